Context: an optimization exercise on an open-source flow, tuned for small area and a short achievable clock period. The choices shown serve that exercise and are no tape-out recipe.
Only simulation tests tie the RTL to the original design; equivalence was not proved.
The runs stand in the order in which they began. Some may have run side by side, so a run need not build on the results above it, and the first need not be the original design.
Some runs may be left out. An edit can pass the tests and still lose a function that they never use.

## flow/config.mk

```make
export PLATFORM = sky130hd
export DESIGN_NAME = conv3x3_unit
export DESIGN_NICKNAME = conv3x3_unit
export VERILOG_FILES = /design/flow/design.v
export SDC_FILE = /design/flow/constraint.sdc
export NUM_CORES = 8
export LEC_CHECK = 0
export CAP_MARGIN = 20
export CORE_MARGIN = 2
export CORE_UTILIZATION = 40
export PLACE_DENSITY = 0.6
export SETUP_SLACK_MARGIN = 4
export SLEW_MARGIN = 20
```

## flow/constraint.sdc

```tcl
create_clock -name core_clock -period 125.0 [get_ports {clk}]
set_input_delay 25.0000 -clock core_clock [delete_from_list [all_inputs] [get_ports {clk}]]
set_output_delay 25.0000 -clock core_clock [all_outputs]
set_load 0.01 [all_outputs]
```

## flow/design.v

```verilog
`timescale 1ns / 1ps
module multiplication_normaliser(in_e, in_m, out_e, out_m);
  input [7:0] in_e;
  input [47:0] in_m;
  output [7:0] out_e;
  output [47:0] out_m;
  wire [7:0] in_e;
  wire [47:0] in_m;
  reg [7:0] out_e;
  reg [47:0] out_m;
  always @ ( * ) begin
    out_e = in_e;
    out_m = in_m;
	  if (in_m[46:41] == 6'b000001) begin
			out_e = in_e - 5;
			out_m = in_m << 5;
		end else if (in_m[46:42] == 5'b00001) begin
			out_e = in_e - 4;
			out_m = in_m << 4;
		end else if (in_m[46:43] == 4'b0001) begin
			out_e = in_e - 3;
			out_m = in_m << 3;
		end else if (in_m[46:44] == 3'b001) begin
			out_e = in_e - 2;
			out_m = in_m << 2;
		end else if (in_m[46:45] == 2'b01) begin
			out_e = in_e - 1;
			out_m = in_m << 1;
		end
  end
endmodule
`timescale 1ns / 1ps
module multiplier(
    a,
    b,
    out
    );
  input wire  [31:0] a, b;
  output wire [31:0] out;
	reg a_sign;
  reg [7:0] a_exponent;
  reg [23:0] a_mantissa;
	reg b_sign;
  reg [7:0] b_exponent;
  reg [23:0] b_mantissa;
  reg o_sign;
  reg [7:0] o_exponent;
  reg [24:0] o_mantissa;
	reg [47:0] product;
  assign out = ((a == 32'h0 || a == 32'h80000000) || (b == 32'h0 || b == 32'h80000000) || (a_exponent == 255 || b_exponent == 255)) ? 32'h0 : {o_sign, o_exponent, o_mantissa[22:0]};
	reg  [7:0] i_e;
	reg  [47:0] i_m;
	wire [7:0] o_e;
	wire [47:0] o_m;
	multiplication_normaliser norm1
	(
		.in_e(i_e),
		.in_m(i_m),
		.out_e(o_e),
		.out_m(o_m)
	);
  always @ ( * ) begin
    i_e = 8'd0;
    i_m = 48'd0;
		a_sign = a[31];
		if(a[30:23] == 0) begin
			a_exponent = 8'b00000001;
			a_mantissa = {1'b0, a[22:0]};
		end else begin
			a_exponent = a[30:23];
			a_mantissa = {1'b1, a[22:0]};
		end
		b_sign = b[31];
		if(b[30:23] == 0) begin
			b_exponent = 8'b00000001;
			b_mantissa = {1'b0, b[22:0]};
		end else begin
			b_exponent = b[30:23];
			b_mantissa = {1'b1, b[22:0]};
		end
    o_sign = a_sign ^ b_sign;
    o_exponent = a_exponent + b_exponent - 127;
    product = a_mantissa * b_mantissa;
    if(product[47] == 1) begin
      o_exponent = o_exponent + 1;
      product = product >> 1;
    end else if((product[46] != 1) && (o_exponent != 0)) begin
      i_e = o_exponent;
      i_m = product;
      o_exponent = o_e;
      product = o_m;
    end
		o_mantissa = product[46:23];
	end
endmodule
`timescale 1ns / 1ps
module addition_normaliser(in_e, in_m, out_e, out_m);
  input [7:0] in_e;
  input [24:0] in_m;
  output [7:0] out_e;
  output [24:0] out_m;
  wire [7:0] in_e;
  wire [24:0] in_m;
  reg [7:0] out_e;
  reg [24:0] out_m;
  always @ ( * ) begin
    out_e = in_e;
    out_m = in_m;
		if (in_m[23:3] == 21'b000000000000000000001) begin
			out_e = in_e - 20;
			out_m = in_m << 20;
		end else if (in_m[23:4] == 20'b00000000000000000001) begin
			out_e = in_e - 19;
			out_m = in_m << 19;
		end else if (in_m[23:5] == 19'b0000000000000000001) begin
			out_e = in_e - 18;
			out_m = in_m << 18;
		end else if (in_m[23:6] == 18'b000000000000000001) begin
			out_e = in_e - 17;
			out_m = in_m << 17;
		end else if (in_m[23:7] == 17'b00000000000000001) begin
			out_e = in_e - 16;
			out_m = in_m << 16;
		end else if (in_m[23:8] == 16'b0000000000000001) begin
			out_e = in_e - 15;
			out_m = in_m << 15;
		end else if (in_m[23:9] == 15'b000000000000001) begin
			out_e = in_e - 14;
			out_m = in_m << 14;
		end else if (in_m[23:10] == 14'b00000000000001) begin
			out_e = in_e - 13;
			out_m = in_m << 13;
		end else if (in_m[23:11] == 13'b0000000000001) begin
			out_e = in_e - 12;
			out_m = in_m << 12;
		end else if (in_m[23:12] == 12'b000000000001) begin
			out_e = in_e - 11;
			out_m = in_m << 11;
		end else if (in_m[23:13] == 11'b00000000001) begin
			out_e = in_e - 10;
			out_m = in_m << 10;
		end else if (in_m[23:14] == 10'b0000000001) begin
			out_e = in_e - 9;
			out_m = in_m << 9;
		end else if (in_m[23:15] == 9'b000000001) begin
			out_e = in_e - 8;
			out_m = in_m << 8;
		end else if (in_m[23:16] == 8'b00000001) begin
			out_e = in_e - 7;
			out_m = in_m << 7;
		end else if (in_m[23:17] == 7'b0000001) begin
			out_e = in_e - 6;
			out_m = in_m << 6;
		end else if (in_m[23:18] == 6'b000001) begin
			out_e = in_e - 5;
			out_m = in_m << 5;
		end else if (in_m[23:19] == 5'b00001) begin
			out_e = in_e - 4;
			out_m = in_m << 4;
		end else if (in_m[23:20] == 4'b0001) begin
			out_e = in_e - 3;
			out_m = in_m << 3;
		end else if (in_m[23:21] == 3'b001) begin
			out_e = in_e - 2;
			out_m = in_m << 2;
		end else if (in_m[23:22] == 2'b01) begin
			out_e = in_e - 1;
			out_m = in_m << 1;
		end
  end
endmodule
`timescale 1ns / 1ps
module adder(
    a,
    b,
    out
    );
  input wire  [31:0] a, b;
  output wire [31:0] out;
	reg a_sign;
	reg [7:0] a_exponent;
	reg [23:0] a_mantissa;
	reg b_sign;
	reg [7:0] b_exponent;
	reg [23:0] b_mantissa;
  reg o_sign;
  reg [7:0] o_exponent;
  reg [24:0] o_mantissa;
  reg [7:0] diff;
  reg [23:0] tmp_mantissa;
  reg [7:0] tmp_exponent;
  reg  [7:0] i_e;
  reg  [24:0] i_m;
  wire [7:0] o_e;
  wire [24:0] o_m;
  assign out = ((a[31] == ~b[31] && a[30:0] == b[30:0]) || ((a == 32'h0 || a == 32'h80000000) && (b == 32'h0 || b == 32'h80000000)) || ((a_exponent == 255) || (b_exponent == 255))) ? 32'h0 : {o_sign, o_exponent[7:0], o_mantissa[22:0]};
  always @ ( * ) begin
    i_e = 8'd0;
    i_m = 25'd0;
    diff = 8'd0;
    tmp_mantissa = 24'd0;
		a_sign = a[31];
		if(a[30:23] == 0) begin
			a_exponent = 8'b00000001;
			a_mantissa = {1'b0, a[22:0]};
		end else begin
			a_exponent = a[30:23];
			a_mantissa = {1'b1, a[22:0]};
		end
		b_sign = b[31];
		if(b[30:23] == 0) begin
			b_exponent = 8'b00000001;
			b_mantissa = {1'b0, b[22:0]};
		end else begin
			b_exponent = b[30:23];
			b_mantissa = {1'b1, b[22:0]};
		end
    if (a_exponent == b_exponent) begin  
      o_exponent = a_exponent;
      if (a_sign == b_sign) begin  
        o_mantissa = a_mantissa + b_mantissa;
        o_mantissa[24] = 1;
        o_sign = a_sign;
      end else begin  
        if(a_mantissa > b_mantissa) begin
          o_mantissa = a_mantissa - b_mantissa;
          o_sign = a_sign;
        end else begin
          o_mantissa = b_mantissa - a_mantissa;
          o_sign = b_sign;
        end
      end
    end else begin  
      if (a_exponent > b_exponent) begin  
        o_exponent = a_exponent;
        o_sign = a_sign;
				diff = a_exponent - b_exponent;
        tmp_mantissa = b_mantissa >> diff;
        if (a_sign == b_sign)
          o_mantissa = a_mantissa + tmp_mantissa;
        else
          	o_mantissa = a_mantissa - tmp_mantissa;
      end else begin  
        o_exponent = b_exponent;
        o_sign = b_sign;
        diff = b_exponent - a_exponent;
        tmp_mantissa = a_mantissa >> diff;
        if (a_sign == b_sign) begin
          o_mantissa = b_mantissa + tmp_mantissa;
        end else begin
					o_mantissa = b_mantissa - tmp_mantissa;
        end
      end
    end
    if(o_mantissa[24] == 1) begin
      o_exponent = o_exponent + 1;
      o_mantissa = o_mantissa >> 1;
    end else if((o_mantissa[23] != 1) && (o_exponent != 0)) begin
      i_e = o_exponent;
      i_m = o_mantissa;
      o_exponent = o_e;
      o_mantissa = o_m;
    end
  end
addition_normaliser norm1
  (
    .in_e(i_e),
    .in_m(i_m),
    .out_e(o_e),
    .out_m(o_m)
  );
endmodule
`timescale 1ns / 1ps
module multiplier_tree
    #(
    parameter in_weight0 = 32'b10111111100000000000000000000000,
    parameter in_weight1 = 32'b0,
    parameter in_weight2 = 32'b00111111100000000000000000000000,
    parameter in_weight3 = 32'b11000000000000000000000000000000,
    parameter in_weight4 = 32'b0,
    parameter in_weight5 = 32'b01000000000000000000000000000000,
    parameter in_weight6 = 32'b10111111100000000000000000000000,
    parameter in_weight7 = 32'b0,
    parameter in_weight8 = 32'b00111111100000000000000000000000
    )
    (
    mul0, 
    mul1,
    mul2, 
    mul3, 
    mul4, 
    mul5, 
    mul6, 
    mul7, 
    mul8,
    in_mul0,
    in_mul1,
    in_mul2,
    in_mul3,
    in_mul4,
    in_mul5,
    in_mul6,
    in_mul7,
    in_mul8
    );
    input wire [31:0] in_mul0,
                    in_mul1,
                    in_mul2,
                    in_mul3,
                    in_mul4,
                    in_mul5,
                    in_mul6,
                    in_mul7,
                    in_mul8;
    output wire [31:0] mul0, 
                    mul1,
                    mul2, 
                    mul3, 
                    mul4, 
                    mul5, 
                    mul6, 
                    mul7, 
                    mul8;
multiplier m0(
    .a(in_mul0),
    .b(in_weight0),
    .out(mul0)
);
multiplier m1(
    .a(in_mul1),
    .b(in_weight1),
    .out(mul1)
);
multiplier m2(
    .a(in_mul2),
    .b(in_weight2),
    .out(mul2)
);
multiplier m3(
    .a(in_mul3),
    .b(in_weight3),
    .out(mul3)
);    
multiplier m4(
    .a(in_mul4),
    .b(in_weight4),
    .out(mul4)
);    
multiplier m5(
    .a(in_mul5),
    .b(in_weight5),
    .out(mul5)
);    
multiplier m6(
    .a(in_mul6),
    .b(in_weight6),
    .out(mul6)
);   
multiplier m7(
    .a(in_mul7),
    .b(in_weight7),
    .out(mul7)
);   
multiplier m8(
    .a(in_mul8),
    .b(in_weight8),
    .out(mul8)
);
endmodule
`timescale 1ns / 1ps
module adder_tree(
    result,
    in_add0,
    in_add1,
    in_add2,
    in_add3,
    in_add4,
    in_add5,
    in_add6,
    in_add7,
    in_add8
    );
    input wire [31:0] in_add0,
                    in_add1,
                    in_add2,
                    in_add3,
                    in_add4,
                    in_add5,
                    in_add6,
                    in_add7,
                    in_add8;
    output wire [31:0] result;
    wire [31:0] add0,
                add1,
                add2,
                add3,
                add4,
                add5,
                add6;
adder a0(
    .a(in_add0),
    .b(in_add1),
    .out(add0)
);
adder a1(
    .a(add0),
    .b(in_add2),
    .out(add1)
);
adder a2(
    .a(add1),
    .b(in_add3),
    .out(add2)
);
adder a3(
    .a(add2),
    .b(in_add4),
    .out(add3)
);
adder a4(
    .a(add3),
    .b(in_add5),
    .out(add4)
);
adder a5(
    .a(add4),
    .b(in_add6),
    .out(add5)
);
adder a6(
    .a(add5),
    .b(in_add7),
    .out(add6)
);
adder a7(
    .a(add6),
    .b(in_add8),
    .out(result)
);
endmodule
`timescale 1ns / 1ps
module conv_core
    #(
    parameter in_weight0 = 32'b10111111100000000000000000000000,
    parameter in_weight1 = 32'b0,
    parameter in_weight2 = 32'b00111111100000000000000000000000,
    parameter in_weight3 = 32'b11000000000000000000000000000000,
    parameter in_weight4 = 32'b0,
    parameter in_weight5 = 32'b01000000000000000000000000000000,
    parameter in_weight6 = 32'b10111111100000000000000000000000,
    parameter in_weight7 = 32'b0,
    parameter in_weight8 = 32'b00111111100000000000000000000000
    )
    (
    result,
    in0,
    in1,
    in2,
    in3,
    in4,
    in5,
    in6,
    in7,
    in8
    );
    input wire [31:0] in0,
                    in1,
                    in2,
                    in3,
                    in4,
                    in5,
                    in6,
                    in7,
                    in8;
    output wire [31:0] result;
    wire [31:0] in_add0,
                in_add1,
                in_add2,
                in_add3,
                in_add4,
                in_add5,
                in_add6,
                in_add7,
                in_add8;
multiplier_tree #(in_weight0,
                  in_weight1,
                  in_weight2,
                  in_weight3,
                  in_weight4,
                  in_weight5,
                  in_weight6,
                  in_weight7,
                  in_weight8)
                  mt0(
    .mul0(in_add0), 
    .mul1(in_add1),
    .mul2(in_add2), 
    .mul3(in_add3), 
    .mul4(in_add4), 
    .mul5(in_add5), 
    .mul6(in_add6), 
    .mul7(in_add7), 
    .mul8(in_add8),
    .in_mul0(in0),
    .in_mul1(in1),
    .in_mul2(in2),
    .in_mul3(in3),
    .in_mul4(in4),
    .in_mul5(in5),
    .in_mul6(in6),
    .in_mul7(in7),
    .in_mul8(in8)
    );
adder_tree at0(
    .result(result),
    .in_add0(in_add0),
    .in_add1(in_add1),
    .in_add2(in_add2),
    .in_add3(in_add3),
    .in_add4(in_add4),
    .in_add5(in_add5),
    .in_add6(in_add6),
    .in_add7(in_add7),
    .in_add8(in_add8)
    );
endmodule
module conv3x3_unit (
    input  wire        clk,
    input  wire        rst,
    input  wire        in_valid,
    input  wire [31:0] in0,
    input  wire [31:0] in1,
    input  wire [31:0] in2,
    input  wire [31:0] in3,
    input  wire [31:0] in4,
    input  wire [31:0] in5,
    input  wire [31:0] in6,
    input  wire [31:0] in7,
    input  wire [31:0] in8,
    output reg         out_valid,
    output reg  [31:0] result
);
    reg        v_q;
    reg [31:0] in0_q, in1_q, in2_q, in3_q, in4_q, in5_q, in6_q, in7_q, in8_q;
    wire [31:0] sum;
    always @(posedge clk) begin
        if (rst) begin
            v_q       <= 1'b0;
            out_valid <= 1'b0;
        end else begin
            v_q       <= in_valid;
            out_valid <= v_q;
        end
        in0_q  <= in0;
        in1_q  <= in1;
        in2_q  <= in2;
        in3_q  <= in3;
        in4_q  <= in4;
        in5_q  <= in5;
        in6_q  <= in6;
        in7_q  <= in7;
        in8_q  <= in8;
        result <= sum;
    end
    conv_core #(
        .in_weight0(32'b10111101110101001000001111011010),
        .in_weight1(32'b10111101101111101011011000001110),
        .in_weight2(32'b10111110000000000010100010110000),
        .in_weight3(32'b10111100101000110010001101101001),
        .in_weight4(32'b10111100110001001010111101111101),
        .in_weight5(32'b10111101101000010100111110001000),
        .in_weight6(32'b00111110000111111001110100100100),
        .in_weight7(32'b00111101100100011000110000001110),
        .in_weight8(32'b00111101111000111111001011001000)
    ) core (
        .result(sum),
        .in0(in0_q), .in1(in1_q), .in2(in2_q),
        .in3(in3_q), .in4(in4_q), .in5(in5_q),
        .in6(in6_q), .in7(in7_q), .in8(in8_q)
    );
endmodule
```

## flow/run.sh

```bash
#!/bin/bash
# synth_recipe.tcl (not shown) runs the flow's synth.tcl, then flattens the netlist and writes it again
# the make line also repeats each setting of config.mk as NAME=value (left out here)
make -C /OpenROAD-flow-scripts/flow DESIGN_CONFIG=/design/flow/config.mk WORK_HOME=/design/flow/orfs CLKGATE_MAP_FILE= SYNTH_SCRIPT=/design/flow/synth_recipe.tcl finish
```

==> reports/metrics.yaml, run 1 <==
global_route:
  first_global_vias: 290000
  grt_max_degree: 86
  antenna_found_initial: 62
  grt_overflow: 0
  track_usage_pct: 39.8
  grt_pass1_wl_um: 2000000
synthesis:
  syn_area_per_cell_um2: 7.09
  synthMuxAreaShare_pct: 2.63
  synthTopCellsByCount: "3862 x inv_1, 3521 x ha_1, 3155 x nor2_1"
  synth_top_cell_by_area: "ha_1"
  ys_seq_area_share_pct: 2.49
  synthTopCellsByArea: "ha_1 17%, fa_1 13%, inv_1 5.6%"
  syn_nets: 42000
  synth_cell_types: 147
  synth_adder_area_share_pct: 29.8
  syn_area_um2: 259000
  synth-compound-area-share_pct: 31.6
  synth_ff_type: "dfxtp_1"
  synth-simple-area-share_pct: 18.8
  yosys_warnings: 5
  synth_top_family_by_area: "compound AO/OA/AOI/OAI gates"
  synthMostInstantiatedCell: "inv_1"
  synth-xor-area-share_pct: 5.62
  synth_top_area_share_pct: 17.0
  async_flop_share_pct: 0
  synth_enable_flop_cells: 0
  synth_seq_cells: 322
  syn_inst: 36500
finish:
  nFillCells: 67200
  multi_input_area_um2: 232000
  ff_latch_area_um2: 6450
  post_layout_nonfiller_instances: 45000
  syn_to_final_growth_pct: 8.83
  nets: 41700
  drive_above_1_share_pct: 8.05
die:
  start_util_pct: 40.1
  dieArea_um2: 653000
  die_w_um: 808
  die_h_um: 808
  coreArea_um2: 645000
  ios: 324
  fp-row-count: 295
worst_setup_path:
  crit_path_end: "result[0]$_SDFF_PP0_"
  end_kind: "flop"
  reg2regPathDepth: 532
  slowest_stage: "o31ai_1"
  worstSetupPathType: "flop to flop"
  worstSetupPathDepth: 532
  cp_num_buf_inv: 58
  r2r-start: "in0_q[25]$_DFF_P_"
  r2r_slack_ns: 10.42
  slowest_delay_ns: 0.95
  crit_fanout: 36
  r2r-end: "result[0]$_SDFF_PP0_"
  cp.arrival_ns: 115.30
  start_kind: "flop"
  worstSetupStartpoint: "in0_q[25]$_DFF_P_"
  critPathMostFrequentCell: "a21oi_1"
  required_ns: 125.72
  path_delay_family: "compound AO/OA/AOI/OAI gates"
timing:
  setup_viol: 0
  tns_ns: 0
  worst-slew-pin-transition_ns: 1.28
  hold_violations: 0
  finClkSkew_ns: 0.0754
  max_freq_mhz: 8.73
  finalCritPeriodShare_pct: 91.7
  rsz0062_at_grt: "false"
  maxSlewHeadroom_pct: 14.1
  fin_crit_ns: 114.58
  drv_slew: 0
status:
  status: "finished clean"
clock_tree:
  cts_tree: "built"
  path_clk_slew_ns: 0.09
  cts_sinks: 322
  htreeDepth: 2
  cts_inserted_buffers: 49
  clock_tree.buffer_depth: 3
  cts-root-buf: "clkbuf_16"
  clk_latency_ns: 0.85
route:
  vias: 302000
  firstDrtPassIters: 12
  wl_per_cell_um: 30.5
  wl_um: 1370000
  drc: 0
  drt_iter0_drc: 41500
  drt-vias-per-instance: 6.70
  ant_nets: 0
min_path:
  min_from: "v_q$_SDFF_PP0_"
  hold-path-endpoint: "out_valid$_SDFF_PP0_"
  hold_class: "flop to flop"
  hold_depth: 1
run:
  cap_violations: 0
placed_design:
  post-place-cells: 44800
  gp_routability_congestion: 1.06
  io_buffers: 323
  dp_hpwl_um: 1090000
cell type report:
cell class / instances / share of cell area (%)
Clock buffer: 54 / 0.460
Inverter: 3923 / 5.24
Multi-Input combinational cell: 30000 / 82.4
Antenna cell: 74 / 0.0657
Tap cell: 8613 / 3.83
Timing Repair Buffer: 1974 / 5.59
Clock inverter: 37 / 0.160
Sequential cell: 322 / 2.29
registers in the layout, summed over array words and instances (netlist names):
signal and flops:
in3_q 32, in1_q 32, in2_q 32, in4_q 32, in0_q 32, result 32, v_q 1, out_valid 1
in8_q 32, in5_q 32, in6_q 32, in7_q 32
cell families (layout without fill, tap and decap cells):
kind of cell / after synthesis / count (layout)
AND/OR/NAND/NOR: 10400 / 10400
multiplexers: 605 / 605
flip-flops: 322 / 322
buffers and inverters: 6156 / 5988
AO/OA/AOI/OAI: 12200 / 12200
XOR/XNOR: 1656 / 1656
other: 2 / 76
adder cells (fa/ha/maj): 5175 / 5175
routing by layer:
| layer | global-route usage (%) | vias to the layer above | wire length (um) |
|---|---|---|---|
| met5 | 0.00731 | - | 310 |
| met4 | 25.0 | 38 | 107000 |
| met3 | 7.62 | 4946 | 135000 |
| met2 | 61.6 | 19600 | 589000 |
| met1 | 50.9 | 145000 | 542000 |
| li1 | - | 132000 | - |
through the flow:
step	area [um^2]	worst slack [ns]	hold slack [ns]	util (%)
global route	282000	3.84	0.474	43.7
global placement	278000	4.18	0.434	43.1
CTS	280000	4.04	0.460	43.4
floorplan	259000	17.10	0.414	-
finish	282000	10.42	0.458	43.7
detailed placement	278000	4.38	0.436	43.1
timing repair:
item | 4_1_cts | 5_1_grt
gates resized for setup | 1 | 314
setup endpoints to repair | 9 | 32
cloned | 0 | 1
pin swaps | 0 | 28
buffers inserted | 0 | 55
hold buffers | 0 | 0
cells in the final DEF, fill, tap and decap left out, types with 226 or more instances in the layout:
master           synthesis  layout
a211oi_1               684     667
a21o_1                 642     640
a21oi_1               2811    2754
a221oi_1               306     301
a22oi_1                268     265
a31oi_1                542     526
and2_1                 231     229
and3_1                 271     270
buf_4                   27    1634
clkdlybuf4s50_1          0     323
dfxtp_1                322     321
fa_1                  1652    1650
ha_1                  3521    3492
inv_1                 3862    3855
mux2i_1                419     406
nand2_1               2980    2958
nand2b_1               237     236
nand3_1                909     902
nand4_1                401     401
nor2_1                3155    3094
nor3_1                 922     873
nor4_1                 274     255
o211ai_1               551     551
o21a_1                 257     254
o21ai_0               2066    2026
o21ai_1                224     226
o21bai_1               467     465
o221ai_1               376     372
o22ai_1                500     496
o31ai_1                278     266
or3_1                  268     261
xnor2_1               1198    1148
xor2_1                 455     440
Power of run 1 is not shown: the default activity estimate is doubtful for this run.
--- run 2: outline of the changes from run 1 ---
flow/design.v: 581 -> 5827 lines; modules unchanged: 0
  fmul0: new, 24 lines
  cmul0: new, 707 lines, not shown
  fmul1: new, 24 lines
  cmul1: new, 643 lines, not shown
  fmul2: new, 24 lines
  cmul2: new, 391 lines, not shown
  fmul3: new, 24 lines
  cmul3: new, 792 lines, shown in part
  fmul4: new, 24 lines
  cmul4: new, 676 lines, not shown
  fmul5: new, 24 lines
  cmul5: new, 512 lines, not shown
  fmul6: new, 24 lines
  cmul6: new, 604 lines, not shown
  fmul7: new, 24 lines
  cmul7: new, 596 lines, not shown
  fmul8: new, 24 lines
  cmul8: new, 604 lines, not shown
  fadd: new, 33 lines
  conv3x3_unit: edited, 55 -> 53 lines
  removed: multiplication_normaliser, multiplier, addition_normaliser, adder, multiplier_tree, adder_tree, conv_core
  code outside the modules changed too, not shown
==> module fmul0 as of run 2 <==
module fmul0 (input [31:0] a, output [31:0] out);
  localparam [7:0] EW = 8'd123;
  localparam SUBNZ = ((8'd1 + EW - 8'd127) != 8'd0);    
  wire [7:0] ea = a[30:23];
  wire ha = |ea;
  wire [7:0] ea1 = {ea[7:1], ea[0] | ~ha};
  wire [47:18] p;
  cmul0 u (.x({ha, a[22:0]}), .p(p));
  reg [2:0] k;
  always @(*) begin
    if (p[47]) k = 3'd0;
    else if (p[46] | ~SUBNZ) k = 3'd1;
    else if (p[45]) k = 3'd2;
    else if (p[44]) k = 3'd3;
    else if (p[43]) k = 3'd4;
    else if (p[42]) k = 3'd5;
    else if (p[41]) k = 3'd6;
    else k = 3'd1;
  end
  wire [28:0] q = p[46:18] << k;
  wire [7:0] eo = ea1 + (EW - 8'd126) - {5'd0, k};
  wire zero = ~|a[30:0] | (&ea);
  assign out = zero ? 32'd0 : {a[31] ^ 1'b1, eo, q[28:6]};
endmodule
==> module fmul1 as of run 2 <==
module fmul1 (input [31:0] a, output [31:0] out);
  localparam [7:0] EW = 8'd123;
  localparam SUBNZ = ((8'd1 + EW - 8'd127) != 8'd0);    
  wire [7:0] ea = a[30:23];
  wire ha = |ea;
  wire [7:0] ea1 = {ea[7:1], ea[0] | ~ha};
  wire [47:18] p;
  cmul1 u (.x({ha, a[22:0]}), .p(p));
  reg [2:0] k;
  always @(*) begin
    if (p[47]) k = 3'd0;
    else if (p[46] | ~SUBNZ) k = 3'd1;
    else if (p[45]) k = 3'd2;
    else if (p[44]) k = 3'd3;
    else if (p[43]) k = 3'd4;
    else if (p[42]) k = 3'd5;
    else if (p[41]) k = 3'd6;
    else k = 3'd1;
  end
  wire [28:0] q = p[46:18] << k;
  wire [7:0] eo = ea1 + (EW - 8'd126) - {5'd0, k};
  wire zero = ~|a[30:0] | (&ea);
  assign out = zero ? 32'd0 : {a[31] ^ 1'b1, eo, q[28:6]};
endmodule
==> module fmul2 as of run 2 <==
module fmul2 (input [31:0] a, output [31:0] out);
  localparam [7:0] EW = 8'd124;
  localparam SUBNZ = ((8'd1 + EW - 8'd127) != 8'd0);    
  wire [7:0] ea = a[30:23];
  wire ha = |ea;
  wire [7:0] ea1 = {ea[7:1], ea[0] | ~ha};
  wire [47:18] p;
  cmul2 u (.x({ha, a[22:0]}), .p(p));
  reg [2:0] k;
  always @(*) begin
    if (p[47]) k = 3'd0;
    else if (p[46] | ~SUBNZ) k = 3'd1;
    else if (p[45]) k = 3'd2;
    else if (p[44]) k = 3'd3;
    else if (p[43]) k = 3'd4;
    else if (p[42]) k = 3'd5;
    else if (p[41]) k = 3'd6;
    else k = 3'd1;
  end
  wire [28:0] q = p[46:18] << k;
  wire [7:0] eo = ea1 + (EW - 8'd126) - {5'd0, k};
  wire zero = ~|a[30:0] | (&ea);
  assign out = zero ? 32'd0 : {a[31] ^ 1'b1, eo, q[28:6]};
endmodule
==> module fmul3 as of run 2 <==
module fmul3 (input [31:0] a, output [31:0] out);
  localparam [7:0] EW = 8'd121;
  localparam SUBNZ = ((8'd1 + EW - 8'd127) != 8'd0);    
  wire [7:0] ea = a[30:23];
  wire ha = |ea;
  wire [7:0] ea1 = {ea[7:1], ea[0] | ~ha};
  wire [47:18] p;
  cmul3 u (.x({ha, a[22:0]}), .p(p));
  reg [2:0] k;
  always @(*) begin
    if (p[47]) k = 3'd0;
    else if (p[46] | ~SUBNZ) k = 3'd1;
    else if (p[45]) k = 3'd2;
    else if (p[44]) k = 3'd3;
    else if (p[43]) k = 3'd4;
    else if (p[42]) k = 3'd5;
    else if (p[41]) k = 3'd6;
    else k = 3'd1;
  end
  wire [28:0] q = p[46:18] << k;
  wire [7:0] eo = ea1 + (EW - 8'd126) - {5'd0, k};
  wire zero = ~|a[30:0] | (&ea);
  assign out = zero ? 32'd0 : {a[31] ^ 1'b1, eo, q[28:6]};
endmodule
==> module cmul3 as of run 2, first 143 of 792 lines <==
module cmul3(input [23:0] x, output [47:18] p);
  wire [23:0] nx = ~x;
  wire t1;
  wire t2;
  wire t3;
  wire t4;
  wire t5;
  wire t6;
  wire t7;
  wire t8;
  wire t9;
  wire t10;
  wire t11;
  wire t12;
  wire t13;
  wire t14;
  wire t15;
  wire t16;
  wire t17;
  wire t18;
  wire t19;
  wire t20;
  wire t21;
  wire t22;
  wire t23;
  wire t24;
  wire t25;
  wire t26;
  wire t27;
  wire t28;
  wire t29;
  wire t30;
  wire t31;
  wire t32;
  wire t33;
  wire t34;
  wire t35;
  wire t36;
  wire t37;
  wire t38;
  wire t39;
  wire t40;
  wire t41;
  wire t42;
  wire t43;
  wire t44;
  wire t45;
  wire t46;
  wire t47;
  wire t48;
  wire t49;
  wire t50;
  wire t51;
  wire t52;
  wire t53;
  wire t54;
  wire t55;
  wire t56;
  wire t57;
  wire t58;
  wire t59;
  wire t60;
  wire t61;
  wire t62;
  wire t63;
  wire t64;
  wire t65;
  wire t66;
  wire t67;
  wire t68;
  wire t69;
  wire t70;
  wire t71;
  wire t72;
  wire t73;
  wire t74;
  wire t75;
  wire t76;
  wire t77;
  wire t78;
  wire t79;
  wire t80;
  wire t81;
  wire t82;
  wire t83;
  wire t84;
  wire t85;
  wire t86;
  wire t87;
  wire t88;
  wire t89;
  wire t90;
  wire t91;
  wire t92;
  wire t93;
  wire t94;
  wire t95;
  wire t96;
  wire t97;
  wire t98;
  wire t99;
  wire t100;
  wire t101;
  wire t102;
  wire t103;
  wire t104;
  wire t105;
  wire t106;
  wire t107;
  wire t108;
  wire t109;
  wire t110;
  wire t111;
  wire t112;
  wire t113;
  wire t114;
  wire t115;
  wire t116;
  wire t117;
  wire t118;
  wire t119;
  wire t120;
  wire t121;
  wire t122;
  wire t123;
  wire t124;
  wire t125;
  wire t126;
  wire t127;
  wire t128;
  wire t129;
  wire t130;
  wire t131;
  wire t132;
  wire t133;
  wire t134;
  wire t135;
  wire t136;
  wire t137;
  wire t138;
  wire t139;
  wire t140;
  wire t141;
==> module fmul4 as of run 2 <==
module fmul4 (input [31:0] a, output [31:0] out);
  localparam [7:0] EW = 8'd121;
  localparam SUBNZ = ((8'd1 + EW - 8'd127) != 8'd0);    
  wire [7:0] ea = a[30:23];
  wire ha = |ea;
  wire [7:0] ea1 = {ea[7:1], ea[0] | ~ha};
  wire [47:18] p;
  cmul4 u (.x({ha, a[22:0]}), .p(p));
  reg [2:0] k;
  always @(*) begin
    if (p[47]) k = 3'd0;
    else if (p[46] | ~SUBNZ) k = 3'd1;
    else if (p[45]) k = 3'd2;
    else if (p[44]) k = 3'd3;
    else if (p[43]) k = 3'd4;
    else if (p[42]) k = 3'd5;
    else if (p[41]) k = 3'd6;
    else k = 3'd1;
  end
  wire [28:0] q = p[46:18] << k;
  wire [7:0] eo = ea1 + (EW - 8'd126) - {5'd0, k};
  wire zero = ~|a[30:0] | (&ea);
  assign out = zero ? 32'd0 : {a[31] ^ 1'b1, eo, q[28:6]};
endmodule
==> module fmul5 as of run 2 <==
module fmul5 (input [31:0] a, output [31:0] out);
  localparam [7:0] EW = 8'd123;
  localparam SUBNZ = ((8'd1 + EW - 8'd127) != 8'd0);    
  wire [7:0] ea = a[30:23];
  wire ha = |ea;
  wire [7:0] ea1 = {ea[7:1], ea[0] | ~ha};
  wire [47:18] p;
  cmul5 u (.x({ha, a[22:0]}), .p(p));
  reg [2:0] k;
  always @(*) begin
    if (p[47]) k = 3'd0;
    else if (p[46] | ~SUBNZ) k = 3'd1;
    else if (p[45]) k = 3'd2;
    else if (p[44]) k = 3'd3;
    else if (p[43]) k = 3'd4;
    else if (p[42]) k = 3'd5;
    else if (p[41]) k = 3'd6;
    else k = 3'd1;
  end
  wire [28:0] q = p[46:18] << k;
  wire [7:0] eo = ea1 + (EW - 8'd126) - {5'd0, k};
  wire zero = ~|a[30:0] | (&ea);
  assign out = zero ? 32'd0 : {a[31] ^ 1'b1, eo, q[28:6]};
endmodule
==> module fmul6 as of run 2 <==
module fmul6 (input [31:0] a, output [31:0] out);
  localparam [7:0] EW = 8'd124;
  localparam SUBNZ = ((8'd1 + EW - 8'd127) != 8'd0);    
  wire [7:0] ea = a[30:23];
  wire ha = |ea;
  wire [7:0] ea1 = {ea[7:1], ea[0] | ~ha};
  wire [47:18] p;
  cmul6 u (.x({ha, a[22:0]}), .p(p));
  reg [2:0] k;
  always @(*) begin
    if (p[47]) k = 3'd0;
    else if (p[46] | ~SUBNZ) k = 3'd1;
    else if (p[45]) k = 3'd2;
    else if (p[44]) k = 3'd3;
    else if (p[43]) k = 3'd4;
    else if (p[42]) k = 3'd5;
    else if (p[41]) k = 3'd6;
    else k = 3'd1;
  end
  wire [28:0] q = p[46:18] << k;
  wire [7:0] eo = ea1 + (EW - 8'd126) - {5'd0, k};
  wire zero = ~|a[30:0] | (&ea);
  assign out = zero ? 32'd0 : {a[31] ^ 1'b0, eo, q[28:6]};
endmodule
==> module fmul7 as of run 2 <==
module fmul7 (input [31:0] a, output [31:0] out);
  localparam [7:0] EW = 8'd123;
  localparam SUBNZ = ((8'd1 + EW - 8'd127) != 8'd0);    
  wire [7:0] ea = a[30:23];
  wire ha = |ea;
  wire [7:0] ea1 = {ea[7:1], ea[0] | ~ha};
  wire [47:18] p;
  cmul7 u (.x({ha, a[22:0]}), .p(p));
  reg [2:0] k;
  always @(*) begin
    if (p[47]) k = 3'd0;
    else if (p[46] | ~SUBNZ) k = 3'd1;
    else if (p[45]) k = 3'd2;
    else if (p[44]) k = 3'd3;
    else if (p[43]) k = 3'd4;
    else if (p[42]) k = 3'd5;
    else if (p[41]) k = 3'd6;
    else k = 3'd1;
  end
  wire [28:0] q = p[46:18] << k;
  wire [7:0] eo = ea1 + (EW - 8'd126) - {5'd0, k};
  wire zero = ~|a[30:0] | (&ea);
  assign out = zero ? 32'd0 : {a[31] ^ 1'b0, eo, q[28:6]};
endmodule
==> module fmul8 as of run 2 <==
module fmul8 (input [31:0] a, output [31:0] out);
  localparam [7:0] EW = 8'd123;
  localparam SUBNZ = ((8'd1 + EW - 8'd127) != 8'd0);    
  wire [7:0] ea = a[30:23];
  wire ha = |ea;
  wire [7:0] ea1 = {ea[7:1], ea[0] | ~ha};
  wire [47:18] p;
  cmul8 u (.x({ha, a[22:0]}), .p(p));
  reg [2:0] k;
  always @(*) begin
    if (p[47]) k = 3'd0;
    else if (p[46] | ~SUBNZ) k = 3'd1;
    else if (p[45]) k = 3'd2;
    else if (p[44]) k = 3'd3;
    else if (p[43]) k = 3'd4;
    else if (p[42]) k = 3'd5;
    else if (p[41]) k = 3'd6;
    else k = 3'd1;
  end
  wire [28:0] q = p[46:18] << k;
  wire [7:0] eo = ea1 + (EW - 8'd126) - {5'd0, k};
  wire zero = ~|a[30:0] | (&ea);
  assign out = zero ? 32'd0 : {a[31] ^ 1'b0, eo, q[28:6]};
endmodule
==> module fadd as of run 2 <==
module fadd (input [31:0] a, input [31:0] b, output [31:0] out);
  wire [7:0] ea = a[30:23], eb = b[30:23];
  wire ha = |ea, hb = |eb;
  wire [7:0] ea1 = {ea[7:1], ea[0] | ~ha};
  wire [7:0] eb1 = {eb[7:1], eb[0] | ~hb};
  wire swap = b[30:0] > a[30:0];
  wire eq = a[30:0] == b[30:0];
  wire [7:0] dab = ea1 - eb1;
  wire [7:0] dba = eb1 - ea1;
  wire [7:0] d = swap ? dba : dab;
  wire eqe = ea1 == eb1;
  wire [7:0] eB = swap ? eb1 : ea1;
  wire [23:0] mB = swap ? {hb, b[22:0]} : {ha, a[22:0]};
  wire [23:0] mS = swap ? {ha, a[22:0]} : {hb, b[22:0]};
  wire sB = swap ? b[31] : a[31];
  wire sub = a[31] ^ b[31];
  wire [23:0] mSa = (|d[7:5]) ? 24'd0 : (mS >> d[4:0]);
  wire [24:0] sum = {1'b0, mB} + {1'b0, mSa ^ {24{sub}}} + {24'd0, sub};
  wire carry = (sum[24] & ~sub) | (eqe & ~sub);
  reg [4:0] lz;
  integer i;
  always @(*) begin
    lz = 5'd0;
    for (i = 3; i <= 22; i = i + 1)
      if (sum[i]) lz = 23 - i;
  end
  wire [4:0] s = (carry | sum[23]) ? 5'd0 : lz;
  wire [23:0] x = carry ? sum[24:1] : sum[23:0];
  wire [23:0] xs = x << s;
  wire [7:0] eo = eB + {7'd0, carry} - {3'd0, s};
  wire zero = (eq & (sub | ~|a[30:0])) | (&ea) | (&eb);
  assign out = zero ? 32'd0 : {sB, eo, xs[22:0]};
endmodule
==> module conv3x3_unit as of run 2 <==
module conv3x3_unit (
    input  wire        clk,
    input  wire        rst,
    input  wire        in_valid,
    input  wire [31:0] in0,
    input  wire [31:0] in1,
    input  wire [31:0] in2,
    input  wire [31:0] in3,
    input  wire [31:0] in4,
    input  wire [31:0] in5,
    input  wire [31:0] in6,
    input  wire [31:0] in7,
    input  wire [31:0] in8,
    output reg         out_valid,
    output reg  [31:0] result
);
    reg        v0, v1, v2;
    reg [31:0] x0, x1, x2, x3, x4, x5, x6, x7, x8;
    reg [31:0] s2_q, p3_q, p4_q, p5_q, p6_q, p7_q, p8_q;
    reg [31:0] s5_q, p6_qq, p7_qq, p8_qq;
    wire [31:0] p0, p1, p2, p3, p4, p5, p6, p7, p8;
    wire [31:0] s1, s2, s3, s4, s5, s6, s7, s8;
    fmul0 m0 (.a(x0), .out(p0));
    fmul1 m1 (.a(x1), .out(p1));
    fmul2 m2 (.a(x2), .out(p2));
    fmul3 m3 (.a(x3), .out(p3));
    fmul4 m4 (.a(x4), .out(p4));
    fmul5 m5 (.a(x5), .out(p5));
    fmul6 m6 (.a(x6), .out(p6));
    fmul7 m7 (.a(x7), .out(p7));
    fmul8 m8 (.a(x8), .out(p8));
    fadd a1 (.a(p0),   .b(p1),    .out(s1));
    fadd a2 (.a(s1),   .b(p2),    .out(s2));
    fadd a3 (.a(s2_q), .b(p3_q),  .out(s3));
    fadd a4 (.a(s3),   .b(p4_q),  .out(s4));
    fadd a5 (.a(s4),   .b(p5_q),  .out(s5));
    fadd a6 (.a(s5_q), .b(p6_qq), .out(s6));
    fadd a7 (.a(s6),   .b(p7_qq), .out(s7));
    fadd a8 (.a(s7),   .b(p8_qq), .out(s8));
    always @(posedge clk) begin
        if (rst) begin
            v0 <= 1'b0; v1 <= 1'b0; v2 <= 1'b0; out_valid <= 1'b0;
        end else begin
            v0 <= in_valid; v1 <= v0; v2 <= v1; out_valid <= v2;
        end
        x0 <= in0; x1 <= in1; x2 <= in2; x3 <= in3; x4 <= in4;
        x5 <= in5; x6 <= in6; x7 <= in7; x8 <= in8;
        s2_q <= s2; p3_q <= p3; p4_q <= p4; p5_q <= p5;
        p6_q <= p6; p7_q <= p7; p8_q <= p8;
        s5_q <= s5; p6_qq <= p6_q; p7_qq <= p7_q; p8_qq <= p8_q;
        result <= s8;
    end
endmodule
--- a/flow/config.mk
+++ b/flow/config.mk
@@ -6,4 +6,5 @@
 export NUM_CORES = 8
 export LEC_CHECK = 0
+export ABC_AREA = 1
 export CAP_MARGIN = 20
 export CORE_MARGIN = 2
==> reports/metrics.yaml, run 2 <==
status:
  status: "finished clean"
die:
  coreArea_um2: 293000  # -55%
  dieArea_um2: 299000  # -54%
  die_w_um: 547  # -32%
  start_util_pct: 40.1  # about the same
  fp-row-count: 199  # -33%
  die_h_um: 547  # -32%
  ios: 324  # unchanged
route:
  wl_um: 374000  # -73%
  drt_iter0_drc: 8941  # -78%
  wl_per_cell_um: 17.9  # -41%
  drt-vias-per-instance: 5.25  # -22%
  ant_nets: 0  # unchanged
  vias: 110000  # -64%
  firstDrtPassIters: 7  # -5
  drc: 0  # unchanged
finish:
  drive_above_1_share_pct: 3.37  # -4.7 points
  final_cell_mix: "3547 x nand2_1, 2848 x inv_1, 1973 x nand3_1"
  nets: 19600  # -53%
  design_area_um2: 127000  # -55%
  utilization_pct: 43.4  # -0.28 points
  syn_to_final_growth_pct: 8.13
  layout_commonest_cell: "nand2_1"
synthesis:
  synth_top_cell_by_area: "fa_1"
  syn_area_um2: 118000  # -55%
  ys_seq_area_share_pct: 11.5  # +9.0 points
  async_flop_share_pct: 0  # unchanged
  synthMostInstantiatedCell: "nand2_1"
  synth_ff_type: "dfxtp_1"
  synthTopCellsByCount: "3550 x nand2_1, 2852 x inv_1, 1974 x nand3_1"
  synth_enable_flop_cells: 0  # unchanged
  syn_nets: 19700  # -53%
  syn_inst: 17000  # -53%
  synth_cell_types: 92  # -37%
  yosys_warnings: 11  # +6
  synth_seq_cells: 676  # +110%
  synth_top_area_share_pct: 20.5  # +3.4 points
  synthTopCellsByArea: "fa_1 20%, ha_1 12%, dfxtp_1 11%"
  syn_area_per_cell_um2: 6.93  # -2.3%
timing:
  setup_viol: 0  # unchanged
  finalCritPeriodShare_pct: 27.4  # -64 points
  worst-slew-pin-transition_ns: 1.06  # -0.217 ns
  fin_crit_ns: 34.25  # -80.34 ns
  finClkSkew_ns: 0.0941  # +0.0187 ns
  fin_worst_hold_slack_ns: 0.318  # -0.141 ns
  hold_violations: 0  # unchanged
  max_freq_mhz: 29.2  # +230%
  tns_ns: 0  # unchanged
  maxSlewHeadroom_pct: 29.2  # +15 points
  rsz0062_at_grt: "false"
  drv_slew: 0  # unchanged
global_route:
  grt_max_degree: 76  # -12%
  antenna_found_initial: 15  # -76%
  first_global_vias: 107000  # -63%
  grt_overflow: 0  # unchanged
  grt_pass1_wl_um: 600000  # -70%
  track_usage_pct: 24.8  # -15 points
placed_design:
  dp_hpwl_um: 315000  # -71%
  gp_routability_congestion: 0.980  # -7.2%
  io_buffers: 323  # unchanged
  place_area_um2: 124000  # -55%
min_path:
  min_from: "p7_q[26]$_SDFF_PP0_"
  hold-path-endpoint: "p7_qq[26]$_DFF_P_"
  hold_class: "flop to flop"
  hold_depth: 0  # -1
worst_setup_path:
  r2r-end: "result[30]$_SDFF_PP0_"
  slowest_delay_ns: 0.86  # -0.09 ns
  worstSetupStartpoint: "p6_qq[27]$_DFF_P_"
  start_kind: "flop"
  critPathMostFrequentCell: "nand2_1"
  required_ns: 125.81  # +0.09 ns
  worstSetupPathType: "flop to flop"
  crit_fanout: 68  # +89%
  r2r-start: "p6_qq[27]$_DFF_P_"
  r2r_slack_ns: 90.75  # +80.34 ns
  reg2regPathDepth: 190  # -64%
  cp.arrival_ns: 35.05  # -80.25 ns
  end_kind: "flop"
  slowest_stage: "nand2_4"
clock_tree:
  htreeDepth: 3  # +1
  cts-root-buf: "clkbuf_16"
  clock_tree.buffer_depth: 4  # +1
  cts-resized-gates: 0  # -1
  clk_latency_ns: 0.87  # +0.02 ns
  cts.hold.buffers_added: 0  # unchanged
  cts_tree: "built"
  cts_sinks: 676  # +110%
  postCtsSetupBuffers: 0  # unchanged
  path_clk_slew_ns: 0.06  # -0.03 ns
  cts_inserted_buffers: 94  # +92%
run:
  cap_violations: 0  # unchanged
-- run 2: cell count changes after synthesis, sizes merged, moves of 467 or more --
cell    change
a211oi    -664
a21oi    -2016
xnor2    -1077
a21o      -601
o21ai    -1034
clkbuf   -1569
nor3      -803
inv       -993
nand2     +625
o22ai     -467
nor2     -2168
nand3    +1086
ha       -2351
-- run 2: metrics by stage --
stage                     setup WS (ns)  cells
after floorplan                   99.67  17000
after global placement            91.71  20800
after detailed placement          91.37  20800
after CTS                         91.31  20900
after global routing              86.76  20900
final                             90.75  20900
-- run 2: cell families after synthesis --
logic type                 count (synthesis)  share of synthesized area [%]
adders and majority gates               2384                           33.0
AOI/OAI and AO/OA                       2620                           12.4
xor gates and xnor gates                 518                           3.95
muxes                                     92                          0.782
DFF                                      676                           11.5
and+or+nand+nor                         7200                           26.7
buffers and inverters                   3505                           11.7
-- run 2: final cells by class --
type / instances / area [um^2]
clock inverters: 51 / 609
flip-flops and latches: 676 / 13500
diodes: 1 / 2.50
inverters: 2941 / 11100
repair buffers: 424 / 4000
clock buffers: 116 / 2600
multi-input cells: 12800 / 90600
fillers: 31000 / 166000
well taps: 3919 / 4900
-- run 2: worst max-delay path, delay by kind of cell (launching register included) --
| kind | cells | cell delay [ns] |
|---|---|---|
| compound gates | 46 | 7.74 |
| xor+xnor | 7 | 1.28 |
| fa+ha+maj | 12 | 4.72 |
| buf+inv | 28 | 6.22 |
| flops | 1 | 0.36 |
| simple gates | 97 | 13.73 |
-- run 2: worst max path at each step --
| stage | end | slack (ns) | cells past startpoint |
|---|---|---|---|
| floorplan | out_valid | 99.67 | 0 |
| global placement | result[30]$_SDFF_PP0_ | 91.71 | 189 |
| detailed placement | result[30]$_SDFF_PP0_ | 91.37 | 190 |
| CTS | result[30]$_SDFF_PP0_ | 91.31 | 189 |
| global route | result[30]$_SDFF_PP0_ | 86.76 | 189 |
| finish | result[30]$_SDFF_PP0_ | 90.75 | 190 |
-- run 2: layer usage --
metal	wire, um	up-vias	track usage [%]
li1	-	54800	-
met1	170000	51700	33.6
met2	174000	2853	41.7
met3	17200	496	2.14
met4	12700	8	7.71
met5	61	-	0
Power of run 2 is not shown: default switching activity piles up to over one toggle a cycle in this logic, so the estimate is an artifact.
## Run 3: large edit since run 2, in outline
flow/design.v: 5827 -> 6265 lines; modules unchanged: 10
  cmul0: edited, 707 -> 708 lines
  cmul0_cpa: new, 181 lines, not shown
  cmul1: edited, 643 -> 644 lines
  cmul1_cpa: new, 181 lines, not shown
  cmul2: edited, 391 -> 214 lines, not shown
  cmul2_pre: new, 95 lines, not shown
  cmul2_cpa: new, 181 lines, not shown
  cmul3: edited, 792 -> 542 lines, shown in part
  cmul3_pre: new, 59 lines
  cmul3_cpa: new, 99 lines, not shown
  cmul4: edited, 676 -> 403 lines, not shown
  cmul4_pre: new, 55 lines
  cmul4_cpa: new, 99 lines, not shown
  cmul5: edited, 512 -> 342 lines, not shown
  cmul5_pre: new, 57 lines
  cmul5_cpa: new, 99 lines, not shown
  cmul6: edited, 604 -> 442 lines, not shown
  cmul6_pre: new, 55 lines
  cmul6_cpa: new, 99 lines, not shown
  cmul7: edited, 596 -> 410 lines, not shown
  cmul7_pre: new, 55 lines
  cmul7_cpa: new, 99 lines, not shown
  cmul8: edited, 604 -> 455 lines, not shown
  cmul8_pre: new, 57 lines
  cmul8_cpa: new, 99 lines, not shown
  fadd: edited, 33 -> 40 lines
  add31: new, 110 lines, not shown
  add8: new, 28 lines
  add24: new, 88 lines, not shown
==> module cmul0, changes in run 3 <==
@@ -1,3 +1,3 @@
-module cmul0(input [23:0] x, output [47:18] p);
+module cmul0 (input [23:0] x, output [47:18] p);
   wire [23:0] nx = ~x;
   wire t1;
@@ -703,5 +703,6 @@
   wire [47:0] ra = {t348, t346, t344, t342, t340, t338, t336, t334, t332, t330, t328, t326, t324, t322, t320, t318, t316, t314, t312, t310, t308, t306, t304, t302, t300, t298, t296, t294, t292, t290, t288, t286, t284, t282, t280, t278, t276, t274, t272, t270, t268, t266, t264, t262, t261, x[1], x[0], 1'b0};
   wire [47:0] rb = {t349, t347, t345, t343, t341, t339, t337, t335, t333, t331, t329, t327, t325, t323, t321, t319, t317, t315, t313, t311, t309, t307, t305, t303, t301, t299, t297, t295, t293, t291, t289, t287, t285, t283, t281, t279, t277, t275, t273, t271, t269, t267, t265, t263, 1'b1, 1'b0, 1'b0, 1'b0};
-  wire [47:0] sm = ra + rb;
+  wire [47:0] sm;
+  cmul0_cpa u (.a(ra), .b(rb), .ci(1'b0), .s(sm));
   assign p = sm[47:18];
 endmodule
==> module cmul1, changes in run 3 <==
@@ -1,3 +1,3 @@
-module cmul1(input [23:0] x, output [47:18] p);
+module cmul1 (input [23:0] x, output [47:18] p);
   wire [23:0] nx = ~x;
   wire t1;
@@ -639,5 +639,6 @@
   wire [47:0] ra = {t316, t314, t312, t310, t308, t306, t304, t302, t300, t298, t296, t294, t292, t290, t288, t286, t284, t282, t280, t278, t276, t274, t272, t270, t268, t266, t264, t262, t260, t258, t256, t254, t252, t250, t248, t246, t244, t242, t241, nx[7], nx[6], nx[5], nx[4], nx[3], nx[2], nx[1], nx[0], 1'b0};
   wire [47:0] rb = {t317, t315, t313, t311, t309, t307, t305, t303, t301, t299, t297, t295, t293, t291, t289, t287, t285, t283, t281, t279, t277, t275, t273, t271, t269, t267, t265, t263, t261, t259, t257, t255, t253, t251, t249, t247, t245, t243, 1'b1, x[4], x[3], x[2], x[1], x[0], 1'b0, 1'b0, 1'b1, 1'b0};
-  wire [47:0] sm = ra + rb;
+  wire [47:0] sm;
+  cmul1_cpa u (.a(ra), .b(rb), .ci(1'b0), .s(sm));
   assign p = sm[47:18];
 endmodule
==> module cmul3 as of run 3, first 138 of 542 lines <==
module cmul3 (input [23:0] x, output [47:18] p);
  wire [27:0] y;
  cmul3_pre up (.a({4'd0, x}), .b({1'b0, x, 3'd0}), .ci(1'b0), .s(y));
  wire [23:0] nx = ~x;
  wire t1;
  wire t2;
  wire t3;
  wire t4;
  wire t5;
  wire t6;
  wire t7;
  wire t8;
  wire t9;
  wire t10;
  wire t11;
  wire t12;
  wire t13;
  wire t14;
  wire t15;
  wire t16;
  wire t17;
  wire t18;
  wire t19;
  wire t20;
  wire t21;
  wire t22;
  wire t23;
  wire t24;
  wire t25;
  wire t26;
  wire t27;
  wire t28;
  wire t29;
  wire t30;
  wire t31;
  wire t32;
  wire t33;
  wire t34;
  wire t35;
  wire t36;
  wire t37;
  wire t38;
  wire t39;
  wire t40;
  wire t41;
  wire t42;
  wire t43;
  wire t44;
  wire t45;
  wire t46;
  wire t47;
  wire t48;
  wire t49;
  wire t50;
  wire t51;
  wire t52;
  wire t53;
  wire t54;
  wire t55;
  wire t56;
  wire t57;
  wire t58;
  wire t59;
  wire t60;
  wire t61;
  wire t62;
  wire t63;
  wire t64;
  wire t65;
  wire t66;
  wire t67;
  wire t68;
  wire t69;
  wire t70;
  wire t71;
  wire t72;
  wire t73;
  wire t74;
  wire t75;
  wire t76;
  wire t77;
  wire t78;
  wire t79;
  wire t80;
  wire t81;
  wire t82;
  wire t83;
  wire t84;
  wire t85;
  wire t86;
  wire t87;
  wire t88;
  wire t89;
  wire t90;
  wire t91;
  wire t92;
  wire t93;
  wire t94;
  wire t95;
  wire t96;
  wire t97;
  wire t98;
  wire t99;
  wire t100;
  wire t101;
  wire t102;
  wire t103;
  wire t104;
  wire t105;
  wire t106;
  wire t107;
  wire t108;
  wire t109;
  wire t110;
  wire t111;
  wire t112;
  wire t113;
  wire t114;
  wire t115;
  wire t116;
  wire t117;
  wire t118;
  wire t119;
  wire t120;
  wire t121;
  wire t122;
  wire t123;
  wire t124;
  wire t125;
  wire t126;
  wire t127;
  wire t128;
  wire t129;
  wire t130;
  wire t131;
  wire t132;
  wire t133;
  wire t134;
==> module cmul3_pre as of run 3 <==
module cmul3_pre (input [27:0] a, input [27:0] b, input ci, output [27:0] s);
  wire [27:0] p0 = a ^ b;
  wire [27:0] g0 = a & b;
  wire gc0 = g0[0] | (p0[0] & ci);
  wire gg1 = g0[1] | (p0[1] & gc0);
  wire gg2 = g0[2] | (p0[2] & gg1);
  wire pp2 = p0[2] & p0[1];
  wire gg3 = g0[3] | (p0[3] & gg2);
  wire pp3 = p0[3] & pp2;
  wire gg4 = g0[4] | (p0[4] & gg3);
  wire pp4 = p0[4] & pp3;
  wire gg5 = g0[5] | (p0[5] & gg4);
  wire pp5 = p0[5] & pp4;
  wire gg6 = g0[6] | (p0[6] & gg5);
  wire pp6 = p0[6] & pp5;
  wire gg7 = g0[7] | (p0[7] & gg6);
  wire pp7 = p0[7] & pp6;
  wire gg8 = g0[8] | (p0[8] & gg7);
  wire pp8 = p0[8] & pp7;
  wire gg9 = g0[9] | (p0[9] & gg8);
  wire pp9 = p0[9] & pp8;
  wire gg10 = g0[10] | (p0[10] & gg9);
  wire pp10 = p0[10] & pp9;
  wire gg11 = g0[11] | (p0[11] & gg10);
  wire pp11 = p0[11] & pp10;
  wire gg12 = g0[12] | (p0[12] & gg11);
  wire pp12 = p0[12] & pp11;
  wire gg13 = g0[13] | (p0[13] & gg12);
  wire pp13 = p0[13] & pp12;
  wire gg14 = g0[14] | (p0[14] & gg13);
  wire pp14 = p0[14] & pp13;
  wire gg15 = g0[15] | (p0[15] & gg14);
  wire pp15 = p0[15] & pp14;
  wire gg16 = g0[16] | (p0[16] & gg15);
  wire pp16 = p0[16] & pp15;
  wire gg17 = g0[17] | (p0[17] & gg16);
  wire pp17 = p0[17] & pp16;
  wire gg18 = g0[18] | (p0[18] & gg17);
  wire pp18 = p0[18] & pp17;
  wire gg19 = g0[19] | (p0[19] & gg18);
  wire pp19 = p0[19] & pp18;
  wire gg20 = g0[20] | (p0[20] & gg19);
  wire pp20 = p0[20] & pp19;
  wire gg21 = g0[21] | (p0[21] & gg20);
  wire pp21 = p0[21] & pp20;
  wire gg22 = g0[22] | (p0[22] & gg21);
  wire pp22 = p0[22] & pp21;
  wire gg23 = g0[23] | (p0[23] & gg22);
  wire pp23 = p0[23] & pp22;
  wire gg24 = g0[24] | (p0[24] & gg23);
  wire pp24 = p0[24] & pp23;
  wire gg25 = g0[25] | (p0[25] & gg24);
  wire pp25 = p0[25] & pp24;
  wire gg26 = g0[26] | (p0[26] & gg25);
  wire pp26 = p0[26] & pp25;
  wire gg27 = g0[27] | (p0[27] & gg26);
  wire pp27 = p0[27] & pp26;
  assign s = p0 ^ {gg26, gg25, gg24, gg23, gg22, gg21, gg20, gg19, gg18, gg17, gg16, gg15, gg14, gg13, gg12, gg11, gg10, gg9, gg8, gg7, gg6, gg5, gg4, gg3, gg2, gg1, gc0, ci};
endmodule
==> module cmul4_pre as of run 3 <==
module cmul4_pre (input [25:0] a, input [25:0] b, input ci, output [25:0] s);
  wire [25:0] p0 = a ^ b;
  wire [25:0] g0 = a & b;
  wire gc0 = g0[0] | (p0[0] & ci);
  wire gg1 = g0[1] | (p0[1] & gc0);
  wire gg2 = g0[2] | (p0[2] & gg1);
  wire pp2 = p0[2] & p0[1];
  wire gg3 = g0[3] | (p0[3] & gg2);
  wire pp3 = p0[3] & pp2;
  wire gg4 = g0[4] | (p0[4] & gg3);
  wire pp4 = p0[4] & pp3;
  wire gg5 = g0[5] | (p0[5] & gg4);
  wire pp5 = p0[5] & pp4;
  wire gg6 = g0[6] | (p0[6] & gg5);
  wire pp6 = p0[6] & pp5;
  wire gg7 = g0[7] | (p0[7] & gg6);
  wire pp7 = p0[7] & pp6;
  wire gg8 = g0[8] | (p0[8] & gg7);
  wire pp8 = p0[8] & pp7;
  wire gg9 = g0[9] | (p0[9] & gg8);
  wire pp9 = p0[9] & pp8;
  wire gg10 = g0[10] | (p0[10] & gg9);
  wire pp10 = p0[10] & pp9;
  wire gg11 = g0[11] | (p0[11] & gg10);
  wire pp11 = p0[11] & pp10;
  wire gg12 = g0[12] | (p0[12] & gg11);
  wire pp12 = p0[12] & pp11;
  wire gg13 = g0[13] | (p0[13] & gg12);
  wire pp13 = p0[13] & pp12;
  wire gg14 = g0[14] | (p0[14] & gg13);
  wire pp14 = p0[14] & pp13;
  wire gg15 = g0[15] | (p0[15] & gg14);
  wire pp15 = p0[15] & pp14;
  wire gg16 = g0[16] | (p0[16] & gg15);
  wire pp16 = p0[16] & pp15;
  wire gg17 = g0[17] | (p0[17] & gg16);
  wire pp17 = p0[17] & pp16;
  wire gg18 = g0[18] | (p0[18] & gg17);
  wire pp18 = p0[18] & pp17;
  wire gg19 = g0[19] | (p0[19] & gg18);
  wire pp19 = p0[19] & pp18;
  wire gg20 = g0[20] | (p0[20] & gg19);
  wire pp20 = p0[20] & pp19;
  wire gg21 = g0[21] | (p0[21] & gg20);
  wire pp21 = p0[21] & pp20;
  wire gg22 = g0[22] | (p0[22] & gg21);
  wire pp22 = p0[22] & pp21;
  wire gg23 = g0[23] | (p0[23] & gg22);
  wire pp23 = p0[23] & pp22;
  wire gg24 = g0[24] | (p0[24] & gg23);
  wire pp24 = p0[24] & pp23;
  wire gg25 = g0[25] | (p0[25] & gg24);
  wire pp25 = p0[25] & pp24;
  assign s = p0 ^ {gg24, gg23, gg22, gg21, gg20, gg19, gg18, gg17, gg16, gg15, gg14, gg13, gg12, gg11, gg10, gg9, gg8, gg7, gg6, gg5, gg4, gg3, gg2, gg1, gc0, ci};
endmodule
==> module cmul5_pre as of run 3 <==
module cmul5_pre (input [26:0] a, input [26:0] b, input ci, output [26:0] s);
  wire [26:0] p0 = a ^ b;
  wire [26:0] g0 = a & b;
  wire gc0 = g0[0] | (p0[0] & ci);
  wire gg1 = g0[1] | (p0[1] & gc0);
  wire gg2 = g0[2] | (p0[2] & gg1);
  wire pp2 = p0[2] & p0[1];
  wire gg3 = g0[3] | (p0[3] & gg2);
  wire pp3 = p0[3] & pp2;
  wire gg4 = g0[4] | (p0[4] & gg3);
  wire pp4 = p0[4] & pp3;
  wire gg5 = g0[5] | (p0[5] & gg4);
  wire pp5 = p0[5] & pp4;
  wire gg6 = g0[6] | (p0[6] & gg5);
  wire pp6 = p0[6] & pp5;
  wire gg7 = g0[7] | (p0[7] & gg6);
  wire pp7 = p0[7] & pp6;
  wire gg8 = g0[8] | (p0[8] & gg7);
  wire pp8 = p0[8] & pp7;
  wire gg9 = g0[9] | (p0[9] & gg8);
  wire pp9 = p0[9] & pp8;
  wire gg10 = g0[10] | (p0[10] & gg9);
  wire pp10 = p0[10] & pp9;
  wire gg11 = g0[11] | (p0[11] & gg10);
  wire pp11 = p0[11] & pp10;
  wire gg12 = g0[12] | (p0[12] & gg11);
  wire pp12 = p0[12] & pp11;
  wire gg13 = g0[13] | (p0[13] & gg12);
  wire pp13 = p0[13] & pp12;
  wire gg14 = g0[14] | (p0[14] & gg13);
  wire pp14 = p0[14] & pp13;
  wire gg15 = g0[15] | (p0[15] & gg14);
  wire pp15 = p0[15] & pp14;
  wire gg16 = g0[16] | (p0[16] & gg15);
  wire pp16 = p0[16] & pp15;
  wire gg17 = g0[17] | (p0[17] & gg16);
  wire pp17 = p0[17] & pp16;
  wire gg18 = g0[18] | (p0[18] & gg17);
  wire pp18 = p0[18] & pp17;
  wire gg19 = g0[19] | (p0[19] & gg18);
  wire pp19 = p0[19] & pp18;
  wire gg20 = g0[20] | (p0[20] & gg19);
  wire pp20 = p0[20] & pp19;
  wire gg21 = g0[21] | (p0[21] & gg20);
  wire pp21 = p0[21] & pp20;
  wire gg22 = g0[22] | (p0[22] & gg21);
  wire pp22 = p0[22] & pp21;
  wire gg23 = g0[23] | (p0[23] & gg22);
  wire pp23 = p0[23] & pp22;
  wire gg24 = g0[24] | (p0[24] & gg23);
  wire pp24 = p0[24] & pp23;
  wire gg25 = g0[25] | (p0[25] & gg24);
  wire pp25 = p0[25] & pp24;
  wire gg26 = g0[26] | (p0[26] & gg25);
  wire pp26 = p0[26] & pp25;
  assign s = p0 ^ {gg25, gg24, gg23, gg22, gg21, gg20, gg19, gg18, gg17, gg16, gg15, gg14, gg13, gg12, gg11, gg10, gg9, gg8, gg7, gg6, gg5, gg4, gg3, gg2, gg1, gc0, ci};
endmodule
==> module cmul6_pre as of run 3 <==
module cmul6_pre (input [25:0] a, input [25:0] b, input ci, output [25:0] s);
  wire [25:0] p0 = a ^ b;
  wire [25:0] g0 = a & b;
  wire gc0 = g0[0] | (p0[0] & ci);
  wire gg1 = g0[1] | (p0[1] & gc0);
  wire gg2 = g0[2] | (p0[2] & gg1);
  wire pp2 = p0[2] & p0[1];
  wire gg3 = g0[3] | (p0[3] & gg2);
  wire pp3 = p0[3] & pp2;
  wire gg4 = g0[4] | (p0[4] & gg3);
  wire pp4 = p0[4] & pp3;
  wire gg5 = g0[5] | (p0[5] & gg4);
  wire pp5 = p0[5] & pp4;
  wire gg6 = g0[6] | (p0[6] & gg5);
  wire pp6 = p0[6] & pp5;
  wire gg7 = g0[7] | (p0[7] & gg6);
  wire pp7 = p0[7] & pp6;
  wire gg8 = g0[8] | (p0[8] & gg7);
  wire pp8 = p0[8] & pp7;
  wire gg9 = g0[9] | (p0[9] & gg8);
  wire pp9 = p0[9] & pp8;
  wire gg10 = g0[10] | (p0[10] & gg9);
  wire pp10 = p0[10] & pp9;
  wire gg11 = g0[11] | (p0[11] & gg10);
  wire pp11 = p0[11] & pp10;
  wire gg12 = g0[12] | (p0[12] & gg11);
  wire pp12 = p0[12] & pp11;
  wire gg13 = g0[13] | (p0[13] & gg12);
  wire pp13 = p0[13] & pp12;
  wire gg14 = g0[14] | (p0[14] & gg13);
  wire pp14 = p0[14] & pp13;
  wire gg15 = g0[15] | (p0[15] & gg14);
  wire pp15 = p0[15] & pp14;
  wire gg16 = g0[16] | (p0[16] & gg15);
  wire pp16 = p0[16] & pp15;
  wire gg17 = g0[17] | (p0[17] & gg16);
  wire pp17 = p0[17] & pp16;
  wire gg18 = g0[18] | (p0[18] & gg17);
  wire pp18 = p0[18] & pp17;
  wire gg19 = g0[19] | (p0[19] & gg18);
  wire pp19 = p0[19] & pp18;
  wire gg20 = g0[20] | (p0[20] & gg19);
  wire pp20 = p0[20] & pp19;
  wire gg21 = g0[21] | (p0[21] & gg20);
  wire pp21 = p0[21] & pp20;
  wire gg22 = g0[22] | (p0[22] & gg21);
  wire pp22 = p0[22] & pp21;
  wire gg23 = g0[23] | (p0[23] & gg22);
  wire pp23 = p0[23] & pp22;
  wire gg24 = g0[24] | (p0[24] & gg23);
  wire pp24 = p0[24] & pp23;
  wire gg25 = g0[25] | (p0[25] & gg24);
  wire pp25 = p0[25] & pp24;
  assign s = p0 ^ {gg24, gg23, gg22, gg21, gg20, gg19, gg18, gg17, gg16, gg15, gg14, gg13, gg12, gg11, gg10, gg9, gg8, gg7, gg6, gg5, gg4, gg3, gg2, gg1, gc0, ci};
endmodule
==> module cmul7_pre as of run 3 <==
module cmul7_pre (input [25:0] a, input [25:0] b, input ci, output [25:0] s);
  wire [25:0] p0 = a ^ b;
  wire [25:0] g0 = a & b;
  wire gc0 = g0[0] | (p0[0] & ci);
  wire gg1 = g0[1] | (p0[1] & gc0);
  wire gg2 = g0[2] | (p0[2] & gg1);
  wire pp2 = p0[2] & p0[1];
  wire gg3 = g0[3] | (p0[3] & gg2);
  wire pp3 = p0[3] & pp2;
  wire gg4 = g0[4] | (p0[4] & gg3);
  wire pp4 = p0[4] & pp3;
  wire gg5 = g0[5] | (p0[5] & gg4);
  wire pp5 = p0[5] & pp4;
  wire gg6 = g0[6] | (p0[6] & gg5);
  wire pp6 = p0[6] & pp5;
  wire gg7 = g0[7] | (p0[7] & gg6);
  wire pp7 = p0[7] & pp6;
  wire gg8 = g0[8] | (p0[8] & gg7);
  wire pp8 = p0[8] & pp7;
  wire gg9 = g0[9] | (p0[9] & gg8);
  wire pp9 = p0[9] & pp8;
  wire gg10 = g0[10] | (p0[10] & gg9);
  wire pp10 = p0[10] & pp9;
  wire gg11 = g0[11] | (p0[11] & gg10);
  wire pp11 = p0[11] & pp10;
  wire gg12 = g0[12] | (p0[12] & gg11);
  wire pp12 = p0[12] & pp11;
  wire gg13 = g0[13] | (p0[13] & gg12);
  wire pp13 = p0[13] & pp12;
  wire gg14 = g0[14] | (p0[14] & gg13);
  wire pp14 = p0[14] & pp13;
  wire gg15 = g0[15] | (p0[15] & gg14);
  wire pp15 = p0[15] & pp14;
  wire gg16 = g0[16] | (p0[16] & gg15);
  wire pp16 = p0[16] & pp15;
  wire gg17 = g0[17] | (p0[17] & gg16);
  wire pp17 = p0[17] & pp16;
  wire gg18 = g0[18] | (p0[18] & gg17);
  wire pp18 = p0[18] & pp17;
  wire gg19 = g0[19] | (p0[19] & gg18);
  wire pp19 = p0[19] & pp18;
  wire gg20 = g0[20] | (p0[20] & gg19);
  wire pp20 = p0[20] & pp19;
  wire gg21 = g0[21] | (p0[21] & gg20);
  wire pp21 = p0[21] & pp20;
  wire gg22 = g0[22] | (p0[22] & gg21);
  wire pp22 = p0[22] & pp21;
  wire gg23 = g0[23] | (p0[23] & gg22);
  wire pp23 = p0[23] & pp22;
  wire gg24 = g0[24] | (p0[24] & gg23);
  wire pp24 = p0[24] & pp23;
  wire gg25 = g0[25] | (p0[25] & gg24);
  wire pp25 = p0[25] & pp24;
  assign s = p0 ^ {gg24, gg23, gg22, gg21, gg20, gg19, gg18, gg17, gg16, gg15, gg14, gg13, gg12, gg11, gg10, gg9, gg8, gg7, gg6, gg5, gg4, gg3, gg2, gg1, gc0, ci};
endmodule
==> module cmul8_pre as of run 3 <==
module cmul8_pre (input [26:0] a, input [26:0] b, input ci, output [26:0] s);
  wire [26:0] p0 = a ^ b;
  wire [26:0] g0 = a & b;
  wire gc0 = g0[0] | (p0[0] & ci);
  wire gg1 = g0[1] | (p0[1] & gc0);
  wire gg2 = g0[2] | (p0[2] & gg1);
  wire pp2 = p0[2] & p0[1];
  wire gg3 = g0[3] | (p0[3] & gg2);
  wire pp3 = p0[3] & pp2;
  wire gg4 = g0[4] | (p0[4] & gg3);
  wire pp4 = p0[4] & pp3;
  wire gg5 = g0[5] | (p0[5] & gg4);
  wire pp5 = p0[5] & pp4;
  wire gg6 = g0[6] | (p0[6] & gg5);
  wire pp6 = p0[6] & pp5;
  wire gg7 = g0[7] | (p0[7] & gg6);
  wire pp7 = p0[7] & pp6;
  wire gg8 = g0[8] | (p0[8] & gg7);
  wire pp8 = p0[8] & pp7;
  wire gg9 = g0[9] | (p0[9] & gg8);
  wire pp9 = p0[9] & pp8;
  wire gg10 = g0[10] | (p0[10] & gg9);
  wire pp10 = p0[10] & pp9;
  wire gg11 = g0[11] | (p0[11] & gg10);
  wire pp11 = p0[11] & pp10;
  wire gg12 = g0[12] | (p0[12] & gg11);
  wire pp12 = p0[12] & pp11;
  wire gg13 = g0[13] | (p0[13] & gg12);
  wire pp13 = p0[13] & pp12;
  wire gg14 = g0[14] | (p0[14] & gg13);
  wire pp14 = p0[14] & pp13;
  wire gg15 = g0[15] | (p0[15] & gg14);
  wire pp15 = p0[15] & pp14;
  wire gg16 = g0[16] | (p0[16] & gg15);
  wire pp16 = p0[16] & pp15;
  wire gg17 = g0[17] | (p0[17] & gg16);
  wire pp17 = p0[17] & pp16;
  wire gg18 = g0[18] | (p0[18] & gg17);
  wire pp18 = p0[18] & pp17;
  wire gg19 = g0[19] | (p0[19] & gg18);
  wire pp19 = p0[19] & pp18;
  wire gg20 = g0[20] | (p0[20] & gg19);
  wire pp20 = p0[20] & pp19;
  wire gg21 = g0[21] | (p0[21] & gg20);
  wire pp21 = p0[21] & pp20;
  wire gg22 = g0[22] | (p0[22] & gg21);
  wire pp22 = p0[22] & pp21;
  wire gg23 = g0[23] | (p0[23] & gg22);
  wire pp23 = p0[23] & pp22;
  wire gg24 = g0[24] | (p0[24] & gg23);
  wire pp24 = p0[24] & pp23;
  wire gg25 = g0[25] | (p0[25] & gg24);
  wire pp25 = p0[25] & pp24;
  wire gg26 = g0[26] | (p0[26] & gg25);
  wire pp26 = p0[26] & pp25;
  assign s = p0 ^ {gg25, gg24, gg23, gg22, gg21, gg20, gg19, gg18, gg17, gg16, gg15, gg14, gg13, gg12, gg11, gg10, gg9, gg8, gg7, gg6, gg5, gg4, gg3, gg2, gg1, gc0, ci};
endmodule
==> module fadd as of run 3 <==
module fadd (input [31:0] a, input [31:0] b, output [31:0] out);
  wire [7:0] ea = a[30:23], eb = b[30:23];
  wire ha = |ea, hb = |eb;
  wire [7:0] ea1 = {ea[7:1], ea[0] | ~ha};
  wire [7:0] eb1 = {eb[7:1], eb[0] | ~hb};
  wire [30:0] cs;
  wire ge;
  add31 ucmp (.a(a[30:0]), .b(~b[30:0]), .ci(1'b1), .s(cs), .co(ge));
  wire swap = ~ge;
  wire [7:0] dab, dba;
  wire cab, cba;
  add8 uab (.a(ea1), .b(~eb1), .ci(1'b1), .s(dab), .co(cab));
  add8 uba (.a(eb1), .b(~ea1), .ci(1'b1), .s(dba), .co(cba));
  wire [7:0] d = swap ? dba : dab;
  wire eqe = ea1 == eb1;
  wire [7:0] eB = swap ? eb1 : ea1;
  wire [23:0] mB = swap ? {hb, b[22:0]} : {ha, a[22:0]};
  wire [23:0] mS = swap ? {ha, a[22:0]} : {hb, b[22:0]};
  wire sB = swap ? b[31] : a[31];
  wire sub = a[31] ^ b[31];
  wire [23:0] mSa = (|d[7:5]) ? 24'd0 : (mS >> d[4:0]);
  wire [23:0] sm;
  wire co;
  add24 uadd (.a(mB), .b(mSa ^ {24{sub}}), .ci(sub), .s(sm), .co(co));
  wire [24:0] sum = {co & ~sub, sm};
  wire carry = sum[24] | (eqe & ~sub);
  reg [4:0] lz;
  integer i;
  always @(*) begin
    lz = 5'd1;
    for (i = 3; i <= 22; i = i + 1)
      if (sum[i]) lz = 24 - i;    
    if (sum[23]) lz = 5'd1;
  end
  wire [4:0] t = carry ? 5'd0 : lz;
  wire [23:0] xs = sum[23:0] << t;
  wire [7:0] eo = eB + 8'd1 - {3'd0, t};
  wire zero = (eqe & ~|sum) | (&ea) | (&eb);
  assign out = zero ? 32'd0 : {sB, eo, xs[23:1]};
endmodule
==> module add8 as of run 3 <==
module add8 (input [7:0] a, input [7:0] b, input ci, output [7:0] s, output co);
  wire [7:0] p0 = a ^ b;
  wire [7:0] g0 = a & b;
  wire gc0 = g0[0] | (p0[0] & ci);
  wire gg1 = g0[1] | (p0[1] & gc0);
  wire gg2 = g0[3] | (p0[3] & g0[2]);
  wire pp2 = p0[3] & p0[2];
  wire gg3 = g0[5] | (p0[5] & g0[4]);
  wire pp3 = p0[5] & p0[4];
  wire gg4 = g0[7] | (p0[7] & g0[6]);
  wire pp4 = p0[7] & p0[6];
  wire gg5 = gg2 | (pp2 & gg1);
  wire pp5 = pp2 & p0[1];
  wire gg6 = gg4 | (pp4 & gg3);
  wire pp6 = pp4 & pp3;
  wire gg7 = gg6 | (pp6 & gg5);
  wire pp7 = pp6 & pp5;
  wire gg8 = gg3 | (pp3 & gg5);
  wire pp8 = pp3 & pp5;
  wire gg9 = g0[2] | (p0[2] & gg1);
  wire pp9 = p0[2] & p0[1];
  wire gg10 = g0[4] | (p0[4] & gg5);
  wire pp10 = p0[4] & pp5;
  wire gg11 = g0[6] | (p0[6] & gg8);
  wire pp11 = p0[6] & pp8;
  assign s = p0 ^ {gg11, gg8, gg10, gg5, gg9, gg1, gc0, ci};
  assign co = gg7;
endmodule
removed: flow/run.sh
==> flow/flow/run.sh (new file) <==
#!/bin/bash
set -euo pipefail
bash standard.sh SETUP_SLACK_MARGIN=98 finish > flow_make.log 2>&1
==> flow/standard.sh (new file) <==
#!/bin/bash
# synth_recipe.tcl (not shown) runs the flow's synth.tcl, then flattens the netlist and writes it again
# the make line also repeats each setting of config.mk as NAME=value (left out here)
make -C /OpenROAD-flow-scripts/flow DESIGN_CONFIG=/design/flow/config.mk WORK_HOME=/design/flow/orfs CLKGATE_MAP_FILE= SYNTH_SCRIPT=/design/flow/synth_recipe.tcl "${@:-finish}"
==> reports/metrics.yaml, run 3 <==
global_route:
  first_global_vias: 93600  # -13%
  antenna_found_initial: 15  # unchanged
  grt_max_degree: 97  # +28%
  grt_overflow: 0  # unchanged
  grt_pass1_wl_um: 515000  # -14%
  track_usage_pct: 23.5  # -1.3 points
placed_design:
  place_area_um2: 114000  # -8.3%
  gp_routability_congestion: 0.970  # -0.99%
  io_buffers: 323  # unchanged
  dp_hpwl_um: 269000  # -15%
route:
  vias: 97500  # -11%
  ant_nets: 0  # unchanged
  firstDrtPassIters: 8  # +1
  drt_iter0_drc: 7340  # -18%
  drt-vias-per-instance: 5.15  # -1.9%
  drc: 0  # unchanged
  wl_um: 331000  # -12%
  wl_per_cell_um: 17.5  # -2.1%
timing:
  drv_slew: 0  # unchanged
  rsz0062_at_grt: "true"
  worst-slew-pin-transition_ns: 1.14  # +0.0773 ns
  tns_ns: 0  # unchanged
  setup_viol: 0  # unchanged
  finClkSkew_ns: 0.0882  # -0.00590 ns
  finalCritPeriodShare_pct: 21.4  # -6.0 points
  max_freq_mhz: 37.4  # +28%
  hold_violations: 0  # unchanged
  maxSlewHeadroom_pct: 24.1  # -5.0 points
  fin_crit_ns: 26.72  # -7.53 ns
clock_tree:
  clk_latency_ns: 0.86  # about the same
  cts_sinks: 676  # unchanged
  cts_inserted_buffers: 88  # -6.4%
  cts-root-buf: "clkbuf_16"
  htreeDepth: 3  # unchanged
  cts.hold.buffers_added: 0  # unchanged
  cts_tree: "built"
  path_clk_slew_ns: 0.06  # about the same
  clock_tree.buffer_depth: 4  # unchanged
worst_setup_path:
  cp_num_buf_inv: 1  # -96%
  worstSetupPathType: "flop to output port"
  r2r_slack_ns: 99.29  # +8.54 ns
  slowest_stage: "clkdlybuf4s50_1"
  end_kind: "output port"
  start_kind: "flop"
  crit_fanout: 1  # -99%
  required_ns: 100.00  # -25.81 ns
  cp_cell_sequence: "clkdlybuf4s50_1"
  cp.arrival_ns: 1.72  # -33.33 ns
  r2r-end: "result[30]$_SDFF_PP0_"
  path_delay_family: "buffers and inverters"
  r2r-start: "s5_q[23]$_SDFF_PP0_"
  reg2regPathDepth: 159  # -16%
  slowest_delay_ns: 0.55  # -0.31 ns
synthesis:
  synth_seq_cells: 676  # unchanged
  synth_enable_flop_cells: 0  # unchanged
  syn_nets: 17600  # -11%
  syn_area_per_cell_um2: 7.24  # +4.5%
  ys_seq_area_share_pct: 12.6  # +1.1 points
  yosys_warnings: 11  # unchanged
  async_flop_share_pct: 0  # unchanged
  syn_area_um2: 108000  # -8.4%
  synthTopCellsByCount: "2970 x nand2_1, 2733 x inv_1, 1401 x o21ai_0"
  synth_top_cell_by_area: "fa_1"
  synth_top_area_share_pct: 22.3  # +1.9 points
  synth_cell_types: 83  # -9.8%
  synthTopCellsByArea: "fa_1 22%, ha_1 14%, dfxtp_1 13%"
  syn_inst: 14900  # -12%
  synthMostInstantiatedCell: "nand2_1"
  synth_ff_type: "dfxtp_1"
die:
  die_w_um: 523  # -4.3%
  start_util_pct: 40.2  # +0.095 points
  ios: 324  # unchanged
  die_h_um: 523  # -4.3%
  fp-row-count: 190  # -4.5%
  coreArea_um2: 268000  # -8.7%
  dieArea_um2: 274000  # -8.4%
finish:
  drive_above_1_share_pct: 9.40  # +6.0 points
  nets: 18000  # -8.2%
  layout_commonest_cell: "nand2_1"
  design_area_um2: 124000  # -2.9%
  syn_to_final_growth_pct: 14.7
  final_cell_mix: "2916 x nand2_1, 2645 x inv_1, 1311 x o21ai_0"
min_path:
  hold_class: "flop to flop"
  hold-path-endpoint: "p7_qq[24]$_DFF_P_"
  min_from: "p7_q[24]$_SDFF_PP0_"
  hold_depth: 0  # unchanged
run:
  cap_violations: 0  # unchanged
status:
  status: "finished clean"
[run 3: cell count changes after synthesis, sizes merged, moves of 49 or more]
cell / before / now
a211oi: 28 / 84
a21oi: 806 / 495
buf: 258 / 124
clkbuf: 306 / 392
inv: 2905 / 2759
nand2: 3614 / 3009
nand3: 2000 / 916
nand4: 232 / 120
nor2: 997 / 948
o21ai: 1267 / 1475
xor2: 395 / 322
[run 3: worst max-delay path by stage]
| stage | cells after the start | slack, ns | startpoint | endpoint |
|---|---|---|---|---|
| after CTS | 163 | 97.97 | x1[17]$_DFF_P_ | s2_q[30]$_SDFF_PP0_ |
| after detailed placement | 155 | 92.58 | x0[27]$_DFF_P_ | s2_q[30]$_SDFF_PP0_ |
| after global routing | 167 | 97.46 | p6_qq[5]$_DFF_P_ | result[30]$_SDFF_PP0_ |
| after global placement | 155 | 92.61 | x0[27]$_DFF_P_ | s2_q[30]$_SDFF_PP0_ |
| after floorplan | 159 | 99.08 | s5_q[27]$_SDFF_PP0_ | result[30]$_SDFF_PP0_ |
| final | 1 | 98.28 | result[31]$_SDFF_PP0_ | result[31] |
[run 3: kinds of logic (layout without fill, tap and decap cells)]
group,count (synthesis),count (layout),synth area share [%]
buffers and inverters,3294,3738,11.8
other,0,14,0
XOR/XNOR,422,422,3.44
AO/OA/AOI/OAI,2635,2639,13.9
flip-flops,676,676,12.6
adder cells (fa/ha/maj),2410,2410,36.3
AND/OR/NAND/NOR,5346,5380,21.0
multiplexers,102,102,0.947
[run 3: worst register-to-register path, delay by kind of cell (launching register included)]
family / cells / cell delay [ns]
adders and majority gates: 23 / 7.64
and+or+nand+nor: 52 / 5.48
xor gates and xnor gates: 9 / 1.63
muxes: 1 / 0.16
DFF: 1 / 0.34
AOI/OAI and AO/OA: 45 / 7.70
buffers and inverters: 29 / 2.64
[run 3: final cells by class]
type	instances	area [um^2]
sequential	676	13700
timing repair inverter	20	129
tap	3552	4440
clock inverter	53	459
fill	27100	144000
clock buffer	105	2390
multi-input combinational	11000	84800
antenna	14	35.0
inverter	2778	10700
timing repair buffer	782	7010
[run 3: metal layers]
layer	up-vias	GRT usage, %	wire length, um
li1	48500	-	-
met1	46000	31.2	147000
met5	-	0	57
met4	8	6.53	10400
met3	457	2.30	15900
met2	2551	40.4	158000
[run 3: repair_timing]
| action | in CTS | in global routing |
|---|---|---|
| setup buffers | 79 | 300 |
| pin swaps | 42 | 192 |
| setup endpoints to repair | 96 | 96 |
| cloned | 34 | 33 |
| gates resized for setup | 264 | 623 |
[run 3: through the flow]
step | instances | worst slack (ns) | hold slack, ns | util [%]
3_3_place_gp | 18300 | 92.61 | 0.310 | 42.5
4_1_cts | 18600 | 97.97 | 0.323 | 44.2
5_1_grt | 18900 | 97.46 | 0.328 | 46.1
2_1_floorplan | 14900 | 99.08 | 0.310 | -
3_5_place_dp | 18300 | 92.58 | 0.312 | 42.5
6_report | 18900 | 98.28 | 0.320 | 46.1
Power of run 3 is left out for the same reason.
## Run 4: large edit since run 3, in outline
flow/design.v: 6265 -> 5435 lines; modules unchanged: 13
  cmul0_cpa: edited, 181 -> 261 lines, not shown
  cmul1_cpa: edited, 181 -> 261 lines, not shown
  cmul2: edited, 214 -> 153 lines, not shown
  cmul3: edited, 542 -> 401 lines, shown in part
  cmul3_pre: edited, 59 -> 9 lines
  cmul4: edited, 403 -> 407 lines
  cmul4_pre: edited, 55 -> 9 lines
  cmul5: edited, 342 -> 346 lines, not shown
  cmul5_pre: edited, 57 -> 9 lines
  cmul6: edited, 442 -> 446 lines
  cmul6_pre: edited, 55 -> 9 lines
  cmul7: edited, 410 -> 337 lines, not shown
  cmul7_pre: edited, 55 -> 9 lines
  cmul8: edited, 455 -> 362 lines, not shown
  cmul8_pre: edited, 57 -> 9 lines
  fadd: edited, 40 -> 39 lines
  cmp31: new, 64 lines
  add8: edited, 28 -> 10 lines
  add24: edited, 88 -> 110 lines, not shown
  fadd_f: new, 39 lines
  cmp31_f: new, 108 lines
  add8_f: new, 28 lines
  add24_f: new, 110 lines, not shown
  conv3x3_unit: edited, 53 -> 55 lines
  removed: cmul3_cpa, cmul4_cpa, cmul5_cpa, cmul6_cpa, cmul7_cpa, cmul8_cpa, add31
==> module cmul3 as of run 4, first 138 of 401 lines <==
module cmul3 (input [23:0] x, output [47:18] p);
  wire [27:0] y;    
  cmul3_pre up (.a({4'd0, x}), .b({1'b0, x, 3'd0}), .ci(1'b0), .s(y));
  wire t1;
  wire t2;
  wire t3;
  wire t4;
  wire t5;
  wire t6;
  wire t7;
  wire t8;
  wire t9;
  wire t10;
  wire t11;
  wire t12;
  wire t13;
  wire t14;
  wire t15;
  wire t16;
  wire t17;
  wire t18;
  wire t19;
  wire t20;
  wire t21;
  wire t22;
  wire t23;
  wire t24;
  wire t25;
  wire t26;
  wire t27;
  wire t28;
  wire t29;
  wire t30;
  wire t31;
  wire t32;
  wire t33;
  wire t34;
  wire t35;
  wire t36;
  wire t37;
  wire t38;
  wire t39;
  wire t40;
  wire t41;
  wire t42;
  wire t43;
  wire t44;
  wire t45;
  wire t46;
  wire t47;
  wire t48;
  wire t49;
  wire t50;
  wire t51;
  wire t52;
  wire t53;
  wire t54;
  wire t55;
  wire t56;
  wire t57;
  wire t58;
  wire t59;
  wire t60;
  wire t61;
  wire t62;
  wire t63;
  wire t64;
  wire t65;
  wire t66;
  wire t67;
  wire t68;
  wire t69;
  wire t70;
  wire t71;
  wire t72;
  wire t73;
  wire t74;
  wire t75;
  wire t76;
  wire t77;
  wire t78;
  wire t79;
  wire t80;
  wire t81;
  wire t82;
  wire t83;
  wire t84;
  wire t85;
  wire t86;
  wire t87;
  wire t88;
  wire t89;
  wire t90;
  wire t91;
  wire t92;
  wire t93;
  wire t94;
  wire t95;
  wire t96;
  wire t97;
  wire t98;
  wire t99;
  wire t100;
  wire t101;
  wire t102;
  wire t103;
  wire t104;
  wire t105;
  wire t106;
  wire t107;
  wire t108;
  wire t109;
  wire t110;
  wire t111;
  wire t112;
  wire t113;
  wire t114;
  wire t115;
  wire t116;
  wire t117;
  wire t118;
  wire t119;
  wire t120;
  wire t121;
  wire t122;
  wire t123;
  wire t124;
  wire t125;
  wire t126;
  wire t127;
  wire t128;
  wire t129;
  wire t130;
  wire t131;
  wire t132;
  wire t133;
  wire t134;
  wire t135;
==> module cmul3_pre as of run 4 <==
module cmul3_pre (input [27:0] a, input [27:0] b, input ci, output [27:0] s);
  wire [28:0] c;
  assign c[0] = ci;
  genvar i;
  generate for (i = 0; i < 28; i = i + 1) begin : g
    assign c[i+1] = (a[i] & b[i]) | (a[i] & c[i]) | (b[i] & c[i]);
  end endgenerate
  assign s = a ^ b ^ c[27:0];
endmodule
==> module cmul4, changes in run 4 <==
@@ -1,5 +1,5 @@
 module cmul4 (input [23:0] x, output [47:18] p);
-  wire [25:0] y;
-  cmul4_pre up (.a({x, 2'd0}), .b({2'h3, ~x}), .ci(1'b1), .s(y));
+  wire [25:0] y;    
+  cmul4_pre up (.a({2'd0, x}), .b({1'b0, x, 1'd0}), .ci(1'b0), .s(y));
   wire [23:0] nx = ~x;
   wire [25:0] ny = ~y;
@@ -398,6 +398,10 @@
   wire [47:0] ra = {t194, t192, t190, t188, t186, t184, t182, t180, t178, t176, t174, t172, t170, t168, t166, t164, t162, t160, t158, t156, t154, t152, t150, t148, t146, t144, t142, t140, t138, t136, t134, t132, t130, t128, t126, t124, t122, t120, t118, t116, t115, ny[6], ny[5], ny[4], ny[3], ny[2], ny[1], ny[0]};
   wire [47:0] rb = {t195, t193, t191, t189, t187, t185, t183, t181, t179, t177, t175, t173, t171, t169, t167, t165, t163, t161, t159, t157, t155, t153, t151, t149, t147, t145, t143, t141, t139, t137, t135, t133, t131, t129, t127, t125, t123, t121, t119, t117, 1'b1, 1'b0, 1'b0, 1'b0, 1'b0, 1'b0, 1'b0, 1'b1};
-  wire [47:0] sm;
-  cmul4_cpa u (.a(ra), .b(rb), .ci(1'b0), .s(sm));
-  assign p = sm[47:18];
+  wire [48:0] c;
+  assign c[0] = 1'b0;
+  genvar i;
+  generate for (i = 0; i < 48; i = i + 1) begin : g
+    assign c[i+1] = (ra[i] & rb[i]) | (ra[i] & c[i]) | (rb[i] & c[i]);
+  end endgenerate
+  assign p = ra[47:18] ^ rb[47:18] ^ c[47:18];
 endmodule
==> module cmul4_pre as of run 4 <==
module cmul4_pre (input [25:0] a, input [25:0] b, input ci, output [25:0] s);
  wire [26:0] c;
  assign c[0] = ci;
  genvar i;
  generate for (i = 0; i < 26; i = i + 1) begin : g
    assign c[i+1] = (a[i] & b[i]) | (a[i] & c[i]) | (b[i] & c[i]);
  end endgenerate
  assign s = a ^ b ^ c[25:0];
endmodule
==> module cmul5_pre as of run 4 <==
module cmul5_pre (input [26:0] a, input [26:0] b, input ci, output [26:0] s);
  wire [27:0] c;
  assign c[0] = ci;
  genvar i;
  generate for (i = 0; i < 27; i = i + 1) begin : g
    assign c[i+1] = (a[i] & b[i]) | (a[i] & c[i]) | (b[i] & c[i]);
  end endgenerate
  assign s = a ^ b ^ c[26:0];
endmodule
==> module cmul6, changes in run 4 <==
@@ -1,5 +1,5 @@
 module cmul6 (input [23:0] x, output [47:18] p);
-  wire [25:0] y;
-  cmul6_pre up (.a({x, 2'd0}), .b({2'h3, ~x}), .ci(1'b1), .s(y));
+  wire [25:0] y;    
+  cmul6_pre up (.a({2'd0, x}), .b({1'b0, x, 1'd0}), .ci(1'b0), .s(y));
   wire [25:0] ny = ~y;
   wire t1;
@@ -437,6 +437,10 @@
   wire [47:0] ra = {t216, t214, t212, t210, t208, t206, t204, t202, t200, t198, t196, t194, t192, t190, t188, t186, t184, t182, t180, t178, t176, t174, t172, t170, t168, t166, t164, t162, t160, t158, t156, t154, t152, t150, t148, t146, t144, t142, t140, t139, x[5], x[4], x[3], x[2], x[1], x[0], 1'b0, 1'b0};
   wire [47:0] rb = {1'b1, t215, t213, t211, t209, t207, t205, t203, t201, t199, t197, t195, t193, t191, t189, t187, t185, t183, t181, t179, t177, t175, t173, t171, t169, t167, t165, t163, t161, t159, t157, t155, t153, t151, t149, t147, t145, t143, t141, 1'b1, x[2], x[1], x[0], 1'b0, 1'b0, 1'b0, 1'b0, 1'b0};
-  wire [47:0] sm;
-  cmul6_cpa u (.a(ra), .b(rb), .ci(1'b0), .s(sm));
-  assign p = sm[47:18];
+  wire [48:0] c;
+  assign c[0] = 1'b0;
+  genvar i;
+  generate for (i = 0; i < 48; i = i + 1) begin : g
+    assign c[i+1] = (ra[i] & rb[i]) | (ra[i] & c[i]) | (rb[i] & c[i]);
+  end endgenerate
+  assign p = ra[47:18] ^ rb[47:18] ^ c[47:18];
 endmodule
==> module cmul6_pre as of run 4 <==
module cmul6_pre (input [25:0] a, input [25:0] b, input ci, output [25:0] s);
  wire [26:0] c;
  assign c[0] = ci;
  genvar i;
  generate for (i = 0; i < 26; i = i + 1) begin : g
    assign c[i+1] = (a[i] & b[i]) | (a[i] & c[i]) | (b[i] & c[i]);
  end endgenerate
  assign s = a ^ b ^ c[25:0];
endmodule
==> module cmul7_pre as of run 4 <==
module cmul7_pre (input [25:0] a, input [25:0] b, input ci, output [25:0] s);
  wire [26:0] c;
  assign c[0] = ci;
  genvar i;
  generate for (i = 0; i < 26; i = i + 1) begin : g
    assign c[i+1] = (a[i] & b[i]) | (a[i] & c[i]) | (b[i] & c[i]);
  end endgenerate
  assign s = a ^ b ^ c[25:0];
endmodule
==> module cmul8_pre as of run 4 <==
module cmul8_pre (input [26:0] a, input [26:0] b, input ci, output [26:0] s);
  wire [27:0] c;
  assign c[0] = ci;
  genvar i;
  generate for (i = 0; i < 27; i = i + 1) begin : g
    assign c[i+1] = (a[i] & b[i]) | (a[i] & c[i]) | (b[i] & c[i]);
  end endgenerate
  assign s = a ^ b ^ c[26:0];
endmodule
==> module fadd, changes in run 4 <==
@@ -4,7 +4,6 @@
   wire [7:0] ea1 = {ea[7:1], ea[0] | ~ha};
   wire [7:0] eb1 = {eb[7:1], eb[0] | ~hb};
-  wire [30:0] cs;
   wire ge;
-  add31 ucmp (.a(a[30:0]), .b(~b[30:0]), .ci(1'b1), .s(cs), .co(ge));
+  cmp31 ucmp (.a(a[30:0]), .b(b[30:0]), .ge(ge));
   wire swap = ~ge;
   wire [7:0] dab, dba;
==> module cmp31 as of run 4 <==
module cmp31 (input [30:0] a, input [30:0] b, output ge);
  wire [30:0] g0 = a & ~b;
  wire [30:0] p0 = a | ~b;
  wire gg1 = g0[1] | (p0[1] & p0[0]);
  wire gg2 = g0[2] | (p0[2] & gg1);
  wire pp2 = p0[2] & p0[1];
  wire gg3 = g0[3] | (p0[3] & gg2);
  wire pp3 = p0[3] & pp2;
  wire gg4 = g0[4] | (p0[4] & gg3);
  wire pp4 = p0[4] & pp3;
  wire gg5 = g0[5] | (p0[5] & gg4);
  wire pp5 = p0[5] & pp4;
  wire gg6 = g0[6] | (p0[6] & gg5);
  wire pp6 = p0[6] & pp5;
  wire gg7 = g0[7] | (p0[7] & gg6);
  wire pp7 = p0[7] & pp6;
  wire gg8 = g0[8] | (p0[8] & gg7);
  wire pp8 = p0[8] & pp7;
  wire gg9 = g0[9] | (p0[9] & gg8);
  wire pp9 = p0[9] & pp8;
  wire gg10 = g0[10] | (p0[10] & gg9);
  wire pp10 = p0[10] & pp9;
  wire gg11 = g0[11] | (p0[11] & gg10);
  wire pp11 = p0[11] & pp10;
  wire gg12 = g0[12] | (p0[12] & gg11);
  wire pp12 = p0[12] & pp11;
  wire gg13 = g0[13] | (p0[13] & gg12);
  wire pp13 = p0[13] & pp12;
  wire gg14 = g0[14] | (p0[14] & gg13);
  wire pp14 = p0[14] & pp13;
  wire gg15 = g0[15] | (p0[15] & gg14);
  wire pp15 = p0[15] & pp14;
  wire gg16 = g0[16] | (p0[16] & gg15);
  wire pp16 = p0[16] & pp15;
  wire gg17 = g0[17] | (p0[17] & gg16);
  wire pp17 = p0[17] & pp16;
  wire gg18 = g0[18] | (p0[18] & gg17);
  wire pp18 = p0[18] & pp17;
  wire gg19 = g0[19] | (p0[19] & gg18);
  wire pp19 = p0[19] & pp18;
  wire gg20 = g0[20] | (p0[20] & gg19);
  wire pp20 = p0[20] & pp19;
  wire gg21 = g0[21] | (p0[21] & gg20);
  wire pp21 = p0[21] & pp20;
  wire gg22 = g0[22] | (p0[22] & gg21);
  wire pp22 = p0[22] & pp21;
  wire gg23 = g0[23] | (p0[23] & gg22);
  wire pp23 = p0[23] & pp22;
  wire gg24 = g0[24] | (p0[24] & gg23);
  wire pp24 = p0[24] & pp23;
  wire gg25 = g0[25] | (p0[25] & gg24);
  wire pp25 = p0[25] & pp24;
  wire gg26 = g0[26] | (p0[26] & gg25);
  wire pp26 = p0[26] & pp25;
  wire gg27 = g0[27] | (p0[27] & gg26);
  wire pp27 = p0[27] & pp26;
  wire gg28 = g0[28] | (p0[28] & gg27);
  wire pp28 = p0[28] & pp27;
  wire gg29 = g0[29] | (p0[29] & gg28);
  wire pp29 = p0[29] & pp28;
  wire gg30 = g0[30] | (p0[30] & gg29);
  wire pp30 = p0[30] & pp29;
  assign ge = gg30;
endmodule
==> module add8 as of run 4 <==
module add8 (input [7:0] a, input [7:0] b, input ci, output [7:0] s, output co);
  wire [8:0] c;
  assign c[0] = ci;
  genvar i;
  generate for (i = 0; i < 8; i = i + 1) begin : g
    assign c[i+1] = (a[i] & b[i]) | (a[i] & c[i]) | (b[i] & c[i]);
  end endgenerate
  assign s = a ^ b ^ c[7:0];
  assign co = c[8];
endmodule
==> module fadd_f as of run 4 <==
module fadd_f (input [31:0] a, input [31:0] b, output [31:0] out);
  wire [7:0] ea = a[30:23], eb = b[30:23];
  wire ha = |ea, hb = |eb;
  wire [7:0] ea1 = {ea[7:1], ea[0] | ~ha};
  wire [7:0] eb1 = {eb[7:1], eb[0] | ~hb};
  wire ge;
  cmp31_f ucmp (.a(a[30:0]), .b(b[30:0]), .ge(ge));
  wire swap = ~ge;
  wire [7:0] dab, dba;
  wire cab, cba;
  add8_f uab (.a(ea1), .b(~eb1), .ci(1'b1), .s(dab), .co(cab));
  add8_f uba (.a(eb1), .b(~ea1), .ci(1'b1), .s(dba), .co(cba));
  wire [7:0] d = swap ? dba : dab;
  wire eqe = ea1 == eb1;
  wire [7:0] eB = swap ? eb1 : ea1;
  wire [23:0] mB = swap ? {hb, b[22:0]} : {ha, a[22:0]};
  wire [23:0] mS = swap ? {ha, a[22:0]} : {hb, b[22:0]};
  wire sB = swap ? b[31] : a[31];
  wire sub = a[31] ^ b[31];
  wire [23:0] mSa = (|d[7:5]) ? 24'd0 : (mS >> d[4:0]);
  wire [23:0] sm;
  wire co;
  add24_f uadd (.a(mB), .b(mSa ^ {24{sub}}), .ci(sub), .s(sm), .co(co));
  wire [24:0] sum = {co & ~sub, sm};
  wire carry = sum[24] | (eqe & ~sub);
  reg [4:0] lz;
  integer i;
  always @(*) begin
    lz = 5'd1;
    for (i = 3; i <= 22; i = i + 1)
      if (sum[i]) lz = 24 - i;    
    if (sum[23]) lz = 5'd1;
  end
  wire [4:0] t = carry ? 5'd0 : lz;
  wire [23:0] xs = sum[23:0] << t;
  wire [7:0] eo = eB + 8'd1 - {3'd0, t};
  wire zero = (eqe & ~|sum) | (&ea) | (&eb);
  assign out = zero ? 32'd0 : {sB, eo, xs[23:1]};
endmodule
==> module cmp31_f as of run 4 <==
module cmp31_f (input [30:0] a, input [30:0] b, output ge);
  wire [30:0] g0 = a & ~b;
  wire [30:0] p0 = a | ~b;
  wire gg1 = g0[1] | (p0[1] & p0[0]);
  wire gg2 = g0[3] | (p0[3] & g0[2]);
  wire pp2 = p0[3] & p0[2];
  wire gg3 = g0[5] | (p0[5] & g0[4]);
  wire pp3 = p0[5] & p0[4];
  wire gg4 = g0[7] | (p0[7] & g0[6]);
  wire pp4 = p0[7] & p0[6];
  wire gg5 = g0[9] | (p0[9] & g0[8]);
  wire pp5 = p0[9] & p0[8];
  wire gg6 = g0[11] | (p0[11] & g0[10]);
  wire pp6 = p0[11] & p0[10];
  wire gg7 = g0[13] | (p0[13] & g0[12]);
  wire pp7 = p0[13] & p0[12];
  wire gg8 = g0[15] | (p0[15] & g0[14]);
  wire pp8 = p0[15] & p0[14];
  wire gg9 = g0[17] | (p0[17] & g0[16]);
  wire pp9 = p0[17] & p0[16];
  wire gg10 = g0[19] | (p0[19] & g0[18]);
  wire pp10 = p0[19] & p0[18];
  wire gg11 = g0[21] | (p0[21] & g0[20]);
  wire pp11 = p0[21] & p0[20];
  wire gg12 = g0[23] | (p0[23] & g0[22]);
  wire pp12 = p0[23] & p0[22];
  wire gg13 = g0[25] | (p0[25] & g0[24]);
  wire pp13 = p0[25] & p0[24];
  wire gg14 = g0[27] | (p0[27] & g0[26]);
  wire pp14 = p0[27] & p0[26];
  wire gg15 = g0[29] | (p0[29] & g0[28]);
  wire pp15 = p0[29] & p0[28];
  wire gg16 = gg2 | (pp2 & gg1);
  wire pp16 = pp2 & p0[1];
  wire gg17 = gg4 | (pp4 & gg3);
  wire pp17 = pp4 & pp3;
  wire gg18 = gg6 | (pp6 & gg5);
  wire pp18 = pp6 & pp5;
  wire gg19 = gg8 | (pp8 & gg7);
  wire pp19 = pp8 & pp7;
  wire gg20 = gg10 | (pp10 & gg9);
  wire pp20 = pp10 & pp9;
  wire gg21 = gg12 | (pp12 & gg11);
  wire pp21 = pp12 & pp11;
  wire gg22 = gg14 | (pp14 & gg13);
  wire pp22 = pp14 & pp13;
  wire gg23 = gg17 | (pp17 & gg16);
  wire pp23 = pp17 & pp16;
  wire gg24 = gg19 | (pp19 & gg18);
  wire pp24 = pp19 & pp18;
  wire gg25 = gg21 | (pp21 & gg20);
  wire pp25 = pp21 & pp20;
  wire gg26 = gg24 | (pp24 & gg23);
  wire pp26 = pp24 & pp23;
  wire gg27 = gg25 | (pp25 & gg26);
  wire pp27 = pp25 & pp26;
  wire gg28 = gg18 | (pp18 & gg23);
  wire pp28 = pp18 & pp23;
  wire gg29 = gg20 | (pp20 & gg26);
  wire pp29 = pp20 & pp26;
  wire gg30 = gg22 | (pp22 & gg27);
  wire pp30 = pp22 & pp27;
  wire gg31 = gg3 | (pp3 & gg16);
  wire pp31 = pp3 & pp16;
  wire gg32 = gg5 | (pp5 & gg23);
  wire pp32 = pp5 & pp23;
  wire gg33 = gg7 | (pp7 & gg28);
  wire pp33 = pp7 & pp28;
  wire gg34 = gg9 | (pp9 & gg26);
  wire pp34 = pp9 & pp26;
  wire gg35 = gg11 | (pp11 & gg29);
  wire pp35 = pp11 & pp29;
  wire gg36 = gg13 | (pp13 & gg27);
  wire pp36 = pp13 & pp27;
  wire gg37 = gg15 | (pp15 & gg30);
  wire pp37 = pp15 & pp30;
  wire gg38 = g0[2] | (p0[2] & gg1);
  wire pp38 = p0[2] & p0[1];
  wire gg39 = g0[4] | (p0[4] & gg16);
  wire pp39 = p0[4] & pp16;
  wire gg40 = g0[6] | (p0[6] & gg31);
  wire pp40 = p0[6] & pp31;
  wire gg41 = g0[8] | (p0[8] & gg23);
  wire pp41 = p0[8] & pp23;
  wire gg42 = g0[10] | (p0[10] & gg32);
  wire pp42 = p0[10] & pp32;
  wire gg43 = g0[12] | (p0[12] & gg28);
  wire pp43 = p0[12] & pp28;
  wire gg44 = g0[14] | (p0[14] & gg33);
  wire pp44 = p0[14] & pp33;
  wire gg45 = g0[16] | (p0[16] & gg26);
  wire pp45 = p0[16] & pp26;
  wire gg46 = g0[18] | (p0[18] & gg34);
  wire pp46 = p0[18] & pp34;
  wire gg47 = g0[20] | (p0[20] & gg29);
  wire pp47 = p0[20] & pp29;
  wire gg48 = g0[22] | (p0[22] & gg35);
  wire pp48 = p0[22] & pp35;
  wire gg49 = g0[24] | (p0[24] & gg27);
  wire pp49 = p0[24] & pp27;
  wire gg50 = g0[26] | (p0[26] & gg36);
  wire pp50 = p0[26] & pp36;
  wire gg51 = g0[28] | (p0[28] & gg30);
  wire pp51 = p0[28] & pp30;
  wire gg52 = g0[30] | (p0[30] & gg37);
  wire pp52 = p0[30] & pp37;
  assign ge = gg52;
endmodule
==> module add8_f as of run 4 <==
module add8_f (input [7:0] a, input [7:0] b, input ci, output [7:0] s, output co);
  wire [7:0] p0 = a ^ b;
  wire [7:0] g0 = a & b;
  wire gc0 = g0[0] | (p0[0] & ci);
  wire gg1 = g0[1] | (p0[1] & gc0);
  wire gg2 = g0[3] | (p0[3] & g0[2]);
  wire pp2 = p0[3] & p0[2];
  wire gg3 = g0[5] | (p0[5] & g0[4]);
  wire pp3 = p0[5] & p0[4];
  wire gg4 = g0[7] | (p0[7] & g0[6]);
  wire pp4 = p0[7] & p0[6];
  wire gg5 = gg2 | (pp2 & gg1);
  wire pp5 = pp2 & p0[1];
  wire gg6 = gg4 | (pp4 & gg3);
  wire pp6 = pp4 & pp3;
  wire gg7 = gg6 | (pp6 & gg5);
  wire pp7 = pp6 & pp5;
  wire gg8 = gg3 | (pp3 & gg5);
  wire pp8 = pp3 & pp5;
  wire gg9 = g0[2] | (p0[2] & gg1);
  wire pp9 = p0[2] & p0[1];
  wire gg10 = g0[4] | (p0[4] & gg5);
  wire pp10 = p0[4] & pp5;
  wire gg11 = g0[6] | (p0[6] & gg8);
  wire pp11 = p0[6] & pp8;
  assign s = p0 ^ {gg11, gg8, gg10, gg5, gg9, gg1, gc0, ci};
  assign co = gg7;
endmodule
==> module conv3x3_unit as of run 4 <==
module conv3x3_unit (
    input  wire        clk,
    input  wire        rst,
    input  wire        in_valid,
    input  wire [31:0] in0,
    input  wire [31:0] in1,
    input  wire [31:0] in2,
    input  wire [31:0] in3,
    input  wire [31:0] in4,
    input  wire [31:0] in5,
    input  wire [31:0] in6,
    input  wire [31:0] in7,
    input  wire [31:0] in8,
    output reg         out_valid,
    output reg  [31:0] result
);
    reg        v0, v1, v2, v3;
    reg [31:0] x0, x1, x2, x3, x4, x5, x6, x7, x8;
    reg [31:0] s2_q, p3_q, p4_q, p5_q, p6_q, p7_q, p8_q;
    reg [31:0] s4_q, p5_qq, p6_qq, p7_qq, p8_qq;
    reg [31:0] s6_q, p7_q3, p8_q3;
    wire [31:0] p0, p1, p2, p3, p4, p5, p6, p7, p8;
    wire [31:0] s1, s2, s3, s4, s5, s6, s7, s8;
    fmul0 m0 (.a(x0), .out(p0));
    fmul1 m1 (.a(x1), .out(p1));
    fmul2 m2 (.a(x2), .out(p2));
    fmul3 m3 (.a(x3), .out(p3));
    fmul4 m4 (.a(x4), .out(p4));
    fmul5 m5 (.a(x5), .out(p5));
    fmul6 m6 (.a(x6), .out(p6));
    fmul7 m7 (.a(x7), .out(p7));
    fmul8 m8 (.a(x8), .out(p8));
    fadd_f a1 (.a(p0),   .b(p1),    .out(s1));
    fadd_f a2 (.a(s1),   .b(p2),    .out(s2));
    fadd a3 (.a(s2_q), .b(p3_q),  .out(s3));
    fadd a4 (.a(s3),   .b(p4_q),  .out(s4));
    fadd a5 (.a(s4_q), .b(p5_qq), .out(s5));
    fadd a6 (.a(s5),   .b(p6_qq), .out(s6));
    fadd a7 (.a(s6_q), .b(p7_q3), .out(s7));
    fadd a8 (.a(s7),   .b(p8_q3), .out(s8));
    always @(posedge clk) begin
        if (rst) begin
            v0 <= 1'b0; v1 <= 1'b0; v2 <= 1'b0; v3 <= 1'b0; out_valid <= 1'b0;
        end else begin
            v0 <= in_valid; v1 <= v0; v2 <= v1; v3 <= v2; out_valid <= v3;
        end
        x0 <= in0; x1 <= in1; x2 <= in2; x3 <= in3; x4 <= in4;
        x5 <= in5; x6 <= in6; x7 <= in7; x8 <= in8;
        s2_q <= s2; p3_q <= p3; p4_q <= p4; p5_q <= p5;
        p6_q <= p6; p7_q <= p7; p8_q <= p8;
        s4_q <= s4; p5_qq <= p5_q; p6_qq <= p6_q; p7_qq <= p7_q; p8_qq <= p8_q;
        s6_q <= s6; p7_q3 <= p7_qq; p8_q3 <= p8_qq;
        result <= s8;
    end
endmodule
==> flow/flow/run.sh (replaced) <==
#!/bin/bash
set -euo pipefail
PORTS="BUFFER_PORTS_ARGS=-buffer_cell sky130_fd_sc_hd__buf_1"
# CTS as standard (config.mk's cluster settings), without dummy loads
CTS="CTS_ARGS=-sink_clustering_enable -repair_clock_nets -dont_use_dummy_load -sink_clustering_size 30 -sink_clustering_max_diameter 60"
bash standard.sh "$PORTS" "$CTS" SETUP_SLACK_MARGIN=98.8 cts > flow_make_cts.log 2>&1
bash standard.sh "$PORTS" "$CTS" SETUP_SLACK_MARGIN=96 finish > flow_make_finish.log 2>&1
--- a/flow/config.mk
+++ b/flow/config.mk
@@ -9,6 +9,7 @@
 export CAP_MARGIN = 20
 export CORE_MARGIN = 2
-export CORE_UTILIZATION = 40
-export PLACE_DENSITY = 0.6
-export SETUP_SLACK_MARGIN = 4
+export CORE_UTILIZATION = 50
+export CTS_CLUSTER_DIAMETER = 60
+export CTS_CLUSTER_SIZE = 30
+export PLACE_DENSITY = 0.65
 export SLEW_MARGIN = 20
==> reports/metrics.yaml, run 4 <==
clock_tree:
  cts_inserted_buffers: 79  # -10%
  path_clk_slew_ns: 0.11  # +0.05 ns
  cts_tree: "built"
  clock_tree.buffer_depth: 3  # -1
  cts-root-buf: "clkbuf_16"
  cts.hold.buffers_added: 0  # unchanged
  cts_sinks: 805  # +19%
  clk_latency_ns: 0.78  # -0.08 ns
  htreeDepth: 3  # unchanged
global_route:
  antenna_found_initial: 13  # -2
  grt_max_degree: 103  # +6.2%
  grt_pass1_wl_um: 477000  # -7.4%
  first_global_vias: 90700  # -3.1%
  track_usage_pct: 27.0  # +3.5 points
  grt_overflow: 0  # unchanged
placed_design:
  post-place-cells: 17800  # -2.5%
  gp_routability_congestion: 0.957  # -1.4%
  dp_hpwl_um: 249000  # -7.5%
  io_buffers: 323  # unchanged
worst_setup_path:
  path_delay_family: "flip-flops"
  required_ns: 100.00  # about the same
  end_kind: "output port"
  slowest_delay_ns: 0.32  # -0.23 ns
  cp_num_buf_inv: 1  # unchanged
  cp.arrival_ns: 1.20  # -0.52 ns
  worstSetupPathType: "flop to output port"
  start_kind: "flop"
  slowest_stage: "dfxtp_1"
  cp_cell_sequence: "buf_2"
  crit_fanout: 1  # unchanged
synthesis:
  synthTopCellsByCount: "3339 x nand2_1, 2710 x inv_1, 1334 x o21ai_0"
  syn_nets: 17500  # -0.65%
  synth_ff_type: "dfxtp_1"
  syn_area_um2: 107000  # -0.67%
  synthTopCellsByArea: "fa_1 20%, dfxtp_1 15%, nand2_1 12%"
  async_flop_share_pct: 0  # unchanged
  yosys_warnings: 12  # +1
  syn_area_per_cell_um2: 7.08  # -2.3%
  ys_seq_area_share_pct: 15.1  # +2.5 points
  synth_seq_cells: 805  # +19%
  synth_top_cell_by_area: "fa_1"
  synth_top_area_share_pct: 20.3  # -2.0 points
  synth_enable_flop_cells: 0  # unchanged
  synth_cell_types: 91  # +9.6%
  syn_inst: 15100  # +1.7%
  synthMostInstantiatedCell: "nand2_1"
finish:
  syn_to_final_growth_pct: 5.00
  multi_input_area_um2: 78500  # -7.4%
  drive_above_1_share_pct: 3.56  # -5.8 points
  final_cell_mix: "3328 x nand2_1, 2707 x inv_1, 1325 x o21ai_0"
  post_layout_nonfiller_instances: 18000  # -5.2%
  layout_commonest_cell: "nand2_1"
  nFillCells: 21500  # -21%
  ff_latch_area_um2: 16100  # +18%
  nets: 17500  # -3.0%
min_path:
  hold_class: "flop to flop"
timing:
  tns_ns: 0  # unchanged
  worst-slew-pin-transition_ns: 0.998  # -0.139 ns
  drv_slew: 0  # unchanged
  rsz0062_at_grt: "false"
  maxSlewHeadroom_pct: 33.0  # +8.8 points
  max_freq_mhz: 38.2  # +2.0%
  fin_crit_ns: 26.20  # -0.517 ns
  setup_viol: 0  # unchanged
  finClkSkew_ns: 0.0968  # +0.00864 ns
  fin_worst_hold_slack_ns: 0.267  # -0.0527 ns
  finalCritPeriodShare_pct: 21.0  # -0.41 points
  hold_violations: 0  # unchanged
die:
  start_util_pct: 50.4  # +10 points
  coreArea_um2: 213000  # -21%
  fp-row-count: 169  # -11%
  dieArea_um2: 218000  # -20%
  ios: 324  # unchanged
  die_w_um: 467  # -11%
  die_h_um: 467  # -11%
route:
  drt_iter0_drc: 6519  # -11%
  drc: 0  # unchanged
  wl_per_cell_um: 16.4  # -6.0%
  ant_nets: 0  # unchanged
  vias: 94300  # -3.3%
  firstDrtPassIters: 6  # -2
  drt-vias-per-instance: 5.25  # +2.0%
  wl_um: 295000  # -11%
run:
  cap_violations: 0  # unchanged
status:
  status: "finished clean"
## run 4: final cells by class
cell class	count	share of cell area, %
tap	2821	3.14
antenna	12	0.0267
multi-input combinational	11100	69.8
inverter	2763	9.24
timing repair inverter	1	0.00445
clock buffer	79	1.76
sequential	805	14.3
timing repair buffer	406	1.68
## run 4: metrics by stage
step | util (%) | setup slack (ns) | cell area [um^2]
floorplan | - | 99.67 | 107000
global placement | 51.8 | 96.82 | 110000
detailed placement | 51.8 | 96.40 | 110000
CTS | 52.9 | 98.73 | 112000
global route | 52.9 | 96.01 | 112000
finish | 52.9 | 98.80 | 112000
## run 4: metal layers
metal  part of all wire [%]  wire, um  GRT usage [%]
met5                 0.0044        13              0
met3                    4.6     13500           2.68
met1                     45    133000           36.1
met4                    3.2      9310           8.20
met2                     47    139000           45.9
## run 4: path summary, 6_finish.rpt
path	depth (start not counted)	endpoint	slack, ns	startpoint
max	1	out_valid	98.80	out_valid$_SDFF_PP0_
min	0	p7_qq[1]$_DFF_P_	0.27	p7_q[1]$_SDFF_PP0_
max reg2reg	173	s2_q[30]$_SDFF_PP0_	98.85	x1[15]$_DFF_P_
min reg2reg	0	p7_qq[1]$_DFF_P_	0.27	p7_q[1]$_SDFF_PP0_
## run 4: repair_timing
item	CTS	global route
setup buffers	6	0
cloned	7	0
pin swaps	5	0
resized for setup	63	12
endpoints found under the setup margin	65	2
## run 4: logic make-up after synthesis
logic type	synth area share [%]
xor+xnor	3.69
mux	1.07
compound gates	12.7
fa+ha+maj	31.6
buf+inv	11.9
flops	15.1
simple gates	24.0
## run 4: worst register-to-register path, delay by kind of cell, from the launching register on
kind	cells	cell delay [ns]
compound gates	36	6.33
xor+xnor	9	1.69
fa+ha+maj	19	6.42
buf+inv	15	1.74
flops	1	0.45
mux	1	0.14
simple gates	93	9.31
Power of run 4 is left out for the same reason.
## Run 5: large edit since run 4, in outline
flow/design.v: 5435 -> 20073 lines; modules unchanged: 0
  conv3x3_unit: edited, 55 -> 20037 lines, shown in part
  fa_cell: new, 24 lines
  ha_cell: new, 12 lines
  removed: fmul0, cmul0, cmul0_cpa, fmul1, cmul1, cmul1_cpa, fmul2, cmul2, cmul2_pre, cmul2_cpa, fmul3, cmul3, cmul3_pre, fmul4, cmul4, cmul4_pre, fmul5, cmul5, cmul5_pre, fmul6, cmul6, cmul6_pre, fmul7, cmul7, cmul7_pre, fmul8, cmul8, cmul8_pre, fadd, cmp31 and 6 more
==> module conv3x3_unit as of run 5, first 98 of 20037 lines <==
module conv3x3_unit(clk, rst, in_valid, in0, in1, in2, in3, in4, in5, in6, in7, in8, out_valid, result);
  input clk;
  wire clk;
  input rst;
  wire rst;
  input in_valid;
  wire in_valid;
  input [31:0] in0;
  wire [31:0] in0;
  input [31:0] in1;
  wire [31:0] in1;
  input [31:0] in2;
  wire [31:0] in2;
  input [31:0] in3;
  wire [31:0] in3;
  input [31:0] in4;
  wire [31:0] in4;
  input [31:0] in5;
  wire [31:0] in5;
  input [31:0] in6;
  wire [31:0] in6;
  input [31:0] in7;
  wire [31:0] in7;
  input [31:0] in8;
  wire [31:0] in8;
  output out_valid;
  reg out_valid;
  output [31:0] result;
  reg [31:0] result;
  wire _0000_;
  wire _0001_;
  wire _0002_;
  wire _0003_;
  wire _0004_;
  wire [4:0] _0005_;
  wire [4:0] _0006_;
  wire [4:0] _0007_;
  wire [4:0] _0008_;
  wire [4:0] _0009_;
  wire [4:0] _0010_;
  wire [4:0] _0011_;
  wire [4:0] _0012_;
  wire [4:0] _0013_;
  wire [4:0] _0014_;
  wire [4:0] _0015_;
  wire [4:0] _0016_;
  wire [4:0] _0017_;
  wire [4:0] _0018_;
  wire [4:0] _0019_;
  wire [4:0] _0020_;
  wire [4:0] _0021_;
  wire [4:0] _0022_;
  wire [4:0] _0023_;
  wire [4:0] _0024_;
  wire [7:0] _0025_;
  wire _0026_;
  wire _0027_;
  wire _0028_;
  wire _0029_;
  wire _0030_;
  wire _0031_;
  wire _0032_;
  wire _0033_;
  wire _0034_;
  wire _0035_;
  wire _0036_;
  wire _0037_;
  wire [23:0] _0038_;
  wire _0039_;
  wire _0040_;
  wire _0041_;
  wire _0042_;
  wire _0043_;
  wire _0044_;
  wire _0045_;
  wire _0046_;
  wire _0047_;
  wire _0048_;
  wire _0049_;
  wire _0050_;
  wire _0051_;
  wire _0052_;
  wire _0053_;
  wire _0054_;
  wire _0055_;
  wire _0056_;
  wire _0057_;
  wire _0058_;
  wire _0059_;
  wire _0060_;
  wire _0061_;
  wire _0062_;
  wire _0063_;
  wire _0064_;
  wire _0065_;
  wire _0066_;
  wire _0067_;
  wire _0068_;
==> module fa_cell as of run 5 <==
module fa_cell(a, b, c, s, co);
  input a;
  wire a;
  input b;
  wire b;
  input c;
  wire c;
  output s;
  wire s;
  output co;
  wire co;
  wire _00_;
  wire _01_;
  wire _02_;
  wire _03_;
  wire _04_;
  assign _00_ = a & b;
  assign _01_ = a & c;
  assign _02_ = b & c;
  assign _03_ = _00_ | _01_;
  assign co = _03_ | _02_;
  assign _04_ = a ^ b;
  assign s = _04_ ^ c;
endmodule
==> module ha_cell as of run 5 <==
module ha_cell(a, b, s, co);
  input a;
  wire a;
  input b;
  wire b;
  output s;
  wire s;
  output co;
  wire co;
  assign co = a & b;
  assign s = a ^ b;
endmodule
==> flow/flow/run.sh (replaced) <==
#!/bin/bash
set -euo pipefail
PORTS="BUFFER_PORTS_ARGS=-buffer_cell sky130_fd_sc_hd__buf_1"
# CTS as standard (config.mk's cluster settings), without dummy loads
CTS="CTS_ARGS=-sink_clustering_enable -repair_clock_nets -dont_use_dummy_load -sink_clustering_size 30 -sink_clustering_max_diameter 60"
bash standard.sh "$PORTS" "$CTS" SETUP_SLACK_MARGIN=99.8 cts > flow_make_cts.log 2>&1
bash standard.sh "$PORTS" "$CTS" SETUP_SLACK_MARGIN=97 finish > flow_make_finish.log 2>&1
--- a/flow/config.mk
+++ b/flow/config.mk
@@ -14,2 +14,3 @@
 export PLACE_DENSITY = 0.65
 export SLEW_MARGIN = 20
+export SYNTH_HIERARCHICAL = 1
==> reports/metrics.yaml, run 5 <==
synthesis:
  synthTopCellsByArea: "fa_1 21%, dfxtp_1 15%, nand2_1 12%"
  ys_seq_area_share_pct: 15.4  # +0.34 points
  syn_area_per_cell_um2: 7.25  # +2.5%
  yosys_warnings: 7  # -5
  syn_nets: 16800  # -4.1%
  async_flop_share_pct: 0  # unchanged
  syn_area_um2: 105000  # -2.2%
  synth_seq_cells: 805  # unchanged
  synth_adder_area_share_pct: 32.0  # +0.40 points
  synth-compound-area-share_pct: 13.2  # +0.51 points
  synth-simple-area-share_pct: 24.2  # +0.25 points
  synth-xor-area-share_pct: 3.73  # +0.042 points
  synth_ff_type: "dfxtp_1"
  synthTopCellsByCount: "3362 x nand2_1, 2091 x inv_1, 1266 x o21ai_0"
  synth_enable_flop_cells: 0  # unchanged
  synth_top_area_share_pct: 20.8  # +0.49 points
  synth_cell_types: 89  # -2.2%
  synth_top_cell_by_area: "fa_1"
  syn_inst: 14400  # -4.6%
  synth_top_family_by_area: "adder cells"
  synthMuxAreaShare_pct: 1.44  # +0.38 points
  synthMostInstantiatedCell: "nand2_1"
die:
  die_h_um: 462  # -1.1%
  die_w_um: 462  # -1.1%
  dieArea_um2: 213000  # -2.2%
  coreArea_um2: 208000  # -2.3%
  start_util_pct: 50.4  # about the same
  ios: 324  # unchanged
  fp-row-count: 167  # -1.2%
route:
  wl_per_cell_um: 17.0  # +3.4%
  ant_nets: 0  # unchanged
  vias: 93000  # -1.4%
  wl_um: 294000  # -0.40%
  firstDrtPassIters: 10  # +4
  drt-vias-per-instance: 5.38  # +2.4%
  drt_iter0_drc: 7202  # +10%
  drc: 0  # unchanged
timing:
  worst-slew-pin-transition_ns: 0.980  # -0.0177 ns
  setup_viol: 0  # unchanged
  finClkSkew_ns: 0.0773  # -0.0196 ns
  maxSlewHeadroom_pct: 34.2  # +1.3 points
  max_freq_mhz: 38.2  # about the same
  fin_crit_ns: 26.18  # -0.0219 ns
  hold_violations: 0  # unchanged
  drv_slew: 0  # unchanged
  finalCritPeriodShare_pct: 20.9  # about the same
  tns_ns: 0  # unchanged
  rsz0062_at_grt: "true"
clock_tree:
  path_clk_slew_ns: 0.10  # about the same
  cts_sinks: 805  # unchanged
  clock_tree.buffer_depth: 3  # unchanged
  htreeDepth: 3  # unchanged
  cts_tree: "built"
  cts-root-buf: "clkbuf_16"
  cts_inserted_buffers: 86  # +8.9%
  cts.hold.buffers_added: 0  # unchanged
  clk_latency_ns: 0.73  # -0.05 ns
finish:
  syn_to_final_growth_pct: 6.12
  ff_latch_area_um2: 16200  # +0.31%
  nets: 16800  # -3.8%
  layout_commonest_cell: "nand2_1"
  final_cell_mix: "3342 x nand2_1, 2069 x inv_1, 1251 x o21ai_0"
  multi_input_area_um2: 78700  # +0.28%
  drive_above_1_share_pct: 4.97  # +1.4 points
  nFillCells: 20700  # -3.6%
worst_setup_path:
  required_ns: 100.00  # about the same
  end_kind: "output port"
  slowest_stage: "dfxtp_2"
  cp.arrival_ns: 1.18  # -0.02 ns
  r2r_slack_ns: 99.43  # +0.58 ns
  crit_fanout: 1  # unchanged
  start_kind: "flop"
  worstSetupPathDepth: 1  # unchanged
  path_delay_family: "flip-flops"
  cp_cell_sequence: "buf_6"
  worstSetupPathType: "flop to output port"
  cp_num_buf_inv: 1  # unchanged
  reg2regPathDepth: 165  # -4.6%
  slowest_delay_ns: 0.32  # about the same
status:
  status: "finished clean"
global_route:
  first_global_vias: 89700  # -1.1%
  grt_overflow: 0  # unchanged
  grt_pass1_wl_um: 476000  # -0.34%
  grt_max_degree: 90  # -13%
  antenna_found_initial: 10  # -3
  track_usage_pct: 27.6  # +0.57 points
placed_design:
  gp_routability_congestion: 0.976  # +2.0%
  io_buffers: 323  # unchanged
  dp_hpwl_um: 244000  # -1.9%
run:
  cap_violations: 0  # unchanged
min_path:
  hold_class: "flop to flop"
  hold_depth: 0  # unchanged
-- run 5: cell types whose count changed after synthesis, moves of 23 or more --
cell     previous run  this run
nand2_1          3339      3362
inv_1            2710      2091
nand3_1          1155      1121
o21ai_0          1334      1266
nand2_2            45        69
a21oi_1           405       464
nor2_1            940       805
ha_1              963       934
nand4_1           125       155
mux2i_1           114       151
-- run 5: kinds of logic (layout without fill, tap and decap cells) --
group	Yosys count	count (layout)
other	0	17
buffers and inverters	2655	2694
multiplexers	151	151
AO/OA/AOI/OAI	2428	2428
adder cells (fa/ha/maj)	2023	2023
AND/OR/NAND/NOR	5935	5945
XOR/XNOR	445	445
flip-flops	805	805
-- run 5: per-layer routing --
layer	share of wire [%]	global-route usage, %	wire (um)
met1	45	37.2	132000
met3	5.0	2.69	14700
met5	0.0031	0	9
met2	47	46.3	137000
met4	3.3	8.96	9590
-- run 5: layout make-up --
| cell class | instances | area share [%] |
|---|---|---|
| inverters | 2159 | 7.36 |
| repair inverters | 8 | 0.0405 |
| diodes | 17 | 0.0383 |
| clock buffers | 86 | 1.94 |
| flip-flops and latches | 805 | 14.6 |
| multi-input cells | 11000 | 70.8 |
| repair buffers | 441 | 2.11 |
| well taps | 2788 | 3.14 |
-- run 5: repair_timing --
item | CTS | global route
buffers inserted | 29 | 6
cloned | 19 | 0
pin swaps | 17 | 0
resized for setup | 181 | 5
endpoints found under the hold margin | 0 | 0
setup endpoints to repair | 69 | 3
-- run 5: modules after synthesis, one instance, submodules excluded --
module | cell area, um^2 | copies in the design
conv3x3_unit | 86400 | 1
ha_cell | 12.5 | 192
fa_cell | 20.0 | 795
-- run 5: through the flow --
stage	instances	area, um^2	setup WS [ns]	hold slack [ns]	util, %
after floorplan	14400	105000	99.68	0.310	-
final	17300	111000	98.82	0.268	53.5
after detailed placement	17100	108000	94.05	0.312	51.9
after global routing	17300	111000	96.84	0.266	53.5
after CTS	17300	111000	98.75	0.267	53.5
after global placement	17100	108000	94.45	0.310	51.9
-- run 5: path summary, 6_finish.rpt --
kind                             start                  end
hold / removal     p7_q[21]$_SDFF_PP0_    p7_qq[21]$_DFF_P_
setup reg to reg        x0[28]$_DFF_P_  s2_q[30]$_SDFF_PP0_
setup / recovery  result[7]$_SDFF_PP0_            result[7]
hold reg to reg    p7_q[21]$_SDFF_PP0_    p7_qq[21]$_DFF_P_
Power of run 5 is left out for the same reason.
==> inputs of run 6 (changes only) <==
==> flow/flow/run.sh (replaced) <==
#!/bin/bash
set -euo pipefail
F=$(cd "$(dirname "$0")" && pwd)
PORTS="BUFFER_PORTS_ARGS=-buffer_cell sky130_fd_sc_hd__buf_1"
# CTS as standard (config.mk's cluster settings), without dummy loads
CTS="CTS_ARGS=-sink_clustering_enable -repair_clock_nets -dont_use_dummy_load -sink_clustering_size 30 -sink_clustering_max_diameter 60"
bash standard.sh "$PORTS" "$CTS" synth > flow_make_synth.log 2>&1
R=orfs/results/${FLOW_PLATFORM:-sky130hd}/conv3x3_unit/base
cp $R/1_2_yosys.v $R/1_2_yosys_standard.v
LIB=$FLOW_HOME/platforms/${FLOW_PLATFORM:-sky130hd}/lib/sky130_fd_sc_hd__tt_025C_1v80.lib
bash "$F/reabc.sh" $R/1_2_yosys_standard.v $R/1_2_yosys.v "$LIB" "$(cat "$F/dont_use.txt")" reabc_yosys.log
rm -f $R/1_synth.odb $R/1_synth.sdc
bash standard.sh "$PORTS" "$CTS" SETUP_SLACK_MARGIN=99.8 cts > flow_make_cts.log 2>&1
bash standard.sh "$PORTS" "$CTS" SETUP_SLACK_MARGIN=97 finish > flow_make_finish.log 2>&1
==> flow/flow/dont_use.txt (new file) <==
sky130_fd_sc_hd__probe_p_8
sky130_fd_sc_hd__probec_p_8
sky130_fd_sc_hd__lpflow_bleeder_1
sky130_fd_sc_hd__lpflow_clkbufkapwr_1
sky130_fd_sc_hd__lpflow_clkbufkapwr_16
sky130_fd_sc_hd__lpflow_clkbufkapwr_2
sky130_fd_sc_hd__lpflow_clkbufkapwr_4
sky130_fd_sc_hd__lpflow_clkbufkapwr_8
sky130_fd_sc_hd__lpflow_clkinvkapwr_1
sky130_fd_sc_hd__lpflow_clkinvkapwr_16
sky130_fd_sc_hd__lpflow_clkinvkapwr_2
sky130_fd_sc_hd__lpflow_clkinvkapwr_4
sky130_fd_sc_hd__lpflow_clkinvkapwr_8
sky130_fd_sc_hd__lpflow_decapkapwr_12
sky130_fd_sc_hd__lpflow_decapkapwr_3
sky130_fd_sc_hd__lpflow_decapkapwr_4
sky130_fd_sc_hd__lpflow_decapkapwr_6
sky130_fd_sc_hd__lpflow_decapkapwr_8
sky130_fd_sc_hd__lpflow_inputiso0n_1
sky130_fd_sc_hd__lpflow_inputiso0p_1
sky130_fd_sc_hd__lpflow_inputiso1n_1
sky130_fd_sc_hd__lpflow_inputiso1p_1
sky130_fd_sc_hd__lpflow_inputisolatch_1
sky130_fd_sc_hd__lpflow_isobufsrc_1
sky130_fd_sc_hd__lpflow_isobufsrc_16
sky130_fd_sc_hd__lpflow_isobufsrc_2
sky130_fd_sc_hd__lpflow_isobufsrc_4
sky130_fd_sc_hd__lpflow_isobufsrc_8
sky130_fd_sc_hd__lpflow_isobufsrckapwr_16
sky130_fd_sc_hd__lpflow_lsbuf_lh_hl_isowell_tap_1
sky130_fd_sc_hd__lpflow_lsbuf_lh_hl_isowell_tap_2
sky130_fd_sc_hd__lpflow_lsbuf_lh_hl_isowell_tap_4
sky130_fd_sc_hd__lpflow_lsbuf_lh_isowell_4
sky130_fd_sc_hd__lpflow_lsbuf_lh_isowell_tap_1
sky130_fd_sc_hd__lpflow_lsbuf_lh_isowell_tap_2
sky130_fd_sc_hd__lpflow_lsbuf_lh_isowell_tap_4
==> flow/flow/reabc.script (new file) <==
strash
dch
map -D 23000
topo
buffer -c
upsize -D 23000
dnsize -D 23000
stime -c
==> flow/flow/reabc.sh (new file) <==
#!/bin/bash
# reabc.sh NETLIST_IN NETLIST_OUT LIB DONTUSE_LIST LOG
# Maps the combinational logic of a synthesized netlist again with ABC (reabc.script:
# area recovery with a delay target). Flip-flops, adder cells and ports stay as they
# are, and so does all logic in the input cone of the first stage's sum registers
# (s2_q), the pipeline's slowest stage, which keeps the standard synthesis's mapping.
set -euo pipefail
IN=$1; OUT=$2; LIB=$3; DU=$4; LOG=$5
D=$(cd "$(dirname "$0")" && pwd)
DUARGS=""
for c in $DU; do DUARGS="$DUARGS -dont_use $c"; done
TYPES=$(grep -o '^ *sky130_fd_sc_hd__[a-z0-9_]*' "$IN" | sort -u | grep -v 'dfxtp\|__fa_\|__ha_' || true)
{
  echo "read_liberty -ignore_miss_func $LIB"
  echo "read_verilog $IN"
  echo "hierarchy -top conv3x3_unit"
  echo "select -set keep c:s2_q* %ci*"
  for t in $TYPES; do echo "chtype -map $t ${t}__keep @keep"; done
  echo "setattr -mod -set keep_hierarchy 1 sky130_fd_sc_hd__fa_1 sky130_fd_sc_hd__ha_1 sky130_fd_sc_hd__dfxtp_1"
  echo "flatten"
  echo "blackbox sky130_fd_sc_hd__fa_1 sky130_fd_sc_hd__ha_1 sky130_fd_sc_hd__dfxtp_1"
  echo "opt_clean"
  echo "abc -liberty $LIB $DUARGS -script $D/reabc.script"
  echo "opt_clean -purge"
  for t in $TYPES; do echo "chtype -map ${t}__keep $t"; done
  echo "stat -liberty $LIB"
  echo "write_verilog -noattr -nohex -nodec -selected $OUT"
} > "$OUT.ys"
yosys -l "$LOG" -q "$OUT.ys" > /dev/null
==> reports/metrics.yaml, run 6 <==
die:
  ios: 324  # unchanged
  start_util_pct: 50.2  # -0.27 points
  die_w_um: 457  # -1.1%
  fp-row-count: 166  # -0.60%
  die_h_um: 457  # -1.1%
  coreArea_um2: 204000  # -1.7%
  dieArea_um2: 208000  # -2.2%
synthesis:
  yosys_warnings: 7  # unchanged
  syn_area_per_cell_um2: 7.30  # +0.62%
  syn_inst: 14000  # -2.8%
  syn_nets: 16300  # -2.4%
  syn_area_um2: 102000  # -2.2%
placed_design:
  gp_routability_congestion: 0.970  # -0.60%
  io_buffers: 323  # unchanged
  dp_hpwl_um: 240000  # -1.6%
  place_area_um2: 105000  # -2.2%
finish:
  syn_to_final_growth_pct: 7.32
  design_area_um2: 110000  # -1.1%
  nets: 16500  # -1.8%
  layout_commonest_cell: "nand2_1"
  final_cell_mix: "2792 x nand2_1, 2004 x inv_1, 1393 x o21ai_0"
  nFillCells: 20200  # -2.6%
  drive_above_1_share_pct: 5.82  # +0.85 points
clock_tree:
  path_clk_slew_ns: 0.08  # -0.02 ns
  cts_tree: "built"
  cts-root-buf: "clkbuf_16"
  cts_inserted_buffers: 85  # -1.2%
  clock_tree.buffer_depth: 3  # unchanged
  cts.hold.buffers_added: 0  # unchanged
  cts_sinks: 805  # unchanged
  clk_latency_ns: 0.76  # +0.03 ns
  htreeDepth: 3  # unchanged
global_route:
  antenna_found_initial: 16  # +6
  grt_overflow: 0  # unchanged
  grt_pass1_wl_um: 474000  # -0.38%
  first_global_vias: 88900  # -0.87%
  track_usage_pct: 28.0  # +0.39 points
  grt_max_degree: 117  # +30%
worst_setup_path:
  path_delay_family: "flip-flops"
  required_ns: 100.00  # about the same
  r2r_slack_ns: 99.57  # +0.14 ns
  crit_fanout: 1  # unchanged
  worstSetupPathType: "flop to output port"
  start_kind: "flop"
  slowest_stage: "dfxtp_2"
  cp_cell_sequence: "buf_6"
  slowest_delay_ns: 0.32  # about the same
  end_kind: "output port"
  cp.arrival_ns: 1.16  # -0.02 ns
  cp_num_buf_inv: 1  # unchanged
timing:
  drv_slew: 0  # unchanged
  hold_violations: 0  # unchanged
  max_freq_mhz: 38.2  # about the same
  tns_ns: 0  # unchanged
  fin_crit_ns: 26.16  # -0.0154 ns
  finClkSkew_ns: 0.0976  # +0.0203 ns
  worst-slew-pin-transition_ns: 1.20  # +0.220 ns
  finalCritPeriodShare_pct: 20.9  # about the same
  rsz0062_at_grt: "true"
  maxSlewHeadroom_pct: 19.2  # -15 points
  setup_viol: 0  # unchanged
min_path:
  hold_class: "flop to flop"
run:
  cap_violations: 0  # unchanged
route:
  wl_per_cell_um: 17.4  # +2.2%
  firstDrtPassIters: 7  # -3
  ant_nets: 0  # unchanged
  wl_um: 293000  # -0.22%
  vias: 91800  # -1.3%
  drt-vias-per-instance: 5.44  # +1.1%
  drc: 0  # unchanged
  drt_iter0_drc: 7050  # -2.1%
status:
  status: "finished clean"
## run 6: final cells by class
| cell class | count | area, um^2 | share of cell area (%) |
|---|---|---|---|
| Multi-Input combinational cell | 10700 | 76900 | 70.0 |
| Sequential cell | 805 | 16200 | 14.7 |
| Inverter | 2102 | 8070 | 7.34 |
| Tap cell | 2688 | 3360 | 3.06 |
| Timing Repair Buffer | 504 | 3080 | 2.80 |
| Clock buffer | 85 | 2130 | 1.94 |
| Timing Repair inverter | 22 | 123 | 0.112 |
| Antenna cell | 12 | 30.0 | 0.0273 |
## run 6: worst paths after layout
kind / start / endpoint / depth (start not counted)
worst max-delay path: result[31]$_SDFF_PP0_ / result[31] / 1
worst min-delay path: p5_q[6]$_SDFF_PP0_ / p5_qq[6]$_DFF_P_ / 0
worst max register to register: x0[12]$_DFF_P_ / s2_q[30]$_SDFF_PP0_ / 182
worst min register to register: p5_q[6]$_SDFF_PP0_ / p5_qq[6]$_DFF_P_ / 0
## run 6: stage by stage
step	utilization (%)	cells	setup WS, ns	hold WS, ns
after floorplan	-	14000	99.68	0.310
after CTS	53.7	16900	98.76	0.249
after global routing	53.8	16900	96.97	0.254
final	53.8	16900	98.84	0.249
after detailed placement	51.6	16700	94.41	0.312
after global placement	51.6	16700	94.94	0.310
## run 6: what timing repair did
item,in CTS,in global routing
pin swaps,37,3
gates cloned,42,2
gates resized for setup,320,33
buffers inserted,90,7
setup endpoints to repair,161,7
## run 6: layer usage
layer	track usage (%)	share of wire [%]	vias to the layer above
li1	-	-	46000
met1	36.9	44	42700
met2	46.9	47	2610
met3	3.23	5.2	487
met4	10.5	3.9	2
met5	0	0.0055	-
Power of run 6 is left out for the same reason.
==> inputs of run 7 (changes only) <==
==> flow/flow/reabc.script (replaced) <==
strash
dch
map -D 23000
strash
dch
map -D 23000
topo
buffer -c
upsize -D 23000
dnsize -D 23000
stime -c
==> reports/metrics.yaml, run 7 <==
placed_design:
  gp_routability_congestion: 0.973  # +0.25%
  io_buffers: 323  # unchanged
  pre_cts_ws_ns: 95.03  # +0.617 ns
  dp_hpwl_um: 256000  # +6.6%
timing:
  worst-slew-pin-transition_ns: 0.943  # -0.257 ns
  maxSlewHeadroom_pct: 36.7  # +17 points
  rsz0062_at_grt: "true"
  finalCritPeriodShare_pct: 20.9  # about the same
  finClkSkew_ns: 0.0737  # -0.0239 ns
  max_freq_mhz: 38.2  # about the same
  fin_crit_ns: 26.18  # +0.0136 ns
  setup_viol: 0  # unchanged
  drv_slew: 0  # unchanged
  tns_ns: 0  # unchanged
  worst_slack_ns: 98.82  # -0.0136 ns
  hold_violations: 0  # unchanged
clock_tree:
  cts.hold.buffers_added: 0  # unchanged
  htreeDepth: 3  # unchanged
  clock_tree.buffer_depth: 3  # unchanged
  clk_latency_ns: 0.74  # -0.02 ns
  cts-root-buf: "clkbuf_16"
  cts_sinks: 805  # unchanged
  cts_tree: "built"
  cts_inserted_buffers: 81  # -4.7%
  path_clk_slew_ns: 0.10  # +0.02 ns
route:
  ant_nets: 0  # unchanged
  wl_per_cell_um: 18.5  # +6.3%
  wl_um: 307000  # +4.6%
  drt-vias-per-instance: 5.51  # +1.4%
  drt_iter0_drc: 7021  # -0.41%
  vias: 91600  # -0.20%
  drc: 0  # unchanged
  firstDrtPassIters: 6  # -1
worst_setup_path:
  required_ns: 100.00  # about the same
  slowest_stage: "dfxtp_2"
  worstSetupPathType: "flop to output port"
  end_kind: "output port"
  path_delay_family: "flip-flops"
  cp.arrival_ns: 1.18  # +0.02 ns
  crit_fanout: 1  # unchanged
  start_kind: "flop"
  cp_num_buf_inv: 1  # unchanged
  slowest_delay_ns: 0.32  # about the same
  cp_cell_sequence: "buf_6"
global_route:
  grt_max_degree: 124  # +6.0%
  track_usage_pct: 29.5  # +1.5 points
  grt_pass1_wl_um: 491000  # +3.5%
  first_global_vias: 91200  # +2.5%
  antenna_found_initial: 11  # -5
  grt_overflow: 0  # unchanged
min_path:
  hold_class: "flop to flop"
synthesis:
  syn_nets: 16100  # -1.5%
  syn_area_um2: 102000  # -0.64%
  syn_area_per_cell_um2: 7.37  # +1.1%
  syn_inst: 13800  # -1.7%
  yosys_warnings: 7  # unchanged
finish:
  utilization_pct: 53.9  # +0.077 points
  nets: 16300  # -1.5%
  drive_above_1_share_pct: 5.64  # -0.18 points
  syn_to_final_growth_pct: 7.19
  nFillCells: 19700  # -2.3%
  layout_commonest_cell: "nand2_1"
  multi_input_area_um2: 76400  # -0.64%
  ff_latch_area_um2: 16200  # about the same
  final_cell_mix: "2624 x nand2_1, 1972 x inv_1, 1456 x o21ai_0"
die:
  dieArea_um2: 207000  # -0.63%
  coreArea_um2: 202000  # -0.91%
  ios: 324  # unchanged
  die_h_um: 455  # -0.32%
  fp-row-count: 165  # -0.60%
  start_util_pct: 50.3  # +0.14 points
  die_w_um: 455  # -0.32%
run:
  cap_violations: 0  # unchanged
status:
  status: "finished clean"
## run 7: layout make-up
class	count	area share, %
inverter	2068	7.27
antenna	9	0.0206
tap	2672	3.07
multi-input combinational	10500	70.1
timing repair buffer	481	2.78
sequential	805	14.9
timing repair inverter	16	0.0746
clock buffer	81	1.86
## run 7: layer usage
| metal | share of wire [%] | up-vias | track usage [%] | wire [um] |
|---|---|---|---|---|
| met5 | 0.0042 | - | 0 | 13 |
| met4 | 3.8 | 2 | 10.5 | 11500 |
| met3 | 4.3 | 488 | 2.75 | 13300 |
| met2 | 48 | 2495 | 50.9 | 147000 |
| met1 | 44 | 43500 | 38.5 | 135000 |
| li1 | - | 45100 | - | - |
## run 7: final timing paths
kind                                           start                  end  slack (ns)  cells past startpoint
worst max-delay path            result[3]$_SDFF_PP0_            result[3]       98.82                      1
worst min-delay path             p6_q[23]$_SDFF_PP0_    p6_qq[23]$_DFF_P_        0.28                      0
worst max register to register        x1[13]$_DFF_P_  s2_q[30]$_SDFF_PP0_       99.40                    168
worst min register to register   p6_q[23]$_SDFF_PP0_    p6_qq[23]$_DFF_P_        0.28                      0
## run 7: what timing repair did
action	in CTS	in global routing
resized for setup	344	3
gates cloned	35	1
pin swaps	44	0
setup buffers	74	0
endpoints found under the hold margin	0	0
setup endpoints to repair	161	2
## run 7: metrics by stage
stage / area (um^2) / cells / hold slack (ns)
after global placement: 105000 / 16400 / 0.310
after CTS: 109000 / 16600 / 0.281
after detailed placement: 105000 / 16400 / 0.312
after global routing: 109000 / 16600 / 0.281
final: 109000 / 16600 / 0.280
after floorplan: 102000 / 13800 / 0.310
## run 7: worst reg2reg max path, delay by kind of cell (launching register included)
family / cells / cell delay, ns
and+or+nand+nor: 84 / 8.54
adders and majority gates: 20 / 7.07
AOI/OAI and AO/OA: 34 / 5.57
buffers and inverters: 21 / 2.23
xor gates and xnor gates: 9 / 1.71
DFF: 1 / 0.38
Power of run 7 is left out for the same reason.
==> inputs of run 8 (changes only) <==
==> flow/flow/reabc.script (replaced) <==
strash
dch
map -D 23000
strash
dch
amap -m
topo
buffer -c
upsize -D 23000
dnsize -D 23000
stime -c
==> reports/metrics.yaml, run 8 <==
die:
  fp-row-count: 162  # -1.8%
  start_util_pct: 50.3  # about the same
  die_w_um: 447  # -1.9%
  die_h_um: 447  # -1.9%
  ios: 324  # unchanged
  dieArea_um2: 199000  # -3.7%
  coreArea_um2: 195000  # -3.7%
timing:
  worst-slew-pin-transition_ns: 0.947  # +0.00418 ns
  tns_ns: 0  # unchanged
  maxSlewHeadroom_pct: 36.4  # -0.34 points
  setup_viol: 0  # unchanged
  hold_violations: 0  # unchanged
  max_freq_mhz: 38.3  # +0.15%
  fin_crit_ns: 26.14  # -0.0395 ns
  finClkSkew_ns: 0.141  # +0.0674 ns
  drv_slew: 0  # unchanged
  rsz0062_at_grt: "true"
  finalCritPeriodShare_pct: 20.9  # -0.032 points
worst_setup_path:
  cp.arrival_ns: 1.14  # -0.04 ns
  path_delay_family: "flip-flops"
  reg2regPathDepth: 191  # +14%
  cp_num_buf_inv: 1  # unchanged
  required_ns: 100.00  # about the same
  slowest_delay_ns: 0.32  # about the same
  cp_cell_sequence: "buf_6"
  crit_fanout: 1  # unchanged
  start_kind: "flop"
  worstSetupPathType: "flop to output port"
  r2r_slack_ns: 99.34  # -0.06 ns
  worstSetupStartpoint: "result[13]$_SDFF_PP0_"
  end_kind: "output port"
  slowest_stage: "dfxtp_2"
  r2r-end: "s2_q[30]$_SDFF_PP0_"
  r2r-start: "x0[12]$_DFF_P_"
global_route:
  antenna_found_initial: 12  # +1
  track_usage_pct: 30.5  # +0.97 points
  first_global_vias: 89300  # -2.0%
  grt_max_degree: 83  # -33%
  grt_overflow: 0  # unchanged
  grt_pass1_wl_um: 487000  # -0.75%
synthesis:
  syn_nets: 14700  # -8.5%
  syn_area_um2: 97900  # -3.8%
  syn_area_per_cell_um2: 7.88  # +6.8%
  syn_inst: 12400  # -9.9%
  yosys_warnings: 7  # unchanged
clock_tree:
  clock_tree.buffer_depth: 3  # unchanged
  path_clk_slew_ns: 0.10  # about the same
  cts-root-buf: "clkbuf_16"
  htreeDepth: 3  # unchanged
  cts_tree: "built"
  clk_latency_ns: 0.75  # about the same
  cts_sinks: 805  # unchanged
  cts.hold.buffers_added: 0  # unchanged
  cts_inserted_buffers: 73  # -9.9%
finish:
  final_cell_mix: "1583 x inv_1, 1491 x nand2_1, 1260 x nor2_1"
  multi_input_area_um2: 74900  # -2.0%
  syn_to_final_growth_pct: 9.35
  layout_commonest_cell: "inv_1"
  ff_latch_area_um2: 16200  # about the same
  nets: 15000  # -8.0%
  drive_above_1_share_pct: 9.24  # +3.6 points
  nFillCells: 18400  # -6.6%
min_path:
  hold_class: "flop to flop"
  hold_depth: 0  # unchanged
  min_from: "p7_q[17]$_SDFF_PP0_"
  hold-path-endpoint: "p7_qq[17]$_DFF_P_"
route:
  ant_nets: 0  # unchanged
  drt_iter0_drc: 7788  # +11%
  drt-vias-per-instance: 5.87  # +6.5%
  wl_um: 307000  # +0.13%
  firstDrtPassIters: 9  # +3
  vias: 89700  # -2.2%
  wl_per_cell_um: 20.1  # +8.9%
  drc: 0  # unchanged
placed_design:
  io_buffers: 323  # unchanged
  dp_hpwl_um: 250000  # -2.5%
  gp_routability_congestion: 0.996  # +2.4%
status:
  status: "finished clean"
run:
  cap_violations: 0  # unchanged
-- run 8: worst reg2reg max path: cells and delay by family, from the launching register on --
family                     cells  cell delay, ns
adders and majority gates     17            5.74
AOI/OAI and AO/OA             35            6.05
and+or+nand+nor               99            8.40
xor gates and xnor gates       7            1.48
buffers and inverters         33            3.48
DFF                            1            0.34
-- run 8: final cells by class --
type / instances / area share, %
Sequential cell: 805 / 15.1
Inverter: 1699 / 6.19
Antenna cell: 7 / 0.0164
Timing Repair Buffer: 603 / 3.85
Clock buffer: 73 / 1.71
Timing Repair inverter: 23 / 0.122
Multi-Input combinational cell: 9443 / 69.9
Tap cell: 2624 / 3.07
-- run 8: worst max path at each step --
| stage | end | slack, ns | cells past startpoint |
|---|---|---|---|
| 2_1_floorplan | out_valid | 99.68 | 0 |
| 3_3_place_gp | s2_q[30]$_SDFF_PP0_ | 95.18 | 163 |
| 3_5_place_dp | s2_q[30]$_SDFF_PP0_ | 94.52 | 166 |
| 4_1_cts | result[13] | 98.79 | 1 |
| 5_1_grt | s4_q[30]$_SDFF_PP0_ | 96.95 | 195 |
| 6_report | result[13] | 98.86 | 1 |
-- run 8: metrics by stage --
stage	instance area, um^2	hold slack [ns]	instances	setup WS [ns]	util, %
2_1_floorplan	98000	0.310	12400	99.68	-
3_3_place_gp	101000	0.310	15000	95.18	51.9
3_5_place_dp	101000	0.312	15000	94.52	51.9
4_1_cts	107000	0.279	15300	98.79	54.7
5_1_grt	107000	0.273	15300	96.95	55.0
6_report	107000	0.278	15300	98.86	55.0
-- run 8: routing by layer --
metal  share of wire, %  up-vias  GRT usage [%]  wire [um]
met5             0.0020        -              0          6
met4                4.5        2           12.2      13900
met3                4.8      583           3.03      14800
met2                 49     2826           53.5     151000
met1                 42    43000           38.3     128000
li1                   -    43200              -          -
-- run 8: what timing repair did --
| item | 4_1_cts | 5_1_grt |
|---|---|---|
| resized for setup | 534 | 72 |
| setup buffers | 142 | 13 |
| pin swaps | 73 | 19 |
| cloned | 51 | 6 |
| setup endpoints to repair | 161 | 13 |
Power of run 8 is left out for the same reason.
==> inputs of run 9 (changes only) <==
--- a/flow/flow/run.sh
+++ b/flow/flow/run.sh
@@ -9,5 +9,5 @@
 cp $R/1_2_yosys.v $R/1_2_yosys_standard.v
 LIB=$FLOW_HOME/platforms/${FLOW_PLATFORM:-sky130hd}/lib/sky130_fd_sc_hd__tt_025C_1v80.lib
-bash "$F/reabc.sh" $R/1_2_yosys_standard.v $R/1_2_yosys.v "$LIB" "$(cat "$F/dont_use.txt")" reabc_yosys.log
+bash "$F/reabc.sh" $R/1_2_yosys_standard.v $R/1_2_yosys.v "$LIB" "$(cat "$F/dont_use.txt")" reabc_yosys.log "${FLOW_SDC:-constraint.sdc}" 103.0
 rm -f $R/1_synth.odb $R/1_synth.sdc
 bash standard.sh "$PORTS" "$CTS" SETUP_SLACK_MARGIN=99.8 cts > flow_make_cts.log 2>&1
==> flow/flow/keep_sta.tcl (new file) <==
# Lists the cells with an output on a path slower than the threshold (slack below
# KEEP_SLACK at the design's clock), which reabc.sh leaves as synthesis mapped them.
read_lef $::env(KEEP_TECH_LEF)
read_lef $::env(KEEP_SC_LEF)
read_liberty $::env(KEEP_LIB)
read_verilog $::env(KEEP_NETLIST)
link_design conv3x3_unit
read_sdc $::env(KEEP_SDC)
set th $::env(KEEP_SLACK)
set f [open $::env(KEEP_OUT) w]
set n 0
foreach c [get_cells *] {
  set crit 0
  foreach p [get_pins -of_objects $c -filter "direction == output"] {
    set s [get_property $p slack_max]
    if {$s ne "INF" && $s < $th} { set crit 1 }
  }
  if {$crit} { puts $f "conv3x3_unit/[get_full_name $c]"; incr n }
}
close $f
puts "kept $n cells"
==> flow/flow/reabc.sh (replaced) <==
#!/bin/bash
set -euo pipefail
IN=$1; OUT=$2; LIB=$3; DU=$4; LOG=$5; SDC=$6; KS=$7
D=$(cd "$(dirname "$0")" && pwd)
PL=$(dirname "$(dirname "$LIB")")
KEEP_TECH_LEF=$PL/lef/sky130_fd_sc_hd.tlef KEEP_SC_LEF=$PL/lef/sky130_fd_sc_hd_merged.lef KEEP_LIB=$LIB \
KEEP_NETLIST=$IN KEEP_SDC=$SDC KEEP_SLACK=$KS KEEP_OUT=$OUT.keep \
  openroad -no_init -exit "$D/keep_sta.tcl" > "$LOG.sta" 2>&1
DUARGS=""
for c in $DU; do DUARGS="$DUARGS -dont_use $c"; done
TYPES=$(grep -o '^ *sky130_fd_sc_hd__[a-z0-9_]*' "$IN" | sort -u | grep -v 'dfxtp\|__fa_\|__ha_' || true)
{
  echo "read_liberty -ignore_miss_func $LIB"
  echo "read_verilog $IN"
  echo "hierarchy -top conv3x3_unit"
  echo "select -read $OUT.keep"
  echo "select -set keep %"
  echo "select -clear"
  for t in $TYPES; do echo "chtype -map $t ${t}__keep @keep"; done
  echo "setattr -mod -set keep_hierarchy 1 sky130_fd_sc_hd__fa_1 sky130_fd_sc_hd__ha_1 sky130_fd_sc_hd__dfxtp_1"
  echo "flatten"
  echo "blackbox sky130_fd_sc_hd__fa_1 sky130_fd_sc_hd__ha_1 sky130_fd_sc_hd__dfxtp_1"
  echo "opt_clean"
  echo "abc -liberty $LIB $DUARGS -script $D/reabc.script"
  echo "opt_clean -purge"
  for t in $TYPES; do echo "chtype -map ${t}__keep $t"; done
  echo "stat -liberty $LIB"
  echo "write_verilog -noattr -nohex -nodec -selected $OUT"
} > "$OUT.ys"
yosys -l "$LOG" -q "$OUT.ys" > /dev/null
==> reports/metrics.yaml, run 9 <==
finish:
  drive_above_1_share_pct: 9.27  # +0.031 points
  final_cell_mix: "1567 x inv_1, 1405 x nand2_1, 1302 x nor2_1"
  layout_commonest_cell: "inv_1"
  multi_input_area_um2: 74700  # -0.29%
  nFillCells: 18200  # -1.1%
  design_area_um2: 107000  # about the same
  nets: 14900  # -0.35%
  ff_latch_area_um2: 16200  # about the same
  syn_to_final_growth_pct: 10.0
synthesis:
  yosys_warnings: 7  # unchanged
  syn_area_per_cell_um2: 7.89  # +0.18%
  syn_nets: 14600  # -0.66%
  syn_area_um2: 97300  # -0.61%
  syn_inst: 12300  # -0.79%
global_route:
  grt_pass1_wl_um: 493000  # +1.3%
  track_usage_pct: 31.2  # +0.70 points
  grt_overflow: 0  # unchanged
  antenna_found_initial: 20  # +8
  first_global_vias: 88900  # -0.46%
  grt_max_degree: 63  # -24%
timing:
  maxSlewHeadroom_pct: 19.5  # -17 points
  finalCritPeriodShare_pct: 20.9  # about the same
  setup_viol: 0  # unchanged
  drv_slew: 0  # unchanged
  rsz0062_at_grt: "true"
  worst-slew-pin-transition_ns: 1.20  # +0.257 ns
  tns_ns: 0  # unchanged
  fin_crit_ns: 26.16  # +0.0165 ns
  hold_violations: 0  # unchanged
  finClkSkew_ns: 0.0903  # -0.0509 ns
  max_freq_mhz: 38.2  # about the same
die:
  fp-row-count: 161  # -0.62%
  die_w_um: 445  # -0.30%
  ios: 324  # unchanged
  dieArea_um2: 198000  # -0.60%
  die_h_um: 445  # -0.30%
  start_util_pct: 50.4  # +0.16 points
  coreArea_um2: 193000  # -0.93%
route:
  drt_iter0_drc: 7860  # +0.92%
  wl_um: 314000  # +2.0%
  drc: 0  # unchanged
  wl_per_cell_um: 20.7  # +3.0%
  ant_nets: 0  # unchanged
  vias: 90300  # +0.70%
  drt-vias-per-instance: 5.97  # +1.6%
  firstDrtPassIters: 8  # -1
worst_setup_path:
  cp.arrival_ns: 1.16  # +0.02 ns
  cp_cell_sequence: "buf_6"
  required_ns: 100.00  # about the same
  start_kind: "flop"
  slowest_delay_ns: 0.33  # about the same
  path_delay_family: "flip-flops"
  end_kind: "output port"
  cp_num_buf_inv: 1  # unchanged
  slowest_stage: "dfxtp_2"
  crit_fanout: 1  # unchanged
  worstSetupPathType: "flop to output port"
placed_design:
  place_area_um2: 100000  # -0.66%
  dp_hpwl_um: 253000  # +1.2%
  io_buffers: 323  # unchanged
  gp_routability_congestion: 0.993  # -0.34%
clock_tree:
  path_clk_slew_ns: 0.10  # about the same
  cts-root-buf: "clkbuf_16"
  clock_tree.buffer_depth: 3  # unchanged
  cts_inserted_buffers: 78  # +6.8%
  htreeDepth: 3  # unchanged
  clk_latency_ns: 0.76  # about the same
  cts_sinks: 805  # unchanged
  cts_tree: "built"
run:
  cap_violations: 0  # unchanged
status:
  status: "finished clean"
min_path:
  hold_class: "flop to flop"
## run 9: timing repair
item,CTS,global route
pin swaps,82,8
resized for setup,566,41
setup endpoints to repair,161,8
setup buffers,160,5
cloned,70,2
hold buffers,0,0
## run 9: worst paths after layout
path | startpoint | slack, ns | depth (start not counted) | to
min | p8_qq[10]$_DFF_P_ | 0.27 | 0 | p8_q3[10]$_DFF_P_
max | out_valid$_SDFF_PP0_ | 98.84 | 1 | out_valid
max reg2reg | p5_qq[2]$_DFF_P_ | 99.26 | 188 | s6_q[30]$_SDFF_PP0_
min reg2reg | p8_qq[10]$_DFF_P_ | 0.27 | 0 | p8_q3[10]$_DFF_P_
## run 9: final cells by class
class                      count  area share (%)
antenna                       15          0.0351
sequential                   805            15.1
clock buffer                  78            1.82
inverter                    1685            6.17
multi-input combinational   9385            69.7
timing repair inverter        32           0.178
tap                         2526            2.95
timing repair buffer         608            4.00
## run 9: per-stage QoR
| step | instances | util, % | worst slack [ns] | hold WS (ns) |
|---|---|---|---|---|
| finish | 15100 | 55.5 | 98.84 | 0.269 |
| global route | 15100 | 55.5 | 96.91 | 0.266 |
| CTS | 15100 | 55.3 | 98.78 | 0.268 |
| detailed placement | 14800 | 52.0 | 93.88 | 0.312 |
| global placement | 14800 | 52.0 | 94.65 | 0.310 |
| floorplan | 12300 | - | 99.68 | 0.310 |
## run 9: routing by layer
metal	vias to the layer above	track usage (%)	wire length, um	share of wire, %
li1	43100	-	-	-
met1	43300	41.0	134000	43
met2	3239	52.8	149000	48
met3	569	3.39	17800	5.7
met4	0	11.6	12900	4.1
met5	-	0	0	0
Power of run 9 is left out for the same reason.

[what the ideal ports hide]
Ports are ideal in the flow. The routed layouts listed here were re-timed in OpenROAD.
Step 1: set_driving_cell puts a clkbuf_16 on clk and a buf_2 on each other input, an assumption about the parent block.
Step 2 adds t to the input delays and takes it off the output delays; t is the mean of the earliest and latest rising clock arrival at the registers after step 1. Input paths then give back, and output paths get back, about the clock's delay inside the block.
Three values: ideal ports, drivers, drivers and shift; two values: the first two.
run | shift t [ns] | setup WS [ns] | slew at the worst register clock pin (ns) | worst data-port slew with drivers (ns) | cell pins on the clock port's net
run 1 | 0.946 | 10.418 / 10.418 / 10.418 | 0.09 / 0.09 | 0.19 | 1
run 2 | 0.930 | 90.755 / 90.755 / 90.755 | 0.07 / 0.07 | 0.15 | 1
run 3 | 0.917 | 98.281 / 98.182 / 98.854 | 0.08 / 0.08 | 0.29 | 1
run 4 | 0.822 | 98.798 / 98.701 / 98.847 | 0.11 / 0.11 | 0.15 | 1
run 5 | 0.798 | 98.820 / 98.728 / 99.280 | 0.10 / 0.10 | 0.11 | 1
run 6 | 0.810 | 98.835 / 98.741 / 99.403 | 0.10 / 0.10 | 0.16 | 1
run 7 | 0.798 | 98.822 / 98.731 / 99.396 | 0.10 / 0.10 | 0.16 | 1
run 8 | 0.767 | 98.861 / 98.774 / 99.337 | 0.10 / 0.10 | 0.13 | 1
run 9 | 0.791 | 98.845 / 98.754 / 99.261 | 0.10 / 0.10 | 0.16 | 1
After both steps setup and hold are still met in every run listed.
